This design comes from an exercise in tuning for small area and a short achievable clock period on the open sky130 flow, not from production work. At most, simulation tests tie the RTL to the original design; equivalence was not proved. Order is by start time. A run may have started before the one above it ended, and the first run may already hold edits. Not every run is shown, and edits may drop behaviour that the tests do not exercise. For runs 1 to 4, only the layout was checked, not whether the RTL still works.

===== flow/design.v =====
module tv80_alu ( 
  Q, F_Out, 
  Arith16, Z16, ALU_Op, IR, ISet, BusA, BusB, F_In
  );
  parameter		Mode   = 0;
  parameter		Flag_C = 0;
  parameter		Flag_N = 1;
  parameter		Flag_P = 2;
  parameter		Flag_X = 3;
  parameter		Flag_H = 4;
  parameter		Flag_Y = 5;
  parameter		Flag_Z = 6;
  parameter		Flag_S = 7;
  input 		Arith16;
  input 		Z16;
  input [3:0]           ALU_Op ;
  input [5:0]           IR;
  input [1:0]           ISet;
  input [7:0]           BusA;
  input [7:0]           BusB;
  input [7:0]           F_In;
  output [7:0]          Q;
  output [7:0]          F_Out;
  reg [7:0]             Q;
  reg [7:0]             F_Out;
  function [4:0] AddSub4;
    input [3:0] A;
    input [3:0] B;
    input Sub;
    input Carry_In;
    begin
      AddSub4 = { 1'b0, A } + { 1'b0, (Sub)?~B:B } + {4'h0,Carry_In};
    end
  endfunction  
  function [3:0] AddSub3;
    input [2:0] A;
    input [2:0] B;
    input Sub;
    input Carry_In;
    begin
      AddSub3 = { 1'b0, A } + { 1'b0, (Sub)?~B:B } + {3'h0,Carry_In};
    end
  endfunction  
  function [1:0] AddSub1;
    input A;
    input B;
    input Sub;
    input Carry_In;
    begin
      AddSub1 = { 1'b0, A } + { 1'b0, (Sub)?~B:B } + {1'h0,Carry_In};
    end
  endfunction  
  reg UseCarry;
  reg Carry7_v;
  reg OverFlow_v;
  reg HalfCarry_v;
  reg Carry_v;
  reg [7:0] Q_v;
  reg [7:0] BitMask;
  always @( ALU_Op or BusA or BusB or F_In or IR)
    begin
      case (IR[5:3])
        3'b000 : BitMask = 8'b00000001;
        3'b001 : BitMask = 8'b00000010;
        3'b010 : BitMask = 8'b00000100; 
        3'b011 : BitMask = 8'b00001000; 
        3'b100 : BitMask = 8'b00010000; 
        3'b101 : BitMask = 8'b00100000; 
        3'b110 : BitMask = 8'b01000000; 
        default: BitMask = 8'b10000000; 
      endcase  
      UseCarry = ~ ALU_Op[2] && ALU_Op[0];
      { HalfCarry_v, Q_v[3:0] } = AddSub4(BusA[3:0], BusB[3:0], ALU_Op[1], ALU_Op[1] ^ (UseCarry && F_In[Flag_C]) );
      { Carry7_v, Q_v[6:4]  } = AddSub3(BusA[6:4], BusB[6:4], ALU_Op[1], HalfCarry_v);
      { Carry_v, Q_v[7] } = AddSub1(BusA[7], BusB[7], ALU_Op[1], Carry7_v);
      OverFlow_v = Carry_v ^ Carry7_v;
    end  
  reg [7:0] Q_t;
  reg [8:0] DAA_Q;
  always @ ( ALU_Op or Arith16 or BitMask or BusA or BusB
	    or Carry_v or F_In or HalfCarry_v or IR or ISet
	    or OverFlow_v or Q_v or Z16)
    begin
      Q_t = 8'hxx;
      DAA_Q = {9{1'bx}};
      F_Out = F_In;
      case (ALU_Op)
	4'b0000, 4'b0001,  4'b0010, 4'b0011, 4'b0100, 4'b0101, 4'b0110, 4'b0111 :
          begin
	    F_Out[Flag_N] = 1'b0;
	    F_Out[Flag_C] = 1'b0;
	    case (ALU_Op[2:0])
	      3'b000, 3'b001 :  
                begin
		  Q_t = Q_v;
		  F_Out[Flag_C] = Carry_v;
		  F_Out[Flag_H] = HalfCarry_v;
		  F_Out[Flag_P] = OverFlow_v;
                end
	      3'b010, 3'b011, 3'b111 :  
                begin
		  Q_t = Q_v;
		  F_Out[Flag_N] = 1'b1;
		  F_Out[Flag_C] = ~ Carry_v;
		  F_Out[Flag_H] = ~ HalfCarry_v;
		  F_Out[Flag_P] = OverFlow_v;
                end
	      3'b100 :  
                begin
		  Q_t[7:0] = BusA & BusB;
		  F_Out[Flag_H] = 1'b1;
                end
	      3'b101 :  
                begin
		  Q_t[7:0] = BusA ^ BusB;
		  F_Out[Flag_H] = 1'b0;
                end
	      default :  
                begin
		  Q_t[7:0] = BusA | BusB;
		  F_Out[Flag_H] = 1'b0;
                end
	    endcase  
	    if (ALU_Op[2:0] == 3'b111 ) 
              begin  
		F_Out[Flag_X] = BusB[3];
		F_Out[Flag_Y] = BusB[5];
	      end 
            else 
              begin
		F_Out[Flag_X] = Q_t[3];
		F_Out[Flag_Y] = Q_t[5];
	      end
	    if (Q_t[7:0] == 8'b00000000 ) 
              begin
		F_Out[Flag_Z] = 1'b1;
		if (Z16 == 1'b1 ) 
                  begin
		    F_Out[Flag_Z] = F_In[Flag_Z];	 
		  end
	      end 
            else 
              begin
		F_Out[Flag_Z] = 1'b0;
	      end  
	    F_Out[Flag_S] = Q_t[7];
	    case (ALU_Op[2:0])
	      3'b000, 3'b001, 3'b010, 3'b011, 3'b111 :  
                ;
	      default :
	        F_Out[Flag_P] = ~(^Q_t);                    
	    endcase  
	    if (Arith16 == 1'b1 ) 
              begin
		F_Out[Flag_S] = F_In[Flag_S];
		F_Out[Flag_Z] = F_In[Flag_Z];
		F_Out[Flag_P] = F_In[Flag_P];
	      end
          end  
	4'b1100 :
          begin
	    F_Out[Flag_H] = F_In[Flag_H];
	    F_Out[Flag_C] = F_In[Flag_C];
	    DAA_Q[7:0] = BusA;
	    DAA_Q[8] = 1'b0;
	    if (F_In[Flag_N] == 1'b0 ) 
              begin
		if (DAA_Q[3:0] > 9 || F_In[Flag_H] == 1'b1 ) 
                  begin
		    if ((DAA_Q[3:0] > 9) ) 
                      begin
			F_Out[Flag_H] = 1'b1;
		      end 
                    else 
                      begin
			F_Out[Flag_H] = 1'b0;
		      end
		    DAA_Q = DAA_Q + 6;
		  end  
		if (DAA_Q[8:4] > 9 || F_In[Flag_C] == 1'b1 ) 
                  begin
		    DAA_Q = DAA_Q + 96;  
		  end
	      end 
            else 
              begin
		if (DAA_Q[3:0] > 9 || F_In[Flag_H] == 1'b1 ) 
                  begin
		    if (DAA_Q[3:0] > 5 ) 
                      begin
			F_Out[Flag_H] = 1'b0;
		      end
		    DAA_Q[7:0] = DAA_Q[7:0] - 6;
		  end
		if (BusA > 153 || F_In[Flag_C] == 1'b1 ) 
                  begin
		    DAA_Q = DAA_Q - 352;  
		  end
	      end  
	    F_Out[Flag_X] = DAA_Q[3];
	    F_Out[Flag_Y] = DAA_Q[5];
	    F_Out[Flag_C] = F_In[Flag_C] || DAA_Q[8];
	    Q_t = DAA_Q[7:0];
	    if (DAA_Q[7:0] == 8'b00000000 ) 
              begin
		F_Out[Flag_Z] = 1'b1;
	      end 
            else 
              begin
		F_Out[Flag_Z] = 1'b0;
	      end
	    F_Out[Flag_S] = DAA_Q[7];
	    F_Out[Flag_P] = ~ (^DAA_Q);
          end  
	4'b1101, 4'b1110 :
          begin
	    Q_t[7:4] = BusA[7:4];
	    if (ALU_Op[0] == 1'b1 ) 
              begin
		Q_t[3:0] = BusB[7:4];
	      end 
            else 
              begin
		Q_t[3:0] = BusB[3:0];
	      end
	    F_Out[Flag_H] = 1'b0;
	    F_Out[Flag_N] = 1'b0;
	    F_Out[Flag_X] = Q_t[3];
	    F_Out[Flag_Y] = Q_t[5];
	    if (Q_t[7:0] == 8'b00000000 ) 
              begin
		F_Out[Flag_Z] = 1'b1;
	      end 
            else 
              begin
		F_Out[Flag_Z] = 1'b0;
	      end
	    F_Out[Flag_S] = Q_t[7];
            F_Out[Flag_P] = ~(^Q_t);
          end  
	4'b1001 :
          begin
	    Q_t[7:0] = BusB & BitMask;
	    F_Out[Flag_S] = Q_t[7];
	    if (Q_t[7:0] == 8'b00000000 ) 
              begin
		F_Out[Flag_Z] = 1'b1;
		F_Out[Flag_P] = 1'b1;
	      end 
            else 
              begin
		F_Out[Flag_Z] = 1'b0;
		F_Out[Flag_P] = 1'b0;
	      end
	    F_Out[Flag_H] = 1'b1;
	    F_Out[Flag_N] = 1'b0;
	    F_Out[Flag_X] = 1'b0;
	    F_Out[Flag_Y] = 1'b0;
	    if (IR[2:0] != 3'b110 ) 
              begin
		F_Out[Flag_X] = BusB[3];
		F_Out[Flag_Y] = BusB[5];
	      end
          end  
	4'b1010 :
	  Q_t[7:0] = BusB | BitMask;
	4'b1011 :
	  Q_t[7:0] = BusB & ~ BitMask;
	4'b1000 :
          begin
	    case (IR[5:3])
	      3'b000 :  
                begin
		  Q_t[7:1] = BusA[6:0];
		  Q_t[0] = BusA[7];
		  F_Out[Flag_C] = BusA[7];
                end
	      3'b010 :  
                begin
		  Q_t[7:1] = BusA[6:0];
		  Q_t[0] = F_In[Flag_C];
		  F_Out[Flag_C] = BusA[7];
                end
	      3'b001 :  
                begin
		  Q_t[6:0] = BusA[7:1];
		  Q_t[7] = BusA[0];
		  F_Out[Flag_C] = BusA[0];
                end
	      3'b011 :  
                begin                        
		  Q_t[6:0] = BusA[7:1];
		  Q_t[7] = F_In[Flag_C];
		  F_Out[Flag_C] = BusA[0];
                end
	      3'b100 :  
                begin
		  Q_t[7:1] = BusA[6:0];
		  Q_t[0] = 1'b0;
		  F_Out[Flag_C] = BusA[7];
                end
	      3'b110 :  
                begin
		  if (Mode == 3 ) 
                    begin
		      Q_t[7:4] = BusA[3:0];
		      Q_t[3:0] = BusA[7:4];
		      F_Out[Flag_C] = 1'b0;                            
		    end 
                  else 
                    begin
		      Q_t[7:1] = BusA[6:0];
		      Q_t[0] = 1'b1;
		      F_Out[Flag_C] = BusA[7];
		    end  
                end  
	      3'b101 :  
                begin
		  Q_t[6:0] = BusA[7:1];
		  Q_t[7] = BusA[7];
		  F_Out[Flag_C] = BusA[0];
                end
	      default :  
                begin
		  Q_t[6:0] = BusA[7:1];
		  Q_t[7] = 1'b0;
		  F_Out[Flag_C] = BusA[0];
                end
	    endcase  
	    F_Out[Flag_H] = 1'b0;
	    F_Out[Flag_N] = 1'b0;
	    F_Out[Flag_X] = Q_t[3];
	    F_Out[Flag_Y] = Q_t[5];
	    F_Out[Flag_S] = Q_t[7];
	    if (Q_t[7:0] == 8'b00000000 ) 
              begin
		F_Out[Flag_Z] = 1'b1;
	      end 
            else 
              begin
		F_Out[Flag_Z] = 1'b0;
	      end
            F_Out[Flag_P] = ~(^Q_t);
	    if (ISet == 2'b00 ) 
              begin
		F_Out[Flag_P] = F_In[Flag_P];
		F_Out[Flag_S] = F_In[Flag_S];
		F_Out[Flag_Z] = F_In[Flag_Z];
	      end
          end  
	default :
	  ;
      endcase  
      Q = Q_t;
    end  
endmodule  
module tv80_mcode 
  ( 
  MCycles, TStates, Prefix, Inc_PC, Inc_WZ, IncDec_16, Read_To_Reg, 
  Read_To_Acc, Set_BusA_To, Set_BusB_To, ALU_Op, Save_ALU, PreserveC, 
  Arith16, Set_Addr_To, IORQ, Jump, JumpE, JumpXY, Call, RstP, LDZ, 
  LDW, LDSPHL, Special_LD, ExchangeDH, ExchangeRp, ExchangeAF, 
  ExchangeRS, I_DJNZ, I_CPL, I_CCF, I_SCF, I_RETN, I_BT, I_BC, I_BTR, 
  I_RLD, I_RRD, I_INRC, SetDI, SetEI, IMode, Halt, NoRead, Write, 
  IR, ISet, MCycle, F, NMICycle, IntCycle
  );
  parameter             Mode   = 0;
  parameter             Flag_C = 0;
  parameter             Flag_N = 1;
  parameter             Flag_P = 2;
  parameter             Flag_X = 3;
  parameter             Flag_H = 4;
  parameter             Flag_Y = 5;
  parameter             Flag_Z = 6;
  parameter             Flag_S = 7;
  input [7:0]           IR;
  input [1:0]           ISet                    ;
  input [6:0]           MCycle                  ;
  input [7:0]           F                       ;
  input                 NMICycle                ;
  input                 IntCycle                ;
  output [2:0]          MCycles                 ;
  output [2:0]          TStates                 ;
  output [1:0]          Prefix                  ;  
  output                Inc_PC                  ;
  output                Inc_WZ                  ;
  output [3:0]          IncDec_16               ;  
  output                Read_To_Reg             ;
  output                Read_To_Acc             ;
  output [3:0]          Set_BusA_To     ;  
  output [3:0]          Set_BusB_To     ;  
  output [3:0]          ALU_Op                  ;
  output                Save_ALU                ;
  output                PreserveC               ;
  output                Arith16                 ;
  output [2:0]          Set_Addr_To             ;  
  output                IORQ                    ;
  output                Jump                    ;
  output                JumpE                   ;
  output                JumpXY                  ;
  output                Call                    ;
  output                RstP                    ;
  output                LDZ                     ;
  output                LDW                     ;
  output                LDSPHL                  ;
  output [2:0]          Special_LD              ;  
  output                ExchangeDH              ;
  output                ExchangeRp              ;
  output                ExchangeAF              ;
  output                ExchangeRS              ;
  output                I_DJNZ                  ;
  output                I_CPL                   ;
  output                I_CCF                   ;
  output                I_SCF                   ;
  output                I_RETN                  ;
  output                I_BT                    ;
  output                I_BC                    ;
  output                I_BTR                   ;
  output                I_RLD                   ;
  output                I_RRD                   ;
  output                I_INRC                  ;
  output                SetDI                   ;
  output                SetEI                   ;
  output [1:0]          IMode                   ;
  output                Halt                    ;
  output                NoRead                  ;
  output                Write   ;                
  reg [2:0]             MCycles                 ;
  reg [2:0]             TStates                 ;
  reg [1:0]             Prefix                  ;  
  reg                   Inc_PC                  ;
  reg                   Inc_WZ                  ;
  reg [3:0]             IncDec_16               ;  
  reg                   Read_To_Reg             ;
  reg                   Read_To_Acc             ;
  reg [3:0]             Set_BusA_To     ;  
  reg [3:0]             Set_BusB_To     ;  
  reg [3:0]             ALU_Op                  ;
  reg                   Save_ALU                ;
  reg                   PreserveC               ;
  reg                   Arith16                 ;
  reg [2:0]             Set_Addr_To             ;  
  reg                   IORQ                    ;
  reg                   Jump                    ;
  reg                   JumpE                   ;
  reg                   JumpXY                  ;
  reg                   Call                    ;
  reg                   RstP                    ;
  reg                   LDZ                     ;
  reg                   LDW                     ;
  reg                   LDSPHL                  ;
  reg [2:0]             Special_LD              ;  
  reg                   ExchangeDH              ;
  reg                   ExchangeRp              ;
  reg                   ExchangeAF              ;
  reg                   ExchangeRS              ;
  reg                   I_DJNZ                  ;
  reg                   I_CPL                   ;
  reg                   I_CCF                   ;
  reg                   I_SCF                   ;
  reg                   I_RETN                  ;
  reg                   I_BT                    ;
  reg                   I_BC                    ;
  reg                   I_BTR                   ;
  reg                   I_RLD                   ;
  reg                   I_RRD                   ;
  reg                   I_INRC                  ;
  reg                   SetDI                   ;
  reg                   SetEI                   ;
  reg [1:0]             IMode                   ;
  reg                   Halt                    ;
  reg                   NoRead                  ;
  reg                   Write   ;                
  parameter             aNone   = 3'b111;
  parameter             aBC     = 3'b000;
  parameter             aDE     = 3'b001;
  parameter             aXY     = 3'b010;
  parameter             aIOA    = 3'b100;
  parameter             aSP     = 3'b101;
  parameter             aZI     = 3'b110;
  function is_cc_true;
    input [7:0] FF;
    input [2:0] cc;
    begin
      if (Mode == 3 ) 
        begin
          case (cc)
            3'b000  : is_cc_true = FF[7] == 1'b0;  
            3'b001  : is_cc_true = FF[7] == 1'b1;  
            3'b010  : is_cc_true = FF[4] == 1'b0;  
            3'b011  : is_cc_true = FF[4] == 1'b1;  
            3'b100  : is_cc_true = 0;
            3'b101  : is_cc_true = 0;
            3'b110  : is_cc_true = 0;
            3'b111  : is_cc_true = 0;
          endcase
        end 
      else 
        begin
          case (cc)
            3'b000  : is_cc_true = FF[6] == 1'b0;  
            3'b001  : is_cc_true = FF[6] == 1'b1;  
            3'b010  : is_cc_true = FF[0] == 1'b0;  
            3'b011  : is_cc_true = FF[0] == 1'b1;  
            3'b100  : is_cc_true = FF[2] == 1'b0;  
            3'b101  : is_cc_true = FF[2] == 1'b1;  
            3'b110  : is_cc_true = FF[7] == 1'b0;  
            3'b111  : is_cc_true = FF[7] == 1'b1;  
          endcase
        end
    end
  endfunction  
  reg [2:0] DDD;
  reg [2:0] SSS;
  reg [1:0] DPAIR;
  always @ ( F or IR or ISet or IntCycle or MCycle
            or NMICycle)
    begin
      DDD = IR[5:3];
      SSS = IR[2:0];
      DPAIR = IR[5:4];
      MCycles = 3'b001;
      if (MCycle[0] ) 
        begin
          TStates = 3'b100;
        end 
      else 
        begin
          TStates = 3'b011;
        end
      Prefix = 2'b00;
      Inc_PC = 1'b0;
      Inc_WZ = 1'b0;
      IncDec_16 = 4'b0000;
      Read_To_Acc = 1'b0;
      Read_To_Reg = 1'b0;
      Set_BusB_To = 4'b0000;
      Set_BusA_To = 4'b0000;
      ALU_Op = { 1'b0, IR[5:3] };
      Save_ALU = 1'b0;
      PreserveC = 1'b0;
      Arith16 = 1'b0;
      IORQ = 1'b0;
      Set_Addr_To = aNone;
      Jump = 1'b0;
      JumpE = 1'b0;
      JumpXY = 1'b0;
      Call = 1'b0;
      RstP = 1'b0;
      LDZ = 1'b0;
      LDW = 1'b0;
      LDSPHL = 1'b0;
      Special_LD = 3'b000;
      ExchangeDH = 1'b0;
      ExchangeRp = 1'b0;
      ExchangeAF = 1'b0;
      ExchangeRS = 1'b0;
      I_DJNZ = 1'b0;
      I_CPL = 1'b0;
      I_CCF = 1'b0;
      I_SCF = 1'b0;
      I_RETN = 1'b0;
      I_BT = 1'b0;
      I_BC = 1'b0;
      I_BTR = 1'b0;
      I_RLD = 1'b0;
      I_RRD = 1'b0;
      I_INRC = 1'b0;
      SetDI = 1'b0;
      SetEI = 1'b0;
      IMode = 2'b11;
      Halt = 1'b0;
      NoRead = 1'b0;
      Write = 1'b0;
      case (ISet)
        2'b00  :
          begin
            casez (IR)
              8'b01zzzzzz :
                begin
                  if (IR[5:0] == 6'b110110)
                    Halt = 1'b1;
                  else if (IR[2:0] == 3'b110)
                    begin
                      MCycles = 3'b010;
                      if (MCycle[0])
                        Set_Addr_To = aXY;
                      if (MCycle[1])
                        begin
                          Set_BusA_To[2:0] = DDD;
                          Read_To_Reg = 1'b1;
                        end
                    end  
                  else if (IR[5:3] == 3'b110)
                    begin
                      MCycles = 3'b010;
                      if (MCycle[0])
                        begin
                          Set_Addr_To = aXY;
                          Set_BusB_To[2:0] = SSS;
                          Set_BusB_To[3] = 1'b0;
                        end
                      if (MCycle[1])
                        Write = 1'b1;
                    end  
                  else
                    begin
                      Set_BusB_To[2:0] = SSS;
                      ExchangeRp = 1'b1;
                      Set_BusA_To[2:0] = DDD;
                      Read_To_Reg = 1'b1;
                    end  
                end  
              8'b00zzz110 :
                begin
                  if (IR[5:3] == 3'b110)
                    begin
                      MCycles = 3'b011;
                      if (MCycle[1])
                        begin
                          Inc_PC = 1'b1;
                          Set_Addr_To = aXY;
                          Set_BusB_To[2:0] = SSS;
                          Set_BusB_To[3] = 1'b0;
                        end
                      if (MCycle[2])
                        Write = 1'b1;
                    end  
                  else
                    begin
                      MCycles = 3'b010;
                      if (MCycle[1])
                        begin
                          Inc_PC = 1'b1;
                          Set_BusA_To[2:0] = DDD;
                          Read_To_Reg = 1'b1;
                        end
                    end
                end
              8'b00001010  :
                begin
                  MCycles = 3'b010;
                  if (MCycle[0])
                    Set_Addr_To = aBC;
                  if (MCycle[1])
                    Read_To_Acc = 1'b1;
                end  
              8'b00011010  :
                begin
                  MCycles = 3'b010;
                  if (MCycle[0])
                    Set_Addr_To = aDE;
                  if (MCycle[1])
                    Read_To_Acc = 1'b1;
                end  
              8'b00111010  :
                begin
                  if (Mode == 3 ) 
                    begin
                      MCycles = 3'b010;
                      if (MCycle[0])
                        Set_Addr_To = aXY;
                      if (MCycle[1])
                        begin
                          Read_To_Acc = 1'b1;
                          IncDec_16 = 4'b1110;
                        end
                    end 
                  else 
                    begin
                      MCycles = 3'b100;
                      if (MCycle[1])
                        begin
                          Inc_PC = 1'b1;
                          LDZ = 1'b1;
                        end
                      if (MCycle[2])
                        begin
                          Set_Addr_To = aZI;
                          Inc_PC = 1'b1;
                        end
                      if (MCycle[3])
                        begin
                          Read_To_Acc = 1'b1;
                        end
                    end  
                end  
              8'b00000010  :
                begin
                  MCycles = 3'b010;
                  if (MCycle[0])
                    begin
                      Set_Addr_To = aBC;
                      Set_BusB_To = 4'b0111;
                    end
                  if (MCycle[1])
                    begin
                      Write = 1'b1;
                    end
                end  
              8'b00010010  :
                begin
                  MCycles = 3'b010;
                  case (1'b1)  
                    MCycle[0] :
                      begin
                        Set_Addr_To = aDE;
                        Set_BusB_To = 4'b0111;
                      end
                    MCycle[1] :
                      Write = 1'b1;
                    default :;
                  endcase  
                end  
              8'b00110010  :
                begin
                  if (Mode == 3 ) 
                    begin
                      MCycles = 3'b010;
                      case (1'b1)  
                        MCycle[0] :
                          begin
                            Set_Addr_To = aXY;
                            Set_BusB_To = 4'b0111;
                          end
                        MCycle[1] :
                          begin
                            Write = 1'b1;
                            IncDec_16 = 4'b1110;
                          end
                        default :;
                      endcase  
                    end 
                  else 
                    begin
                      MCycles = 3'b100;
                      case (1'b1)  
                        MCycle[1] :
                          begin
                            Inc_PC = 1'b1;
                            LDZ = 1'b1;
                          end
                        MCycle[2] :
                          begin
                            Set_Addr_To = aZI;
                            Inc_PC = 1'b1;
                            Set_BusB_To = 4'b0111;
                          end
                        MCycle[3] :
                          begin
                            Write = 1'b1;
                          end
                        default :;
                      endcase
                    end  
                end  
              8'b00000001,8'b00010001,8'b00100001,8'b00110001  :
                begin
                  MCycles = 3'b011;
                  case (1'b1)  
                    MCycle[1] :
                      begin
                        Inc_PC = 1'b1;
                        Read_To_Reg = 1'b1;
                        if (DPAIR == 2'b11 ) 
                          begin
                            Set_BusA_To[3:0] = 4'b1000;
                          end 
                        else 
                          begin
                            Set_BusA_To[2:1] = DPAIR;
                            Set_BusA_To[0] = 1'b1;
                          end
                      end  
                    MCycle[2] :
                      begin
                        Inc_PC = 1'b1;
                        Read_To_Reg = 1'b1;
                        if (DPAIR == 2'b11 ) 
                          begin
                            Set_BusA_To[3:0] = 4'b1001;
                          end 
                        else 
                          begin
                            Set_BusA_To[2:1] = DPAIR;
                            Set_BusA_To[0] = 1'b0;
                          end
                      end  
                    default :;
                  endcase  
                end  
              8'b00101010  :
                begin
                  if (Mode == 3 ) 
                    begin
                      MCycles = 3'b010;
                      case (1'b1)  
                        MCycle[0] :
                          Set_Addr_To = aXY;
                        MCycle[1] :
                          begin
                            Read_To_Acc = 1'b1;
                            IncDec_16 = 4'b0110;
                          end
                        default :;
                      endcase
                    end 
                  else 
                    begin
                      MCycles = 3'b101;
                      case (1'b1)  
                        MCycle[1] :
                          begin
                            Inc_PC = 1'b1;
                            LDZ = 1'b1;
                          end
                        MCycle[2] :
                          begin
                            Set_Addr_To = aZI;
                            Inc_PC = 1'b1;
                            LDW = 1'b1;
                          end
                        MCycle[3] :
                          begin
                            Set_BusA_To[2:0] = 3'b101;  
                            Read_To_Reg = 1'b1;
                            Inc_WZ = 1'b1;
                            Set_Addr_To = aZI;
                          end
                        MCycle[4] :
                          begin
                            Set_BusA_To[2:0] = 3'b100;  
                            Read_To_Reg = 1'b1;
                          end
                        default :;
                      endcase
                    end  
                end  
              8'b00100010  :
                begin
                  if (Mode == 3 ) 
                    begin
                      MCycles = 3'b010;
                      case (1'b1)  
                        MCycle[0] :
                          begin
                            Set_Addr_To = aXY;
                            Set_BusB_To = 4'b0111;
                          end
                        MCycle[1] :
                          begin
                            Write = 1'b1;
                            IncDec_16 = 4'b0110;
                          end
                        default :;
                      endcase
                    end 
                  else 
                    begin
                      MCycles = 3'b101;
                      case (1'b1)  
                        MCycle[1] :
                          begin
                            Inc_PC = 1'b1;
                            LDZ = 1'b1;
                          end
                        MCycle[2] :
                          begin
                            Set_Addr_To = aZI;
                            Inc_PC = 1'b1;
                            LDW = 1'b1;
                            Set_BusB_To = 4'b0101;  
                          end
                        MCycle[3] :
                          begin
                            Inc_WZ = 1'b1;
                            Set_Addr_To = aZI;
                            Write = 1'b1;
                            Set_BusB_To = 4'b0100;  
                          end
                        MCycle[4] :                          
                          Write = 1'b1;
                        default :;
                      endcase
                    end  
                end  
              8'b11111001  :
                begin
                  TStates = 3'b110;
                  LDSPHL = 1'b1;
                end
              8'b11zz0101 :
                begin
                  MCycles = 3'b011;
                  case (1'b1)  
                    MCycle[0] :
                      begin
                        TStates = 3'b101;
                        IncDec_16 = 4'b1111;
                        Set_Addr_To = aSP;
                        if (DPAIR == 2'b11 ) 
                          begin
                            Set_BusB_To = 4'b0111;
                          end 
                        else
                          begin
                            Set_BusB_To[2:1] = DPAIR;
                            Set_BusB_To[0] = 1'b0;
                            Set_BusB_To[3] = 1'b0;
                          end
                      end  
                    MCycle[1] :
                      begin
                        IncDec_16 = 4'b1111;
                        Set_Addr_To = aSP;
                        if (DPAIR == 2'b11 ) 
                          begin
                            Set_BusB_To = 4'b1011;
                          end 
                        else 
                          begin
                            Set_BusB_To[2:1] = DPAIR;
                            Set_BusB_To[0] = 1'b1;
                            Set_BusB_To[3] = 1'b0;
                          end
                        Write = 1'b1;
                      end  
                    MCycle[2] :
                      Write = 1'b1;
                    default :;
                  endcase  
                end  
              8'b11zz0001 :
                begin
                  MCycles = 3'b011;
                  case (1'b1)  
                    MCycle[0] :
                      Set_Addr_To = aSP;
                    MCycle[1] :
                      begin
                        IncDec_16 = 4'b0111;
                        Set_Addr_To = aSP;
                        Read_To_Reg = 1'b1;
                        if (DPAIR == 2'b11 ) 
                          begin
                            Set_BusA_To[3:0] = 4'b1011;
                          end 
                        else 
                          begin
                            Set_BusA_To[2:1] = DPAIR;
                            Set_BusA_To[0] = 1'b1;
                          end
                      end  
                    MCycle[2] :
                      begin
                        IncDec_16 = 4'b0111;
                        Read_To_Reg = 1'b1;
                        if (DPAIR == 2'b11 ) 
                          begin
                            Set_BusA_To[3:0] = 4'b0111;
                          end 
                        else 
                          begin
                            Set_BusA_To[2:1] = DPAIR;
                            Set_BusA_To[0] = 1'b0;
                          end
                      end  
                    default :;
                  endcase  
                end  
              8'b11101011  :
                begin
                  if (Mode != 3 ) 
                    begin
                      ExchangeDH = 1'b1;
                    end
                end
              8'b00001000  :
                begin
                  if (Mode == 3 ) 
                    begin
                      MCycles = 3'b101;
                      case (1'b1)  
                        MCycle[1] :
                          begin
                            Inc_PC = 1'b1;
                            LDZ = 1'b1;
                          end
                        MCycle[2] :
                          begin
                            Set_Addr_To = aZI;
                            Inc_PC = 1'b1;
                            LDW = 1'b1;
                            Set_BusB_To = 4'b1000;
                          end
                        MCycle[3] :
                          begin
                            Inc_WZ = 1'b1;
                            Set_Addr_To = aZI;
                            Write = 1'b1;
                            Set_BusB_To = 4'b1001;
                          end
                        MCycle[4] :
                          Write = 1'b1;
                        default :;
                      endcase
                    end 
                  else if (Mode < 2 ) 
                    begin
                      ExchangeAF = 1'b1;
                    end
                end  
              8'b11011001  :
                begin
                  if (Mode == 3 ) 
                    begin
                      MCycles = 3'b011;
                      case (1'b1)  
                        MCycle[0] :
                          Set_Addr_To = aSP;
                        MCycle[1] :
                          begin
                            IncDec_16 = 4'b0111;
                            Set_Addr_To = aSP;
                            LDZ = 1'b1;
                          end
                        MCycle[2] :
                          begin
                            Jump = 1'b1;
                            IncDec_16 = 4'b0111;
                            I_RETN = 1'b1;
                            SetEI = 1'b1;
                          end
                        default :;
                      endcase
                    end 
                  else if (Mode < 2 ) 
                    begin
                      ExchangeRS = 1'b1;
                    end
                end  
              8'b11100011  :
                begin
                  if (Mode != 3 ) 
                    begin
                      MCycles = 3'b101;
                      case (1'b1)  
                        MCycle[0] :
                          Set_Addr_To = aSP;
                        MCycle[1] :
                          begin
                            Read_To_Reg = 1'b1;
                            Set_BusA_To = 4'b0101;
                            Set_BusB_To = 4'b0101;
                            Set_Addr_To = aSP;
                          end
                        MCycle[2] :
                          begin
                            IncDec_16 = 4'b0111;
                            Set_Addr_To = aSP;
                            TStates = 3'b100;
                            Write = 1'b1;
                          end
                        MCycle[3] :
                          begin
                            Read_To_Reg = 1'b1;
                            Set_BusA_To = 4'b0100;
                            Set_BusB_To = 4'b0100;
                            Set_Addr_To = aSP;
                          end
                        MCycle[4] :
                          begin
                            IncDec_16 = 4'b1111;
                            TStates = 3'b101;
                            Write = 1'b1;
                          end
                        default :;
                      endcase
                    end  
                end  
              8'b10zzzzzz :
                begin
                  if (IR[2:0] == 3'b110)
                    begin
                      MCycles = 3'b010;
                      case (1'b1)  
                        MCycle[0] :
                          Set_Addr_To = aXY;
                        MCycle[1] :
                          begin
                            Read_To_Reg = 1'b1;
                            Save_ALU = 1'b1;
                            Set_BusB_To[2:0] = SSS;
                            Set_BusA_To[2:0] = 3'b111;
                          end
                        default :;
                      endcase  
                    end  
                  else
                    begin
                      Set_BusB_To[2:0] = SSS;
                      Set_BusA_To[2:0] = 3'b111;
                      Read_To_Reg = 1'b1;
                      Save_ALU = 1'b1;
                    end  
                end  
              8'b11zzz110 :
                begin
                  MCycles = 3'b010;
                  if (MCycle[1] ) 
                    begin
                      Inc_PC = 1'b1;
                      Read_To_Reg = 1'b1;
                      Save_ALU = 1'b1;
                      Set_BusB_To[2:0] = SSS;
                      Set_BusA_To[2:0] = 3'b111;
                    end
                end
              8'b00zzz100 :
                begin
                  if (IR[5:3] == 3'b110)
                    begin
                      MCycles = 3'b011;
                      case (1'b1)  
                        MCycle[0] :
                          Set_Addr_To = aXY;
                        MCycle[1] :
                          begin
                            TStates = 3'b100;
                            Set_Addr_To = aXY;
                            Read_To_Reg = 1'b1;
                            Save_ALU = 1'b1;
                            PreserveC = 1'b1;
                            ALU_Op = 4'b0000;
                            Set_BusB_To = 4'b1010;
                            Set_BusA_To[2:0] = DDD;
                          end  
                        MCycle[2] :
                          Write = 1'b1;
                        default :;
                      endcase  
                    end  
                  else
                    begin
                      Set_BusB_To = 4'b1010;
                      Set_BusA_To[2:0] = DDD;
                      Read_To_Reg = 1'b1;
                      Save_ALU = 1'b1;
                      PreserveC = 1'b1;
                      ALU_Op = 4'b0000;
                    end
                end
              8'b00zzz101 :
                begin               
                  if (IR[5:3] == 3'b110)
                    begin
                      MCycles = 3'b011;
                      case (1'b1)  
                        MCycle[0] :
                          Set_Addr_To = aXY;
                        MCycle[1] :
                          begin
                            TStates = 3'b100;
                            Set_Addr_To = aXY;
                            ALU_Op = 4'b0010;
                            Read_To_Reg = 1'b1;
                            Save_ALU = 1'b1;
                            PreserveC = 1'b1;
                            Set_BusB_To = 4'b1010;
                            Set_BusA_To[2:0] = DDD;
                          end  
                        MCycle[2] :
                          Write = 1'b1;
                        default :;
                      endcase  
                    end
                  else
                    begin
                      Set_BusB_To = 4'b1010;
                      Set_BusA_To[2:0] = DDD;
                      Read_To_Reg = 1'b1;
                      Save_ALU = 1'b1;
                      PreserveC = 1'b1;
                      ALU_Op = 4'b0010;
                    end
                end
              8'b00100111  :
                begin
                  Set_BusA_To[2:0] = 3'b111;
                  Read_To_Reg = 1'b1;
                  ALU_Op = 4'b1100;
                  Save_ALU = 1'b1;
                end
              8'b00101111  :
                I_CPL = 1'b1;
              8'b00111111  :
                I_CCF = 1'b1;
              8'b00110111  :
                I_SCF = 1'b1;
              8'b00000000  :
                begin
                  if (NMICycle == 1'b1 ) 
                    begin
                      MCycles = 3'b011;
                      case (1'b1)  
                        MCycle[0] :
                          begin
                            TStates = 3'b101;
                            IncDec_16 = 4'b1111;
                            Set_Addr_To = aSP;
                            Set_BusB_To = 4'b1101;
                          end
                        MCycle[1] :
                          begin
                            TStates = 3'b100;
                            Write = 1'b1;
                            IncDec_16 = 4'b1111;
                            Set_Addr_To = aSP;
                            Set_BusB_To = 4'b1100;
                          end
                        MCycle[2] :
                          begin
                            TStates = 3'b100;
                            Write = 1'b1;
                          end
                        default :;
                      endcase  
                    end 
                  else if (IntCycle == 1'b1 ) 
                    begin
                      MCycles = 3'b101;
                      case (1'b1)  
                        MCycle[0] :
                          begin
                            LDZ = 1'b1;
                            TStates = 3'b101;
                            IncDec_16 = 4'b1111;
                            Set_Addr_To = aSP;
                            Set_BusB_To = 4'b1101;
                          end
                        MCycle[1] :
                          begin
                            TStates = 3'b100;
                            Write = 1'b1;
                            IncDec_16 = 4'b1111;
                            Set_Addr_To = aSP;
                            Set_BusB_To = 4'b1100;
                          end
                        MCycle[2] :
                          begin
                            TStates = 3'b100;
                            Write = 1'b1;
                          end
                        MCycle[3] :
                          begin
                            Inc_PC = 1'b1;
                            LDZ = 1'b1;
                          end
                        MCycle[4] :
                          Jump = 1'b1;
                        default :;
                      endcase
                    end
                end  
              8'b11110011  :
                SetDI = 1'b1;
              8'b11111011  :
                SetEI = 1'b1;
              8'b00zz1001  :
                begin
                  MCycles = 3'b011;
                  case (1'b1)  
                    MCycle[1] :
                      begin
                        NoRead = 1'b1;
                        ALU_Op = 4'b0000;
                        Read_To_Reg = 1'b1;
                        Save_ALU = 1'b1;
                        Set_BusA_To[2:0] = 3'b101;
                        case (IR[5:4])
                          0,1,2  :
                            begin
                              Set_BusB_To[2:1] = IR[5:4];
                              Set_BusB_To[0] = 1'b1;
                            end
                          default :
                            Set_BusB_To = 4'b1000;
                        endcase  
                        TStates = 3'b100;
                        Arith16 = 1'b1;
                      end  
                    MCycle[2] :
                      begin
                        NoRead = 1'b1;
                        Read_To_Reg = 1'b1;
                        Save_ALU = 1'b1;
                        ALU_Op = 4'b0001;
                        Set_BusA_To[2:0] = 3'b100;
                        case (IR[5:4])
                          0,1,2  :
                            Set_BusB_To[2:1] = IR[5:4];
                          default :
                            Set_BusB_To = 4'b1001;
                        endcase
                        Arith16 = 1'b1;
                      end  
                    default :;
                  endcase  
                end  
              8'b00zz0011 :
                begin
                  TStates = 3'b110;
                  IncDec_16[3:2] = 2'b01;
                  IncDec_16[1:0] = DPAIR;
                end
              8'b00zz1011 :
                begin
                  TStates = 3'b110;
                  IncDec_16[3:2] = 2'b11;
                  IncDec_16[1:0] = DPAIR;
                end
              8'b00000111,
                  8'b00010111,
                  8'b00001111,
                  8'b00011111 :
                    begin
                      Set_BusA_To[2:0] = 3'b111;
                      ALU_Op = 4'b1000;
                      Read_To_Reg = 1'b1;
                      Save_ALU = 1'b1;
                    end  
              8'b11000011  :
                begin
                  MCycles = 3'b011;
                  if (MCycle[1])
                    begin
                      Inc_PC = 1'b1;
                      LDZ = 1'b1;
                    end
                  if (MCycle[2])
                    begin
                      Inc_PC = 1'b1;
                      Jump = 1'b1;
                    end
                end  
              8'b11zzz010  :
                begin
                  if (IR[5] == 1'b1 && Mode == 3 ) 
                    begin
                      case (IR[4:3])
                        2'b00  :
                          begin
                            MCycles = 3'b010;
                            case (1'b1)  
                              MCycle[0] :
                                begin
                                  Set_Addr_To = aBC;
                                  Set_BusB_To   = 4'b0111;
                                end
                              MCycle[1] :
                                begin
                                  Write = 1'b1;
                                  IORQ = 1'b1;
                                end
                              default :;
                            endcase  
                          end  
                        2'b01  :
                          begin
                            MCycles = 3'b100;
                            case (1'b1)  
                              MCycle[1] :
                                begin
                                  Inc_PC = 1'b1;
                                  LDZ = 1'b1;
                                end
                              MCycle[2] :
                                begin
                                  Set_Addr_To = aZI;
                                  Inc_PC = 1'b1;
                                  Set_BusB_To = 4'b0111;
                                end
                              MCycle[3] :
                                Write = 1'b1;
                              default :;
                            endcase  
                          end  
                        2'b10  :
                          begin
                            MCycles = 3'b010;
                            case (1'b1)  
                              MCycle[0] :
                                Set_Addr_To = aBC;
                              MCycle[1] :
                                begin
                                  Read_To_Acc = 1'b1;
                                  IORQ = 1'b1;
                                end
                              default :;
                            endcase  
                          end  
                        2'b11  :
                          begin
                            MCycles = 3'b100;
                            case (1'b1)  
                              MCycle[1] :
                                begin
                                  Inc_PC = 1'b1;
                                  LDZ = 1'b1;
                                end
                              MCycle[2] :
                                begin
                                  Set_Addr_To = aZI;
                                  Inc_PC = 1'b1;
                                end
                              MCycle[3] :
                                Read_To_Acc = 1'b1;
                              default :;
                            endcase  
                          end
                      endcase
                    end 
                  else 
                    begin
                      MCycles = 3'b011;
                      case (1'b1)  
                        MCycle[1] :
                          begin
                            Inc_PC = 1'b1;
                            LDZ = 1'b1;
                          end
                        MCycle[2] :
                          begin
                            Inc_PC = 1'b1;
                            if (is_cc_true(F, IR[5:3]) ) 
                              begin
                                Jump = 1'b1;
                              end
                          end
                        default :;
                      endcase
                    end  
                end  
              8'b00011000  :
                begin
                  if (Mode != 2 ) 
                    begin
                      MCycles = 3'b011;
                      case (1'b1)  
                        MCycle[1] :
                          Inc_PC = 1'b1;
                        MCycle[2] :
                          begin
                            NoRead = 1'b1;
                            JumpE = 1'b1;
                            TStates = 3'b101;
                          end
                        default :;
                      endcase
                    end  
                end  
              8'b001zz000  :
                begin
                  if (Mode != 2 ) 
                    begin
                      MCycles = 3'd3;
                      case (1'b1)  
                        MCycle[1] :
                          begin
                            Inc_PC = 1'b1;
                            case (IR[4:3])
                              0 : MCycles = (F[Flag_Z]) ? 3'd2 : 3'd3;
                              1 : MCycles = (!F[Flag_Z]) ? 3'd2 : 3'd3;
                              2 : MCycles = (F[Flag_C]) ? 3'd2 : 3'd3;
                              3 : MCycles = (!F[Flag_C]) ? 3'd2 : 3'd3;
                            endcase
                          end
                        MCycle[2] :
                          begin
                            NoRead = 1'b1;
                            JumpE = 1'b1;
                            TStates = 3'd5;
                          end
                        default :;
                      endcase
                    end  
                end  
              8'b11101001  :
                JumpXY = 1'b1;
              8'b00010000  :
                begin
                  if (Mode == 3 ) 
                    begin
                      I_DJNZ = 1'b1;
                    end 
                  else if (Mode < 2 ) 
                    begin
                      MCycles = 3'b011;
                      case (1'b1)  
                        MCycle[0] :
                          begin
                            TStates = 3'b101;
                            I_DJNZ = 1'b1;
                            Set_BusB_To = 4'b1010;
                            Set_BusA_To[2:0] = 3'b000;
                            Read_To_Reg = 1'b1;
                            Save_ALU = 1'b1;
                            ALU_Op = 4'b0010;
                          end
                        MCycle[1] :
                          begin
                            I_DJNZ = 1'b1;
                            Inc_PC = 1'b1;
                          end
                        MCycle[2] :
                          begin
                            NoRead = 1'b1;
                            JumpE = 1'b1;
                            TStates = 3'b101;
                          end
                        default :;
                      endcase
                    end  
                end  
              8'b11001101  :
                begin
                  MCycles = 3'b101;
                  case (1'b1)  
                    MCycle[1] :
                      begin
                        Inc_PC = 1'b1;
                        LDZ = 1'b1;
                      end
                    MCycle[2] :
                      begin
                        IncDec_16 = 4'b1111;
                        Inc_PC = 1'b1;
                        TStates = 3'b100;
                        Set_Addr_To = aSP;
                        LDW = 1'b1;
                        Set_BusB_To = 4'b1101;
                      end
                    MCycle[3] :
                      begin
                        Write = 1'b1;
                        IncDec_16 = 4'b1111;
                        Set_Addr_To = aSP;
                        Set_BusB_To = 4'b1100;
                      end
                    MCycle[4] :
                      begin
                        Write = 1'b1;
                        Call = 1'b1;
                      end
                    default :;
                  endcase  
                end  
              8'b11zzz100  :
                begin
                  if (IR[5] == 1'b0 || Mode != 3 ) 
                    begin
                      MCycles = 3'b101;
                      case (1'b1)  
                        MCycle[1] :
                          begin
                            Inc_PC = 1'b1;
                            LDZ = 1'b1;
                          end
                        MCycle[2] :
                          begin
                            Inc_PC = 1'b1;
                            LDW = 1'b1;
                            if (is_cc_true(F, IR[5:3]) ) 
                              begin
                                IncDec_16 = 4'b1111;
                                Set_Addr_To = aSP;
                                TStates = 3'b100;
                                Set_BusB_To = 4'b1101;
                              end 
                            else 
                              begin
                                MCycles = 3'b011;
                              end  
                          end  
                        MCycle[3] :
                          begin
                            Write = 1'b1;
                            IncDec_16 = 4'b1111;
                            Set_Addr_To = aSP;
                            Set_BusB_To = 4'b1100;
                          end
                        MCycle[4] :
                          begin
                            Write = 1'b1;
                            Call = 1'b1;
                          end
                        default :;
                      endcase
                    end  
                end  
              8'b11001001  :
                begin
                  MCycles = 3'b011;
                  case (1'b1)  
                    MCycle[0] :
                      begin
                        TStates = 3'b101;
                        Set_Addr_To = aSP;
                      end
                    MCycle[1] :
                      begin
                        IncDec_16 = 4'b0111;
                        Set_Addr_To = aSP;
                        LDZ = 1'b1;
                      end
                    MCycle[2] :
                      begin
                        Jump = 1'b1;
                        IncDec_16 = 4'b0111;
                      end
                    default :;
                  endcase  
                end  
              8'b11000000,8'b11001000,8'b11010000,8'b11011000,8'b11100000,8'b11101000,8'b11110000,8'b11111000  :
                begin                  
                  if (IR[5] == 1'b1 && Mode == 3 ) 
                    begin
                      case (IR[4:3])
                        2'b00  :
                          begin
                            MCycles = 3'b011;
                            case (1'b1)  
                              MCycle[1] :
                                begin
                                  Inc_PC = 1'b1;
                                  Set_Addr_To = aIOA;
                                  Set_BusB_To   = 4'b0111;
                                end
                              MCycle[2] :
                                Write = 1'b1;
                              default :;
                            endcase  
                          end  
                        2'b01  :
                          begin
                            MCycles = 3'b011;
                            case (1'b1)  
                              MCycle[1] :
                                begin
                                  ALU_Op = 4'b0000;
                                  Inc_PC = 1'b1;
                                  Read_To_Reg = 1'b1;
                                  Save_ALU = 1'b1;
                                  Set_BusA_To = 4'b1000;
                                  Set_BusB_To = 4'b0110;
                                end
                              MCycle[2] :
                                begin
                                  NoRead = 1'b1;
                                  Read_To_Reg = 1'b1;
                                  Save_ALU = 1'b1;
                                  ALU_Op = 4'b0001;
                                  Set_BusA_To = 4'b1001;
                                  Set_BusB_To = 4'b1110;         
                                end
                              default :;
                            endcase  
                          end  
                        2'b10  :
                          begin
                            MCycles = 3'b011;
                            case (1'b1)  
                              MCycle[1] :
                                begin
                                  Inc_PC = 1'b1;
                                  Set_Addr_To = aIOA;
                                end
                              MCycle[2] :
                                Read_To_Acc = 1'b1;
                              default :;
                            endcase  
                          end  
                        2'b11  :
                          begin
                            MCycles = 3'b101;
                            case (1'b1)  
                              MCycle[1] :
                                begin
                                  Inc_PC = 1'b1;
                                  LDZ = 1'b1;
                                end
                              MCycle[2] :
                                begin
                                  Set_Addr_To = aZI;
                                  Inc_PC = 1'b1;
                                  LDW = 1'b1;
                                end
                              MCycle[3] :
                                begin
                                  Set_BusA_To[2:0] = 3'b101;  
                                  Read_To_Reg = 1'b1;
                                  Inc_WZ = 1'b1;
                                  Set_Addr_To = aZI;
                                end
                              MCycle[4] :
                                begin
                                  Set_BusA_To[2:0] = 3'b100;  
                                  Read_To_Reg = 1'b1;
                                end
                              default :;
                            endcase  
                          end  
                      endcase  
                    end 
                  else 
                    begin
                      MCycles = 3'b011;
                      case (1'b1)  
                        MCycle[0] :
                          begin
                            if (is_cc_true(F, IR[5:3]) )                              
                              begin
                                Set_Addr_To = aSP;
                              end 
                            else 
                              begin
                                MCycles = 3'b001;
                              end
                            TStates = 3'b101;
                          end  
                        MCycle[1] :
                          begin
                            IncDec_16 = 4'b0111;
                            Set_Addr_To = aSP;
                            LDZ = 1'b1;
                          end
                        MCycle[2] :
                          begin
                            Jump = 1'b1;
                            IncDec_16 = 4'b0111;
                          end
                        default :;
                      endcase
                    end  
                end  
              8'b11000111,8'b11001111,8'b11010111,8'b11011111,8'b11100111,8'b11101111,8'b11110111,8'b11111111  :
                begin
                  MCycles = 3'b011;
                  case (1'b1)  
                    MCycle[0] :
                      begin
                        TStates = 3'b101;
                        IncDec_16 = 4'b1111;
                        Set_Addr_To = aSP;
                        Set_BusB_To = 4'b1101;
                      end
                    MCycle[1] :
                      begin
                        Write = 1'b1;
                        IncDec_16 = 4'b1111;
                        Set_Addr_To = aSP;
                        Set_BusB_To = 4'b1100;
                      end
                    MCycle[2] :
                      begin
                        Write = 1'b1;
                        RstP = 1'b1;
                      end
                    default :;
                  endcase  
                end  
              8'b11011011  :
                begin
                  if (Mode != 3 ) 
                    begin
                      MCycles = 3'b011;
                      case (1'b1)  
                        MCycle[1] :
                          begin
                            Inc_PC = 1'b1;
                            Set_Addr_To = aIOA;
                          end
                        MCycle[2] :
                          begin
                            Read_To_Acc = 1'b1;
                            IORQ = 1'b1;
                          end
                        default :;
                      endcase
                    end  
                end  
              8'b11010011  :
                begin
                  if (Mode != 3 ) 
                    begin
                      MCycles = 3'b011;
                      case (1'b1)  
                        MCycle[1] :
                          begin
                            Inc_PC = 1'b1;
                            Set_Addr_To = aIOA;
                            Set_BusB_To = 4'b0111;
                          end
                        MCycle[2] :
                          begin
                            Write = 1'b1;
                            IORQ = 1'b1;
                          end
                        default :;
                      endcase
                    end  
                end  
              8'b11001011  :
                begin
                  if (Mode != 2 ) 
                    begin
                      Prefix = 2'b01;
                    end
                end              
              8'b11101101  :
                begin
                  if (Mode < 2 ) 
                    begin
                      Prefix = 2'b10;
                    end
                end
              8'b11011101,8'b11111101  :
                begin
                  if (Mode < 2 ) 
                    begin
                      Prefix = 2'b11;
                    end
                end
            endcase  
          end  
        2'b01  :
          begin
            Set_BusA_To[2:0] = IR[2:0];
            Set_BusB_To[2:0] = IR[2:0];
            casez (IR)
              8'b00000000,8'b00000001,8'b00000010,8'b00000011,8'b00000100,8'b00000101,8'b00000111,
              8'b00010000,8'b00010001,8'b00010010,8'b00010011,8'b00010100,8'b00010101,8'b00010111,
              8'b00001000,8'b00001001,8'b00001010,8'b00001011,8'b00001100,8'b00001101,8'b00001111,
              8'b00011000,8'b00011001,8'b00011010,8'b00011011,8'b00011100,8'b00011101,8'b00011111,
              8'b00100000,8'b00100001,8'b00100010,8'b00100011,8'b00100100,8'b00100101,8'b00100111,
              8'b00101000,8'b00101001,8'b00101010,8'b00101011,8'b00101100,8'b00101101,8'b00101111,
              8'b00110000,8'b00110001,8'b00110010,8'b00110011,8'b00110100,8'b00110101,8'b00110111,
              8'b00111000,8'b00111001,8'b00111010,8'b00111011,8'b00111100,8'b00111101,8'b00111111 :
                begin
                  if (MCycle[0] ) begin
                    ALU_Op = 4'b1000;
                    Read_To_Reg = 1'b1;
                    Save_ALU = 1'b1;
                  end
                end  
              8'b00zzz110  :
                begin
                  MCycles = 3'b011;
                  case (1'b1)  
                    MCycle[0], MCycle[6] :
                      Set_Addr_To = aXY;
                    MCycle[1] :
                      begin
                        ALU_Op = 4'b1000;
                        Read_To_Reg = 1'b1;
                        Save_ALU = 1'b1;
                        Set_Addr_To = aXY;
                        TStates = 3'b100;
                      end
                    MCycle[2] :
                      Write = 1'b1;
                    default :;
                  endcase  
                end  
              8'b01000000,8'b01000001,8'b01000010,8'b01000011,8'b01000100,8'b01000101,8'b01000111,
                  8'b01001000,8'b01001001,8'b01001010,8'b01001011,8'b01001100,8'b01001101,8'b01001111,
                  8'b01010000,8'b01010001,8'b01010010,8'b01010011,8'b01010100,8'b01010101,8'b01010111,
                  8'b01011000,8'b01011001,8'b01011010,8'b01011011,8'b01011100,8'b01011101,8'b01011111,
                  8'b01100000,8'b01100001,8'b01100010,8'b01100011,8'b01100100,8'b01100101,8'b01100111,
                  8'b01101000,8'b01101001,8'b01101010,8'b01101011,8'b01101100,8'b01101101,8'b01101111,
                  8'b01110000,8'b01110001,8'b01110010,8'b01110011,8'b01110100,8'b01110101,8'b01110111,
                  8'b01111000,8'b01111001,8'b01111010,8'b01111011,8'b01111100,8'b01111101,8'b01111111 :
                    begin
                      if (MCycle[0] )
                        begin
                          Set_BusB_To[2:0] = IR[2:0];
                          ALU_Op = 4'b1001;
                        end
                    end  
              8'b01000110,8'b01001110,8'b01010110,8'b01011110,8'b01100110,8'b01101110,8'b01110110,8'b01111110  :
                begin
                  MCycles = 3'b010;
                  case (1'b1)  
                    MCycle[0], MCycle[6] :
                      Set_Addr_To = aXY;
                    MCycle[1] :
                      begin
                        ALU_Op = 4'b1001;
                        TStates = 3'b100;
                      end
                    default :;
                  endcase  
                end  
              8'b11000000,8'b11000001,8'b11000010,8'b11000011,8'b11000100,8'b11000101,8'b11000111,
                  8'b11001000,8'b11001001,8'b11001010,8'b11001011,8'b11001100,8'b11001101,8'b11001111,
                  8'b11010000,8'b11010001,8'b11010010,8'b11010011,8'b11010100,8'b11010101,8'b11010111,
                  8'b11011000,8'b11011001,8'b11011010,8'b11011011,8'b11011100,8'b11011101,8'b11011111,
                  8'b11100000,8'b11100001,8'b11100010,8'b11100011,8'b11100100,8'b11100101,8'b11100111,
                  8'b11101000,8'b11101001,8'b11101010,8'b11101011,8'b11101100,8'b11101101,8'b11101111,
                  8'b11110000,8'b11110001,8'b11110010,8'b11110011,8'b11110100,8'b11110101,8'b11110111,
                  8'b11111000,8'b11111001,8'b11111010,8'b11111011,8'b11111100,8'b11111101,8'b11111111 :
                    begin
                      if (MCycle[0] ) 
                        begin
                          ALU_Op = 4'b1010;
                          Read_To_Reg = 1'b1;
                          Save_ALU = 1'b1;
                        end
                    end  
              8'b11000110,8'b11001110,8'b11010110,8'b11011110,8'b11100110,8'b11101110,8'b11110110,8'b11111110  :
                begin
                  MCycles = 3'b011;
                  case (1'b1)  
                    MCycle[0], MCycle[6] :
                      Set_Addr_To = aXY;
                    MCycle[1] :
                      begin
                        ALU_Op = 4'b1010;
                        Read_To_Reg = 1'b1;
                        Save_ALU = 1'b1;
                        Set_Addr_To = aXY;
                        TStates = 3'b100;
                      end
                    MCycle[2] :
                      Write = 1'b1;
                    default :;
                  endcase  
                end  
              8'b10000000,8'b10000001,8'b10000010,8'b10000011,8'b10000100,8'b10000101,8'b10000111,
                  8'b10001000,8'b10001001,8'b10001010,8'b10001011,8'b10001100,8'b10001101,8'b10001111,
                  8'b10010000,8'b10010001,8'b10010010,8'b10010011,8'b10010100,8'b10010101,8'b10010111,
                  8'b10011000,8'b10011001,8'b10011010,8'b10011011,8'b10011100,8'b10011101,8'b10011111,
                  8'b10100000,8'b10100001,8'b10100010,8'b10100011,8'b10100100,8'b10100101,8'b10100111,
                  8'b10101000,8'b10101001,8'b10101010,8'b10101011,8'b10101100,8'b10101101,8'b10101111,
                  8'b10110000,8'b10110001,8'b10110010,8'b10110011,8'b10110100,8'b10110101,8'b10110111,
                  8'b10111000,8'b10111001,8'b10111010,8'b10111011,8'b10111100,8'b10111101,8'b10111111 :
                    begin
                      if (MCycle[0] ) 
                        begin
                          ALU_Op = 4'b1011;
                          Read_To_Reg = 1'b1;
                          Save_ALU = 1'b1;
                        end
                    end  
              8'b10000110,8'b10001110,8'b10010110,8'b10011110,8'b10100110,8'b10101110,8'b10110110,8'b10111110  :
                begin
                  MCycles = 3'b011;
                  case (1'b1)  
                    MCycle[0], MCycle[6] :
                      Set_Addr_To = aXY;
                    MCycle[1] :
                      begin
                        ALU_Op = 4'b1011;
                        Read_To_Reg = 1'b1;
                        Save_ALU = 1'b1;
                        Set_Addr_To = aXY;
                        TStates = 3'b100;
                      end
                    MCycle[2] :
                      Write = 1'b1;
                    default :;
                  endcase  
                end  
            endcase  
          end  
        default :
          begin : default_ed_block
            casez (IR)
              8'b01010111  :
                begin
                  Special_LD = 3'b100;
                  TStates = 3'b101;
                end
              8'b01011111  :
                begin
                  Special_LD = 3'b101;
                  TStates = 3'b101;
                end
              8'b01000111  :
                begin
                  Special_LD = 3'b110;
                  TStates = 3'b101;
                end
              8'b01001111  :
                begin
                  Special_LD = 3'b111;
                  TStates = 3'b101;
                end
              8'b01001011,8'b01011011,8'b01101011,8'b01111011  :
                begin
                  MCycles = 3'b101;
                  case (1'b1)  
                    MCycle[1] :
                      begin
                        Inc_PC = 1'b1;
                        LDZ = 1'b1;
                      end
                    MCycle[2] :
                      begin
                        Set_Addr_To = aZI;
                        Inc_PC = 1'b1;
                        LDW = 1'b1;
                      end
                    MCycle[3] :
                      begin
                        Read_To_Reg = 1'b1;
                        if (IR[5:4] == 2'b11 ) 
                          begin
                            Set_BusA_To = 4'b1000;
                          end 
                        else 
                          begin
                            Set_BusA_To[2:1] = IR[5:4];
                            Set_BusA_To[0] = 1'b1;
                          end
                        Inc_WZ = 1'b1;
                        Set_Addr_To = aZI;
                      end  
                    MCycle[4] :
                      begin
                        Read_To_Reg = 1'b1;
                        if (IR[5:4] == 2'b11 ) 
                          begin
                            Set_BusA_To = 4'b1001;
                          end 
                        else 
                          begin
                            Set_BusA_To[2:1] = IR[5:4];
                            Set_BusA_To[0] = 1'b0;
                          end
                      end  
                    default :;
                  endcase  
                end  
              8'b01000011,8'b01010011,8'b01100011,8'b01110011  :
                begin
                  MCycles = 3'b101;
                  case (1'b1)  
                    MCycle[1] :
                      begin
                        Inc_PC = 1'b1;
                        LDZ = 1'b1;
                      end
                    MCycle[2] :
                      begin
                        Set_Addr_To = aZI;
                        Inc_PC = 1'b1;
                        LDW = 1'b1;
                        if (IR[5:4] == 2'b11 ) 
                          begin
                            Set_BusB_To = 4'b1000;
                          end 
                        else 
                          begin
                            Set_BusB_To[2:1] = IR[5:4];
                            Set_BusB_To[0] = 1'b1;
                            Set_BusB_To[3] = 1'b0;
                          end
                      end  
                    MCycle[3] :
                      begin
                        Inc_WZ = 1'b1;
                        Set_Addr_To = aZI;
                        Write = 1'b1;
                        if (IR[5:4] == 2'b11 ) 
                          begin
                            Set_BusB_To = 4'b1001;
                          end 
                        else 
                          begin
                            Set_BusB_To[2:1] = IR[5:4];
                            Set_BusB_To[0] = 1'b0;
                            Set_BusB_To[3] = 1'b0;
                          end
                      end  
                    MCycle[4] :
                      begin
                        Write = 1'b1;
                      end
                    default :;
                  endcase  
                end  
              8'b10100000 , 8'b10101000 , 8'b10110000 , 8'b10111000  :
                begin
                  MCycles = 3'b100;
                  case (1'b1)  
                    MCycle[0] :
                      begin
                        Set_Addr_To = aXY;
                        IncDec_16 = 4'b1100;  
                      end
                    MCycle[1] :
                      begin
                        Set_BusB_To = 4'b0110;
                        Set_BusA_To[2:0] = 3'b111;
                        ALU_Op = 4'b0000;
                        Set_Addr_To = aDE;
                        if (IR[3] == 1'b0 ) 
                          begin
                            IncDec_16 = 4'b0110;  
                          end 
                        else 
                          begin
                            IncDec_16 = 4'b1110;
                          end
                      end  
                    MCycle[2] :
                      begin
                        I_BT = 1'b1;
                        TStates = 3'b101;
                        Write = 1'b1;
                        if (IR[3] == 1'b0 ) 
                          begin
                            IncDec_16 = 4'b0101;  
                          end 
                        else 
                          begin
                            IncDec_16 = 4'b1101;
                          end
                      end  
                    MCycle[3] :
                      begin
                        NoRead = 1'b1;
                        TStates = 3'b101;
                      end
                    default :;
                  endcase  
                end  
              8'b10100001 , 8'b10101001 , 8'b10110001 , 8'b10111001  :
                begin
                  MCycles = 3'b100;
                  case (1'b1)  
                    MCycle[0] :
                      begin
                        Set_Addr_To = aXY;
                        IncDec_16 = 4'b1100;  
                      end
                    MCycle[1] :
                      begin
                        Set_BusB_To = 4'b0110;
                        Set_BusA_To[2:0] = 3'b111;
                        ALU_Op = 4'b0111;
                        Save_ALU = 1'b1;
                        PreserveC = 1'b1;
                        if (IR[3] == 1'b0 ) 
                          begin
                            IncDec_16 = 4'b0110;
                          end 
                        else 
                          begin
                            IncDec_16 = 4'b1110;
                          end
                      end  
                    MCycle[2] :
                      begin
                        NoRead = 1'b1;
                        I_BC = 1'b1;
                        TStates = 3'b101;
                      end
                    MCycle[3] :
                      begin
                        NoRead = 1'b1;
                        TStates = 3'b101;
                      end
                    default :;
                  endcase  
                end  
              8'b01000100,8'b01001100,8'b01010100,8'b01011100,8'b01100100,8'b01101100,8'b01110100,8'b01111100  :
                begin
                  ALU_Op = 4'b0010;
                  Set_BusB_To = 4'b0111;
                  Set_BusA_To = 4'b1010;
                  Read_To_Acc = 1'b1;
                  Save_ALU = 1'b1;
                end
              8'b01000110,8'b01001110,8'b01100110,8'b01101110  :
                begin
                  IMode = 2'b00;
                end
              8'b01010110,8'b01110110  :
                IMode = 2'b01;
              8'b01011110,8'b01110111  :
                IMode = 2'b10;
              8'b01001010,8'b01011010,8'b01101010,8'b01111010  :
                begin
                  MCycles = 3'b011;
                  case (1'b1)  
                    MCycle[1] :
                      begin
                        NoRead = 1'b1;
                        ALU_Op = 4'b0001;
                        Read_To_Reg = 1'b1;
                        Save_ALU = 1'b1;
                        Set_BusA_To[2:0] = 3'b101;
                        case (IR[5:4])
                          0,1,2  :
                            begin
                              Set_BusB_To[2:1] = IR[5:4];
                              Set_BusB_To[0] = 1'b1;
                            end
                          default :
                            Set_BusB_To = 4'b1000;
                        endcase
                        TStates = 3'b100;
                      end  
                    MCycle[2] :
                      begin
                        NoRead = 1'b1;
                        Read_To_Reg = 1'b1;
                        Save_ALU = 1'b1;
                        ALU_Op = 4'b0001;
                        Set_BusA_To[2:0] = 3'b100;
                        case (IR[5:4])
                          0,1,2  :
                            begin
                              Set_BusB_To[2:1] = IR[5:4];
                              Set_BusB_To[0] = 1'b0;
                            end
                          default :
                            Set_BusB_To = 4'b1001;
                        endcase  
                      end  
                    default :;
                  endcase  
                end  
              8'b01000010,8'b01010010,8'b01100010,8'b01110010  :
                begin
                  MCycles = 3'b011;
                  case (1'b1)  
                    MCycle[1] :
                      begin
                        NoRead = 1'b1;
                        ALU_Op = 4'b0011;
                        Read_To_Reg = 1'b1;
                        Save_ALU = 1'b1;
                        Set_BusA_To[2:0] = 3'b101;
                        case (IR[5:4])
                          0,1,2  :
                            begin
                              Set_BusB_To[2:1] = IR[5:4];
                              Set_BusB_To[0] = 1'b1;
                            end
                          default :
                            Set_BusB_To = 4'b1000;
                        endcase
                        TStates = 3'b100;
                      end  
                    MCycle[2] :
                      begin
                        NoRead = 1'b1;
                        ALU_Op = 4'b0011;
                        Read_To_Reg = 1'b1;
                        Save_ALU = 1'b1;
                        Set_BusA_To[2:0] = 3'b100;
                        case (IR[5:4])
                          0,1,2  :
                            Set_BusB_To[2:1] = IR[5:4];
                          default :
                            Set_BusB_To = 4'b1001;
                        endcase
                      end  
                    default :;
                  endcase  
                end  
              8'b01101111  :
                begin
                  MCycles = 3'b100;
                  case (1'b1)  
                    MCycle[1] :
                      begin
                        NoRead = 1'b1;
                        Set_Addr_To = aXY;
                      end
                    MCycle[2] :
                      begin
                        Read_To_Reg = 1'b1;
                        Set_BusB_To[2:0] = 3'b110;
                        Set_BusA_To[2:0] = 3'b111;
                        ALU_Op = 4'b1101;
                        TStates = 3'b100;
                        Set_Addr_To = aXY;
                        Save_ALU = 1'b1;
                      end
                    MCycle[3] :
                      begin
                        I_RLD = 1'b1;
                        Write = 1'b1;
                      end
                    default :;
                  endcase  
                end  
              8'b01100111  :
                begin
                  MCycles = 3'b100;
                  case (1'b1)  
                    MCycle[1] :
                      Set_Addr_To = aXY;
                    MCycle[2] :
                      begin
                        Read_To_Reg = 1'b1;
                        Set_BusB_To[2:0] = 3'b110;
                        Set_BusA_To[2:0] = 3'b111;
                        ALU_Op = 4'b1110;
                        TStates = 3'b100;
                        Set_Addr_To = aXY;
                        Save_ALU = 1'b1;
                      end
                    MCycle[3] :
                      begin
                        I_RRD = 1'b1;
                        Write = 1'b1;
                      end
                    default :;
                  endcase  
                end  
              8'b01000101,8'b01001101,8'b01010101,8'b01011101,8'b01100101,8'b01101101,8'b01110101,8'b01111101  :
                begin
                  MCycles = 3'b011;
                  case (1'b1)  
                    MCycle[0] :
                      Set_Addr_To = aSP;
                    MCycle[1] :
                      begin
                        IncDec_16 = 4'b0111;
                        Set_Addr_To = aSP;
                        LDZ = 1'b1;
                      end
                    MCycle[2] :
                      begin
                        Jump = 1'b1;
                        IncDec_16 = 4'b0111;
                        I_RETN = 1'b1;
                      end
                    default :;
                  endcase  
                end  
              8'b01000000,8'b01001000,8'b01010000,8'b01011000,8'b01100000,8'b01101000,8'b01110000,8'b01111000  :
                begin
                  MCycles = 3'b010;
                  case (1'b1)  
                    MCycle[0] :
                      Set_Addr_To = aBC;
                    MCycle[1] :
                      begin
                        IORQ = 1'b1;
                        if (IR[5:3] != 3'b110 ) 
                          begin
                            Read_To_Reg = 1'b1;
                            Set_BusA_To[2:0] = IR[5:3];
                          end
                        I_INRC = 1'b1;
                      end
                    default :;
                  endcase  
                end  
              8'b01000001,8'b01001001,8'b01010001,8'b01011001,8'b01100001,8'b01101001,8'b01110001,8'b01111001  :
                begin
                  MCycles = 3'b010;
                  case (1'b1)  
                    MCycle[0] :
                      begin
                        Set_Addr_To = aBC;
                        Set_BusB_To[2:0]        = IR[5:3];
                        if (IR[5:3] == 3'b110 ) 
                          begin
                            Set_BusB_To[3] = 1'b1;
                          end
                      end
                    MCycle[1] :
                      begin
                        Write = 1'b1;
                        IORQ = 1'b1;
                      end
                    default :;
                  endcase  
                end  
              8'b10100010 , 8'b10101010 , 8'b10110010 , 8'b10111010  :
                begin
                  MCycles = 3'b100;
                  case (1'b1)  
                    MCycle[0] :
                      begin
                        Set_Addr_To = aBC;
                        Set_BusB_To = 4'b1010;
                        Set_BusA_To = 4'b0000;
                        Read_To_Reg = 1'b1;
                        Save_ALU = 1'b1;
                        ALU_Op = 4'b0010;
                      end
                    MCycle[1] :
                      begin
                        IORQ = 1'b1;
                        Set_BusB_To = 4'b0110;
                        Set_Addr_To = aXY;
                      end
                    MCycle[2] :
                      begin
                        if (IR[3] == 1'b0 ) 
                          begin
			    IncDec_16 = 4'b0110;
                          end 
                        else 
                          begin
			    IncDec_16 = 4'b1110;
                          end
                        TStates = 3'b100;
                        Write = 1'b1;
                        I_BTR = 1'b1;
                      end  
                    MCycle[3] :
                      begin
                        NoRead = 1'b1;
                        TStates = 3'b101;
                      end
                    default :;
                  endcase  
                end  
              8'b10100011 , 8'b10101011 , 8'b10110011 , 8'b10111011  :
                begin
                  MCycles = 3'b100;
                  case (1'b1)  
                    MCycle[0] :
                      begin
                        TStates = 3'b101;
                        Set_Addr_To = aXY;
                        Set_BusB_To = 4'b1010;
                        Set_BusA_To = 4'b0000;
                        Read_To_Reg = 1'b1;
                        Save_ALU = 1'b1;
                        ALU_Op = 4'b0010;
                      end
                    MCycle[1] :
                      begin
                        Set_BusB_To = 4'b0110;
                        Set_Addr_To = aBC;
                        if (IR[3] == 1'b0 ) 
                          begin
                            IncDec_16 = 4'b0110;
                          end 
                        else 
                          begin
                            IncDec_16 = 4'b1110;
                          end
                      end
                    MCycle[2] :
                      begin
                        if (IR[3] == 1'b0 ) 
                          begin
                            IncDec_16 = 4'b0010;
                          end 
                        else 
                          begin
                            IncDec_16 = 4'b1010;
                          end
                        IORQ = 1'b1;
                        Write = 1'b1;
                        I_BTR = 1'b1;
                      end  
                    MCycle[3] :
                      begin
                        NoRead = 1'b1;
                        TStates = 3'b101;
                      end
                    default :;
                  endcase  
                end  
              default : ;
            endcase  
          end  
      endcase  
      if (Mode == 1 ) 
        begin
          if (MCycle[0] ) 
            begin
            end 
          else 
            begin
              TStates = 3'b011;
            end
        end
      if (Mode == 3 ) 
        begin
          if (MCycle[0] ) 
            begin
            end 
          else 
            begin
              TStates = 3'b100;
            end
        end
      if (Mode < 2 ) 
        begin
          if (MCycle[5] ) 
            begin
              Inc_PC = 1'b1;
              if (Mode == 1 ) 
                begin
                  Set_Addr_To = aXY;
                  TStates = 3'b100;
                  Set_BusB_To[2:0] = SSS;
                  Set_BusB_To[3] = 1'b0;
                end
              if (IR == 8'b00110110 || IR == 8'b11001011 ) 
                begin
                  Set_Addr_To = aNone;
                end
            end
          if (MCycle[6] ) 
            begin
              if (Mode == 0 ) 
                begin
                  TStates = 3'b101;
                end
              if (ISet != 2'b01 ) 
                begin
                  Set_Addr_To = aXY;
                end
              Set_BusB_To[2:0] = SSS;
              Set_BusB_To[3] = 1'b0;
              if (IR == 8'b00110110 || ISet == 2'b01 ) 
                begin
                  Inc_PC = 1'b1;
                end 
              else 
                begin
                  NoRead = 1'b1;
                end
            end
        end  
    end  
endmodule  
module tv80_reg ( 
  DOBH, DOAL, DOCL, DOBL, DOCH, DOAH, 
  AddrC, AddrA, AddrB, DIH, DIL, clk, CEN, WEH, WEL
  );
    input  [2:0] AddrC;
    output [7:0] DOBH;
    input  [2:0] AddrA;
    input  [2:0] AddrB;
    input  [7:0] DIH;
    output [7:0] DOAL;
    output [7:0] DOCL;
    input  [7:0] DIL;
    output [7:0] DOBL;
    output [7:0] DOCH;
    output [7:0] DOAH;
    input  clk, CEN, WEH, WEL;
  reg [7:0] RegsH [0:7];
  reg [7:0] RegsL [0:7];
  always @(posedge clk)
    begin
      if (CEN)
        begin
          if (WEH) RegsH[AddrA] <= DIH;
          if (WEL) RegsL[AddrA] <= DIL;
        end
    end
  assign DOAH = RegsH[AddrA];
  assign DOAL = RegsL[AddrA];
  assign DOBH = RegsH[AddrB];
  assign DOBL = RegsL[AddrB];
  assign DOCH = RegsH[AddrC];
  assign DOCL = RegsL[AddrC];
endmodule
module tv80_core ( 
  m1_n, iorq, no_read, write, rfsh_n, halt_n, busak_n, A, dout, mc,
  ts, intcycle_n, IntE, stop,
  reset_n, clk, cen, wait_n, int_n, nmi_n, busrq_n, dinst, di
  );
  parameter Mode = 1;    
  parameter IOWait = 1;  
  parameter Flag_C = 0;
  parameter Flag_N = 1;
  parameter Flag_P = 2;
  parameter Flag_X = 3;
  parameter Flag_H = 4;
  parameter Flag_Y = 5;
  parameter Flag_Z = 6;
  parameter Flag_S = 7;
  input     reset_n;            
  input     clk;                
  input     cen;                
  input     wait_n;             
  input     int_n;              
  input     nmi_n;              
  input     busrq_n;            
  output    m1_n;               
  output    iorq;               
  output    no_read;            
  output    write;              
  output    rfsh_n;             
  output    halt_n;             
  output    busak_n;            
  output [15:0] A; 
  input [7:0]   dinst;  
  input [7:0]   di;     
  output [7:0]  dout;     
  output [6:0]  mc;     
  output [6:0]  ts;     
  output        intcycle_n;     
  output        IntE;           
  output        stop;           
  reg    m1_n;          
  reg    iorq; 
  reg    halt_n;                
  reg    busak_n;               
  reg [15:0] A; 
  reg [7:0]  dout;        
  reg [6:0]  mc;        
  reg [6:0]  ts;        
  reg   intcycle_n;     
  reg   IntE;           
  reg   stop;           
  parameter     aNone    = 3'b111;
  parameter     aBC      = 3'b000;
  parameter     aDE      = 3'b001;
  parameter     aXY      = 3'b010;
  parameter     aIOA     = 3'b100;
  parameter     aSP      = 3'b101;
  parameter     aZI      = 3'b110;
  reg [7:0]     ACC, F;
  reg [7:0]     Ap, Fp;
  reg [7:0]     I;
  reg [15:0]    SP, PC;
  reg [7:0]     RegDIH;
  reg [7:0]     RegDIL;
  wire [15:0]   RegBusA;
  wire [15:0]   RegBusB;
  wire [15:0]   RegBusC;
  reg [2:0]     RegAddrA_r;
  reg [2:0]     RegAddrA;
  reg [2:0]     RegAddrB_r;
  reg [2:0]     RegAddrB;
  reg [2:0]     RegAddrC;
  reg           RegWEH;
  reg           RegWEL;
  reg           Alternate;
  reg [15:0]    TmpAddr;         
  reg [7:0]     IR;              
  reg [1:0]     ISet;            
  reg [15:0]    RegBusA_r;
  reg [15:0]    ID16;
  reg [7:0]     Save_Mux;
  reg [6:0]     tstate;
  reg [6:0]     mcycle;
  reg           last_mcycle, last_tstate;
  reg           IntE_FF1;
  reg           IntE_FF2;
  reg           Halt_FF;
  reg           BusReq_s;
  reg           BusAck;
  reg           ClkEn;
  reg           NMI_s;
  reg           INT_s;
  reg [1:0]     IStatus;
  reg [7:0]     DI_Reg;
  reg           T_Res;
  reg [1:0]     XY_State;
  reg [2:0]     Pre_XY_F_M;
  reg           NextIs_XY_Fetch;
  reg           XY_Ind;
  reg           No_BTR;
  reg           BTR_r;
  reg           Auto_Wait;
  reg           Auto_Wait_t1;
  reg           Auto_Wait_t2;
  reg           IncDecZ;
  reg [7:0]     BusB;
  reg [7:0]     BusA;
  wire [7:0]    ALU_Q;
  wire [7:0]    F_Out;
  reg [4:0]     Read_To_Reg_r;
  reg           Arith16_r;
  reg           Z16_r;
  reg [3:0]     ALU_Op_r;
  reg           Save_ALU_r;
  reg           PreserveC_r;
  reg [2:0]     mcycles;
  wire [2:0]    mcycles_d;
  wire [2:0]    tstates;
  reg           IntCycle;
  reg           NMICycle;
  wire          Inc_PC;
  wire          Inc_WZ;
  wire [3:0]    IncDec_16;
  wire [1:0]    Prefix;
  wire          Read_To_Acc;
  wire          Read_To_Reg;
  wire [3:0]     Set_BusB_To;
  wire [3:0]     Set_BusA_To;
  wire [3:0]     ALU_Op;
  wire           Save_ALU;
  wire           PreserveC;
  wire           Arith16;
  wire [2:0]     Set_Addr_To;
  wire           Jump;
  wire           JumpE;
  wire           JumpXY;
  wire           Call;
  wire           RstP;
  wire           LDZ;
  wire           LDW;
  wire           LDSPHL;
  wire           iorq_i;
  wire [2:0]     Special_LD;
  wire           ExchangeDH;
  wire           ExchangeRp;
  wire           ExchangeAF;
  wire           ExchangeRS;
  wire           I_DJNZ;
  wire           I_CPL;
  wire           I_CCF;
  wire           I_SCF;
  wire           I_RETN;
  wire           I_BT;
  wire           I_BC;
  wire           I_BTR;
  wire           I_RLD;
  wire           I_RRD;
  wire           I_INRC;
  wire           SetDI;
  wire           SetEI;
  wire [1:0]     IMode;
  wire           Halt;
  reg [15:0]     PC16;
  reg [15:0]     PC16_B;
  reg [15:0]     SP16, SP16_A, SP16_B;
  reg [15:0]     ID16_B;
  reg            Oldnmi_n;
  tv80_mcode #(Mode, Flag_C, Flag_N, Flag_P, Flag_X, Flag_H, Flag_Y, Flag_Z, Flag_S) i_mcode
    (
     .IR                   (IR),
     .ISet                 (ISet),
     .MCycle               (mcycle),
     .F                    (F),
     .NMICycle             (NMICycle),
     .IntCycle             (IntCycle),
     .MCycles              (mcycles_d),
     .TStates              (tstates),
     .Prefix               (Prefix),
     .Inc_PC               (Inc_PC),
     .Inc_WZ               (Inc_WZ),
     .IncDec_16            (IncDec_16),
     .Read_To_Acc          (Read_To_Acc),
     .Read_To_Reg          (Read_To_Reg),
     .Set_BusB_To          (Set_BusB_To),
     .Set_BusA_To          (Set_BusA_To),
     .ALU_Op               (ALU_Op),
     .Save_ALU             (Save_ALU),
     .PreserveC            (PreserveC),
     .Arith16              (Arith16),
     .Set_Addr_To          (Set_Addr_To),
     .IORQ                 (iorq_i),
     .Jump                 (Jump),
     .JumpE                (JumpE),
     .JumpXY               (JumpXY),
     .Call                 (Call),
     .RstP                 (RstP),
     .LDZ                  (LDZ),
     .LDW                  (LDW),
     .LDSPHL               (LDSPHL),
     .Special_LD           (Special_LD),
     .ExchangeDH           (ExchangeDH),
     .ExchangeRp           (ExchangeRp),
     .ExchangeAF           (ExchangeAF),
     .ExchangeRS           (ExchangeRS),
     .I_DJNZ               (I_DJNZ),
     .I_CPL                (I_CPL),
     .I_CCF                (I_CCF),
     .I_SCF                (I_SCF),
     .I_RETN               (I_RETN),
     .I_BT                 (I_BT),
     .I_BC                 (I_BC),
     .I_BTR                (I_BTR),
     .I_RLD                (I_RLD),
     .I_RRD                (I_RRD),
     .I_INRC               (I_INRC),
     .SetDI                (SetDI),
     .SetEI                (SetEI),
     .IMode                (IMode),
     .Halt                 (Halt),
     .NoRead               (no_read),
     .Write                (write)
     );
  tv80_alu #(Mode, Flag_C, Flag_N, Flag_P, Flag_X, Flag_H, Flag_Y, Flag_Z, Flag_S) i_alu
    (
     .Arith16              (Arith16_r),
     .Z16                  (Z16_r),
     .ALU_Op               (ALU_Op_r),
     .IR                   (IR[5:0]),
     .ISet                 (ISet),
     .BusA                 (BusA),
     .BusB                 (BusB),
     .F_In                 (F),
     .Q                    (ALU_Q),
     .F_Out                (F_Out)
     );
  function [6:0] number_to_bitvec;
    input [2:0] num;
    begin
      case (num)
        1 : number_to_bitvec = 7'b0000001;
        2 : number_to_bitvec = 7'b0000010;
        3 : number_to_bitvec = 7'b0000100;
        4 : number_to_bitvec = 7'b0001000;
        5 : number_to_bitvec = 7'b0010000;
        6 : number_to_bitvec = 7'b0100000;
        7 : number_to_bitvec = 7'b1000000;
        default : number_to_bitvec = 7'bx;
      endcase  
    end
  endfunction  
  function [2:0] mcyc_to_number;
    input [6:0] mcyc;
    begin
      casez (mcyc)
        7'b1zzzzzz : mcyc_to_number = 3'h7;
        7'b01zzzzz : mcyc_to_number = 3'h6;
        7'b001zzzz : mcyc_to_number = 3'h5;
        7'b0001zzz : mcyc_to_number = 3'h4;
        7'b00001zz : mcyc_to_number = 3'h3;
        7'b000001z : mcyc_to_number = 3'h2;
        7'b0000001 : mcyc_to_number = 3'h1;
        default : mcyc_to_number = 3'h1;
      endcase
    end
  endfunction
  always @( mcycle or mcycles or tstate or tstates)
    begin
      case (mcycles)
        1 : last_mcycle = mcycle[0];
        2 : last_mcycle = mcycle[1];
        3 : last_mcycle = mcycle[2];
        4 : last_mcycle = mcycle[3];
        5 : last_mcycle = mcycle[4];
        6 : last_mcycle = mcycle[5];
        7 : last_mcycle = mcycle[6];
        default : last_mcycle = 1'bx;
      endcase  
      case (tstates)
        0 : last_tstate = tstate[0];
        1 : last_tstate = tstate[1];
        2 : last_tstate = tstate[2];
        3 : last_tstate = tstate[3];
        4 : last_tstate = tstate[4];
        5 : last_tstate = tstate[5];
        6 : last_tstate = tstate[6];
        default : last_tstate = 1'bx;
      endcase
    end  
  always @( ALU_Q or BusAck or BusB or DI_Reg
	   or ExchangeRp or IR or Save_ALU_r or Set_Addr_To or XY_Ind
	   or XY_State or cen or last_tstate or mcycle)
    begin
      ClkEn = cen && ~ BusAck;
      if (last_tstate)
        T_Res = 1'b1;
      else T_Res = 1'b0;
      if (XY_State != 2'b00 && XY_Ind == 1'b0 &&
          ((Set_Addr_To == aXY) ||
           (mcycle[0] && IR == 8'b11001011) ||
           (mcycle[0] && IR == 8'b00110110)))
        NextIs_XY_Fetch = 1'b1;
      else 
        NextIs_XY_Fetch = 1'b0;
      if (ExchangeRp)
        Save_Mux = BusB;
      else if (!Save_ALU_r)
        Save_Mux = DI_Reg;
      else
        Save_Mux = ALU_Q;
    end  
  always @ (posedge clk or negedge reset_n)
    begin
      if (reset_n == 1'b0 ) 
        begin
          PC <= 0;   
          A <= 0;
          TmpAddr <= 0;
          IR <= 8'b00000000;
          ISet <= 2'b00;
          XY_State <= 2'b00;
          IStatus <= 2'b00;
          mcycles <= 3'b000;
          dout <= 8'b00000000;
          ACC <= 8'hFF;
          F <= 8'hFF;
          Ap <= 8'hFF;
          Fp <= 8'hFF;
          I <= 0;
          SP <= 16'hFFFF;
          Alternate <= 1'b0;
          Read_To_Reg_r <= 5'b00000;
          Arith16_r <= 1'b0;
          BTR_r <= 1'b0;
          Z16_r <= 1'b0;
          ALU_Op_r <= 4'b0000;
          Save_ALU_r <= 1'b0;
          PreserveC_r <= 1'b0;
          XY_Ind <= 1'b0;
        end 
      else 
        begin
          if (ClkEn == 1'b1 ) 
            begin
              ALU_Op_r <= 4'b0000;
              Save_ALU_r <= 1'b0;
              Read_To_Reg_r <= 5'b00000;
              mcycles <= mcycles_d;
              if (IMode != 2'b11 ) 
                begin
                  IStatus <= IMode;
                end
              Arith16_r <= Arith16;
              PreserveC_r <= PreserveC;
              if (ISet == 2'b10 && ALU_Op[2] == 1'b0 && ALU_Op[0] == 1'b1 && mcycle[2] ) 
                begin
                  Z16_r <= 1'b1;
                end 
              else 
                begin
                  Z16_r <= 1'b0;
                end
              if (mcycle[0] && (tstate[1] | tstate[2] | tstate[3] )) 
                begin
                  if (tstate[2] && wait_n == 1'b1 ) 
                    begin
                      if (Jump == 1'b0 && Call == 1'b0 && NMICycle == 1'b0 && IntCycle == 1'b0 && ~ (Halt_FF == 1'b1 || Halt == 1'b1) ) 
                        begin
                          PC <= PC16;
                        end
                      if (IntCycle == 1'b1 && IStatus == 2'b01 ) 
                        begin
                          IR <= 8'b11111111;
                        end 
                      else if (Halt_FF == 1'b1 || (IntCycle == 1'b1 && IStatus == 2'b10) || NMICycle == 1'b1 ) 
                        begin
                          IR <= 8'b00000000;
			  TmpAddr[7:0] <= dinst;  
                        end 
                      else 
                        begin
                          IR <= dinst;
                        end
                      ISet <= 2'b00;
                      if (Prefix != 2'b00 ) 
                        begin
                          if (Prefix == 2'b11 ) 
                            begin
                              if (IR[5] == 1'b1 ) 
                                begin
                                  XY_State <= 2'b10;
                                end 
                              else 
                                begin
                                  XY_State <= 2'b01;
                                end
                            end 
                          else 
                            begin
                              if (Prefix == 2'b10 ) 
                                begin
                                  XY_State <= 2'b00;
                                  XY_Ind <= 1'b0;
                                end
                              ISet <= Prefix;
                            end
                        end 
                      else 
                        begin
                          XY_State <= 2'b00;
                          XY_Ind <= 1'b0;
                        end
                    end  
                end 
              else 
                begin
                  if (mcycle[5] ) 
                    begin
                      XY_Ind <= 1'b1;
                      if (Prefix == 2'b01 ) 
                        begin
                          ISet <= 2'b01;
                        end
                    end
                  if (T_Res == 1'b1 ) 
                    begin
                      BTR_r <= (I_BT || I_BC || I_BTR) && ~ No_BTR;
                      if (Jump == 1'b1 ) 
                        begin
                          A[15:8] <= DI_Reg;
                          A[7:0] <= TmpAddr[7:0];
                          PC[15:8] <= DI_Reg;
                          PC[7:0] <= TmpAddr[7:0];
                        end 
                      else if (JumpXY == 1'b1 ) 
                        begin
                          A <= RegBusC;
                          PC <= RegBusC;
                        end else if (Call == 1'b1 || RstP == 1'b1 ) 
                          begin
                            A <= TmpAddr;
                            PC <= TmpAddr;
                          end 
                        else if (last_mcycle && NMICycle == 1'b1 ) 
                          begin
                            A <= 16'b0000000001100110;
                            PC <= 16'b0000000001100110;
                          end 
                        else if (mcycle[2] && IntCycle == 1'b1 && IStatus == 2'b10 ) 
                          begin
                            A[15:8] <= I;
                            A[7:0] <= TmpAddr[7:0];
                            PC[15:8] <= I;
                            PC[7:0] <= TmpAddr[7:0];
                          end 
                        else 
                          begin
                            case (Set_Addr_To)
                              aXY :
                                begin
                                  if (XY_State == 2'b00 ) 
                                    begin
                                      A <= RegBusC;
                                    end 
                                  else 
                                    begin
                                      if (NextIs_XY_Fetch == 1'b1 )
                                        begin
                                          A <= PC;
                                        end 
                                      else 
                                        begin
                                          A <= TmpAddr;
                                        end
                                    end  
                                end  
                              aIOA :
                                begin
                                  if (Mode == 3 ) 
                                    begin
                                      A[15:8] <= 8'hFF;
                                    end 
                                  else if (Mode == 2 ) 
                                    begin
                                      A[15:8] <= DI_Reg;
                                    end 
                                  else 
                                    begin
                                      A[15:8] <= ACC;
                                    end
                                  A[7:0] <= DI_Reg;
                                end  
                              aSP :
                                begin
                                  A <= SP;
                                end
                              aBC :
                                begin
                                  if (Mode == 3 && iorq_i == 1'b1 ) 
                                    begin
                                      A[15:8] <= 8'hFF;
                                      A[7:0] <= RegBusC[7:0];
                                    end 
                                  else 
                                    begin
                                      A <= RegBusC;
                                    end
                                end  
                              aDE :
                                begin
                                  A <= RegBusC;
                                end
                              aZI :
                                begin                                  
                                  if (Inc_WZ == 1'b1 ) 
                                    begin
                                      A <= TmpAddr + 1;
                                    end 
                                  else 
                                    begin
                                      A[15:8] <= DI_Reg;
                                      A[7:0] <= TmpAddr[7:0];
                                    end
                                end  
                              default   :
                                begin                                    
                                  A <= PC;
                                end
                            endcase  
                          end  
                      Save_ALU_r <= Save_ALU;
                      ALU_Op_r <= ALU_Op;
                      if (I_CPL == 1'b1 ) 
                        begin
                          ACC <= ~ ACC;
                          F[Flag_Y] <= ~ ACC[5];
                          F[Flag_H] <= 1'b1;
                          F[Flag_X] <= ~ ACC[3];
                          F[Flag_N] <= 1'b1;
                        end
                      if (I_CCF == 1'b1 ) 
                        begin
                          F[Flag_C] <= ~ F[Flag_C];
                          F[Flag_Y] <= ACC[5];
                          F[Flag_H] <= F[Flag_C];
                          F[Flag_X] <= ACC[3];
                          F[Flag_N] <= 1'b0;
                        end
                      if (I_SCF == 1'b1 ) 
                        begin
                          F[Flag_C] <= 1'b1;
                          F[Flag_Y] <= ACC[5];
                          F[Flag_H] <= 1'b0;
                          F[Flag_X] <= ACC[3];
                          F[Flag_N] <= 1'b0;
                        end
                    end  
                  if (tstate[2] && wait_n == 1'b1 ) 
                    begin
                      if (ISet == 2'b01 && mcycle[6] ) 
                        begin
                          IR <= dinst;
                        end
                      if (JumpE == 1'b1 ) 
                        begin
                          PC <= PC16;
                        end 
                      else if (Inc_PC == 1'b1 ) 
                        begin
                          PC <= PC16;
                        end
                      if (BTR_r == 1'b1 ) 
                        begin
                          PC <= PC16;
                        end
                      if (RstP == 1'b1 ) 
                        begin
                          TmpAddr <= { 10'h0, IR[5:3], 3'h0 };
                        end
                    end
                  if (tstate[3] && mcycle[5] ) 
                    begin
                      TmpAddr <= SP16;
                    end
                  if ((tstate[2] && wait_n == 1'b1) || (tstate[4] && mcycle[0]) ) 
                    begin
                      if (IncDec_16[2:0] == 3'b111 ) 
                        begin
                          SP <= SP16;
                        end
                    end
                  if (LDSPHL == 1'b1 ) 
                    begin
                      SP <= RegBusC;
                    end
                  if (ExchangeAF == 1'b1 ) 
                    begin
                      Ap <= ACC;
                      ACC <= Ap;
                      Fp <= F;
                      F <= Fp;
                    end
                  if (ExchangeRS == 1'b1 ) 
                    begin
                      Alternate <= ~ Alternate;
                    end
                end  
              if (tstate[3] ) 
                begin
                  if (LDZ == 1'b1 ) 
                    begin
                      TmpAddr[7:0] <= DI_Reg;
                    end
                  if (LDW == 1'b1 ) 
                    begin
                      TmpAddr[15:8] <= DI_Reg;
                    end
                  if (Special_LD[2] == 1'b1 ) 
                    begin
                      case (Special_LD[1:0])
                        2'b00 :
                          begin
                            ACC <= I;
                            F[Flag_P] <= IntE_FF2;
			    F[Flag_Z] <= (I == 0);
			    F[Flag_S] <= I[7];
			    F[Flag_H] <= 0;
			    F[Flag_N] <= 0; 
                          end
                        2'b01 :
                          begin
                            ACC <= 0;
                            F[Flag_P] <= IntE_FF2;
			    F[Flag_Z] <= (I == 0);
			    F[Flag_S] <= I[7];
			    F[Flag_H] <= 0;
			    F[Flag_N] <= 0; 
                          end
                        2'b10 :
                          I <= ACC;
                        default : ;
                      endcase
                    end
                end  
              if ((I_DJNZ == 1'b0 && Save_ALU_r == 1'b1) || ALU_Op_r == 4'b1001 ) 
                begin
                  if (Mode == 3 ) 
                    begin
                      F[6] <= F_Out[6];
                      F[5] <= F_Out[5];
                      F[7] <= F_Out[7];
                      if (PreserveC_r == 1'b0 ) 
                        begin
                          F[4] <= F_Out[4];
                        end
                    end 
                  else 
                    begin
                      F[7:1] <= F_Out[7:1];
                      if (PreserveC_r == 1'b0 ) 
                        begin
                          F[Flag_C] <= F_Out[0];
                        end
                    end
                end  
              if (T_Res == 1'b1 && I_INRC == 1'b1 ) 
                begin
                  F[Flag_H] <= 1'b0;
                  F[Flag_N] <= 1'b0;
                  if (DI_Reg[7:0] == 8'b00000000 ) 
                    begin
                      F[Flag_Z] <= 1'b1;
                    end 
                  else 
                    begin
                      F[Flag_Z] <= 1'b0;
                    end
                  F[Flag_S] <= DI_Reg[7];
                  F[Flag_P] <= ~ (^DI_Reg[7:0]);
                end  
              if (tstate[1] && Auto_Wait_t1 == 1'b0 ) 
                begin
                  dout <= BusB;
                  if (I_RLD == 1'b1 ) 
                    begin
                      dout[3:0] <= BusA[3:0];
                      dout[7:4] <= BusB[3:0];
                    end
                  if (I_RRD == 1'b1 ) 
                    begin
                      dout[3:0] <= BusB[7:4];
                      dout[7:4] <= BusA[3:0];
                    end
                end
              if (T_Res == 1'b1 ) 
                begin
                  Read_To_Reg_r[3:0] <= Set_BusA_To;
                  Read_To_Reg_r[4] <= Read_To_Reg;
                  if (Read_To_Acc == 1'b1 ) 
                    begin
                      Read_To_Reg_r[3:0] <= 4'b0111;
                      Read_To_Reg_r[4] <= 1'b1;
                    end
                end
              if (tstate[1] && I_BT == 1'b1 ) 
                begin
                  F[Flag_X] <= ALU_Q[3];
                  F[Flag_Y] <= ALU_Q[1];
                  F[Flag_H] <= 1'b0;
                  F[Flag_N] <= 1'b0;
                end
              if (I_BC == 1'b1 || I_BT == 1'b1 ) 
                begin
                  F[Flag_P] <= IncDecZ;
                end
              if ((tstate[1] && Save_ALU_r == 1'b0 && Auto_Wait_t1 == 1'b0) ||
                  (Save_ALU_r == 1'b1 && ALU_Op_r != 4'b0111) ) 
                begin
                  case (Read_To_Reg_r)
                    5'b10111 :
                      ACC <= Save_Mux;
                    5'b10110 :
                      dout <= Save_Mux;
                    5'b11000 :
                      SP[7:0] <= Save_Mux;
                    5'b11001 :
                      SP[15:8] <= Save_Mux;
                    5'b11011 :
                      F <= Save_Mux;
                    default : ;
                  endcase
                end  
            end  
        end  
    end
  always @ (posedge clk)
    begin
      if (ClkEn == 1'b1 ) 
        begin
          RegAddrA_r <= { Alternate, Set_BusA_To[2:1] };
          if (XY_Ind == 1'b0 && XY_State != 2'b00 && Set_BusA_To[2:1] == 2'b10 ) 
            begin
              RegAddrA_r <= { XY_State[1],  2'b11 };
            end
          RegAddrB_r <= { Alternate, Set_BusB_To[2:1] };
          if (XY_Ind == 1'b0 && XY_State != 2'b00 && Set_BusB_To[2:1] == 2'b10 ) 
            begin
              RegAddrB_r <= { XY_State[1],  2'b11 };
            end
          RegAddrC <= { Alternate,  Set_Addr_To[1:0] };
          if ((JumpXY == 1'b1 || LDSPHL == 1'b1) ) 
            begin
              RegAddrC <= { Alternate, 2'b10 };
            end
          if (((JumpXY == 1'b1 || LDSPHL == 1'b1) && XY_State != 2'b00) || (mcycle[5]) ) 
            begin
              RegAddrC <= { XY_State[1],  2'b11 };
            end
          if (I_DJNZ == 1'b1 && Save_ALU_r == 1'b1 && Mode < 2 ) 
            begin
              IncDecZ <= F_Out[Flag_Z];
            end
          if ((tstate[2] || (tstate[3] && mcycle[0])) && IncDec_16[2:0] == 3'b100 ) 
            begin
              if (ID16 == 0 ) 
                begin
                  IncDecZ <= 1'b0;
                end 
              else 
                begin
                  IncDecZ <= 1'b1;
                end
            end
          RegBusA_r <= RegBusA;
        end
    end  
  always @( Alternate or ExchangeDH or IncDec_16
	   or RegAddrA_r or RegAddrB_r or XY_State or mcycle or tstate)
    begin
      if ((tstate[2] || (tstate[3] && mcycle[0] && IncDec_16[2] == 1'b1)) && XY_State == 2'b00)
        RegAddrA = { Alternate, IncDec_16[1:0] };
      else if ((tstate[2] || (tstate[3] && mcycle[0] && IncDec_16[2] == 1'b1)) && IncDec_16[1:0] == 2'b10)
        RegAddrA = { XY_State[1], 2'b11 };
      else if (ExchangeDH == 1'b1 && tstate[3])
        RegAddrA = { Alternate, 2'b10 };
      else if (ExchangeDH == 1'b1 && tstate[4])
        RegAddrA = { Alternate, 2'b01 };
      else
        RegAddrA = RegAddrA_r;
      if (ExchangeDH == 1'b1 && tstate[3])
        RegAddrB = { Alternate, 2'b01 };
      else
        RegAddrB = RegAddrB_r;
    end  
  always @( ALU_Op_r or Auto_Wait_t1 or ExchangeDH
	   or IncDec_16 or Read_To_Reg_r or Save_ALU_r or mcycle
	   or tstate or wait_n)
    begin
      RegWEH = 1'b0;
      RegWEL = 1'b0;
      if ((tstate[1] && ~Save_ALU_r && ~Auto_Wait_t1) ||
          (Save_ALU_r && (ALU_Op_r != 4'b0111)) ) 
        begin
          case (Read_To_Reg_r)
            5'b10000 , 5'b10001 , 5'b10010 , 5'b10011 , 5'b10100 , 5'b10101 :
              begin
                RegWEH = ~ Read_To_Reg_r[0];
                RegWEL = Read_To_Reg_r[0];
              end  
            default : ;
          endcase  
        end  
      if (ExchangeDH && (tstate[3] || tstate[4]) ) 
        begin
          RegWEH = 1'b1;
          RegWEL = 1'b1;
        end
      if (IncDec_16[2] && ((tstate[2] && wait_n && ~mcycle[0]) || (tstate[3] && mcycle[0])) ) 
        begin
          case (IncDec_16[1:0])
            2'b00 , 2'b01 , 2'b10 :
              begin
                RegWEH = 1'b1;
                RegWEL = 1'b1;
              end  
            default : ;
          endcase
        end
    end  
  always @( ExchangeDH or ID16 or IncDec_16 or RegBusA_r
	   or RegBusB or Save_Mux or mcycle or tstate)
    begin
      RegDIH = Save_Mux;
      RegDIL = Save_Mux;
      if (ExchangeDH == 1'b1 && tstate[3] ) 
        begin
          RegDIH = RegBusB[15:8];
          RegDIL = RegBusB[7:0];
        end
      else if (ExchangeDH == 1'b1 && tstate[4] ) 
        begin
          RegDIH = RegBusA_r[15:8];
          RegDIL = RegBusA_r[7:0];
        end
      else if (IncDec_16[2] == 1'b1 && ((tstate[2] && ~mcycle[0]) || (tstate[3] && mcycle[0])) ) 
        begin
          RegDIH = ID16[15:8];
          RegDIL = ID16[7:0];
        end
    end
  tv80_reg i_reg
    (
     .clk                  (clk),
     .CEN                  (ClkEn),
     .WEH                  (RegWEH),
     .WEL                  (RegWEL),
     .AddrA                (RegAddrA),
     .AddrB                (RegAddrB),
     .AddrC                (RegAddrC),
     .DIH                  (RegDIH),
     .DIL                  (RegDIL),
     .DOAH                 (RegBusA[15:8]),
     .DOAL                 (RegBusA[7:0]),
     .DOBH                 (RegBusB[15:8]),
     .DOBL                 (RegBusB[7:0]),
     .DOCH                 (RegBusC[15:8]),
     .DOCL                 (RegBusC[7:0])
     );
  always @ (posedge clk)
    begin
      if (ClkEn == 1'b1 ) 
        begin
          case (Set_BusB_To)
            4'b0111 :
              BusB <= ACC;
            4'b0000 , 4'b0001 , 4'b0010 , 4'b0011 , 4'b0100 , 4'b0101 :
              begin
                if (Set_BusB_To[0] == 1'b1 ) 
                  begin
                    BusB <= RegBusB[7:0];
                  end 
                else 
                  begin
                    BusB <= RegBusB[15:8];
                  end
              end
            4'b0110 :
              BusB <= DI_Reg;
            4'b1000 :
              BusB <= SP[7:0];
            4'b1001 :
              BusB <= SP[15:8];
            4'b1010 :
              BusB <= 8'b00000001;
            4'b1011 :
              BusB <= F;
            4'b1100 :
              BusB <= PC[7:0];
            4'b1101 :
              BusB <= PC[15:8];
            4'b1110 :
              BusB <= 8'b00000000;
            default :
              BusB <= 8'h0;
          endcase
          case (Set_BusA_To)
            4'b0111 :
              BusA <= ACC;
            4'b0000 , 4'b0001 , 4'b0010 , 4'b0011 , 4'b0100 , 4'b0101 :
              begin
                if (Set_BusA_To[0] == 1'b1 )
                  begin
                    BusA <= RegBusA[7:0];
                  end 
                else 
                  begin
                    BusA <= RegBusA[15:8];
                  end
              end
            4'b0110 :
              BusA <= DI_Reg;
            4'b1000 :
              BusA <= SP[7:0];
            4'b1001 :
              BusA <= SP[15:8];
            4'b1010 :
              BusA <= 8'b00000000;
            default :
              BusA <= 8'h0;
          endcase
        end
    end
  assign rfsh_n = 1'b1;
  always @( BusAck or Halt_FF or I_DJNZ or IntCycle
	   or IntE_FF1 or di or iorq_i or mcycle or tstate)
    begin
      mc = mcycle;
      ts = tstate;
      DI_Reg = di;
      halt_n = ~ Halt_FF;
      busak_n = ~ BusAck;
      intcycle_n = ~ IntCycle;
      IntE = IntE_FF1;
      iorq = iorq_i;
      stop = I_DJNZ;
    end
  always @ (posedge clk or negedge reset_n)
    begin : sync_inputs
      if (~reset_n) 
        begin
          BusReq_s <= 1'b0;
          INT_s <= 1'b0;
          NMI_s <= 1'b0;
          Oldnmi_n <= 1'b0;
        end 
      else
        begin
          if (cen == 1'b1 ) 
            begin
              BusReq_s <= ~ busrq_n;
              INT_s <= ~ int_n;
              if (NMICycle == 1'b1 ) 
                begin
                  NMI_s <= 1'b0;
                end 
              else if (nmi_n == 1'b0 && Oldnmi_n == 1'b1 ) 
                begin
                  NMI_s <= 1'b1;
                end
              Oldnmi_n <= nmi_n;
            end
        end
    end
  always @ (posedge clk or negedge reset_n)
    begin
      if (reset_n == 1'b0 ) 
        begin
          mcycle <= 7'b0000001;
          tstate <= 7'b0000001;
          Pre_XY_F_M <= 3'b000;
          Halt_FF <= 1'b0;
          BusAck <= 1'b0;
          NMICycle <= 1'b0;
          IntCycle <= 1'b0;
          IntE_FF1 <= 1'b0;
          IntE_FF2 <= 1'b0;
          No_BTR <= 1'b0;
          Auto_Wait_t1 <= 1'b0;
          Auto_Wait_t2 <= 1'b0;
          m1_n <= 1'b1;
        end 
      else
        begin
          if (cen == 1'b1 ) 
            begin
              if (T_Res == 1'b1 ) 
                begin
                  Auto_Wait_t1 <= 1'b0;
                end 
              else 
                begin
		  Auto_Wait_t1 <= Auto_Wait || (iorq_i & ~Auto_Wait_t2);
                end
              Auto_Wait_t2 <= Auto_Wait_t1 & !T_Res;
              No_BTR <= (I_BT && (~ IR[4] || ~ F[Flag_P])) ||
                        (I_BC && (~ IR[4] || F[Flag_Z] || ~ F[Flag_P])) ||
                        (I_BTR && (~ IR[4] || F[Flag_Z]));
              if (tstate[2] ) 
                begin
                  if (SetEI == 1'b1 ) 
                    begin
                      if (!NMICycle)
                        IntE_FF1 <= 1'b1;
                      IntE_FF2 <= 1'b1;
                    end
                  if (I_RETN == 1'b1 ) 
                    begin
                      IntE_FF1 <= IntE_FF2;
                    end
                end
              if (tstate[3] ) 
                begin
                  if (SetDI == 1'b1 ) 
                    begin
                      IntE_FF1 <= 1'b0;
                      IntE_FF2 <= 1'b0;
                    end
                end
              if (IntCycle == 1'b1 || NMICycle == 1'b1 ) 
                begin
                  Halt_FF <= 1'b0;
                end
              if (mcycle[0] && tstate[2] && wait_n == 1'b1 ) 
                begin
                  m1_n <= 1'b1;
                end
              if (BusReq_s == 1'b1 && BusAck == 1'b1 ) 
                begin
                end 
              else 
                begin
                  BusAck <= 1'b0;
                  if (tstate[2] && wait_n == 1'b0 ) 
                    begin
                    end 
                  else if (T_Res == 1'b1 ) 
                    begin
                      if (Halt == 1'b1 ) 
                        begin
                          Halt_FF <= 1'b1;
                        end
                      if (BusReq_s == 1'b1 ) 
                        begin
                          BusAck <= 1'b1;
                        end 
                      else 
                        begin
                          tstate <= 7'b0000010;
                          if (NextIs_XY_Fetch == 1'b1 ) 
                            begin
                              mcycle <= 7'b0100000;
                              Pre_XY_F_M <= mcyc_to_number(mcycle);
                              if (IR == 8'b00110110 && Mode == 0 ) 
                                begin
                                  Pre_XY_F_M <= 3'b010;
                                end
                            end 
                          else if ((mcycle[6]) || (mcycle[5] && Mode == 1 && ISet != 2'b01) ) 
                            begin
                              mcycle <= number_to_bitvec(Pre_XY_F_M + 1);
                            end 
                          else if ((last_mcycle) ||
                                   No_BTR == 1'b1 ||
                                   (mcycle[1] && I_DJNZ == 1'b1 && IncDecZ == 1'b1) ) 
                            begin
                              m1_n <= 1'b0;
                              mcycle <= 7'b0000001;
                              IntCycle <= 1'b0;
                              NMICycle <= 1'b0;
                              if (NMI_s == 1'b1 && Prefix == 2'b00 ) 
                                begin
                                  NMICycle <= 1'b1;
                                  IntE_FF1 <= 1'b0;
                                end 
                              else if ((IntE_FF1 == 1'b1 && INT_s == 1'b1) && Prefix == 2'b00 && SetEI == 1'b0 ) 
                                begin
                                  IntCycle <= 1'b1;
                                  IntE_FF1 <= 1'b0;
                                  IntE_FF2 <= 1'b0;
                                end
                            end 
                          else 
                            begin
                              mcycle <= { mcycle[5:0], mcycle[6] };
                            end
                        end
                    end 
                  else 
                    begin    
                      if ( ~(Auto_Wait == 1'b1 && Auto_Wait_t2 == 1'b0) &&
                           ~(IOWait == 1 && iorq_i == 1'b1 && Auto_Wait_t1 == 1'b0) ) 
                        begin
                          tstate <= { tstate[5:0], tstate[6] };
                        end
                    end
                end
              if (tstate[0]) 
                begin
                  m1_n <= 1'b0;
                end
            end
        end
    end
  always @( BTR_r or DI_Reg or IncDec_16 or JumpE or PC
	   or RegBusA or RegBusC or SP or tstate)
    begin
      if (JumpE == 1'b1 ) 
        begin
          PC16_B = { {8{DI_Reg[7]}}, DI_Reg };
        end 
      else if (BTR_r == 1'b1 ) 
        begin
          PC16_B = -2;
        end
      else
        begin
          PC16_B = 1;
        end
      if (tstate[3])
        begin
          SP16_A = RegBusC;
          SP16_B = { {8{DI_Reg[7]}}, DI_Reg };
        end
      else
        begin
          SP16_A = SP;
          if (IncDec_16[3] == 1'b1)
            SP16_B = -1;
          else
            SP16_B = 1;
        end
      if (IncDec_16[3])  
        ID16_B = -1;
      else
        ID16_B = 1;
      ID16 = RegBusA + ID16_B;
      PC16 = PC + PC16_B;
      SP16 = SP16_A + SP16_B;
    end  
  always @( IntCycle or NMICycle or mcycle)
    begin
      Auto_Wait = 1'b0;
      if (IntCycle == 1'b1 || NMICycle == 1'b1 ) 
        begin
          if (mcycle[0] ) 
            begin
              Auto_Wait = 1'b1;
            end
        end
    end  
endmodule  
module tv80n ( 
  m1_n, mreq_n, iorq_n, rd_n, wr_n, rfsh_n, halt_n, busak_n, A, dout,
  reset_n, clk, wait_n, int_n, nmi_n, busrq_n, di
  );
  parameter Mode = 0;     
  parameter T2Write = 0;  
  parameter IOWait  = 1;  
  input         reset_n; 
  input         clk; 
  input         wait_n; 
  input         int_n; 
  input         nmi_n; 
  input         busrq_n; 
  output        m1_n; 
  output        mreq_n; 
  output        iorq_n; 
  output        rd_n; 
  output        wr_n; 
  output        rfsh_n; 
  output        halt_n; 
  output        busak_n; 
  output [15:0] A;
  input [7:0]   di;
  output [7:0]  dout;
  reg           mreq_n; 
  reg           iorq_n; 
  reg           rd_n; 
  reg           wr_n; 
  reg           nxt_mreq_n; 
  reg           nxt_iorq_n; 
  reg           nxt_rd_n; 
  reg           nxt_wr_n; 
  wire          cen;
  wire          intcycle_n;
  wire          no_read;
  wire          write;
  wire          iorq;
  reg [7:0]     di_reg;
  wire [6:0]    mcycle;
  wire [6:0]    tstate;
  assign    cen = 1;
  tv80_core #(Mode, IOWait) i_tv80_core
    (
     .cen (cen),
     .m1_n (m1_n),
     .iorq (iorq),
     .no_read (no_read),
     .write (write),
     .rfsh_n (rfsh_n),
     .halt_n (halt_n),
     .wait_n (wait_n),
     .int_n (int_n),
     .nmi_n (nmi_n),
     .reset_n (reset_n),
     .busrq_n (busrq_n),
     .busak_n (busak_n),
     .clk (clk),
     .IntE (),
     .stop (),
     .A (A),
     .dinst (di),
     .di (di_reg),
     .dout (dout),
     .mc (mcycle),
     .ts (tstate),
     .intcycle_n (intcycle_n)
     );  
  always @*
    begin
      nxt_mreq_n = 1;
      nxt_rd_n   = 1;
      nxt_iorq_n = 1;
      nxt_wr_n   = 1;
      if (mcycle[0])
        begin
	  if (tstate[1] || tstate[2])
            begin
	      nxt_rd_n = ~ intcycle_n;
	      nxt_mreq_n = ~ intcycle_n;
	      nxt_iorq_n = intcycle_n;
	    end
        end  
      else
        begin
	  if ((tstate[1] || tstate[2]) && !no_read && !write)
            begin
	      nxt_rd_n = 1'b0;
	      nxt_iorq_n = ~ iorq;
	      nxt_mreq_n = iorq;
	    end
	  if (T2Write == 0)
            begin                          
	      if (tstate[2] && write)
                begin
		  nxt_wr_n = 1'b0;
		  nxt_iorq_n = ~ iorq;
		  nxt_mreq_n = iorq;
                end
            end
	  else
            begin
	      if ((tstate[1] || (tstate[2] && !wait_n)) && write)
                begin
		  nxt_wr_n = 1'b0;
		  nxt_iorq_n = ~ iorq;
		  nxt_mreq_n = iorq;
		end
	    end  
	end  
    end  
  always @(posedge clk)
    begin
      if (!reset_n)
        begin
	  rd_n   <= 1'b1;
	  wr_n   <= 1'b1;
	  iorq_n <= 1'b1;
	  mreq_n <= 1'b1;
        end
      else
        begin
	  rd_n <= nxt_rd_n;
	  wr_n <= nxt_wr_n;
	  iorq_n <= nxt_iorq_n;
	  mreq_n <= nxt_mreq_n;
	end  
    end  
  always @(posedge clk)
    begin
      if (!reset_n)
        begin
	  di_reg <= 0;
        end
      else
        begin
	  if (tstate[2] && wait_n == 1'b1)
	    di_reg <= di;
	end  
    end  
endmodule  

===== flow/run.sh =====
#!/bin/bash
# synth_recipe.tcl (not shown) runs the flow's synth.tcl, then flattens the netlist and writes it again
# the make line also repeats each setting of config.mk as NAME=value (left out here)
make -C /OpenROAD-flow-scripts/flow DESIGN_CONFIG=/design/flow/config.mk WORK_HOME=/design/flow/orfs CLKGATE_MAP_FILE= SYNTH_SCRIPT=/design/flow/synth_recipe.tcl finish

===== flow/config.mk =====
export PLATFORM = sky130hd
export DESIGN_NAME = tv80n
export DESIGN_NICKNAME = tv80n
export VERILOG_FILES = /design/flow/design.v
export SDC_FILE = /design/flow/constraint.sdc
export NUM_CORES = 4
export LEC_CHECK = 0
export CAP_MARGIN = 20
export CORE_MARGIN = 2
export CORE_UTILIZATION = 40
export SLEW_MARGIN = 20

===== flow/constraint.sdc =====
create_clock -name core_clock -period 12.0 [get_ports {clk}]
set_input_delay 2.4000 -clock core_clock [delete_from_list [all_inputs] [get_ports {clk}]]
set_output_delay 2.4000 -clock core_clock [all_outputs]
set_load 0.01 [all_outputs]

==> results of run 1 <==
cells by family (layout without fill, tap and decap cells):
| group | after synthesis | in the layout | share of synthesized area, % |
|---|---|---|---|
| adders and majority gates | 110 | 110 | 4.13 |
| DFF | 358 | 358 | 28.2 |
| buffers and inverters | 475 | 426 | 5.65 |
| xor gates and xnor gates | 96 | 96 | 2.44 |
| and+or+nand+nor | 1604 | 1604 | 21.8 |
| AOI/OAI and AO/OA | 1572 | 1572 | 29.7 |
| other | 1 | 5 | 0.0108 |
| muxes | 224 | 224 | 8.08 |
cells in the mapped netlist, types with 16 or more instances:
cell type,instances,area [sq um]
nand2_1,559,2100
nor2_1,404,1520
o21ai_0,385,1930
a21oi_1,368,1840
clkbuf_1,269,1010
edfxtp_1,170,5100
nand3_1,149,746
dfrtp_1,125,3130
mux2i_1,113,1130
inv_1,107,402
ha_1,101,1260
nor3_1,90,450
a22oi_1,89,668
o22ai_1,88,551
a211oi_1,78,586
o211ai_1,75,563
mux2_2,71,800
xnor2_1,65,569
dfstp_2,51,1340
nor2b_1,48,300
nand2b_1,47,294
nand4_1,47,294
nor4_1,47,294
a31oi_1,46,288
o221ai_1,43,377
a221oi_1,42,368
and3_1,40,250
mux4_2,38,856
a21o_1,37,278
buf_1,35,131
buf_2,35,175
and2_1,32,200
xor2_1,30,263
or3_1,23,144
a21boi_0,22,165
o31ai_1,22,165
o32ai_1,21,184
a22o_1,19,166
o21a_1,19,143
or2_2,19,119
o21bai_1,16,120
layout make-up:
type | count | area, sq um | area share, %
clock inverters | 14 | 280 | 0.731
multi-input cells | 3607 | 23200 | 60.4
well taps | 1155 | 1450 | 3.77
diodes | 4 | 10.0 | 0.0261
clock buffers | 68 | 1330 | 3.48
repair buffers | 230 | 1850 | 4.83
inverters | 114 | 429 | 1.12
flip-flops and latches | 358 | 9830 | 25.6
how the worst max path moves through the flow:
stage | start | to | slack (ps) | cells past startpoint
2_1_floorplan | i_tv80_core.IR[6]$_DFFE_PN0P_ | i_tv80_core.SP[14]$_DFFE_PN1N_ | 5310 | 33
3_3_place_gp | i_tv80_core.IR[3]$_DFFE_PN0P_ | i_tv80_core.i_reg.RegsH[4][2]$_DFFE_PP_ | 2730 | 23
3_5_place_dp | i_tv80_core.IR[3]$_DFFE_PN0P_ | i_tv80_core.i_reg.RegsH[2][2]$_DFFE_PP_ | 2350 | 23
4_1_cts | i_tv80_core.IR[3]$_DFFE_PN0P_ | i_tv80_core.i_reg.RegsH[2][2]$_DFFE_PP_ | 2270 | 23
5_1_grt | i_tv80_core.IR[2]$_DFFE_PN0P_ | i_tv80_core.i_reg.RegsH[2][2]$_DFFE_PP_ | 2040 | 25
6_report | i_tv80_core.IR[3]$_DFFE_PN0P_ | i_tv80_core.i_reg.RegsH[2][2]$_DFFE_PP_ | 2150 | 23
worst max-delay path, stage by stage, from the launching register on:
cell and delay (ps):
dfrtp_4 820, buf_4 570, or2_1 260, or4_1 190
a31oi_1 270, or4_1 710, nor2_1 490, nand3_2 660
buf_4 460, and3_1 190, a32o_1 280, a21o_1 460
nand3_1 560, o22a_1 210, o221ai_1 110, nor3_1 540
ha_1 440, nand3_1 150, o21ai_0 130, or3_4 410
a21o_1 200, xor2_1 250, a211oi_1 120, o31ai_1 940
layout by cell type, fill, tap and decap left out, types with 40 or more instances in the layout:
cell / Yosys / final
o21ai_0: 385 / 382
dfrtp_1: 125 / 117
a31oi_1: 46 / 46
nor2_1: 404 / 398
dfstp_2: 51 / 51
clkdlybuf4s50_1: 0 / 43
nand3_1: 149 / 148
nor3_1: 90 / 84
o211ai_1: 75 / 75
nor4_1: 47 / 45
mux2_2: 71 / 71
nor2b_1: 48 / 46
a21oi_1: 368 / 368
buf_4: 6 / 185
o221ai_1: 43 / 43
a22oi_1: 89 / 89
inv_1: 107 / 107
xnor2_1: 65 / 65
nand4_1: 47 / 47
and3_1: 40 / 40
a221oi_1: 42 / 42
a211oi_1: 78 / 77
nand2b_1: 47 / 47
ha_1: 101 / 101
mux2i_1: 113 / 111
clkbuf_16: 0 / 45
edfxtp_1: 170 / 170
nand2_1: 559 / 559
o22ai_1: 88 / 88
routing by layer:
metal	global-route usage, %	vias up	wire length (um)
met5	0.0529	-	125
met4	17.5	8	10200
met3	15.0	583	28400
met2	61.7	3007	81300
met1	64.2	19700	86900
li1	-	16600	-
per-stage QoR:
stage	area [sq um]	utilization, %	cells	hold WS, ps
6_report	38300	44.3	5550	478
3_3_place_gp	36700	42.4	5464	460
2_1_floorplan	34800	-	4440	439
4_1_cts	38300	44.3	5546	481
5_1_grt	38300	44.3	5546	511
3_5_place_dp	36700	42.4	5464	465
==> results by group, run 1 <==
Global routing
  – Grt ovf: 0
  – Number of global-route vias before repair: 36600
  – Largest net degree at the start of global routing: 102
  – Gr usage total: 44.9%
  – Initial antenna violation count: 11
  – Global-route wire length before repair: 288000 um

STA
  – Setup TNS: 0 ps
  – RSZ-0062 raised after global routing: no
  – # setup viols final: 0
  – Worst-Margin Slew: 1390 ps
  – Max-slew headroom: 6.49%
  – Final setup skew: 25.9 ps
  – Fmax: 102 MHz
  – Final worst-path cycle share: 82.1%
  – Setup ws final: 2150 ps
  – Final min period: 9850 ps
  – Final hold vios: 0
  – Slew Limit Fails: 0

Cells and area
  – Largest registers: i_tv80_core.i_reg.RegsH: 64 flops, i_tv80_core.i_reg.RegsL: 64 flops
  – Fill count: 8846
  – Area growth from synthesis to layout: 10.3%
  – Layout cells sized above 1: 12.2%
  – Final net count: 4478

Clocking
  – Reg clk slew, reported paths: 60 ps
  – Post-CTS sizing: 0
  – Hold-fix buffers at CTS: 0
  – Root Buffer: clkbuf_16
  – Clk Latency, worst-skew pair: 650 ps
  – CTS Buf Count: 44
  – Longest Clk Path Bufs: 3
  – TritonCTS clock tree: built
  – Htree depth: 2
  – Sink Count: 358
  – Post-CTS Setup Bufs: 0

Drt
  – Routed wire length: 207000 um
  – Antenna Violating Nets Remaining: 0
  – Vias: 39800
  – TritonRoute pass-1 iters: 8
  – DRC viols: 0
  – Vias per cell: 7.18
  – WL per Instance: 37.3 um
  – First DRT Iteration DRCs: 6550

Synth
  – Synth Instances: 4440
  – Synth Cell Area: 34800 sq um
  – FFs w/ async S/R, synth: 49.2%
  – Synthesized flop and latch total: 358
  – Synth unique cells: 128
  – EDFF count, synth: 170
  – Net Count, Synth: 4563
  – Synth Warn #: 5
  – Sequential fraction of the synthesis area: 28.2%
  – Avg Cell Area, Syn: 7.83 sq um
  – Main flop type after synthesis: edfxtp_1

Setup path
  – Register-to-Register Path Depth: 23
  – Worst Setup End Kind: flip-flop
  – Startpoint types: flip-flop
  – Critical path class: flip-flop to flip-flop
  – Worst R2R End: i_tv80_core.i_reg.RegsH[2][2]$_DFFE_PP_
  – Worst Path Max Fanout: 43
  – Req. time, crit path: 12290 ps
  – FF-to-FF Start: i_tv80_core.IR[3]$_DFFE_PN0P_
  – Arrival time at the worst endpoint: 10130 ps
  – Flop-to-flop setup slack: 2150 ps

Die
  – Starting Density: 40.2%
  – Die height: 299 um
  – Die Width: 299 um
  – IO Pins: 46
  – Num rows: 108
  – Core area: 86500 sq um
  – Die Area: 89300 sq um

Hold path
  – Hold EP: i_tv80_core.A[4]$_DFFE_PN0P_
  – Worst Hold Launch: i_tv80_core.A[4]$_DFFE_PN0P_
  – HP Class: flip-flop to flip-flop
  – Worst Hold Depth: 2

Placement
  – Hpwl dp: 157000 um
  – GP Congestion: 1.09
  – Pre-CTS WS: 2350 ps
  – Port Buffers: 44

Status
  – Status: timing/DRC/antenna clean

Job
  – Max_cap viols: 0
Power of run 1 is not shown: the default activity estimate is doubtful for this run.
==> run 2, diff against run 1 <==
--- a/flow/config.mk
+++ b/flow/config.mk
@@ -7,5 +7,7 @@
 export LEC_CHECK = 0
-export CAP_MARGIN = 20
+export CAP_MARGIN = 0
 export CORE_MARGIN = 2
-export CORE_UTILIZATION = 40
-export SLEW_MARGIN = 20
+export CORE_UTILIZATION = 55
+export CTS_BUF_LIST = sky130_fd_sc_hd__clkbuf_4 sky130_fd_sc_hd__clkbuf_8
+export CTS_CLUSTER_SIZE = 30
+export SLEW_MARGIN = 0
==> run 2 against run 1 <==
The layout now fails its checks (max-capacitance violations, max-slew violations); core utilization rose by 15 points; first-iteration DRC count is 29% higher; non-clock buffer count decreased by 34; critical path type unchanged; critical endpoint is now i_tv80_core.i_reg.RegsH[1][2]$_DFFE_PP_; largest cell class unchanged; highest routed layer unchanged.
==> results by group, run 2 <==
Placement
  – Hpwl dp: 136000 um
  – Port Buffers: 44
  – GP Congestion: 1.13
  – Placed Area: 36000 sq um

Setup path
  – Req. time, crit path: 12340 ps
  – Flop-to-flop setup slack: 2420 ps
  – Setup crit start: i_tv80_core.IR[0]$_DFFE_PN0P_
  – Worst Setup End Kind: flip-flop
  – Cell mode on critical path: buf_4
  – Startpoint types: flip-flop
  – Slowest cell delay on critical path: 850 ps
  – Crit-path leading delay family: simple AND/OR/NAND/NOR gates
  – Arrival time at the worst endpoint: 9930 ps
  – FF-to-FF Start: i_tv80_core.IR[0]$_DFFE_PN0P_
  – Slowest cell on the critical path: o31ai_1
  – WP buf/inv: 4
  – Critical path class: flip-flop to flip-flop
  – Worst Path Max Fanout: 33

Drt
  – Routed wire length: 189000 um
  – DRC viols: 0
  – TritonRoute pass-1 iters: 12
  – Vias per cell: 7.90
  – WL per Instance: 36.0 um
  – Antenna Violating Nets Remaining: 0
  – First DRT Iteration DRCs: 8431
  – Vias: 41400

Cells and area
  – Largest registers: i_tv80_core.i_reg.RegsH: 64 flops, i_tv80_core.i_reg.RegsL: 64 flops
  – Fin util: 59.5%
  – Final Instance Area: 37300 sq um
  – Commonest non-fill, non-tap cell in the layout: nand2_1
  – Layout cells sized above 1: 11.8%
  – Most frequent cells in the layout: nand2_1 (559), nor2_1 (403), o21ai_0 (382)
  – Area growth from synthesis to layout: 7.31%
  – Final net count: 4459

Synth
  – Avg Cell Area, Syn: 7.83 sq um
  – Synth top area share: 14.7%
  – Area leader, netlist: edfxtp_1
  – Synthesized flop and latch total: 358
  – Synth Warn #: 5
  – Sequential fraction of the synthesis area: 28.2%
  – FFs w/ async S/R, synth: 49.2%
  – Synth Cell Area: 34800 sq um
  – Main flop type after synthesis: edfxtp_1
  – Net Count, Synth: 4563
  – Top-count cell post-synth: nand2_1
  – Synth unique cells: 128
  – EDFF count, synth: 170
  – Largest cells by area after synthesis: edfxtp_1 (15%), dfrtp_1 (9.0%), nand2_1 (6.0%)
  – Synth Instances: 4440
  – Post-synth top cells: nand2_1 (559), nor2_1 (404), o21ai_0 (385), a21oi_1 (368), clkbuf_1 (269)

Global routing
  – Grt ovf: 0
  – Initial antenna violation count: 13
  – Gr usage total: 55.8%
  – Global-route wire length before repair: 269000 um
  – Largest net degree at the start of global routing: 154
  – Number of global-route vias before repair: 38200

Hold path
  – HP Class: flip-flop to flip-flop
  – Worst Hold Launch: i_tv80_core.A[4]$_DFFE_PN0P_

Die
  – IO Pins: 46
  – Core area: 62700 sq um
  – Die Area: 65200 sq um
  – Starting Density: 55.4%
  – Die height: 255 um
  – Num rows: 92
  – Die Width: 255 um

STA
  – Max-slew headroom: -10.6%
  – Final worst-path cycle share: 79.9%
  – Setup TNS: 0 ps
  – Final setup skew: 41.2 ps
  – # setup viols final: 0
  – Min Hold Slack: 484 ps
  – Final min period: 9580 ps
  – Fmax: 104 MHz
  – Slew Limit Fails: 9
  – Final hold vios: 0
  – Worst-Margin Slew: 1640 ps
  – RSZ-0062 raised after global routing: no

Clocking
  – Sink Count: 358
  – TritonCTS clock tree: built
  – Reg clk slew, reported paths: 60 ps
  – CTS Buf Count: 59
  – Root Buffer: clkbuf_8
  – Longest Clk Path Bufs: 3
  – Clk Latency, worst-skew pair: 720 ps
  – Htree depth: 2
  – Post-CTS Setup Bufs: 0
  – Hold-fix buffers at CTS: 0
  – Post-CTS sizing: 0

Status
  – Layout Check Fails: max-capacitance violations, max-slew violations
  – Status: complete, but fails checks

Job
  – Max_cap viols: 2
==> run 2: cell types whose count changed in the layout (fill, tap and decap cells not counted), sizes merged <==
cell,before,now
buf,186,150
bufinv,6,2
clkbuf,69,91
clkinv,10,21
clkinvlp,2,1
diode,4,11
==> run 2: cell type report <==
class                      count  area [sq um]
clock inverter                20           169
fill                        5513         25400
timing repair buffer         196          1610
sequential                   358          9830
inverter                     114           428
clock buffer                  88          1090
antenna                       11          27.5
multi-input combinational   3607         23100
tap                          846          1060
==> run 2: tightest hold or removal path: stages, from the launching register on <==
cell     delay [ps]
dfrtp_1         340
nand2_1          50
o21ai_0          60
==> run 2: cell families (layout without fill, tap and decap cells) <==
| kind of cell | Yosys count | in the layout | synth area share, % |
|---|---|---|---|
| adder cells (fa/ha/maj) | 110 | 110 | 4.13 |
| other | 1 | 12 | 0.0108 |
| AND/OR/NAND/NOR | 1604 | 1604 | 21.8 |
| flip-flops | 358 | 358 | 28.2 |
| AO/OA/AOI/OAI | 1572 | 1572 | 29.7 |
| buffers and inverters | 475 | 418 | 5.65 |
| multiplexers | 224 | 224 | 8.08 |
| XOR/XNOR | 96 | 96 | 2.44 |
==> run 2: final timing paths <==
kind,to,cells after the start
max reg2reg,i_tv80_core.i_reg.RegsH[1][2]$_DFFE_PP_,25
max,i_tv80_core.i_reg.RegsH[1][2]$_DFFE_PP_,25
max in group asynchronous,i_tv80_core.IR[3]$_DFFE_PN0P_,2
min in group asynchronous,i_tv80_core.tstate[4]$_DFFE_PN0P_,1
min,i_tv80_core.A[4]$_DFFE_PN0P_,2
min reg2reg,i_tv80_core.A[4]$_DFFE_PN0P_,2
==> run 2: stage by stage <==
stage          setup slack [ps]  instances
2_1_floorplan              5310       4440
3_3_place_gp               3150       5119
3_5_place_dp               2910       5119
4_1_cts                    2810       5227
5_1_grt                    2070       5230
6_report                   2420       5240
==> run 2: per-layer routing <==
metal | wire, um | vias to the layer above | GRT usage [%]
met5 | 214 | - | 1.39
met2 | 74400 | 4259 | 78.3
met3 | 30900 | 1365 | 23.3
met4 | 20300 | 12 | 43.8
li1 | - | 16600 | -
met1 | 62900 | 19200 | 66.9
Power of run 2 is not shown: the default activity estimate is doubtful for this run.
==> run 3, diff against run 2 <==
--- a/flow/design.v
+++ b/flow/design.v
@@ -58,2 +58,3 @@
   reg [7:0] Q_v;
+  reg [7:0] BusB_v;
   reg [7:0] BitMask;
@@ -72,5 +73,6 @@
       UseCarry = ~ ALU_Op[2] && ALU_Op[0];
-      { HalfCarry_v, Q_v[3:0] } = AddSub4(BusA[3:0], BusB[3:0], ALU_Op[1], ALU_Op[1] ^ (UseCarry && F_In[Flag_C]) );
-      { Carry7_v, Q_v[6:4]  } = AddSub3(BusA[6:4], BusB[6:4], ALU_Op[1], HalfCarry_v);
-      { Carry_v, Q_v[7] } = AddSub1(BusA[7], BusB[7], ALU_Op[1], Carry7_v);
+      BusB_v = (ALU_Op[1]) ? ~BusB : BusB;
+      { Carry_v, Q_v } = { 1'b0, BusA } + { 1'b0, BusB_v } + { 8'h00, ALU_Op[1] ^ (UseCarry && F_In[Flag_C]) };
+      HalfCarry_v = Q_v[4] ^ BusA[4] ^ BusB_v[4];
+      Carry7_v = Q_v[7] ^ BusA[7] ^ BusB_v[7];
       OverFlow_v = Carry_v ^ Carry7_v;
@@ -2689,3 +2691,4 @@
   wire [2:0]    mcycles_d;
-  wire [2:0]    tstates;
+  wire [2:0]    tstates_mc;
+  reg  [2:0]    tstates;
   reg           IntCycle;
@@ -2694,2 +2697,3 @@
   wire          Inc_WZ;
+  wire [3:0]    IncDec_16_mc;
   wire [3:0]    IncDec_16;
@@ -2715,2 +2719,3 @@
   wire [2:0]     Special_LD;
+  wire           ExchangeDH_mc;
   wire           ExchangeDH;
@@ -2736,3 +2741,4 @@
   reg [15:0]     PC16_B;
-  reg [15:0]     SP16, SP16_A, SP16_B;
+  reg [15:0]     SP16, XYD16;
+  reg            ID16Z;
   reg [15:0]     ID16_B;
@@ -2748,3 +2754,3 @@
      .MCycles              (mcycles_d),
-     .TStates              (tstates),
+     .TStates              (tstates_mc),
      .Prefix               (Prefix),
@@ -2752,3 +2758,3 @@
      .Inc_WZ               (Inc_WZ),
-     .IncDec_16            (IncDec_16),
+     .IncDec_16            (IncDec_16_mc),
      .Read_To_Acc          (Read_To_Acc),
@@ -2772,3 +2778,3 @@
      .Special_LD           (Special_LD),
-     .ExchangeDH           (ExchangeDH),
+     .ExchangeDH           (ExchangeDH_mc),
      .ExchangeRp           (ExchangeRp),
@@ -2794,2 +2800,90 @@
      );
+  wire [7:0]     IR_m1n = (IntCycle == 1'b1 && IStatus == 2'b01) ? 8'b11111111 :
+                          (Halt_FF == 1'b1 || (IntCycle == 1'b1 && IStatus == 2'b10) || NMICycle == 1'b1) ? 8'b00000000 :
+                          dinst;
+  wire [1:0]     ISet_m1n = (Prefix == 2'b01 || Prefix == 2'b10) ? Prefix : 2'b00;
+  wire [3:0]     IncDec_16_m1n;
+  wire           ExchangeDH_m1n;
+  reg  [3:0]     IncDec_16_q;
+  reg            ExchangeDH_q;
+  reg            IR_m1_loaded;
+  tv80_mcode #(Mode, Flag_C, Flag_N, Flag_P, Flag_X, Flag_H, Flag_Y, Flag_Z, Flag_S) i_mcode_m1
+    (
+     .IR                   (IR_m1n),
+     .ISet                 (ISet_m1n),
+     .MCycle               (7'b0000001),
+     .F                    (F),
+     .NMICycle             (NMICycle),
+     .IntCycle             (IntCycle),
+     .MCycles              (),
+     .TStates              (),
+     .Prefix               (),
+     .Inc_PC               (),
+     .Inc_WZ               (),
+     .IncDec_16            (IncDec_16_m1n),
+     .Read_To_Acc          (),
+     .Read_To_Reg          (),
+     .Set_BusB_To          (),
+     .Set_BusA_To          (),
+     .ALU_Op               (),
+     .Save_ALU             (),
+     .PreserveC            (),
+     .Arith16              (),
+     .Set_Addr_To          (),
+     .IORQ                 (),
+     .Jump                 (),
+     .JumpE                (),
+     .JumpXY               (),
+     .Call                 (),
+     .RstP                 (),
+     .LDZ                  (),
+     .LDW                  (),
+     .LDSPHL               (),
+     .Special_LD           (),
+     .ExchangeDH           (ExchangeDH_m1n),
+     .ExchangeRp           (),
+     .ExchangeAF           (),
+     .ExchangeRS           (),
+     .I_DJNZ               (),
+     .I_CPL                (),
+     .I_CCF                (),
+     .I_SCF                (),
+     .I_RETN               (),
+     .I_BT                 (),
+     .I_BC                 (),
+     .I_BTR                (),
+     .I_RLD                (),
+     .I_RRD                (),
+     .I_INRC               (),
+     .SetDI                (),
+     .SetEI                (),
+     .IMode                (),
+     .Halt                 (),
+     .NoRead               (),
+     .Write                ()
+     );
+  always @ (posedge clk)
+    begin
+      if (ClkEn == 1'b1 && mcycle[0] && tstate[2] && wait_n == 1'b1)
+        begin
+          IncDec_16_q <= IncDec_16_m1n;
+          ExchangeDH_q <= ExchangeDH_m1n;
+        end
+      else if (mcycle[0] && (tstate[3] || (tstate[2] && IR_m1_loaded)))
+        begin
+          IncDec_16_q <= IncDec_16_q;
+          ExchangeDH_q <= ExchangeDH_q;
+        end
+      else
+        begin
+          IncDec_16_q <= IncDec_16_mc;
+          ExchangeDH_q <= mcycle[0] & ExchangeDH_mc;
+        end
+      if (tstate[1])
+        IR_m1_loaded <= 1'b0;
+      else if (ClkEn == 1'b1 && mcycle[0] && tstate[2] && wait_n == 1'b1)
+        IR_m1_loaded <= 1'b1;
+    end
+  assign IncDec_16 = IncDec_16_q;
+  assign ExchangeDH = ExchangeDH_q;
   tv80_alu #(Mode, Flag_C, Flag_N, Flag_P, Flag_X, Flag_H, Flag_Y, Flag_Z, Flag_S) i_alu
@@ -2837,2 +2931,4 @@
   endfunction
+  always @ (posedge clk)
+    tstates <= tstates_mc;
   always @( mcycle or mcycles or tstate or tstates)
@@ -2888,3 +2984,3 @@
           A <= 0;
-          TmpAddr <= 0;
+          ;
           IR <= 8'b00000000;
@@ -2893,18 +2989,18 @@
           IStatus <= 2'b00;
-          mcycles <= 3'b000;
-          dout <= 8'b00000000;
-          ACC <= 8'hFF;
-          F <= 8'hFF;
-          Ap <= 8'hFF;
-          Fp <= 8'hFF;
-          I <= 0;
-          SP <= 16'hFFFF;
+          ;
+          ;
+          ;
+          ;
+          ;
+          ;
+          ;
+          ;
           Alternate <= 1'b0;
-          Read_To_Reg_r <= 5'b00000;
-          Arith16_r <= 1'b0;
+          ;
+          ;
           BTR_r <= 1'b0;
-          Z16_r <= 1'b0;
-          ALU_Op_r <= 4'b0000;
-          Save_ALU_r <= 1'b0;
-          PreserveC_r <= 1'b0;
+          ;
+          ;
+          ;
+          ;
           XY_Ind <= 1'b0;
@@ -2915,6 +3011,6 @@
             begin
-              ALU_Op_r <= 4'b0000;
-              Save_ALU_r <= 1'b0;
-              Read_To_Reg_r <= 5'b00000;
-              mcycles <= mcycles_d;
+              ;
+              ;
+              ;
+              ;
               if (IMode != 2'b11 ) 
@@ -2923,7 +3019,7 @@
                 end
-              Arith16_r <= Arith16;
-              PreserveC_r <= PreserveC;
+              ;
+              ;
               if (ISet == 2'b10 && ALU_Op[2] == 1'b0 && ALU_Op[0] == 1'b1 && mcycle[2] ) 
                 begin
-                  Z16_r <= 1'b1;
+                  ;
                 end 
@@ -2931,3 +3027,3 @@
                 begin
-                  Z16_r <= 1'b0;
+                  ;
                 end
@@ -2948,3 +3044,3 @@
                           IR <= 8'b00000000;
-			  TmpAddr[7:0] <= dinst;  
+			  ;  
                         end 
@@ -3101,2 +3197,426 @@
                           end  
+                      ;
+                      ;
+                      if (I_CPL == 1'b1 ) 
+                        begin
+                          ;
+                          ;
+                          ;
+                          ;
+                          ;
+                        end
+                      if (I_CCF == 1'b1 ) 
+                        begin
+                          ;
+                          ;
+                          ;
+                          ;
+                          ;
+                        end
+                      if (I_SCF == 1'b1 ) 
+                        begin
+                          ;
+                          ;
+                          ;
+                          ;
+                          ;
+                        end
+                    end  
+                  if (tstate[2] && wait_n == 1'b1 ) 
+                    begin
+                      if (ISet == 2'b01 && mcycle[6] ) 
+                        begin
+                          IR <= dinst;
+                        end
+                      if (JumpE == 1'b1 ) 
+                        begin
+                          PC <= PC16;
+                        end 
+                      else if (Inc_PC == 1'b1 ) 
+                        begin
+                          PC <= PC16;
+                        end
+                      if (BTR_r == 1'b1 ) 
+                        begin
+                          PC <= PC16;
+                        end
+                      if (RstP == 1'b1 ) 
+                        begin
+                          ;
+                        end
+                    end
+                  if (tstate[3] && mcycle[5] ) 
+                    begin
+                      ;
+                    end
+                  if ((tstate[2] && wait_n == 1'b1) || (tstate[4] && mcycle[0]) ) 
+                    begin
+                      if (IncDec_16[2:0] == 3'b111 ) 
+                        begin
+                          ;
+                        end
+                    end
+                  if (LDSPHL == 1'b1 ) 
+                    begin
+                      ;
+                    end
+                  if (ExchangeAF == 1'b1 ) 
+                    begin
+                      ;
+                      ;
+                      ;
+                      ;
+                    end
+                  if (ExchangeRS == 1'b1 ) 
+                    begin
+                      Alternate <= ~ Alternate;
+                    end
+                end  
+              if (tstate[3] ) 
+                begin
+                  if (LDZ == 1'b1 ) 
+                    begin
+                      ;
+                    end
+                  if (LDW == 1'b1 ) 
+                    begin
+                      ;
+                    end
+                  if (Special_LD[2] == 1'b1 ) 
+                    begin
+                      case (Special_LD[1:0])
+                        2'b00 :
+                          begin
+                            ;
+                            ;
+			    ;
+			    ;
+			    ;
+			    ; 
+                          end
+                        2'b01 :
+                          begin
+                            ;
+                            ;
+			    ;
+			    ;
+			    ;
+			    ; 
+                          end
+                        2'b10 :
+                          ;
+                        default : ;
+                      endcase
+                    end
+                end  
+              if ((I_DJNZ == 1'b0 && Save_ALU_r == 1'b1) || ALU_Op_r == 4'b1001 ) 
+                begin
+                  if (Mode == 3 ) 
+                    begin
+                      ;
+                      ;
+                      ;
+                      if (PreserveC_r == 1'b0 ) 
+                        begin
+                          ;
+                        end
+                    end 
+                  else 
+                    begin
+                      ;
+                      if (PreserveC_r == 1'b0 ) 
+                        begin
+                          ;
+                        end
+                    end
+                end  
+              if (T_Res == 1'b1 && I_INRC == 1'b1 ) 
+                begin
+                  ;
+                  ;
+                  if (DI_Reg[7:0] == 8'b00000000 ) 
+                    begin
+                      ;
+                    end 
+                  else 
+                    begin
+                      ;
+                    end
+                  ;
+                  ;
+                end  
+              if (tstate[1] && Auto_Wait_t1 == 1'b0 ) 
+                begin
+                  ;
+                  if (I_RLD == 1'b1 ) 
+                    begin
+                      ;
+                      ;
+                    end
+                  if (I_RRD == 1'b1 ) 
+                    begin
+                      ;
+                      ;
+                    end
+                end
+              if (T_Res == 1'b1 ) 
+                begin
+                  ;
+                  ;
+                  if (Read_To_Acc == 1'b1 ) 
+                    begin
+                      ;
+                      ;
+                    end
+                end
+              if (tstate[1] && I_BT == 1'b1 ) 
+                begin
+                  ;
+                  ;
+                  ;
+                  ;
+                end
+              if (I_BC == 1'b1 || I_BT == 1'b1 ) 
+                begin
+                  ;
+                end
+              if ((tstate[1] && Save_ALU_r == 1'b0 && Auto_Wait_t1 == 1'b0) ||
+                  (Save_ALU_r == 1'b1 && ALU_Op_r != 4'b0111) ) 
+                begin
+                  case (Read_To_Reg_r)
+                    5'b10111 :
+                      ;
+                    5'b10110 :
+                      ;
+                    5'b11000 :
+                      ;
+                    5'b11001 :
+                      ;
+                    5'b11011 :
+                      ;
+                    default : ;
+                  endcase
+                end  
+            end  
+        end  
+    end
+  always @ (posedge clk)
+    begin
+      if (1'b0) 
+        begin
+          ;   
+          ;
+          TmpAddr <= 0;
+          ;
+          ;
+          ;
+          ;
+          mcycles <= 3'b000;
+          dout <= 8'b00000000;
+          ACC <= 8'hFF;
+          F <= 8'hFF;
+          Ap <= 8'hFF;
+          Fp <= 8'hFF;
+          I <= 0;
+          SP <= 16'hFFFF;
+          ;
+          Read_To_Reg_r <= 5'b00000;
+          Arith16_r <= 1'b0;
+          ;
+          Z16_r <= 1'b0;
+          ALU_Op_r <= 4'b0000;
+          Save_ALU_r <= 1'b0;
+          PreserveC_r <= 1'b0;
+          ;
+        end 
+      else 
+        begin
+          if (ClkEn == 1'b1 ) 
+            begin
+              ALU_Op_r <= 4'b0000;
+              Save_ALU_r <= 1'b0;
+              Read_To_Reg_r <= 5'b00000;
+              mcycles <= mcycles_d;
+              if (IMode != 2'b11 ) 
+                begin
+                  ;
+                end
+              Arith16_r <= Arith16;
+              PreserveC_r <= PreserveC;
+              if (ISet == 2'b10 && ALU_Op[2] == 1'b0 && ALU_Op[0] == 1'b1 && mcycle[2] ) 
+                begin
+                  Z16_r <= 1'b1;
+                end 
+              else 
+                begin
+                  Z16_r <= 1'b0;
+                end
+              if (mcycle[0] && (tstate[1] | tstate[2] | tstate[3] )) 
+                begin
+                  if (tstate[2] && wait_n == 1'b1 ) 
+                    begin
+                      if (Jump == 1'b0 && Call == 1'b0 && NMICycle == 1'b0 && IntCycle == 1'b0 && ~ (Halt_FF == 1'b1 || Halt == 1'b1) ) 
+                        begin
+                          ;
+                        end
+                      if (IntCycle == 1'b1 && IStatus == 2'b01 ) 
+                        begin
+                          ;
+                        end 
+                      else if (Halt_FF == 1'b1 || (IntCycle == 1'b1 && IStatus == 2'b10) || NMICycle == 1'b1 ) 
+                        begin
+                          ;
+			  TmpAddr[7:0] <= dinst;  
+                        end 
+                      else 
+                        begin
+                          ;
+                        end
+                      ;
+                      if (Prefix != 2'b00 ) 
+                        begin
+                          if (Prefix == 2'b11 ) 
+                            begin
+                              if (IR[5] == 1'b1 ) 
+                                begin
+                                  ;
+                                end 
+                              else 
+                                begin
+                                  ;
+                                end
+                            end 
+                          else 
+                            begin
+                              if (Prefix == 2'b10 ) 
+                                begin
+                                  ;
+                                  ;
+                                end
+                              ;
+                            end
+                        end 
+                      else 
+                        begin
+                          ;
+                          ;
+                        end
+                    end  
+                end 
+              else 
+                begin
+                  if (mcycle[5] ) 
+                    begin
+                      ;
+                      if (Prefix == 2'b01 ) 
+                        begin
+                          ;
+                        end
+                    end
+                  if (T_Res == 1'b1 ) 
+                    begin
+                      ;
+                      if (Jump == 1'b1 ) 
+                        begin
+                          ;
+                          ;
+                          ;
+                          ;
+                        end 
+                      else if (JumpXY == 1'b1 ) 
+                        begin
+                          ;
+                          ;
+                        end else if (Call == 1'b1 || RstP == 1'b1 ) 
+                          begin
+                            ;
+                            ;
+                          end 
+                        else if (last_mcycle && NMICycle == 1'b1 ) 
+                          begin
+                            ;
+                            ;
+                          end 
+                        else if (mcycle[2] && IntCycle == 1'b1 && IStatus == 2'b10 ) 
+                          begin
+                            ;
+                            ;
+                            ;
+                            ;
+                          end 
+                        else 
+                          begin
+                            case (Set_Addr_To)
+                              aXY :
+                                begin
+                                  if (XY_State == 2'b00 ) 
+                                    begin
+                                      ;
+                                    end 
+                                  else 
+                                    begin
+                                      if (NextIs_XY_Fetch == 1'b1 )
+                                        begin
+                                          ;
+                                        end 
+                                      else 
+                                        begin
+                                          ;
+                                        end
+                                    end  
+                                end  
+                              aIOA :
+                                begin
+                                  if (Mode == 3 ) 
+                                    begin
+                                      ;
+                                    end 
+                                  else if (Mode == 2 ) 
+                                    begin
+                                      ;
+                                    end 
+                                  else 
+                                    begin
+                                      ;
+                                    end
+                                  ;
+                                end  
+                              aSP :
+                                begin
+                                  ;
+                                end
+                              aBC :
+                                begin
+                                  if (Mode == 3 && iorq_i == 1'b1 ) 
+                                    begin
+                                      ;
+                                      ;
+                                    end 
+                                  else 
+                                    begin
+                                      ;
+                                    end
+                                end  
+                              aDE :
+                                begin
+                                  ;
+                                end
+                              aZI :
+                                begin                                  
+                                  if (Inc_WZ == 1'b1 ) 
+                                    begin
+                                      ;
+                                    end 
+                                  else 
+                                    begin
+                                      ;
+                                      ;
+                                    end
+                                end  
+                              default   :
+                                begin                                    
+                                  ;
+                                end
+                            endcase  
+                          end  
                       Save_ALU_r <= Save_ALU;
@@ -3132,3 +3652,3 @@
                         begin
-                          IR <= dinst;
+                          ;
                         end
@@ -3136,3 +3656,3 @@
                         begin
-                          PC <= PC16;
+                          ;
                         end 
@@ -3140,3 +3660,3 @@
                         begin
-                          PC <= PC16;
+                          ;
                         end
@@ -3144,3 +3664,3 @@
                         begin
-                          PC <= PC16;
+                          ;
                         end
@@ -3153,3 +3673,3 @@
                     begin
-                      TmpAddr <= SP16;
+                      TmpAddr <= XYD16;
                     end
@@ -3175,3 +3695,3 @@
                     begin
-                      Alternate <= ~ Alternate;
+                      ;
                     end
@@ -3335,3 +3855,3 @@
             begin
-              if (ID16 == 0 ) 
+              if (ID16Z) 
                 begin
@@ -3521,4 +4041,4 @@
         begin
-          BusReq_s <= 1'b0;
-          INT_s <= 1'b0;
+          ;
+          ;
           NMI_s <= 1'b0;
@@ -3530,4 +4050,4 @@
             begin
-              BusReq_s <= ~ busrq_n;
-              INT_s <= ~ int_n;
+              ;
+              ;
               if (NMICycle == 1'b1 ) 
@@ -3544,2 +4064,29 @@
     end
+  always @ (posedge clk)
+    begin : sync_inputs_nr
+      if (1'b0) 
+        begin
+          BusReq_s <= 1'b0;
+          INT_s <= 1'b0;
+          ;
+          ;
+        end 
+      else
+        begin
+          if (cen == 1'b1 ) 
+            begin
+              BusReq_s <= ~ busrq_n;
+              INT_s <= ~ int_n;
+              if (NMICycle == 1'b1 ) 
+                begin
+                  ;
+                end 
+              else if (nmi_n == 1'b0 && Oldnmi_n == 1'b1 ) 
+                begin
+                  ;
+                end
+              ;
+            end
+        end
+    end
   always @ (posedge clk or negedge reset_n)
@@ -3557,4 +4104,4 @@
           IntE_FF2 <= 1'b0;
-          No_BTR <= 1'b0;
-          Auto_Wait_t1 <= 1'b0;
+          ;
+          ;
           Auto_Wait_t2 <= 1'b0;
@@ -3568,3 +4115,3 @@
                 begin
-                  Auto_Wait_t1 <= 1'b0;
+                  ;
                 end 
@@ -3572,8 +4119,6 @@
                 begin
-		  Auto_Wait_t1 <= Auto_Wait || (iorq_i & ~Auto_Wait_t2);
+		  ;
                 end
               Auto_Wait_t2 <= Auto_Wait_t1 & !T_Res;
-              No_BTR <= (I_BT && (~ IR[4] || ~ F[Flag_P])) ||
-                        (I_BC && (~ IR[4] || F[Flag_Z] || ~ F[Flag_P])) ||
-                        (I_BTR && (~ IR[4] || F[Flag_Z]));
+              ;
               if (tstate[2] ) 
@@ -3684,37 +4229,167 @@
     end
-  always @( BTR_r or DI_Reg or IncDec_16 or JumpE or PC
-	   or RegBusA or RegBusC or SP or tstate)
+  always @ (posedge clk)
     begin
-      if (JumpE == 1'b1 ) 
+      if (1'b0) 
         begin
-          PC16_B = { {8{DI_Reg[7]}}, DI_Reg };
+          ;
+          ;
+          ;
+          ;
+          ;
+          ;
+          ;
+          ;
+          ;
+          No_BTR <= 1'b0;
+          Auto_Wait_t1 <= 1'b0;
+          ;
+          ;
         end 
-      else if (BTR_r == 1'b1 ) 
-        begin
-          PC16_B = -2;
-        end
       else
         begin
-          PC16_B = 1;
-        end
-      if (tstate[3])
-        begin
-          SP16_A = RegBusC;
-          SP16_B = { {8{DI_Reg[7]}}, DI_Reg };
-        end
-      else
-        begin
-          SP16_A = SP;
-          if (IncDec_16[3] == 1'b1)
-            SP16_B = -1;
-          else
-            SP16_B = 1;
+          if (cen == 1'b1 ) 
+            begin
+              if (T_Res == 1'b1 ) 
+                begin
+                  Auto_Wait_t1 <= 1'b0;
+                end 
+              else 
+                begin
+		  Auto_Wait_t1 <= Auto_Wait || (iorq_i & ~Auto_Wait_t2);
+                end
+              ;
+              No_BTR <= (I_BT && (~ IR[4] || ~ F[Flag_P])) || (I_BC && (~ IR[4] || F[Flag_Z] || ~ F[Flag_P])) || (I_BTR && (~ IR[4] || F[Flag_Z]));
+              if (tstate[2] ) 
+                begin
+                  if (SetEI == 1'b1 ) 
+                    begin
+                      if (!NMICycle)
+                        ;
+                      ;
+                    end
+                  if (I_RETN == 1'b1 ) 
+                    begin
+                      ;
+                    end
+                end
+              if (tstate[3] ) 
+                begin
+                  if (SetDI == 1'b1 ) 
+                    begin
+                      ;
+                      ;
+                    end
+                end
+              if (IntCycle == 1'b1 || NMICycle == 1'b1 ) 
+                begin
+                  ;
+                end
+              if (mcycle[0] && tstate[2] && wait_n == 1'b1 ) 
+                begin
+                  ;
+                end
+              if (BusReq_s == 1'b1 && BusAck == 1'b1 ) 
+                begin
+                end 
+              else 
+                begin
+                  ;
+                  if (tstate[2] && wait_n == 1'b0 ) 
+                    begin
+                    end 
+                  else if (T_Res == 1'b1 ) 
+                    begin
+                      if (Halt == 1'b1 ) 
+                        begin
+                          ;
+                        end
+                      if (BusReq_s == 1'b1 ) 
+                        begin
+                          ;
+                        end 
+                      else 
+                        begin
+                          ;
+                          if (NextIs_XY_Fetch == 1'b1 ) 
+                            begin
+                              ;
+                              ;
+                              if (IR == 8'b00110110 && Mode == 0 ) 
+                                begin
+                                  ;
+                                end
+                            end 
+                          else if ((mcycle[6]) || (mcycle[5] && Mode == 1 && ISet != 2'b01) ) 
+                            begin
+                              ;
+                            end 
+                          else if ((last_mcycle) ||
+                                   No_BTR == 1'b1 ||
+                                   (mcycle[1] && I_DJNZ == 1'b1 && IncDecZ == 1'b1) ) 
+                            begin
+                              ;
+                              ;
+                              ;
+                              ;
+                              if (NMI_s == 1'b1 && Prefix == 2'b00 ) 
+                                begin
+                                  ;
+                                  ;
+                                end 
+                              else if ((IntE_FF1 == 1'b1 && INT_s == 1'b1) && Prefix == 2'b00 && SetEI == 1'b0 ) 
+                                begin
+                                  ;
+                                  ;
+                                  ;
+                                end
+                            end 
+                          else 
+                            begin
+                              ;
+                            end
+                        end
+                    end 
+                  else 
+                    begin    
+                      if ( ~(Auto_Wait == 1'b1 && Auto_Wait_t2 == 1'b0) &&
+                           ~(IOWait == 1 && iorq_i == 1'b1 && Auto_Wait_t1 == 1'b0) ) 
+                        begin
+                          ;
+                        end
+                    end
+                end
+              if (tstate[0]) 
+                begin
+                  ;
+                end
+            end
         end
-      if (IncDec_16[3])  
-        ID16_B = -1;
+    end
+  function [15:0] incdec16;
+    input [15:0] a;
+    input        dec;
+    reg   [15:0] x;
+    reg   [15:0] t;
+    integer      k;
+    begin
+      x = dec ? ~a : a;
+      t[0] = 1'b1;
+      for (k = 1; k < 16; k = k + 1)
+        t[k] = t[k-1] & x[k-1];
+      incdec16 = a ^ t;
+    end
+  endfunction
+  always @( BTR_r or DI_Reg or IncDec_16 or JumpE or PC
+	   or RegBusA or RegBusC or SP)
+    begin
+      if (JumpE == 1'b1 )
+        PC16 = PC + { {8{DI_Reg[7]}}, DI_Reg };
+      else if (BTR_r == 1'b1 )
+        PC16 = { incdec16(PC[15:1], 1'b1), PC[0] };
       else
-        ID16_B = 1;
-      ID16 = RegBusA + ID16_B;
-      PC16 = PC + PC16_B;
-      SP16 = SP16_A + SP16_B;
+        PC16 = incdec16(PC, 1'b0);
+      SP16 = incdec16(SP, IncDec_16[3]);
+      XYD16 = RegBusC + { {8{DI_Reg[7]}}, DI_Reg };
+      ID16 = incdec16(RegBusA, IncDec_16[3]);
+      ID16Z = IncDec_16[3] ? (RegBusA == 16'h0001) : (RegBusA == 16'hFFFF);
     end  
==> flow/config.mk (replaced) <==
export PLATFORM = sky130hd
export DESIGN_NAME = tv80n
export DESIGN_NICKNAME = tv80n
export VERILOG_FILES = /design/flow/design.v
export SDC_FILE = /design/flow/constraint.sdc
export NUM_CORES = 4
export LEC_CHECK = 0
export CAP_MARGIN = 20
export CORE_MARGIN = 2
export CORE_UTILIZATION = 40
export SLEW_MARGIN = 20
==> run 3 against run 2 <==
Now clean on timing, DRC and antenna; global-route usage is 14 points lower; non-clock buffer count is 2 higher; clock-buffer cell count is 36 lower; largest cell class unchanged; highest routed layer unchanged.
==> results by group, run 3 <==
Clocking
  – Reg clk slew, reported paths: 60 ps
  – Sink Count: 367
  – CTS Buf Count: 47
  – Clk Latency, worst-skew pair: 640 ps
  – Post-CTS sizing: 0
  – Hold-fix buffers at CTS: 0
  – Post-CTS Setup Bufs: 0
  – TritonCTS clock tree: built
  – Longest Clk Path Bufs: 3
  – Htree depth: 2
  – Root Buffer: clkbuf_16

Setup path
  – Worst-path cell chain: a31o_2 -> a311oi_2 -> or2_2 -> o21ai_0 -> or2_2 -> a221oi_1 -> nand4_1 -> a21oi_1 -> buf_4 -> xor2_1 -> nor2_1 -> o31ai_1
  – Worst Path Max Fanout: 29
  – Arrival time at the worst endpoint: 6880 ps
  – Critical path class: flip-flop to flip-flop
  – Crit-path leading delay family: compound AO/OA/AOI/OAI gates
  – Worst Setup End Kind: flip-flop
  – Setup crit start: i_tv80_core.tstate[3]$_DFFE_PN0P_
  – Req. time, crit path: 12250 ps
  – Slowest cell delay on critical path: 890 ps
  – Startpoint types: flip-flop
  – WP buf/inv: 1
  – Cell mode on critical path: or2_2
  – FF-to-FF Start: i_tv80_core.tstate[3]$_DFFE_PN0P_
  – Slowest cell on the critical path: o31ai_1

Synth
  – Net Count, Synth: 4598
  – Synth unique cells: 109
  – Synth Instances: 4460
  – Top-count cell post-synth: nand2_1
  – Sequential fraction of the synthesis area: 28.7%
  – EDFF count, synth: 271
  – Synth Cell Area: 36400 sq um
  – Area leader, netlist: edfxtp_1
  – Main flop type after synthesis: edfxtp_1
  – Avg Cell Area, Syn: 8.15 sq um
  – Synth Warn #: 5
  – FFs w/ async S/R, synth: 20.7%
  – Synthesized flop and latch total: 367
  – Largest cells by area after synthesis: edfxtp_1 (22%), dfrtp_1 (5.0%), a21oi_1 (5.0%)
  – Synth top area share: 22.4%
  – Post-synth top cells: nand2_1 (454), nor2_1 (420), a21oi_1 (362), o21ai_0 (277), edfxtp_1 (271)

Cells and area
  – Fill count: 9137
  – Most frequent cells in the layout: nand2_1 (454), nor2_1 (412), a21oi_1 (360)
  – Area growth from synthesis to layout: 9.07%
  – Final net count: 4481
  – Layout cells sized above 1: 10.5%
  – Largest registers: i_tv80_core.i_reg.RegsH: 64 flops, i_tv80_core.i_reg.RegsL: 64 flops
  – Commonest non-fill, non-tap cell in the layout: nand2_1

Drt
  – DRC viols: 0
  – Metal-1 WL: 75400 um
  – Vias: 40500
  – Top Metal Used: met5
  – Antenna Violating Nets Remaining: 0
  – WL per Instance: 35.8 um
  – Routed wire length: 199000 um
  – DR WL met3: 24500 um
  – First DRT Iteration DRCs: 6681
  – Wire length on met2: 84300 um
  – TritonRoute pass-1 iters: 8
  – Vias per cell: 7.27

STA
  – # setup viols final: 0
  – Slew Limit Fails: 0
  – Final min period: 6620 ps
  – Fmax: 151 MHz
  – Final setup skew: 39.5 ps
  – Final worst-path cycle share: 55.2%
  – Final hold vios: 0
  – Worst-Margin Slew: 1250 ps
  – Setup TNS: 0 ps
  – RSZ-0062 raised after global routing: no
  – Max-slew headroom: 15.7%

Die
  – Die Area: 93300 sq um
  – Die height: 306 um
  – Core area: 90000 sq um
  – Starting Density: 40.4%
  – Num rows: 110
  – Die Width: 306 um
  – IO Pins: 46

Global routing
  – Grt ovf: 0
  – Global-route wire length before repair: 281000 um
  – Number of global-route vias before repair: 37600
  – Initial antenna violation count: 14
  – Gr usage total: 41.3%
  – Largest net degree at the start of global routing: 81

Hold path
  – Worst Hold Launch: i_tv80_core.IR_m1_loaded$_SDFFE_PP0P_
  – HP Class: flip-flop to flip-flop

Placement
  – GP Congestion: 1.09
  – Port Buffers: 44
  – Hpwl dp: 149000 um

Job
  – Max_cap viols: 0

Status
  – Status: timing/DRC/antenna clean
run 3: cell count changes in the layout (fill, tap and decap cells not counted), sizes merged, moves of 23 or more:
cell | previous run | this run
a31oi | 46 | 73
clkbuf | 91 | 52
dfrtp | 125 | 73
dfstp | 51 | 3
edfxtp | 170 | 271
inv | 110 | 139
mux2 | 73 | 46
nand2 | 561 | 454
nor3 | 91 | 114
o21ai | 399 | 287
run 3: kinds of logic (layout without fill, tap and decap cells):
kind of cell             count (synthesis)  in the layout  share of synthesized area (%)
AND/OR/NAND/NOR                       1596           1596                           21.4
AO/OA/AOI/OAI                         1545           1545                           29.0
buffers and inverters                  500            421                           5.78
flip-flops                             367            367                           28.7
multiplexers                           208            208                           7.88
adder cells (fa/ha/maj)                124            124                           4.35
XOR/XNOR                               119            119                           2.87
other                                    1              9                         0.0103
run 3: worst min-delay path, stage by stage, from the launching register on:
cell     delay, ps
dfxtp_1        330
nor2_1          50
nor2_1          70
run 3: per-stage QoR:
step	cells	setup slack (ps)	instance area, sq um	hold WS, ps	utilization [%]
CTS	5557	5620	39600	481	44.0
detailed placement	5470	5650	38000	465	42.2
finish	5565	5380	39700	487	44.1
global placement	5467	4920	37900	457	42.2
global route	5557	5190	39600	509	44.0
floorplan	4460	5760	36400	417	-
run 3: metal layers:
layer  vias to the layer above  GRT usage (%)
met3                       820           11.5
li1                      17000              -
met1                     19500           52.8
met5                         -              0
met4                        10           25.5
met2                      3188           61.8
run 3: worst paths after layout:
path | endpoint | slack (ps) | depth (start not counted)
min in group asynchronous | i_tv80_core.IntE_FF1$_DFF_PN0_ | 1750 | 1
max reg2reg | i_tv80_core.i_reg.RegsL[2][6]$_DFFE_PP_ | 5380 | 12
max | i_tv80_core.i_reg.RegsL[2][6]$_DFFE_PP_ | 5380 | 12
max in group asynchronous | i_tv80_core.A[3]$_DFFE_PN0P_ | 8940 | 2
min reg2reg | i_tv80_core.IR_m1_loaded$_SDFFE_PP0P_ | 490 | 2
min | i_tv80_core.IR_m1_loaded$_SDFFE_PP0P_ | 490 | 2
run 3: area by class of cell:
type / instances / area (sq um) / area share (%)
multi-input combinational: 3593 / 24000 / 60.4
sequential: 367 / 10500 / 26.4
timing repair buffer: 198 / 1610 / 4.05
tap: 1176 / 1470 / 3.71
clock buffer: 52 / 1210 / 3.06
inverter: 136 / 515 / 1.30
clock inverter: 35 / 425 / 1.07
antenna: 8 / 20.0 / 0.0505
Power of run 3 is not shown: the default activity estimate is doubtful for this run.
==> run 4, diff against run 3 <==
--- a/flow/design.v
+++ b/flow/design.v
@@ -366,3 +366,3 @@
   I_RLD, I_RRD, I_INRC, SetDI, SetEI, IMode, Halt, NoRead, Write, 
-  IR, ISet, MCycle, F, NMICycle, IntCycle
+  IR, ISet, MCycle_i, F, NMICycle, IntCycle
   );
@@ -379,3 +379,4 @@
   input [1:0]           ISet                    ;
-  input [6:0]           MCycle                  ;
+  input [6:0]           MCycle_i                ;
+  reg   [6:0]           MCycle                  ;
   input [7:0]           F                       ;
@@ -517,5 +518,14 @@
   reg [1:0] DPAIR;
-  always @ ( F or IR or ISet or IntCycle or MCycle
+  always @ ( F or IR or ISet or IntCycle or MCycle_i
             or NMICycle)
     begin
+      casez (MCycle_i)
+        7'bzzzzzz1 : MCycle = 7'b0000001;
+        7'bzzzzz10 : MCycle = 7'b0000010;
+        7'bzzzz100 : MCycle = 7'b0000100;
+        7'bzzz1000 : MCycle = 7'b0001000;
+        7'bzz10000 : MCycle = 7'b0010000;
+        7'bz100000 : MCycle = 7'b0100000;
+        default    : MCycle = 7'b1000000;
+      endcase
       DDD = IR[5:3];
@@ -2691,4 +2701,3 @@
   wire [2:0]    mcycles_d;
-  wire [2:0]    tstates_mc;
-  reg  [2:0]    tstates;
+  wire [2:0]    tstates;
   reg           IntCycle;
@@ -2749,3 +2758,3 @@
      .ISet                 (ISet),
-     .MCycle               (mcycle),
+     .MCycle_i             (mcycle),
      .F                    (F),
@@ -2754,3 +2763,3 @@
      .MCycles              (mcycles_d),
-     .TStates              (tstates_mc),
+     .TStates              (tstates),
      .Prefix               (Prefix),
@@ -2813,3 +2822,3 @@
      .ISet                 (ISet_m1n),
-     .MCycle               (7'b0000001),
+     .MCycle_i             (7'b0000001),
      .F                    (F),
@@ -2931,4 +2940,2 @@
   endfunction
-  always @ (posedge clk)
-    tstates <= tstates_mc;
   always @( mcycle or mcycles or tstate or tstates)
==> run 4 against run 3 <==
First-iteration DRC count increased by 7.5%; clock-buffer cell count increased by 1; wire length fell by 2.8%; global-route usage decreased by 0.21 points; register-to-register slack got worse by 50 ps; critical path type unchanged.
==> results by group, run 4 <==
Status
  – Status: timing/DRC/antenna clean

STA
  – Slew Limit Fails: 0
  – Setup TNS: 0 ps
  – Final min period: 6670 ps
  – Final worst-path cycle share: 55.6%
  – Worst-Margin Slew: 1280 ps
  – Final hold vios: 0
  – Final setup skew: 33.7 ps
  – Fmax: 150 MHz
  – # setup viols final: 0
  – Max-slew headroom: 13.6%
  – RSZ-0062 raised after global routing: no

Cells and area
  – Final net count: 4496
  – Most frequent cells in the layout: nand2_1 (520), nor2_1 (420), a21oi_1 (344)
  – Layout cells sized above 1: 9.01%
  – Commonest non-fill, non-tap cell in the layout: nand2_1
  – Largest registers: i_tv80_core.i_reg.RegsH: 64 flops, i_tv80_core.i_reg.RegsL: 64 flops
  – Area growth from synthesis to layout: 8.56%

Synth
  – Top-count cell post-synth: nand2_1
  – Largest cells by area after synthesis: edfxtp_1 (23%), nand2_1 (5.5%), dfrtp_1 (5.1%)
  – Sequential fraction of the synthesis area: 29.1%
  – Synthesized flop and latch total: 364
  – Main flop type after synthesis: edfxtp_1
  – Avg Cell Area, Syn: 7.96 sq um
  – Synth top area share: 22.8%
  – Post-synth top cells: nand2_1 (520), nor2_1 (425), a21oi_1 (345), o21ai_0 (303), edfxtp_1 (271)
  – Area leader, netlist: edfxtp_1
  – Synth Instances: 4488
  – FFs w/ async S/R, synth: 20.9%
  – Synth Warn #: 5
  – EDFF count, synth: 271
  – Synth Cell Area: 35700 sq um
  – Net Count, Synth: 4626
  – Synth unique cells: 116

Setup path
  – Cell mode on critical path: buf_4
  – Startpoint types: flip-flop
  – Critical path class: flip-flop to flip-flop
  – Worst Setup End Kind: flip-flop
  – Worst Path Max Fanout: 57
  – FF-to-FF Start: i_tv80_core.IR[3]$_DFFE_PN0P_
  – Req. time, crit path: 12490 ps
  – Slowest cell on the critical path: nand2b_1
  – Arrival time at the worst endpoint: 7160 ps
  – Slowest cell delay on critical path: 910 ps
  – Worst-path cell chain: buf_4 -> buf_4 -> or3_1 -> nand2_1 -> a31oi_1 -> nand4_1 -> o31a_1 -> a311o_1 -> a21o_1 -> a31oi_4 -> buf_4 -> nand2b_1 -> nor2_1 -> a22o_1
  – Setup crit start: i_tv80_core.IR[3]$_DFFE_PN0P_

Hold path
  – Worst Hold Launch: i_tv80_core.A[6]$_DFFE_PN0P_
  – HP Class: flip-flop to flip-flop

Job
  – Max_cap viols: 0

Clocking
  – TritonCTS clock tree: built
  – Root Buffer: clkbuf_16
  – Post-CTS sizing: 0
  – CTS Buf Count: 44
  – Hold-fix buffers at CTS: 0
  – Reg clk slew, reported paths: 60 ps
  – Htree depth: 2
  – Post-CTS Setup Bufs: 0
  – Sink Count: 364
  – Clk Latency, worst-skew pair: 630 ps
  – Longest Clk Path Bufs: 3

Placement
  – Port Buffers: 44
  – GP Congestion: 1.14
  – Hpwl dp: 142000 um

Drt
  – WL per Instance: 34.8 um
  – Routed wire length: 194000 um
  – Vias per cell: 7.25
  – TritonRoute pass-1 iters: 26
  – DRC viols: 0
  – First DRT Iteration DRCs: 7179
  – Antenna Violating Nets Remaining: 0
  – Vias: 40300

Die
  – Core area: 88500 sq um
  – Num rows: 109
  – Die Width: 303 um
  – Starting Density: 40.4%
  – Die Area: 91700 sq um
  – IO Pins: 46
  – Die height: 303 um

Global routing
  – Initial antenna violation count: 10
  – Global-route wire length before repair: 273000 um
  – Largest net degree at the start of global routing: 65
  – Gr usage total: 41.1%
  – Grt ovf: 0
  – Number of global-route vias before repair: 36800
run 4: cell count changes after synthesis, sizes merged, moves of 19 or more:
cell and delta:
a22oi -35, mux2i +19, mux4 -20, nand2 +67
o21ai +40, o221ai -24
run 4: per-stage QoR:
step | util [%] | instance area [sq um] | std cells | setup slack (ps) | hold slack [ps]
finish | 43.8 | 38800 | 5563 | 5330 | 484
global route | 43.8 | 38800 | 5559 | 5400 | 475
CTS | 43.8 | 38800 | 5558 | 5850 | 466
detailed placement | 42.1 | 37300 | 5476 | 5850 | 456
global placement | 42.1 | 37200 | 5474 | 5900 | 457
floorplan | - | 35700 | 4488 | 6510 | 421
run 4: worst paths after layout:
path,endpoint,slack [ps],depth (start not counted)
max,i_tv80_core.A[1]$_DFFE_PN0P_,5330,14
min,i_tv80_core.A[6]$_DFFE_PN0P_,480,2
max reg2reg,i_tv80_core.A[1]$_DFFE_PN0P_,5330,14
min reg2reg,i_tv80_core.A[6]$_DFFE_PN0P_,480,2
max in group asynchronous,i_tv80_core.A[2]$_DFFE_PN0P_,8960,2
min in group asynchronous,i_tv80_core.NMICycle$_DFFE_PN0P_,1700,1
run 4: critical path: cells and delay by family (launching register included):
family                 cells  cell delay [ps]
AOI/OAI and AO/OA          6             2120
and+or+nand+nor            5             2110
buffers and inverters      3             1600
DFF                        1              580
run 4: final cells by class:
type                            count  area (sq um)
Timing Repair Buffer              191          1550
Antenna cell                        4          10.0
Clock buffer                       53          1180
Clock inverter                     29           327
Sequential cell                   364         10400
Inverter                          128           483
Fill cell                        8852         49700
Multi-Input combinational cell   3629         23400
Tap cell                         1165          1460
run 4: kinds of logic after synthesis:
family | after synthesis | share of synthesized area [%]
buffers and inverters | 495 | 5.81
flip-flops | 364 | 29.1
AO/OA/AOI/OAI | 1493 | 27.8
multiplexers | 195 | 6.99
AND/OR/NAND/NOR | 1688 | 22.7
other | 1 | 0.0105
adder cells (fa/ha/maj) | 125 | 4.45
XOR/XNOR | 127 | 3.11
run 4: routing by layer:
metal,vias to the layer above,global-route usage (%),part of all wire (%)
met5,-,0,0.031
met4,10,22.6,6.9
met3,798,13.7,14
met2,3315,59.5,41
met1,19400,53.8,38
li1,16800,-,-
Power of run 4 is not shown: default switching activity piles up to over one toggle a cycle in this logic, so the estimate is an artifact.
==> run 5, diff against run 4 <==
--- a/flow/design.v
+++ b/flow/design.v
@@ -2997,3 +2997,3 @@
           ;
-          ;
+          dout <= 8'b00000000;
           ;
@@ -3356,7 +3356,7 @@
                 begin
-                  ;
+                  dout <= BusB;
                   if (I_RLD == 1'b1 ) 
                     begin
-                      ;
-                      ;
+                      dout[3:0] <= BusA[3:0];
+                      dout[7:4] <= BusB[3:0];
                     end
@@ -3364,4 +3364,4 @@
                     begin
-                      ;
-                      ;
+                      dout[3:0] <= BusB[7:4];
+                      dout[7:4] <= BusA[3:0];
                     end
@@ -3396,3 +3396,3 @@
                     5'b10110 :
-                      ;
+                      dout <= Save_Mux;
                     5'b11000 :
@@ -3421,3 +3421,3 @@
           mcycles <= 3'b000;
-          dout <= 8'b00000000;
+          ;
           ACC <= 8'hFF;
@@ -3780,7 +3780,7 @@
                 begin
-                  dout <= BusB;
+                  ;
                   if (I_RLD == 1'b1 ) 
                     begin
-                      dout[3:0] <= BusA[3:0];
-                      dout[7:4] <= BusB[3:0];
+                      ;
+                      ;
                     end
@@ -3788,4 +3788,4 @@
                     begin
-                      dout[3:0] <= BusB[7:4];
-                      dout[7:4] <= BusA[3:0];
+                      ;
+                      ;
                     end
@@ -3820,3 +3820,3 @@
                     5'b10110 :
-                      dout <= Save_Mux;
+                      ;
                     5'b11000 :
==> flow/flow/run.sh (new file) <==
#!/bin/bash
# The standard layout (standard.sh), with one change: Yosys's ABC technology
# mapping uses flow/abc_speed.script, an area-oriented script, in place of ORFS's
# scripts/abc_speed.script. Everything else, including the flip-flop mapping
# and so the registers, is the standard flow's.
set -euo pipefail
W=$(pwd)
rm -rf "$W/orfs_scripts"
cp -r "$FLOW_HOME/scripts" "$W/orfs_scripts"
cp "$W/flow/abc_speed.script" "$W/orfs_scripts/abc_speed.script"
bash "$W/standard.sh" SCRIPTS_DIR="$W/orfs_scripts" finish > "$W/flow_make.log" 2>&1
==> flow/flow/abc_speed.script (new file) <==
strash
&get -n
&st
&deepsyn -T 30
&put
dch -f
map -a -B 0.9
topo
&get -n
&st
&dch -f
&nf -R 1000
&st
&syn2
&dch -f
&nf -R 1000
&put
topo
stime -c
buffer -c
upsize -c
dnsize -c
==> flow/standard.sh (new file) <==
#!/bin/bash
# synth_recipe.tcl (not shown) runs the flow's synth.tcl, then flattens the netlist and writes it again
# the make line also repeats each setting of config.mk as NAME=value (left out here)
make -C /OpenROAD-flow-scripts/flow DESIGN_CONFIG=/design/flow/config.mk WORK_HOME=/design/flow/orfs CLKGATE_MAP_FILE= SYNTH_SCRIPT=/design/flow/synth_recipe.tcl "${@:-finish}"
removed: flow/run.sh
==> run 5 against run 4 <==
Still clean; wire length is 22% lower; global-route usage is 2.2 points lower; sequential cell count unchanged; clock-buffer cell count increased by 2; cell count is 17% lower; sequential share of layout area rose by 4.8 points; critical path depth up 7; via count decreased by 19%.
==> results by group, run 5 <==
Synth
  – XOR/XNOR share of the synthesized area: 3.23%
  – Synth Warn #: 5
  – Multiplexer area fraction after synthesis: 1.53%
  – Synthesized flop and latch total: 364
  – Top-count cell post-synth: nor2_1
  – Largest cells by area after synthesis: edfxtp_1 (27%), dfrtp_1 (6.9%), a21oi_1 (5.6%)
  – FFs w/ async S/R, synth: 23.1%
  – Post-synth top cells: nor2_1 (429), nand2_1 (386), a21oi_1 (333), o21ai_0 (269), edfxtp_1 (263)
  – Main combinational cell family by area after synthesis: compound AO/OA/AOI/OAI gates
  – Synth unique cells: 102
  – Compound-gate portion of the synthesized area: 28.1%
  – EDFF count, synth: 263
  – Main flop type after synthesis: edfxtp_1
  – Synth top area share: 26.8%
  – Area leader, netlist: edfxtp_1
  – Sequential fraction of the synthesis area: 35.1%
  – Post-synthesis adder-cell area fraction: 5.36%
  – Synth Area in Simple Gates: 22.0%
  – Synth Instances: 3632
  – Net Count, Synth: 3770
  – Synth Cell Area: 29500 sq um
  – Avg Cell Area, Syn: 8.13 sq um

Setup path
  – Worst Setup End Kind: flip-flop
  – Req. time, crit path: 12450 ps
  – Arrival time at the worst endpoint: 7830 ps
  – Worst Path Max Fanout: 46
  – Critical path class: flip-flop to flip-flop
  – Startpoint types: flip-flop

STA
  – Final hold vios: 0
  – Fmax: 136 MHz
  – Worst-Margin Slew: 1290 ps
  – Max-slew headroom: 13.3%
  – Final worst-path cycle share: 61.4%
  – Setup TNS: 0 ps
  – # setup viols final: 0
  – Final min period: 7370 ps
  – RSZ-0062 raised after global routing: no
  – Slew Limit Fails: 0
  – Final setup skew: 41.6 ps

Clocking
  – Longest Clk Path Bufs: 3
  – Reg clk slew, reported paths: 70 ps
  – Hold-fix buffers at CTS: 0
  – Htree depth: 2
  – Sink Count: 364
  – Root Buffer: clkbuf_16
  – Clk Latency, worst-skew pair: 620 ps
  – CTS Buf Count: 44
  – Post-CTS sizing: 0
  – Post-CTS Setup Bufs: 0
  – TritonCTS clock tree: built

Drt
  – Vias per cell: 7.08
  – First DRT Iteration DRCs: 5841
  – Vias: 32600
  – TritonRoute pass-1 iters: 8
  – WL per Instance: 32.8 um
  – Routed wire length: 151000 um
  – Antenna Violating Nets Remaining: 0
  – DRC viols: 0

Cells and area
  – Most frequent cells in the layout: nor2_1 (422), nand2_1 (386), a21oi_1 (332)
  – Commonest non-fill, non-tap cell in the layout: nor2_1
  – Largest registers: i_tv80_core.i_reg.RegsH: 64 flops, i_tv80_core.i_reg.RegsL: 64 flops
  – Area growth from synthesis to layout: 11.0%
  – Fill count: 7336
  – Layout cells sized above 1: 8.54%
  – Final net count: 3744

Hold path
  – HP Class: flip-flop to flip-flop

Status
  – Status: timing/DRC/antenna clean

Global routing
  – Number of global-route vias before repair: 30000
  – Gr usage total: 38.9%
  – Global-route wire length before repair: 216000 um
  – Grt ovf: 0
  – Largest net degree at the start of global routing: 64
  – Initial antenna violation count: 9

Die
  – Core area: 73000 sq um
  – Starting Density: 40.4%
  – Die height: 276 um
  – Num rows: 99
  – Die Area: 76000 sq um
  – Die Width: 276 um
  – IO Pins: 46

Placement
  – GP Congestion: 1.05
  – Hpwl dp: 112000 um
  – Port Buffers: 44

Job
  – Max_cap viols: 0
run 5: routing by layer:
| layer | track usage (%) | vias up | wire [um] |
|---|---|---|---|
| li1 | - | 13800 | - |
| met1 | 53.5 | 15700 | 60000 |
| met2 | 57.2 | 2606 | 62900 |
| met3 | 9.65 | 509 | 19900 |
| met4 | 18.1 | 10 | 8200 |
| met5 | 0 | - | 92 |
run 5: cells by family (layout without fill, tap and decap cells):
logic type | after synthesis | count (layout)
adder cells (fa/ha/maj) | 124 | 124
other | 1 | 4
flip-flops | 364 | 364
AO/OA/AOI/OAI | 1270 | 1270
XOR/XNOR | 109 | 109
buffers and inverters | 348 | 358
AND/OR/NAND/NOR | 1378 | 1378
multiplexers | 38 | 38
run 5: through the flow:
step	instances	setup slack [ps]	utilization (%)	instance area [sq um]	hold WS (ps)
global route	4601	4840	44.9	32800	508
detailed placement	4518	5200	42.7	31200	477
floorplan	3632	7020	-	29500	419
global placement	4518	5000	42.7	31200	465
finish	4604	4630	44.9	32800	483
CTS	4600	5170	44.9	32700	486
run 5: area by class of cell:
class | count | area, sq um | area share [%]
multi-input combinational | 2920 | 17900 | 54.5
clock buffer | 55 | 1200 | 3.68
sequential | 364 | 10300 | 31.6
timing repair buffer | 166 | 1350 | 4.13
antenna | 3 | 7.51 | 0.0229
clock inverter | 27 | 367 | 1.12
inverter | 110 | 418 | 1.28
tap | 959 | 1200 | 3.66
run 5: final timing paths:
check / start / end / cells after the start / slack (ps)
worst max-delay path: i_tv80_core.IR[3]$_DFFE_PN0P_ / i_tv80_core.PC[7]$_DFFE_PN0P_ / 21 / 4630
worst min-delay path: i_tv80_core.Auto_Wait_t1$_SDFF_PN0_ / i_tv80_core.Auto_Wait_t2$_DFF_PN0_ / 1 / 480
worst max register to register: i_tv80_core.IR[3]$_DFFE_PN0P_ / i_tv80_core.PC[7]$_DFFE_PN0P_ / 21 / 4630
worst min register to register: i_tv80_core.Auto_Wait_t1$_SDFF_PN0_ / i_tv80_core.Auto_Wait_t2$_DFF_PN0_ / 1 / 480
max in group asynchronous: reset_n / i_tv80_core.A[14]$_DFFE_PN0P_ / 3 / 8820
min in group asynchronous: reset_n / i_tv80_core.IntCycle$_DFFE_PN0P_ / 1 / 1740
run 5: critical path, stage by stage (launching register included):
cell      delay, ps
dfrtp_2         670
buf_4           610
inv_2           400
nand2_1         250
nor2_1           70
buf_4           180
a211oi_1        510
o41ai_1         330
a21oi_1         510
nand2b_1        280
or4b_1          620
nor4_1          210
a21oi_1          90
nor2_1          110
buf_4           270
a21oi_1         290
and3_1          520
or2_1           310
nand2_1         130
nand2_1         140
a311oi_1        480
o32ai_1         160
Power of run 5 is left out for the same reason.
==> run 6, diff against run 5 <==
==> flow/flow/abc_speed.script (replaced) <==
strash
&get -n
&st
&deepsyn -T 30
&put
dch -f
map -B 0.9
topo
&get -n
&st
&dch -f
&nf -R 20
&st
&syn2
&dch -f
&nf -R 20
&put
topo
stime -c
buffer -c
upsize -c
dnsize -c
==> run 6 against run 5 <==
Highest routed layer unchanged; synthesized cell count increased by 0.66%; sequential cell count unchanged; worst setup slack better by 660 ps; critical path type unchanged; sequential share of layout area down 0.24 points; cell count is essentially flat; critical path depth shrank 7.
==> results by group, run 6 <==
Status
  – Status: timing/DRC/antenna clean

Cells and area
  – Commonest non-fill, non-tap cell in the layout: nor2_1
  – Multi-input gate area: 18400 sq um
  – Fill count: 7502
  – FF+latch area: 10300 sq um
  – Area growth from synthesis to layout: 9.43%
  – Most frequent cells in the layout: nor2_1 (434), nand2_1 (386), a21oi_1 (289)
  – Largest registers: i_tv80_core.i_reg.RegsH: 64 flops, i_tv80_core.i_reg.RegsL: 64 flops
  – Layout cells sized above 1: 8.19%
  – Final net count: 3733

Synth
  – Largest cells by area after synthesis: edfxtp_1 (26%), dfrtp_1 (6.7%), nor2_1 (5.4%)
  – Synth Instances: 3656
  – Synth unique cells: 124
  – Avg Cell Area, Syn: 8.26 sq um
  – Synthesized flop and latch total: 364
  – Sequential fraction of the synthesis area: 34.3%
  – FFs w/ async S/R, synth: 23.1%
  – Post-synth top cells: nor2_1 (437), nand2_1 (386), a21oi_1 (291), edfxtp_1 (263), o21ai_0 (258)
  – Main flop type after synthesis: edfxtp_1
  – Synth Area in Simple Gates: 22.6%
  – Net Count, Synth: 3794
  – Synth Cell Area: 30200 sq um
  – Synth Warn #: 5
  – Compound-gate portion of the synthesized area: 26.9%
  – Area leader, netlist: edfxtp_1
  – EDFF count, synth: 263
  – Multiplexer area fraction after synthesis: 2.63%
  – Main combinational cell family by area after synthesis: compound AO/OA/AOI/OAI gates
  – Top-count cell post-synth: nor2_1
  – Post-synthesis adder-cell area fraction: 5.24%
  – XOR/XNOR share of the synthesized area: 3.15%
  – Synth top area share: 26.2%

STA
  – Setup TNS: 0 ps
  – # setup viols final: 0
  – Final worst-path cycle share: 55.9%
  – Worst-Margin Slew: 1190 ps
  – Slew Limit Fails: 0
  – Final hold vios: 0
  – RSZ-0062 raised after global routing: no
  – Fmax: 149 MHz
  – Final setup skew: 44.4 ps
  – Final min period: 6710 ps
  – Max-slew headroom: 19.8%
  – Min Hold Slack: 459 ps
  – Setup ws final: 5290 ps

Placement
  – Port Buffers: 44
  – Hpwl dp: 111000 um
  – GP Congestion: 1.06
  – Pre-CTS WS: 5630 ps

Drt
  – Routed wire length: 150000 um
  – Antenna Violating Nets Remaining: 0
  – DRC viols: 0
  – First DRT Iteration DRCs: 5789
  – TritonRoute pass-1 iters: 9
  – Vias: 32800
  – WL per Instance: 32.7 um
  – Vias per cell: 7.13

Clocking
  – Reg clk slew, reported paths: 60 ps
  – Longest Clk Path Bufs: 3
  – TritonCTS clock tree: built
  – Root Buffer: clkbuf_16
  – Htree depth: 2
  – Hold-fix buffers at CTS: 0
  – Post-CTS Setup Bufs: 0
  – Post-CTS sizing: 0
  – Sink Count: 364
  – CTS Buf Count: 43
  – Clk Latency, worst-skew pair: 620 ps

Setup path
  – Req. time, crit path: 12270 ps
  – Arrival time at the worst endpoint: 6990 ps
  – Startpoint types: flip-flop
  – Critical path class: flip-flop to flip-flop
  – Worst Path Max Fanout: 46
  – Worst Setup End Kind: flip-flop

Global routing
  – Number of global-route vias before repair: 30200
  – Met3 track demand over resource: 11.4%
  – Grt ovf: 0
  – GR peak layer: met2
  – Gr usage total: 37.3%
  – Largest net degree at the start of global routing: 64
  – M1 GR Usage: 50.2%
  – Initial antenna violation count: 7
  – Global-route wire length before repair: 215000 um
  – Met2 usage: 54.6%

Die
  – Core area: 74600 sq um
  – Num rows: 100
  – Die Width: 279 um
  – Starting Density: 40.5%
  – Die Area: 77700 sq um
  – Die height: 279 um
  – IO Pins: 46

Hold path
  – HP Class: flip-flop to flip-flop

Job
  – Max_cap viols: 0
## run 6: worst max-delay path: stages (launching register included)
cell       delay, ps
dfrtp_2          860
buf_4            640
and4_4           370
nand3_1          140
nand4b_1         360
o2111ai_2        160
nor2_1           330
and2_1           540
nand4_1          930
o211ai_1         380
o21ai_0          130
buf_4            210
inv_1            130
o21ai_0          200
o32ai_1          980
## run 6: kinds of logic after synthesis
group                      count (synthesis)
and+or+nand+nor                         1408
xor gates and xnor gates                 107
muxes                                     56
adders and majority gates                124
AOI/OAI and AO/OA                       1222
other                                      1
DFF                                      364
buffers and inverters                    374
## run 6: layer usage
layer / share of wire [%] / routed length, um
met1: 39 / 58300
met2: 41 / 62100
met5: 0.015 / 23
met4: 5.8 / 8750
met3: 14 / 21200
## run 6: final timing paths
kind,slack (ps),startpoint,cells past startpoint,endpoint
worst max register to register,5290,i_tv80_core.IR[3]$_DFFE_PN0P_,14,i_tv80_core.i_reg.RegsH[2][2]$_DFFE_PP_
worst min-delay path,460,i_tv80_core.NMI_s$_DFFE_PN0P_,1,i_tv80_core.IntE_FF1$_DFF_PN0_
max in group asynchronous,8840,reset_n,3,i_tv80_core.A[11]$_DFFE_PN0P_
worst min register to register,460,i_tv80_core.NMI_s$_DFFE_PN0P_,1,i_tv80_core.IntE_FF1$_DFF_PN0_
worst max-delay path,5290,i_tv80_core.IR[3]$_DFFE_PN0P_,14,i_tv80_core.i_reg.RegsH[2][2]$_DFFE_PP_
min in group asynchronous,1690,reset_n,1,i_tv80_core.Oldnmi_n$_DFF_PN0_
## run 6: area by class of cell
type                            instances  share of cell area [%]
Antenna cell                            4                  0.0303
Clock buffer                           52                    3.42
Clock inverter                         25                   0.909
Inverter                              122                    1.39
Multi-Input combinational cell       2918                    55.6
Sequential cell                       364                    31.3
Tap cell                              969                    3.67
Timing Repair Buffer                  146                    3.64
## run 6: stage by stage
| step | utilization, % | instance area (sq um) | std cells |
|---|---|---|---|
| 2_1_floorplan | - | 30200 | 3656 |
| 3_3_place_gp | 42.3 | 31600 | 4517 |
| 3_5_place_dp | 42.3 | 31600 | 4518 |
| 4_1_cts | 44.3 | 33000 | 4595 |
| 5_1_grt | 44.3 | 33000 | 4596 |
| 6_report | 44.3 | 33000 | 4600 |
Power of run 6 is not shown: the default activity estimate is doubtful for this run.
==> run 7, diff against run 6 <==
==> flow/flow/abc_speed.script (replaced) <==
strash
&get -n
&st
&deepsyn -T 30
&put
dch -f
map -a -B 0.9
topo
&get -n
&st
&dch -f
&nf -R 1000
&st
&syn2
&dch -f
&nf -R 1000
&put
topo
stime -c
buffer -c
upsize -c
dnsize -c
--- a/flow/config.mk
+++ b/flow/config.mk
@@ -10,2 +10,3 @@
 export CORE_UTILIZATION = 40
+export SETUP_SLACK_MARGIN = 5.0
 export SLEW_MARGIN = 20
==> run 7 against run 6 <==
Clock-buffer cell count is 10 higher; critical path type unchanged; via count up 0.64%; register-to-register slack got worse by 310 ps; sequential share of layout area increased by 0.12 points; maximum frequency fell by 4.4%; cell count is 0.50% lower; synthesized area decreased by 1.5%; sequential cell count is the same; first-iteration DRC count grew 13%; wire length grew 4.0%.
==> results by group, run 7 <==
Drt
  – Vias per cell: 7.21
  – Routed wire length: 156000 um
  – TritonRoute pass-1 iters: 12
  – Vias: 33000
  – DRC viols: 0
  – Antenna Violating Nets Remaining: 0
  – WL per Instance: 34.2 um
  – First DRT Iteration DRCs: 6536

Clocking
  – Root Buffer: clkbuf_16
  – Longest Clk Path Bufs: 3
  – Post-CTS sizing: 0
  – Hold-fix buffers at CTS: 0
  – Clk Latency, worst-skew pair: 610 ps
  – Post-CTS Setup Bufs: 0
  – TritonCTS clock tree: built
  – Htree depth: 2
  – Sink Count: 364
  – CTS Buf Count: 45
  – Reg clk slew, reported paths: 60 ps

Hold path
  – HP Class: flip-flop to flip-flop
  – Worst Hold Launch: i_tv80_core.IR_m1_loaded$_SDFFE_PP0P_

Cells and area
  – Layout cells sized above 1: 8.75%
  – Most frequent cells in the layout: nor2_1 (415), nand2_1 (415), a21oi_1 (276)
  – Largest registers: i_tv80_core.i_reg.RegsH: 64 flops, i_tv80_core.i_reg.RegsL: 64 flops
  – Area growth from synthesis to layout: 10.6%
  – Final net count: 3713
  – Fill count: 7371

Setup path
  – Worst Setup End Kind: flip-flop
  – Req. time, crit path: 12460 ps
  – WP buf/inv: 2
  – Crit-path leading delay family: simple AND/OR/NAND/NOR gates
  – Slowest cell on the critical path: nor2b_2
  – Cell mode on critical path: nor2_1
  – Slowest cell delay on critical path: 830 ps
  – FF-to-FF Start: i_tv80_core.IR[4]$_DFFE_PN0P_
  – Arrival time at the worst endpoint: 7480 ps
  – Startpoint types: flip-flop
  – Critical path class: flip-flop to flip-flop
  – Worst Path Max Fanout: 27
  – Setup crit start: i_tv80_core.IR[4]$_DFFE_PN0P_

Placement
  – Port Buffers: 44
  – Hpwl dp: 115000 um
  – Pre-CTS WS: 5230 ps
  – GP Congestion: 1.14

Global routing
  – Grt ovf: 0
  – Gr usage total: 39.5%
  – Initial antenna violation count: 7
  – Largest net degree at the start of global routing: 69
  – Number of global-route vias before repair: 30500
  – Global-route wire length before repair: 223000 um

Synth
  – Synth top area share: 26.6%
  – Post-synth top cells: nor2_1 (425), nand2_1 (415), a21oi_1 (276), o21ai_0 (264), edfxtp_1 (263)
  – Main flop type after synthesis: edfxtp_1
  – Synth Instances: 3605
  – Avg Cell Area, Syn: 8.25 sq um
  – Synth Warn #: 5
  – Synth Cell Area: 29700 sq um
  – FFs w/ async S/R, synth: 23.1%
  – Sequential fraction of the synthesis area: 34.8%
  – Synthesized flop and latch total: 364
  – Largest cells by area after synthesis: edfxtp_1 (27%), dfrtp_1 (6.8%), nor2_1 (5.4%)
  – Top-count cell post-synth: nor2_1
  – EDFF count, synth: 263
  – Net Count, Synth: 3743
  – Area leader, netlist: edfxtp_1
  – Synth unique cells: 109

Die
  – Die height: 277 um
  – IO Pins: 46
  – Num rows: 99
  – Die Width: 277 um
  – Core area: 73300 sq um
  – Die Area: 76500 sq um
  – Starting Density: 40.6%

STA
  – Fmax: 142 MHz
  – Final worst-path cycle share: 58.5%
  – Final min period: 7020 ps
  – Final hold vios: 0
  – Setup TNS: 0 ps
  – Slew Limit Fails: 0
  – Setup ws final: 4980 ps
  – RSZ-0062 raised after global routing: yes
  – Max-slew headroom: 5.87%
  – Worst-Margin Slew: 1400 ps
  – Final setup skew: 41.7 ps
  – # setup viols final: 0

Job
  – Max_cap viols: 0

Status
  – Status: timing/DRC/antenna clean
[run 7: kinds of logic after synthesis]
logic type               Yosys count  share of synthesized area (%)
XOR/XNOR                         108                           3.18
other                              1                         0.0126
AND/OR/NAND/NOR                 1376                           21.8
adder cells (fa/ha/maj)          124                           5.32
flip-flops                       364                           34.8
multiplexers                      48                           2.30
buffers and inverters            348                           4.61
AO/OA/AOI/OAI                   1236                           28.0
[run 7: final cells by class]
| class | count | area, sq um | area share, % |
|---|---|---|---|
| timing repair buffer | 157 | 1290 | 3.91 |
| clock buffer | 62 | 1250 | 3.81 |
| tap | 959 | 1200 | 3.65 |
| clock inverter | 21 | 236 | 0.719 |
| sequential | 364 | 10300 | 31.4 |
| multi-input combinational | 2893 | 18100 | 55.1 |
| inverter | 114 | 430 | 1.31 |
| antenna | 7 | 17.5 | 0.0532 |
[run 7: per-stage QoR]
stage                     utilization, %  area, sq um  hold slack (ps)  std cells
final                               44.9        32900              484       4577
after detailed placement            42.8        31400              469       4487
after global placement              42.8        31400              454       4487
after CTS                           44.8        32900              481       4570
after floorplan                        -        29700              419       3605
after global routing                44.8        32900              510       4571
[run 7: worst reg2reg max path, stage by stage (launching register included)]
cell	delay [ps]
dfrtp_1	500
buf_4	420
nor2b_2	840
nand4_1	510
nand2_2	280
a21oi_2	60
nor2b_4	160
nand4_2	110
nor2_1	70
or3_4	400
nor4_4	540
nand2_4	230
nor3_4	200
nor2_2	60
a21oi_2	140
nor2_1	90
o221ai_4	470
nand3_4	230
nor2_8	300
nor2_4	160
o221ai_1	230
nor2_1	70
a211oi_1	380
o21ai_1	100
a222oi_1	260
inv_1	70
[run 7: worst paths after layout]
kind	end	slack, ps	cells after the start
worst max-delay path	i_tv80_core.A[9]$_DFFE_PN0P_	4980	25
worst min-delay path	i_tv80_core.IR_m1_loaded$_SDFFE_PP0P_	480	2
worst max register to register	i_tv80_core.A[9]$_DFFE_PN0P_	4980	25
worst min register to register	i_tv80_core.IR_m1_loaded$_SDFFE_PP0P_	480	2
max in group asynchronous	i_tv80_core.A[3]$_DFFE_PN0P_	8890	2
min in group asynchronous	i_tv80_core.Oldnmi_n$_DFF_PN0_	1850	1
[run 7: metal layers]
| metal | track usage (%) | vias to the layer above | part of all wire, % |
|---|---|---|---|
| met3 | 11.8 | 664 | 14 |
| li1 | - | 13700 | - |
| met1 | 51.9 | 15800 | 38 |
| met4 | 22.9 | 4 | 7.4 |
| met5 | 0 | - | 0.017 |
| met2 | 57.4 | 2829 | 41 |
Power of run 7 is not shown: the default activity estimate is doubtful for this run.
==> run 8, diff against run 7 <==
==> flow/flow/run.sh (replaced) <==
#!/bin/bash
set -euo pipefail
W=$(pwd)
rm -rf "$W/orfs_scripts"
cp -r "$FLOW_HOME/scripts" "$W/orfs_scripts"
cp "$W/flow/abc_speed.script" "$W/orfs_scripts/abc_speed.script"
bash "$W/standard.sh" SCRIPTS_DIR="$W/orfs_scripts" SETUP_SLACK_MARGIN=6.5 finish > "$W/flow_make.log" 2>&1
==> flow/flow/abc_speed.script (replaced) <==
strash
&get -n
&st
&deepsyn -T 30
&put
dch -f
map -B 0.9
topo
&get -n
&st
&dch -f
&nf -R 20
&st
&syn2
&dch -f
&nf -R 20
&put
topo
stime -c
buffer -c
upsize -c
dnsize -c
--- a/flow/config.mk
+++ b/flow/config.mk
@@ -10,3 +10,2 @@
 export CORE_UTILIZATION = 40
-export SETUP_SLACK_MARGIN = 5.0
 export SLEW_MARGIN = 20
==> run 8 against run 7 <==
Critical endpoint is now i_tv80_core.PC[10]$_DFFE_PN0P_; synthesized cell count up 1.4%; final area up 2.7%; die area up 1.5%; highest routed layer unchanged; register-to-register slack better by 1600 ps; first-iteration DRC count down 13%; clock skew up 5.1 ps; cell count up 1.5%; synthesized area up 1.5%; clock-buffer cell count down 10; core utilization up 0.46 points; largest cell class unchanged.
==> results by group, run 8 <==
Status
  – Status: timing/DRC/antenna clean

Cells and area
  – Final net count: 3777
  – Commonest non-fill, non-tap cell in the layout: nor2_1
  – Area growth from synthesis to layout: 12.0%
  – Largest registers: i_tv80_core.i_reg.RegsH: 64 flops, i_tv80_core.i_reg.RegsL: 64 flops
  – Most frequent cells in the layout: nor2_1 (427), nand2_1 (385), a21oi_1 (286)
  – Fill count: 7470
  – Layout cells sized above 1: 10.7%

Clocking
  – Hold-fix buffers at CTS: 0
  – CTS Buf Count: 43
  – Sink Count: 364
  – Reg clk slew, reported paths: 60 ps
  – Clk Latency, worst-skew pair: 620 ps
  – Htree depth: 2
  – TritonCTS clock tree: built
  – Root Buffer: clkbuf_16
  – Longest Clk Path Bufs: 3

Setup path
  – FF-to-FF Start: i_tv80_core.mcycle[1]$_DFFE_PN0P_
  – Worst Setup End Kind: flip-flop
  – Register-to-Register Path Depth: 18
  – Setup crit start: i_tv80_core.mcycle[1]$_DFFE_PN0P_
  – Req. time, crit path: 12450 ps
  – Flop-to-flop setup slack: 6530 ps
  – Worst R2R End: i_tv80_core.PC[10]$_DFFE_PN0P_
  – Arrival time at the worst endpoint: 5910 ps
  – Startpoint types: flip-flop
  – Worst Path Max Fanout: 14
  – Critical path class: flip-flop to flip-flop

Synth
  – Area leader, netlist: edfxtp_1
  – EDFF count, synth: 263
  – Synth unique cells: 124
  – FFs w/ async S/R, synth: 23.1%
  – Post-synth top cells: nor2_1 (437), nand2_1 (386), a21oi_1 (291), edfxtp_1 (263), o21ai_0 (258)
  – Synth top area share: 26.2%
  – Synthesized flop and latch total: 364
  – Top-count cell post-synth: nor2_1
  – Sequential fraction of the synthesis area: 34.3%
  – Net Count, Synth: 3794
  – Synth Instances: 3656
  – Avg Cell Area, Syn: 8.26 sq um
  – Synth Cell Area: 30200 sq um
  – Main flop type after synthesis: edfxtp_1
  – Synth Warn #: 5
  – Largest cells by area after synthesis: edfxtp_1 (26%), dfrtp_1 (6.7%), nor2_1 (5.4%)

Drt
  – Vias: 33000
  – Wire length on met2: 62100 um
  – DRC viols: 0
  – WL per Instance: 32.7 um
  – Antenna Violating Nets Remaining: 0
  – Routed wire length: 152000 um
  – Metal-1 WL: 58200 um
  – Top Metal Used: met5
  – DR WL met3: 21600 um
  – Vias per cell: 7.11
  – TritonRoute pass-1 iters: 13
  – First DRT Iteration DRCs: 5685

STA
  – Worst-Margin Slew: 1150 ps
  – Final worst-path cycle share: 45.6%
  – Final setup skew: 46.7 ps
  – # setup viols final: 0
  – Fmax: 183 MHz
  – RSZ-0062 raised after global routing: no
  – Final min period: 5470 ps
  – Slew Limit Fails: 0
  – Min Hold Slack: 460 ps
  – Max-slew headroom: 22.5%
  – Setup TNS: 0 ps
  – Final hold vios: 0

Die
  – Die height: 279 um
  – Num rows: 100
  – Die Width: 279 um
  – Core area: 74600 sq um
  – Starting Density: 40.5%
  – Die Area: 77700 sq um
  – IO Pins: 46

Global routing
  – Gr usage total: 37.5%
  – Initial antenna violation count: 9
  – Largest net degree at the start of global routing: 64
  – Number of global-route vias before repair: 30400
  – Global-route wire length before repair: 216000 um
  – Grt ovf: 0

Placement
  – Hpwl dp: 111000 um
  – GP Congestion: 1.06
  – Port Buffers: 44

Job
  – Max_cap viols: 0

Hold path
  – Worst Hold Launch: i_tv80_core.NMI_s$_DFFE_PN0P_
  – Worst Hold Depth: 1
  – HP Class: flip-flop to flip-flop
  – Hold EP: i_tv80_core.IntE_FF1$_DFF_PN0_
-- run 8: layout make-up --
type,instances,area [sq um],area share [%]
Antenna cell,6,15.0,0.0444
Clock buffer,52,1130,3.34
Clock inverter,25,300,0.889
Inverter,122,468,1.38
Multi-Input combinational cell,2921,18700,55.4
Sequential cell,364,10400,30.6
Tap cell,969,1210,3.59
Timing Repair Buffer,187,1610,4.75
-- run 8: metal layers --
metal | vias to the layer above | global-route usage [%]
li1 | 13900 | -
met1 | 15800 | 50.2
met2 | 2759 | 54.2
met3 | 623 | 11.6
met4 | 8 | 19.3
met5 | - | 0
-- run 8: worst max-delay path by stage --
stage	end	slack (ps)
floorplan	busak_n	7020
global placement	i_tv80_core.PC[10]$_DFFE_PN0P_	5380
detailed placement	i_tv80_core.PC[10]$_DFFE_PN0P_	5630
CTS	i_tv80_core.PC[10]$_DFFE_PN0P_	6420
global route	i_tv80_core.TmpAddr[15]$_DFFE_PN_	6500
finish	i_tv80_core.PC[10]$_DFFE_PN0P_	6530
-- run 8: kinds of logic after synthesis --
| group | share of synthesized area, % |
|---|---|
| AO/OA/AOI/OAI | 26.9 |
| XOR/XNOR | 3.15 |
| adder cells (fa/ha/maj) | 5.24 |
| buffers and inverters | 5.14 |
| flip-flops | 34.3 |
| multiplexers | 2.63 |
| other | 0.0124 |
| AND/OR/NAND/NOR | 22.6 |
-- run 8: worst max-delay path, cell delays in order (launching register included) --
cell and delay, ps:
dfrtp_1 630, nor2_4 410, nand2_1 380, buf_4 280, nor2_2 440, nand4_1 340
nor3_1 300, nand4_1 150, nor2_1 270, o21a_4 360, a21oi_4 150, and3_1 320
a221o_1 320, a21oi_1 130, nor3_1 60, a21oi_1 370, o221ai_1 160, nor2_1 120
o22ai_1 70
-- run 8: timing repair --
action | CTS | global route
cloned | 2 | 1
setup endpoints to repair | 198 | 175
buffers inserted | 11 | 31
gates resized for setup | 33 | 61
pin swaps | 4 | 6
-- run 8: through the flow --
stage / setup slack, ps / cell area, sq um / std cells / util (%)
2_1_floorplan: 7020 / 30200 / 3656 / -
3_3_place_gp: 5380 / 31600 / 4517 / 42.3
3_5_place_dp: 5630 / 31600 / 4518 / 42.3
4_1_cts: 6420 / 33300 / 4608 / 44.6
5_1_grt: 6500 / 33800 / 4640 / 45.3
6_report: 6530 / 33800 / 4646 / 45.3
Power of run 8 is not shown: the default activity estimate is doubtful for this run.
==> run 9, diff against run 8 <==
==> flow/flow/abc_speed.script (replaced) <==
strash
&get -n
&st
&deepsyn -T 30
&put
dch -f
map -a -B 0.9
topo
&get -n
&st
&dch -f
&nf -R 1000
&st
&syn2
&dch -f
&nf -R 1000
&put
topo
stime -c
buffer -c
upsize -c
dnsize -c
==> run 9 against run 8 <==
Still clean; first-iteration DRC count grew 0.26%; cell count shrank 0.88%; clock skew shrank 18 ps; synthesized cell count shrank 1.5%; maximum frequency shrank 1.1%; synthesized area shrank 1.7%; worst setup slack lost 62 ps; die area shrank 1.7%; register-to-register slack lost 60 ps; non-clock buffer count grew 10; core utilization grew 0.92 points; global-route usage grew 1.6 points; critical path type unchanged.
==> results by group, run 9 <==
Clocking
  – Sink Count: 364
  – TritonCTS clock tree: built
  – Htree depth: 2
  – Longest Clk Path Bufs: 3
  – CTS Buf Count: 45
  – Reg clk slew, reported paths: 60 ps
  – Clk Latency, worst-skew pair: 620 ps
  – Hold-fix buffers at CTS: 0
  – Root Buffer: clkbuf_16

Setup path
  – Cell mode on critical path: nand3_1
  – Startpoint types: flip-flop
  – WP buf/inv: 2
  – Critical path class: flip-flop to flip-flop
  – Slowest cell delay on critical path: 600 ps
  – Worst-path cell chain: buf_6 -> nand2b_2 -> nor2_2 -> nand3_1 -> nor2_2 -> nor2_1 -> nand3_1 -> nor2_1 -> buf_4 -> a211o_1 -> nand2_1 -> nand4_1 -> nand2_1 -> nand2_1 -> a32oi_2 -> nand3_1 -> nor2_1 -> a22o_1 -> a21oi_1 -> nand3_1
  – Crit-path leading delay family: simple AND/OR/NAND/NOR gates
  – Slowest cell on the critical path: nor2_2
  – Worst Setup End Kind: flip-flop
  – Arrival time at the worst endpoint: 5970 ps
  – Req. time, crit path: 12440 ps
  – Worst Path Max Fanout: 32

Synth
  – Sequential fraction of the synthesis area: 34.9%
  – Synth unique cells: 108
  – EDFF count, synth: 263
  – Synth Instances: 3602
  – FFs w/ async S/R, synth: 23.1%
  – Post-synth top cells: nor2_1 (438), nand2_1 (398), a21oi_1 (286), edfxtp_1 (263), o21ai_0 (232)
  – Synth top area share: 26.6%
  – Top-count cell post-synth: nor2_1
  – Main flop type after synthesis: edfxtp_1
  – Synthesized flop and latch total: 364
  – Net Count, Synth: 3740
  – Synth Cell Area: 29700 sq um
  – Largest cells by area after synthesis: edfxtp_1 (27%), dfrtp_1 (6.8%), nor2_1 (5.5%)
  – Synth Warn #: 5
  – Area leader, netlist: edfxtp_1
  – Avg Cell Area, Syn: 8.23 sq um

Die
  – Die Area: 76300 sq um
  – Core area: 73200 sq um
  – Starting Density: 40.5%
  – Die height: 276 um
  – Num rows: 99
  – Die Width: 276 um
  – IO Pins: 46

Drt
  – Antenna Violating Nets Remaining: 0
  – Routed wire length: 156000 um
  – Vias per cell: 7.05
  – First DRT Iteration DRCs: 5700
  – DRC viols: 0
  – WL per Instance: 33.9 um
  – Vias: 32500
  – TritonRoute pass-1 iters: 10

Placement
  – Hpwl dp: 115000 um
  – Dpl cells: 4479
  – Port Buffers: 44
  – Pre-CTS WS: 5570 ps
  – GP Congestion: 1.07

Cells and area
  – Layout cells sized above 1: 12.3%
  – Largest registers: i_tv80_core.i_reg.RegsH: 64 flops, i_tv80_core.i_reg.RegsL: 64 flops
  – Area growth from synthesis to layout: 14.1%
  – Layout Cells excl Fill: 4605
  – Most frequent cells in the layout: nor2_1 (410), nand2_1 (392), a21oi_1 (281)
  – Commonest non-fill, non-tap cell in the layout: nor2_1
  – Final net count: 3746

Global routing
  – Largest net degree at the start of global routing: 65
  – Number of global-route vias before repair: 30000
  – Gr usage total: 39.1%
  – Global-route wire length before repair: 220000 um
  – Grt ovf: 0
  – Initial antenna violation count: 5

Hold path
  – HP Class: flip-flop to flip-flop

STA
  – Final worst-path cycle share: 46.1%
  – Setup ws final: 6470 ps
  – Final hold vios: 0
  – # setup viols final: 0
  – Setup TNS: 0 ps
  – Worst-Margin Slew: 1190 ps
  – RSZ-0062 raised after global routing: yes
  – Slew Limit Fails: 0
  – Final setup skew: 29.1 ps
  – Fmax: 181 MHz
  – Min Hold Slack: 476 ps
  – Max-slew headroom: 19.9%
  – Final min period: 5530 ps

Job
  – Max_cap viols: 0

Status
  – Status: timing/DRC/antenna clean
==> run 9: timing repair <==
| item | 4_1_cts | 5_1_grt |
|---|---|---|
| buffers inserted | 14 | 22 |
| endpoints found under the setup margin | 218 | 175 |
| pin swaps | 6 | 11 |
| resized for setup | 65 | 105 |
| gates cloned | 4 | 1 |
==> run 9: per-stage QoR <==
step / cell area (sq um) / util [%]
3_3_place_gp: 31300 / 42.7
4_1_cts: 33200 / 45.3
5_1_grt: 33800 / 46.2
2_1_floorplan: 29700 / -
6_report: 33900 / 46.2
3_5_place_dp: 31300 / 42.7
==> run 9: final timing paths <==
check	start	to	slack, ps	depth (start not counted)
min in group asynchronous	reset_n	i_tv80_core.Oldnmi_n$_DFF_PN0_	1610	1
max	i_tv80_core.IR[4]$_DFFE_PN0P_	i_tv80_core.BusB[3]$_DFFE_PN_	6470	20
max in group asynchronous	reset_n	i_tv80_core.A[6]$_DFFE_PN0P_	8820	3
min reg2reg	i_tv80_core.IR_m1_loaded$_SDFFE_PP0P_	i_tv80_core.IR_m1_loaded$_SDFFE_PP0P_	480	2
min	i_tv80_core.IR_m1_loaded$_SDFFE_PP0P_	i_tv80_core.IR_m1_loaded$_SDFFE_PP0P_	480	2
max reg2reg	i_tv80_core.IR[4]$_DFFE_PN0P_	i_tv80_core.BusB[3]$_DFFE_PN_	6470	20
==> run 9: kinds of logic (layout without fill, tap and decap cells) <==
group / Yosys count / in the layout / share of synthesized area (%)
flip-flops: 364 / 364 / 34.9
XOR/XNOR: 111 / 111 / 3.28
AND/OR/NAND/NOR: 1387 / 1391 / 21.9
other: 1 / 4 / 0.0126
buffers and inverters: 354 / 391 / 4.78
AO/OA/AOI/OAI: 1198 / 1198 / 26.9
multiplexers: 63 / 63 / 2.91
adder cells (fa/ha/maj): 124 / 124 / 5.33
==> run 9: area by class of cell <==
type | count | area, sq um
Sequential cell | 364 | 10400
Fill cell | 7215 | 39400
Multi-Input combinational cell | 2888 | 18600
Inverter | 112 | 435
Clock buffer | 51 | 1150
Tap cell | 959 | 1200
Clock inverter | 31 | 383
Antenna cell | 3 | 7.51
Timing Repair Buffer | 197 | 1730
==> run 9: per-layer routing <==
layer | track usage (%) | wire [um] | share of wire (%) | up-vias
li1 | - | - | - | 13700
met1 | 51.4 | 59800 | 38 | 15500
met2 | 57.7 | 64400 | 41 | 2662
met3 | 12.2 | 21400 | 14 | 572
met4 | 20.1 | 10200 | 6.5 | 10
met5 | 0 | 52 | 0.033 | -
==> run 9: worst register-to-register path, delay by kind of cell, from the launching register on <==
family / cells / cell delay (ps)
AO/OA/AOI/OAI: 4 / 1190
buffers and inverters: 2 / 410
flip-flops: 1 / 370
AND/OR/NAND/NOR: 14 / 3370
Power of run 9 is not shown: the default activity estimate is doubtful for this run.
==> run 10, diff against run 9 <==
==> flow/flow/run.sh (replaced) <==
#!/bin/bash
set -euo pipefail
W=$(pwd)
rm -rf "$W/orfs_scripts"
cp -r "$FLOW_HOME/scripts" "$W/orfs_scripts"
cp "$W/flow/abc_speed.script" "$W/orfs_scripts/abc_speed.script"
bash "$W/standard.sh" SCRIPTS_DIR="$W/orfs_scripts" SETUP_SLACK_MARGIN=7 finish > "$W/flow_make.log" 2>&1
==> flow/flow/abc_speed.script (replaced) <==
strash
&get -n
&st
&deepsyn -T 30
&put
dch -f
map -B 0.9
topo
&get -n
&st
&dch -f
&nf -R 20
&st
&syn2
&dch -f
&nf -R 20
&put
topo
stime -c
buffer -c
upsize -c
dnsize -c
==> run 10 against run 9 <==
First-iteration DRC count increased by 8.5%; core utilization increased by 1.3 points; critical path depth increased by 1; wire length increased by 5.3%; sequential cell count unchanged.
==> results by group, run 10 <==
Status
  – Status: timing/DRC/antenna clean

STA
  – Final hold vios: 0
  – # setup viols final: 0
  – RSZ-0062 raised after global routing: yes
  – Min Hold Slack: 477 ps
  – Fmax: 195 MHz
  – Worst-Margin Slew: 1290 ps
  – Max-slew headroom: 14.2%
  – Final setup skew: 27.3 ps
  – Slew Limit Fails: 0
  – Final worst-path cycle share: 42.6%
  – Final min period: 5120 ps
  – Setup TNS: 0 ps

Hold path
  – Worst Hold Depth: 2
  – Worst Hold Launch: i_tv80_core.A[5]$_DFFE_PN0P_
  – HP Class: flip-flop to flip-flop
  – Hold EP: i_tv80_core.A[5]$_DFFE_PN0P_

Global routing
  – GR peak layer: met2
  – Met2 usage: 58.3%
  – Grt ovf: 0
  – Number of global-route vias before repair: 31000
  – Met3 track demand over resource: 11.4%
  – Largest net degree at the start of global routing: 56
  – Global-route wire length before repair: 229000 um
  – Initial antenna violation count: 7
  – M1 GR Usage: 55.0%
  – Gr usage total: 40.3%

Cells and area
  – Layout cells sized above 1: 16.0%
  – Most frequent cells in the layout: nand2_1 (402), nor2_1 (369), edfxtp_1 (263)
  – Fin util: 47.5%
  – Commonest non-fill, non-tap cell in the layout: nand2_1
  – Area growth from synthesis to layout: 17.2%
  – Largest registers: i_tv80_core.i_reg.RegsH: 64 flops, i_tv80_core.i_reg.RegsL: 64 flops
  – Final net count: 3860

Synth
  – Avg Cell Area, Syn: 8.32 sq um
  – Top-count cell post-synth: nand2_1
  – Area leader, netlist: edfxtp_1
  – Sequential fraction of the synthesis area: 34.2%
  – EDFF count, synth: 263
  – Synth top area share: 26.1%
  – Post-synth top cells: nand2_1 (425), nor2_1 (397), edfxtp_1 (263), o21ai_0 (261), a21oi_1 (248)
  – FFs w/ async S/R, synth: 23.1%
  – Synth Instances: 3638
  – Net Count, Synth: 3776
  – Synth Warn #: 5
  – Synth Cell Area: 30300 sq um
  – Synthesized flop and latch total: 364
  – Largest cells by area after synthesis: edfxtp_1 (26%), dfrtp_1 (6.7%), nand2_1 (5.3%)
  – Synth unique cells: 120
  – Main flop type after synthesis: edfxtp_1

Setup path
  – Arrival time at the worst endpoint: 5610 ps
  – FF-to-FF Start: i_tv80_core.IR[0]$_DFFE_PN0P_
  – Worst-path cell chain: clkbuf_16 -> inv_2 -> nand2_1 -> a31oi_1 -> nand3_2 -> a211oi_4 -> o21ai_2 -> a2111oi_4 -> nand2_2 -> o41ai_4 -> buf_6 -> a21oi_1 -> buf_4 -> and3_1 -> or2_1 -> nand2_2 -> nand2_1 -> a21oi_2 -> a2bb2oi_1 -> o21ai_0 -> a22o_1
  – Flop-to-flop setup slack: 6880 ps
  – Worst R2R End: i_tv80_core.PC[7]$_DFFE_PN0P_
  – Critical path class: flip-flop to flip-flop
  – Slowest cell delay on critical path: 480 ps
  – Register-to-Register Path Depth: 21
  – Worst Setup End Kind: flip-flop
  – Startpoint types: flip-flop
  – Req. time, crit path: 12490 ps
  – Crit-path leading delay family: compound AO/OA/AOI/OAI gates
  – Worst Path Max Fanout: 11
  – WP buf/inv: 4
  – Slowest cell on the critical path: dfrtp_2

Die
  – IO Pins: 46
  – Core area: 74700 sq um
  – Die Width: 279 um
  – Die height: 279 um
  – Starting Density: 40.5%
  – Num rows: 100
  – Die Area: 77900 sq um

Clocking
  – Longest Clk Path Bufs: 3
  – Htree depth: 2
  – Clk Latency, worst-skew pair: 610 ps
  – CTS Buf Count: 44
  – TritonCTS clock tree: built
  – Sink Count: 364
  – Reg clk slew, reported paths: 60 ps
  – Hold-fix buffers at CTS: 0
  – Root Buffer: clkbuf_16

Drt
  – WL per Instance: 34.7 um
  – DRC viols: 0
  – First DRT Iteration DRCs: 6187
  – Antenna Violating Nets Remaining: 0
  – Vias: 33700
  – Routed wire length: 164000 um
  – TritonRoute pass-1 iters: 11
  – Vias per cell: 7.13

Placement
  – Port Buffers: 44
  – Hpwl dp: 118000 um
  – GP Congestion: 1.06

Job
  – Max_cap viols: 0
[run 10: cell count changes in the layout (fill, tap and decap cells not counted), sizes merged, moves of 9 or more]
cell,change
a221oi,-9
o211ai,+20
o21ai,+44
nor2,-44
nand2,+25
inv,+11
nand3,+13
a21oi,-40
o21a,-12
a22oi,-10
buf,+78
[run 10: worst max-delay path by stage]
stage | from | end | slack (ps) | depth (start not counted)
finish | i_tv80_core.IR[0]$_DFFE_PN0P_ | i_tv80_core.PC[7]$_DFFE_PN0P_ | 6880 | 21
global route | i_tv80_core.RegAddrC[1]$_SDFFCE_PP1N_ | i_tv80_core.TmpAddr[15]$_DFFE_PN_ | 6880 | 25
CTS | i_tv80_core.BusA[2]$_DFFE_PN_ | i_tv80_core.F[2]$_DFFE_PN_ | 7000 | 22
detailed placement | i_tv80_core.IR[1]$_DFFE_PN0P_ | i_tv80_core.i_reg.RegsH[4][3]$_DFFE_PP_ | 5460 | 14
global placement | i_tv80_core.IR[1]$_DFFE_PN0P_ | i_tv80_core.i_reg.RegsH[7][3]$_DFFE_PP_ | 5440 | 14
floorplan | i_tv80_core.BusAck$_DFFE_PN0N_ | busak_n | 7040 | 1
[run 10: cell type report]
cell class | instances | area [sq um]
Multi-Input combinational cell | 2901 | 19300
Antenna cell | 1 | 2.50
Tap cell | 969 | 1210
Sequential cell | 364 | 10400
Timing Repair Buffer | 283 | 2660
Inverter | 128 | 493
Clock inverter | 29 | 260
Fill cell | 7326 | 39200
Clock buffer | 51 | 1170
[run 10: tightest hold or removal path, delay by kind of cell, from the launching register on]
kind / cells / cell delay [ps]
flops: 1 / 340
simple gates: 2 / 110
[run 10: metrics by stage]
step,cell area (sq um),worst slack (ps),std cells
after global placement,31800,5440,4524
final,35500,6880,4726
after floorplan,30300,7040,3638
after detailed placement,31800,5460,4525
after global routing,35500,6880,4725
after CTS,34300,7000,4662
[run 10: metal layers]
metal	vias up	share of wire (%)
met5	-	0.037
met4	10	6.4
met3	653	14
met2	2766	41
met1	16300	39
li1	14000	-
[run 10: cell families (layout without fill, tap and decap cells)]
kind of cell               after synthesis  after routing  synth area share (%)
muxes                                   61             61                  2.74
DFF                                    364            364                  34.2
AOI/OAI and AO/OA                     1232           1233                  27.7
other                                    1              2                0.0124
buffers and inverters                  375            491                  5.24
xor gates and xnor gates               109            109                  3.15
and+or+nand+nor                       1372           1373                  21.8
adders and majority gates              124            124                  5.22
[run 10: repair_timing]
action / CTS / global route
setup endpoints to repair: 266 / 183
buffers inserted: 55 / 54
gates cloned: 2 / 9
gates resized for setup: 146 / 132
pin swaps: 18 / 38
Power of run 10 is not shown: the default activity estimate is doubtful for this run.
==> run 11, diff against run 10 <==
--- a/flow/config.mk
+++ b/flow/config.mk
@@ -10,2 +10,4 @@
 export CORE_UTILIZATION = 40
+export CTS_CLUSTER_DIAMETER = 100
+export CTS_CLUSTER_SIZE = 20
 export SLEW_MARGIN = 20
==> run 11 against run 10 <==
Final area down 1.7%; synthesized area fell by 0.31%; non-clock buffer count unchanged; critical endpoint is now i_tv80_core.TmpAddr[15]$_DFFE_PN_; die area is 0.30% lower; synthesized cell count up 0.49%; clock-buffer cell count is 16 lower; first-iteration DRC count down 2.4%; sequential share of layout area rose by 0.50 points; still clean on timing, DRC and antenna; critical path depth is 2 higher.
==> results by group, run 11 <==
Global routing
  – Gr usage total: 37.9%
  – Largest net degree at the start of global routing: 64
  – Grt ovf: 0
  – Initial antenna violation count: 6
  – Number of global-route vias before repair: 30600
  – Global-route wire length before repair: 218000 um

Synth
  – Sequential fraction of the synthesis area: 34.3%
  – Area leader, netlist: edfxtp_1
  – Synth Warn #: 5
  – Synthesized flop and latch total: 364
  – Top-count cell post-synth: nor2_1
  – Avg Cell Area, Syn: 8.26 sq um
  – EDFF count, synth: 263
  – Synth Cell Area: 30200 sq um
  – Largest cells by area after synthesis: edfxtp_1 (26%), dfrtp_1 (6.7%), nor2_1 (5.4%)
  – Synth Instances: 3656
  – Synth unique cells: 124
  – Post-synth top cells: nor2_1 (437), nand2_1 (386), a21oi_1 (291), edfxtp_1 (263), o21ai_0 (258)
  – Net Count, Synth: 3794
  – Main flop type after synthesis: edfxtp_1
  – Synth top area share: 26.2%
  – FFs w/ async S/R, synth: 23.1%

Cells and area
  – Area growth from synthesis to layout: 15.5%
  – Layout cells sized above 1: 15.0%
  – Most frequent cells in the layout: nor2_1 (405), nand2_1 (379), a21oi_1 (271)
  – Commonest non-fill, non-tap cell in the layout: nor2_1
  – Fill count: 7388
  – Final Instance Area: 34900 sq um
  – Largest registers: i_tv80_core.i_reg.RegsH: 64 flops, i_tv80_core.i_reg.RegsL: 64 flops
  – Final net count: 3858

Setup path
  – Slowest cell on the critical path: edfxtp_1
  – Critical path class: flip-flop to flip-flop
  – FF-to-FF Start: i_tv80_core.RegAddrC[0]$_SDFFCE_PP1N_
  – Worst R2R End: i_tv80_core.TmpAddr[15]$_DFFE_PN_
  – Worst-path cell chain: buf_4 -> or2_2 -> o22ai_2 -> or4_1 -> o21ai_1 -> buf_4 -> ha_4 -> a21oi_4 -> o21bai_2 -> a21oi_2 -> nor2_1 -> o21a_1 -> o21a_1 -> o21a_1 -> o21a_1 -> o21a_1 -> o21a_1 -> o21a_1 -> nor2_2 -> o21bai_1 -> a21oi_1 -> xnor3_1 -> a221o_1
  – Flop-to-flop setup slack: 6970 ps
  – Crit-path leading delay family: compound AO/OA/AOI/OAI gates
  – WP buf/inv: 2
  – Arrival time at the worst endpoint: 5390 ps
  – Worst path depth: 23
  – Slowest cell delay on critical path: 560 ps
  – Req. time, crit path: 12370 ps
  – Setup crit start: i_tv80_core.RegAddrC[0]$_SDFFCE_PP1N_
  – Startpoint types: flip-flop
  – Register-to-Register Path Depth: 23
  – Cell mode on critical path: o21a_1
  – Worst Path Max Fanout: 6
  – Worst Setup End Kind: flip-flop

Drt
  – Vias: 33600
  – First DRT Iteration DRCs: 6038
  – TritonRoute pass-1 iters: 9
  – Routed wire length: 156000 um
  – Antenna Violating Nets Remaining: 0
  – DRC viols: 0
  – WL per Instance: 33.0 um
  – Vias per cell: 7.13

STA
  – Max-slew headroom: 10.5%
  – Fmax: 199 MHz
  – # setup viols final: 0
  – Setup TNS: 0 ps
  – Final worst-path cycle share: 41.9%
  – RSZ-0062 raised after global routing: yes
  – Worst-Margin Slew: 1330 ps
  – Final setup skew: 30.9 ps
  – Final min period: 5030 ps
  – Final hold vios: 0
  – Slew Limit Fails: 0

Die
  – Die height: 279 um
  – Die Width: 279 um
  – Starting Density: 40.5%
  – Core area: 74600 sq um
  – IO Pins: 46
  – Num rows: 100
  – Die Area: 77700 sq um

Hold path
  – Worst Hold Depth: 1
  – HP Class: flip-flop to flip-flop
  – Hold EP: i_tv80_core.IntE_FF1$_DFF_PN0_
  – Worst Hold Launch: i_tv80_core.NMI_s$_DFFE_PN0P_

Clocking
  – Root Buffer: clkbuf_16
  – CTS Buf Count: 25
  – TritonCTS clock tree: built
  – Reg clk slew, reported paths: 90 ps
  – Longest Clk Path Bufs: 3
  – Clk Latency, worst-skew pair: 620 ps
  – Htree depth: 1
  – Sink Count: 364
  – Hold-fix buffers at CTS: 0

Placement
  – GP Congestion: 1.06
  – Placed Area: 31600 sq um
  – Hpwl dp: 111000 um
  – Port Buffers: 44

Status
  – Status: timing/DRC/antenna clean

Job
  – Max_cap viols: 0
-- run 11: layout make-up --
class	instances	area, sq um	share of cell area, %
timing repair buffer	283	2640	7.58
clock buffer	35	663	1.90
sequential	364	10400	29.7
antenna	6	15.0	0.0431
multi-input combinational	2924	19400	55.5
tap	969	1210	3.48
clock inverter	11	138	0.395
inverter	122	472	1.35
-- run 11: worst max path at each step --
stage,to
5_1_grt,i_tv80_core.TmpAddr[15]$_DFFE_PN_
3_5_place_dp,i_tv80_core.PC[10]$_DFFE_PN0P_
3_3_place_gp,i_tv80_core.PC[10]$_DFFE_PN0P_
4_1_cts,i_tv80_core.PC[10]$_DFFE_PN0P_
2_1_floorplan,busak_n
6_report,i_tv80_core.TmpAddr[15]$_DFFE_PN_
-- run 11: logic make-up after synthesis --
logic type               synth area share (%)
AND/OR/NAND/NOR                          22.6
AO/OA/AOI/OAI                            26.9
buffers and inverters                    5.14
flip-flops                               34.3
adder cells (fa/ha/maj)                  5.24
XOR/XNOR                                 3.15
multiplexers                             2.63
other                                  0.0124
-- run 11: per-stage QoR --
| step | cells | util, % | hold slack [ps] | worst slack, ps |
|---|---|---|---|---|
| 2_1_floorplan | 3656 | - | 424 | 7020 |
| 3_3_place_gp | 4517 | 42.3 | 460 | 5380 |
| 3_5_place_dp | 4518 | 42.3 | 454 | 5630 |
| 4_1_cts | 4619 | 44.8 | 466 | 6840 |
| 5_1_grt | 4708 | 46.7 | 489 | 6790 |
| 6_report | 4714 | 46.8 | 466 | 6970 |
-- run 11: per-layer routing --
metal	share of wire, %	track usage [%]	vias up	routed length, um
met5	0.023	0	-	36
met4	7.0	18.7	6	10900
met3	14	11.7	690	21900
met2	41	55.3	2763	63300
met1	38	50.7	16100	59400
li1	-	-	14000	-
-- run 11: repair_timing --
action,CTS,global route
hold endpoints to repair,0,0
pin swaps,15,45
cloned,6,6
endpoints found under the setup margin,246,201
resized for setup,125,155
buffers inserted,49,83
Power of run 11 is not shown: the default activity estimate is doubtful for this run.

[port drivers added, routing unchanged]
No port has a modelled driver above. Below, the same layouts with a new extraction and two added sets of constraints. Step 1 assumes that a clkbuf_16 drives the clock port and a buf_2 every other input. Step 2 moves the port delays by t, midway between the first and last clock arrival at a register: inputs arrive t later, outputs are due t later. That takes back most of the time a late clock gives input paths. a / b / c = no drivers / after step 1 / after step 2; a / b = the first two.
run	t (ns)	setup slack, ns	worst slew at a driven data input, ns
run 1	0.704	2.154 / 2.154 / 2.154	0.09
run 2	0.766	2.415 / 2.415 / 2.415	0.05
run 3	0.688	5.375 / 5.375 / 5.375	0.06
run 4	0.681	5.325 / 5.325 / 5.325	0.03
run 5	0.667	4.629 / 4.629 / 4.629	0.04
run 6	0.659	5.286 / 5.286 / 5.286	0.07
run 7	0.659	4.976 / 4.976 / 4.976	0.04
run 8	0.659	6.534 / 6.534 / 6.218	0.07
run 9	0.671	6.472 / 6.472 / 6.210	0.04
run 10	0.659	6.885 / 6.885 / 6.567	0.05
run 11	0.671	6.973 / 6.973 / 6.527	0.08
The setup slack of run 11, which loses most, moves by 0.000 ns with the drivers and by -0.446 ns with both steps.
